What follows belongs to an exercise in optimizing a design on an open flow for small area, a short achievable clock period and few clock cycles; a production flow would make more cautious choices.
The RTL was checked by simulation tests, not by an equivalence proof against the original design.
Order is by start time. A run may have started before the one above it ended, and the first run may already hold edits.
The series may have gaps, and a smaller design here may also do less where the tests do not look.
Power and IR drop assume default switching activity.

==> flow/design.v <==
`timescale 1ns / 100ps
module fpu_double( clk, rst, enable, rmode, fpu_op, opa, opb, out, ready, underflow,
overflow, inexact, exception, invalid);
input		clk;
input		rst;
input		enable;
input	[1:0]	rmode;
input	[2:0]	fpu_op;
input	[63:0]	opa, opb;
output	[63:0]	out;
output		ready;
output		underflow;
output		overflow;
output		inexact;
output		exception;
output		invalid;
reg [63:0]	opa_reg;
reg [63:0]	opb_reg;
reg [2:0]	fpu_op_reg;
reg [1:0]	rmode_reg;
reg			enable_reg;
reg			enable_reg_1;  
reg			enable_reg_2;  
reg			enable_reg_3;  
reg			op_enable;	  
reg [63:0]	out;
reg [6:0] 	count_cycles;
reg [6:0]	count_ready;
wire		count_busy = (count_ready <= count_cycles);
reg			ready;
reg			ready_0;
reg			ready_1;
reg		underflow;
reg		overflow;
reg		inexact;
reg		exception;
reg		invalid;
wire		underflow_0;
wire		overflow_0;
wire		inexact_0;
wire		exception_0;
wire		invalid_0;
wire	add_enable_0 = (fpu_op_reg == 3'b000) & !(opa_reg[63] ^ opb_reg[63]);
wire	add_enable_1 = (fpu_op_reg == 3'b001) & (opa_reg[63] ^ opb_reg[63]);
reg		add_enable; 
wire	sub_enable_0 = (fpu_op_reg == 3'b000) & (opa_reg[63] ^ opb_reg[63]);
wire	sub_enable_1 = (fpu_op_reg == 3'b001) & !(opa_reg[63] ^ opb_reg[63]);
reg		sub_enable; 
reg		mul_enable; 
reg		div_enable; 
wire	[55:0]	sum_out;
wire	[55:0]	diff_out;
reg		[55:0]	addsub_out;
wire	[55:0]	mul_out;
wire	[55:0]	div_out;
reg		[55:0]	mantissa_round;
wire	[10:0] 	exp_add_out;
wire	[10:0] 	exp_sub_out;
wire	[11:0] 	exp_mul_out;
wire	[11:0] 	exp_div_out;
reg		[11:0] 	exponent_round;
reg		[11:0] 	exp_addsub;
wire	[11:0]	exponent_post_round;
wire	add_sign;
wire	sub_sign;
wire	mul_sign;
wire	div_sign;
reg		addsub_sign;
reg		sign_round;
wire	[63:0]	out_round;
wire	[63:0]	out_except;
wire		except_enable;
fpu_add u1(
	.clk(clk),.rst(rst),.enable(add_enable),.opa(opa_reg),.opb(opb_reg),
	.sign(add_sign),.sum_2(sum_out),.exponent_2(exp_add_out));
fpu_sub u2(
	.clk(clk),.rst(rst),.enable(sub_enable),.opa(opa_reg),.opb(opb_reg),
	.fpu_op(fpu_op_reg),.sign(sub_sign),.diff_2(diff_out),
	.exponent_2(exp_sub_out));
fpu_mul u3(
	.clk(clk),.rst(rst),.enable(mul_enable),.opa(opa_reg),.opb(opb_reg),
	.sign(mul_sign),.product_7(mul_out),.exponent_5(exp_mul_out));	
fpu_div u4(
	.clk(clk),.rst(rst),.enable(div_enable),.opa(opa_reg),.opb(opb_reg),
	.sign(div_sign),.mantissa_7(div_out),.exponent_out(exp_div_out));	
fpu_round u5(.clk(clk),.rst(rst),.enable(op_enable),	.round_mode(rmode_reg),
	.sign_term(sign_round),.mantissa_term(mantissa_round), .exponent_term(exponent_round),
	.round_out(out_round),.exponent_final(exponent_post_round));		
fpu_exceptions u6(.clk(clk),.rst(rst),.enable(op_enable),.rmode(rmode_reg),
	.opa(opa_reg),.opb(opb_reg),
	.in_except(out_round), .exponent_in(exponent_post_round),
	.mantissa_in(mantissa_round[1:0]),.fpu_op(fpu_op_reg),.out(out_except),
	.ex_enable(except_enable),.underflow(underflow_0),.overflow(overflow_0),
	.inexact(inexact_0),.exception(exception_0),.invalid(invalid_0));
always @(posedge clk)
begin
	case (fpu_op_reg)
	3'b000:		mantissa_round <= addsub_out;
	3'b001:		mantissa_round <= addsub_out;
	3'b010:		mantissa_round <= mul_out;
	3'b011:		mantissa_round <= div_out;
	default:	mantissa_round <= 0;
	endcase
end
always @(posedge clk)
begin
	case (fpu_op_reg)
	3'b000:		exponent_round <= exp_addsub;
	3'b001:		exponent_round <= exp_addsub;
	3'b010:		exponent_round <= exp_mul_out;
	3'b011:		exponent_round <= exp_div_out;
	default:	exponent_round <= 0;
	endcase
end
always @(posedge clk)
begin
	case (fpu_op_reg)
	3'b000:		sign_round <= addsub_sign;
	3'b001:		sign_round <= addsub_sign;
	3'b010:		sign_round <= mul_sign;
	3'b011:		sign_round <= div_sign;
	default:	sign_round <= 0;
	endcase
end
always @(posedge clk)
begin
	case (fpu_op_reg)
	3'b000:		count_cycles <= 24;
	3'b001:		count_cycles <= 24;
	3'b010:		count_cycles <= 32;
	3'b011:		count_cycles <= 80;
	default:	count_cycles <= 0;
	endcase
end
always @(posedge clk)
begin
	if (rst) begin
		add_enable <= 0;
		sub_enable <= 0;
		mul_enable <= 0;
		div_enable <= 0;
		addsub_out <= 0;
		addsub_sign <= 0;
		exp_addsub <= 0;
		end
	else begin
		add_enable <= (add_enable_0 | add_enable_1) & op_enable;
		sub_enable <= (sub_enable_0 | sub_enable_1) & op_enable;
		mul_enable <= (fpu_op_reg == 3'b010) & op_enable;
		div_enable <= (fpu_op_reg == 3'b011) & op_enable & enable_reg_3;
		addsub_out <= add_enable ? sum_out : diff_out;
		addsub_sign <= add_enable ? add_sign : sub_sign;
		exp_addsub <= add_enable ? { 1'b0, exp_add_out} : { 1'b0, exp_sub_out};
		end
end 
always @ (posedge clk)
begin
	if (rst)
		count_ready <= 0;
	else if (enable_reg_1) 
		count_ready <= 0;
	else if (count_busy)
		count_ready <= count_ready + 1; 
end
always @(posedge clk)
begin
	if (rst) begin
		enable_reg <= 0;
		enable_reg_1 <= 0;
		enable_reg_2 <= 0;	   
		enable_reg_3 <= 0;
		end
	else begin
		enable_reg <= enable;
		enable_reg_1 <= enable & !enable_reg;
		enable_reg_2 <= enable_reg_1;  
		enable_reg_3 <= enable_reg_1 | enable_reg_2;
		end
end 
always @(posedge clk) 
begin
	if (rst) begin
		opa_reg <= 0;
		opb_reg <= 0;
		fpu_op_reg <= 0; 
		rmode_reg <= 0;
		op_enable <= 0;
		end
	else if (enable_reg_1) begin
		opa_reg <= opa;
		opb_reg <= opb;
		fpu_op_reg <= fpu_op; 
		rmode_reg <= rmode;
		op_enable <= 1;
		end
end
always @(posedge clk)
begin
	if (rst) begin
		ready_0 <= 0;
		ready_1 <= 0;
		ready <= 0;	   
		end
	else if (enable_reg_1) begin
		ready_0 <= 0;
		ready_1 <= 0;
		ready <= 0;	 
		end
	else begin
		ready_0 <= !count_busy;
		ready_1 <= ready_0;
		ready <= ready_1;  
		end
end 
always @(posedge clk)
begin
	if (rst) begin
		underflow <= 0;
		overflow <= 0;
		inexact <= 0;
		exception <= 0;
		invalid <= 0;	   	 
		out <= 0;
		end
	else if (ready_1) begin
		underflow <= underflow_0;
		overflow <= overflow_0;
		inexact <= inexact_0;
		exception <= exception_0;
		invalid <= invalid_0; 	
		out <= except_enable ? out_except : out_round;
		end
end 
endmodule
`timescale 1ns / 100ps
module fpu_add( clk, rst, enable, opa, opb, sign, sum_2, exponent_2);
input		clk;
input		rst;
input		enable;
input	[63:0]	opa, opb;
output		sign;
output  [55:0]	sum_2;
output	[10:0]	exponent_2;
reg   sign;
reg   [10:0] exponent_a;
reg   [10:0] exponent_b;
reg   [51:0] mantissa_a;
reg   [51:0] mantissa_b;
reg   expa_gt_expb;
reg   [10:0] exponent_small;
reg   [10:0] exponent_large;
reg   [51:0] mantissa_small;
reg   [51:0] mantissa_large;
reg   small_is_denorm;
reg   large_is_denorm;
reg   large_norm_small_denorm;
reg   [10:0] exponent_diff;
reg   [55:0] large_add;
reg   [55:0] small_add;
reg   [55:0] small_shift;
wire   small_shift_nonzero = |small_shift[55:0];
wire	small_is_nonzero = (exponent_small > 0) | |mantissa_small[51:0]; 
wire   small_fraction_enable = small_is_nonzero & !small_shift_nonzero;
wire   [55:0] small_shift_2 = { 55'b0, 1'b1 };
reg   [55:0] small_shift_3;
reg   [55:0] sum;
wire   sum_overflow = sum[55];  
reg   [55:0] sum_2;
reg   [10:0] exponent;
wire   sum_leading_one = sum_2[54];  
reg   denorm_to_norm;
reg   [10:0] exponent_2;
always @(posedge clk) 
	begin
		if (rst) begin
			sign <= 0;
			exponent_a <= 0;
			exponent_b <= 0;
			mantissa_a <= 0;
			mantissa_b <= 0;
			expa_gt_expb <= 0;
			exponent_small  <= 0;
			exponent_large  <= 0;
			mantissa_small  <= 0;
			mantissa_large  <= 0;
			small_is_denorm <= 0;
			large_is_denorm <= 0;
			large_norm_small_denorm <= 0;
			exponent_diff <= 0;
			large_add <= 0;
			small_add <= 0;
			small_shift <= 0;
			small_shift_3 <= 0;
			sum <= 0;
			sum_2 <= 0;
			exponent <= 0;
			denorm_to_norm <= 0;
			exponent_2 <= 0;
		end
		else if (enable) begin
			sign <= opa[63];
			exponent_a <= opa[62:52];
			exponent_b <= opb[62:52];
			mantissa_a <= opa[51:0];
			mantissa_b <= opb[51:0];
			expa_gt_expb <= exponent_a > exponent_b;
			exponent_small  <= expa_gt_expb ? exponent_b : exponent_a;
			exponent_large  <= expa_gt_expb ? exponent_a : exponent_b;
			mantissa_small  <= expa_gt_expb ? mantissa_b : mantissa_a;
			mantissa_large  <= expa_gt_expb ? mantissa_a : mantissa_b;
			small_is_denorm <= !(exponent_small > 0);
			large_is_denorm <= !(exponent_large > 0);
			large_norm_small_denorm <= (small_is_denorm && !large_is_denorm);
			exponent_diff <= exponent_large - exponent_small - large_norm_small_denorm;
			large_add <= { 1'b0, !large_is_denorm, mantissa_large, 2'b0 };
			small_add <= { 1'b0, !small_is_denorm, mantissa_small, 2'b0 };
			small_shift <= small_add >> exponent_diff;
			small_shift_3 <= small_fraction_enable ? small_shift_2 : small_shift;
			sum <= large_add + small_shift_3;
			sum_2 <= sum_overflow ? sum >> 1 : sum;
			exponent <= sum_overflow ? exponent_large + 1: exponent_large;
			denorm_to_norm <= sum_leading_one & large_is_denorm;
			exponent_2 <= denorm_to_norm ? exponent + 1 : exponent;
		end
	end
endmodule
`timescale 1ns / 100ps
module fpu_sub( clk, rst, enable, opa, opb, fpu_op, sign, diff_2, exponent_2);
input		clk;
input		rst;
input		enable;
input	[63:0]	opa, opb;	  
input	[2:0]	fpu_op;
output		sign;
output	[55:0]	diff_2;
output	[10:0]	exponent_2;
reg [6:0] 	diff_shift;
reg [6:0] 	diff_shift_2;
reg   [10:0] exponent_a;
reg   [10:0] exponent_b;
reg   [51:0] mantissa_a;
reg   [51:0] mantissa_b;
reg   expa_gt_expb;
reg   expa_et_expb;
reg   mana_gtet_manb;
reg   a_gtet_b;
reg   sign;
reg   [10:0] exponent_small;
reg   [10:0] exponent_large;
reg   [51:0] mantissa_small;
reg   [51:0] mantissa_large;
reg   small_is_denorm;
reg   large_is_denorm;
reg   large_norm_small_denorm;
reg   small_is_nonzero;
reg   [10:0] exponent_diff;
reg   [54:0] minuend;
reg   [54:0] subtrahend;
reg   [54:0] subtra_shift;
wire   subtra_shift_nonzero = |subtra_shift[54:0];
wire   subtra_fraction_enable = small_is_nonzero & !subtra_shift_nonzero;
wire   [54:0] subtra_shift_2 = { 54'b0, 1'b1 };
reg   [54:0] subtra_shift_3;
reg   [54:0] diff;
reg   diffshift_gt_exponent;
reg   diffshift_et_55;  
reg   [54:0] diff_1;
reg   [10:0] exponent;
reg   [10:0] exponent_2;
wire   in_norm_out_denorm = (exponent_large > 0) & (exponent== 0);
reg   [55:0] diff_2;
always @(posedge clk) 
	begin
		if (rst) begin
		exponent_a <= 0;
		exponent_b <= 0;
		mantissa_a <= 0;
		mantissa_b <= 0;
		expa_gt_expb <= 0;
		expa_et_expb <= 0;
		mana_gtet_manb <= 0;
   		a_gtet_b <= 0;
   		sign <= 0;
   		exponent_small  <= 0;
   		exponent_large  <= 0;
  		mantissa_small  <= 0;
   		mantissa_large  <= 0;
   		small_is_denorm <= 0;
   		large_is_denorm <= 0;
   		large_norm_small_denorm <= 0;
   		small_is_nonzero <= 0;
		exponent_diff <= 0;
		minuend <= 0;
		subtrahend <= 0;
		subtra_shift <= 0;
		subtra_shift_3 <= 0;
		diff_shift_2 <= 0;
		diff <= 0;
		diffshift_gt_exponent <= 0;
		diffshift_et_55 <= 0;
		diff_1 <= 0;
		exponent <= 0;
		exponent_2 <= 0;
		diff_2 <= 0;
		end
		else if (enable) begin
		exponent_a <= opa[62:52];
		exponent_b <= opb[62:52];
		mantissa_a <= opa[51:0];
		mantissa_b <= opb[51:0];
		expa_gt_expb <= exponent_a > exponent_b;
		expa_et_expb <= exponent_a == exponent_b;
		mana_gtet_manb <= mantissa_a >= mantissa_b;
   		a_gtet_b <= expa_gt_expb | (expa_et_expb & mana_gtet_manb);
   		sign <= a_gtet_b ? opa[63] :!opb[63] ^ (fpu_op == 3'b000);
   		exponent_small  <= a_gtet_b ? exponent_b : exponent_a;
   		exponent_large  <= a_gtet_b ? exponent_a : exponent_b;
  		mantissa_small  <= a_gtet_b ? mantissa_b : mantissa_a;
   		mantissa_large  <= a_gtet_b ? mantissa_a : mantissa_b;
   		small_is_denorm <= !(exponent_small > 0);
   		large_is_denorm <= !(exponent_large > 0);
   		large_norm_small_denorm <= (small_is_denorm == 1 && large_is_denorm == 0);
   		small_is_nonzero <= (exponent_small > 0) | |mantissa_small[51:0];
		exponent_diff <= exponent_large - exponent_small - large_norm_small_denorm;
		minuend <= { !large_is_denorm, mantissa_large, 2'b00 };
		subtrahend <= { !small_is_denorm, mantissa_small, 2'b00 };
		subtra_shift <= subtrahend >> exponent_diff;
		subtra_shift_3 <= subtra_fraction_enable ? subtra_shift_2 : subtra_shift;
		diff_shift_2 <= diff_shift;
		diff <= minuend - subtra_shift_3;
		diffshift_gt_exponent <= diff_shift_2 > exponent_large;
		diffshift_et_55 <= diff_shift_2 == 55; 
		diff_1 <= diffshift_gt_exponent ? diff << exponent_large : diff << diff_shift_2;
		exponent <= diffshift_gt_exponent ? 0 : (exponent_large - diff_shift_2);
		exponent_2 <= diffshift_et_55 ? 0 : exponent;
		diff_2 <= in_norm_out_denorm ? { 1'b0, diff_1 >> 1} : {1'b0, diff_1};
		end
	end
always @(diff)
   casex(diff)	
    55'b1??????????????????????????????????????????????????????: diff_shift <=  0;
	55'b01?????????????????????????????????????????????????????: diff_shift <=  1;
	55'b001????????????????????????????????????????????????????: diff_shift <=  2;
	55'b0001???????????????????????????????????????????????????: diff_shift <=  3;
	55'b00001??????????????????????????????????????????????????: diff_shift <=  4;
	55'b000001?????????????????????????????????????????????????: diff_shift <=  5;
	55'b0000001????????????????????????????????????????????????: diff_shift <=  6;
	55'b00000001???????????????????????????????????????????????: diff_shift <=  7;
	55'b000000001??????????????????????????????????????????????: diff_shift <=  8;
	55'b0000000001?????????????????????????????????????????????: diff_shift <=  9;
	55'b00000000001????????????????????????????????????????????: diff_shift <=  10;
	55'b000000000001???????????????????????????????????????????: diff_shift <=  11;
	55'b0000000000001??????????????????????????????????????????: diff_shift <=  12;
	55'b00000000000001?????????????????????????????????????????: diff_shift <=  13;
	55'b000000000000001????????????????????????????????????????: diff_shift <=  14;
	55'b0000000000000001???????????????????????????????????????: diff_shift <=  15;
	55'b00000000000000001??????????????????????????????????????: diff_shift <=  16;
	55'b000000000000000001?????????????????????????????????????: diff_shift <=  17;
	55'b0000000000000000001????????????????????????????????????: diff_shift <=  18;
	55'b00000000000000000001???????????????????????????????????: diff_shift <=  19;
	55'b000000000000000000001??????????????????????????????????: diff_shift <=  20;
	55'b0000000000000000000001?????????????????????????????????: diff_shift <=  21;
	55'b00000000000000000000001????????????????????????????????: diff_shift <=  22;
	55'b000000000000000000000001???????????????????????????????: diff_shift <=  23;
	55'b0000000000000000000000001??????????????????????????????: diff_shift <=  24;
	55'b00000000000000000000000001?????????????????????????????: diff_shift <=  25;
	55'b000000000000000000000000001????????????????????????????: diff_shift <=  26;
	55'b0000000000000000000000000001???????????????????????????: diff_shift <=  27;
	55'b00000000000000000000000000001??????????????????????????: diff_shift <=  28;
	55'b000000000000000000000000000001?????????????????????????: diff_shift <=  29;
	55'b0000000000000000000000000000001????????????????????????: diff_shift <=  30;
	55'b00000000000000000000000000000001???????????????????????: diff_shift <=  31;
	55'b000000000000000000000000000000001??????????????????????: diff_shift <=  32;
	55'b0000000000000000000000000000000001?????????????????????: diff_shift <=  33;
	55'b00000000000000000000000000000000001????????????????????: diff_shift <=  34;
	55'b000000000000000000000000000000000001???????????????????: diff_shift <=  35;
	55'b0000000000000000000000000000000000001??????????????????: diff_shift <=  36;
	55'b00000000000000000000000000000000000001?????????????????: diff_shift <=  37;
	55'b000000000000000000000000000000000000001????????????????: diff_shift <=  38;
	55'b0000000000000000000000000000000000000001???????????????: diff_shift <=  39;
	55'b00000000000000000000000000000000000000001??????????????: diff_shift <=  40;
	55'b000000000000000000000000000000000000000001?????????????: diff_shift <=  41;
	55'b0000000000000000000000000000000000000000001????????????: diff_shift <=  42;
	55'b00000000000000000000000000000000000000000001???????????: diff_shift <=  43;
	55'b000000000000000000000000000000000000000000001??????????: diff_shift <=  44;
	55'b0000000000000000000000000000000000000000000001?????????: diff_shift <=  45;
	55'b00000000000000000000000000000000000000000000001????????: diff_shift <=  46;
	55'b000000000000000000000000000000000000000000000001???????: diff_shift <=  47;
	55'b0000000000000000000000000000000000000000000000001??????: diff_shift <=  48;
    55'b00000000000000000000000000000000000000000000000001?????: diff_shift <=  49;
	55'b000000000000000000000000000000000000000000000000001????: diff_shift <=  50;
	55'b0000000000000000000000000000000000000000000000000001???: diff_shift <=  51;
	55'b00000000000000000000000000000000000000000000000000001??: diff_shift <=  52;
	55'b000000000000000000000000000000000000000000000000000001?: diff_shift <=  53;
	55'b0000000000000000000000000000000000000000000000000000001: diff_shift <=  54;
	55'b0000000000000000000000000000000000000000000000000000000: diff_shift <=  55;
	endcase	
endmodule
`timescale 1ns / 100ps
module fpu_mul( clk, rst, enable, opa, opb, sign, product_7, exponent_5);
input		clk;
input		rst;
input		enable;
input	[63:0]	opa, opb;
output		sign;
output  [55:0] product_7;
output  [11:0] exponent_5;
reg [5:0] 	product_shift;
reg [5:0] 	product_shift_2;
reg   sign;
reg   [51:0] mantissa_a;
reg   [51:0] mantissa_b;
reg   [10:0] exponent_a;
reg   [10:0] exponent_b;
reg		a_is_norm;
reg		b_is_norm;
reg		a_is_zero; 
reg		b_is_zero; 
reg		in_zero;
reg   [11:0] exponent_terms;
reg    exponent_gt_expoffset;
reg   [11:0] exponent_under;
reg   [11:0] exponent_1;
wire   [11:0] exponent = 0;
reg   [11:0] exponent_2;
reg   exponent_gt_prodshift;
reg   [11:0] exponent_3;
reg   [11:0] exponent_4;
reg  exponent_et_zero;
reg   [52:0] mul_a;
reg   [52:0] mul_b;
reg		[40:0] product_a;
reg		[40:0] product_b;
reg		[40:0] product_c;
reg		[25:0] product_d;
reg		[33:0] product_e;
reg		[33:0] product_f;
reg		[35:0] product_g;
reg		[28:0] product_h;
reg		[28:0] product_i;
reg		[30:0] product_j;
reg		[41:0] sum_0;
reg		[35:0] sum_1;
reg		[41:0] sum_2;
reg		[35:0] sum_3;
reg		[36:0] sum_4;
reg		[27:0] sum_5;
reg		[29:0] sum_6;
reg		[36:0] sum_7;
reg		[30:0] sum_8;
reg   [105:0] product;
reg   [105:0] product_1;
reg   [105:0] product_2;
reg   [105:0] product_3;
reg   [105:0] product_4; 
reg   [105:0] product_5;
reg   [105:0] product_6;
reg		product_lsb;  
wire  [55:0] product_7 =  { 1'b0, product_6[105:52], product_lsb }; 
reg  [11:0] exponent_5;		
always @(posedge clk) 
begin
	if (rst) begin
		sign <= 0;
		mantissa_a <= 0;
		mantissa_b <= 0;
		exponent_a <= 0;
		exponent_b <= 0;
		a_is_norm <= 0;
		b_is_norm <= 0;
		a_is_zero <= 0; 
		b_is_zero <= 0; 
		in_zero <= 0;
		exponent_terms <= 0;
		exponent_gt_expoffset <= 0;
		exponent_under <= 0;
		exponent_1 <= 0; 
		exponent_2 <= 0;
		exponent_gt_prodshift <= 0;
		exponent_3 <= 0;
		exponent_4 <= 0;
		exponent_et_zero <= 0;
		mul_a <= 0; 
		mul_b <= 0;
		product_a <= 0;
		product_b <= 0;
		product_c <= 0;
		product_d <= 0;
		product_e <= 0;
		product_f <= 0;
		product_g <= 0;
		product_h <= 0;
		product_i <= 0;
		product_j <= 0;
		sum_0 <= 0;
		sum_1 <= 0;
		sum_2 <= 0;
		sum_3 <= 0;
		sum_4 <= 0;
		sum_5 <= 0;
		sum_6 <= 0;
		sum_7 <= 0;
		sum_8 <= 0;
		product <= 0;
		product_1 <= 0;
		product_2 <= 0; 
		product_3 <= 0;
		product_4 <= 0;
		product_5 <= 0; 
		product_6 <= 0;
		product_lsb <= 0;
		exponent_5 <= 0;
		product_shift_2 <= 0;
	end
	else if (enable) begin
		sign <= opa[63] ^ opb[63];
		mantissa_a <= opa[51:0];
		mantissa_b <= opb[51:0];
		exponent_a <= opa[62:52];
		exponent_b <= opb[62:52];
		a_is_norm <= |exponent_a;
		b_is_norm <= |exponent_b;
		a_is_zero <= !(|opa[62:0]); 
		b_is_zero <= !(|opb[62:0]); 
		in_zero <= a_is_zero | b_is_zero;
		exponent_terms <= exponent_a + exponent_b + !a_is_norm + !b_is_norm;
		exponent_gt_expoffset <= exponent_terms > 1021;
		exponent_under <= 1022 - exponent_terms;
		exponent_1 <= exponent_terms - 1022; 
		exponent_2 <= exponent_gt_expoffset ? exponent_1 : exponent;
		exponent_gt_prodshift <= exponent_2 > product_shift_2;
		exponent_3 <= exponent_2 - product_shift;
		exponent_4 <= exponent_gt_prodshift ? exponent_3 : exponent;
		exponent_et_zero <= exponent_4 == 0;
		mul_a <= { a_is_norm, mantissa_a };
		mul_b <= { b_is_norm, mantissa_b };
		product_a <= mul_a[23:0] * mul_b[16:0];
		product_b <= mul_a[23:0] * mul_b[33:17];
		product_c <= mul_a[23:0] * mul_b[50:34];
		product_d <= mul_a[23:0] * mul_b[52:51];
		product_e <= mul_a[40:24] * mul_b[16:0];
		product_f <= mul_a[40:24] * mul_b[33:17];
		product_g <= mul_a[40:24] * mul_b[52:34];
		product_h <= mul_a[52:41] * mul_b[16:0];
		product_i <= mul_a[52:41] * mul_b[33:17];
		product_j <= mul_a[52:41] * mul_b[52:34];
		sum_0 <= product_a[40:17] + product_b;
		sum_1 <= sum_0[41:7] + product_e;
		sum_2 <= sum_1[35:10] + product_c;
		sum_3 <= sum_2[41:7] + product_h;
		sum_4 <= sum_3 + product_f;
		sum_5 <= sum_4[36:10] + product_d;
		sum_6 <= sum_5[27:7] + product_i;
		sum_7 <= sum_6 + product_g;
		sum_8 <= sum_7[36:17] + product_j;
		product <= { sum_8, sum_7[16:0], sum_5[6:0], sum_4[9:0], sum_2[6:0],
					sum_1[9:0], sum_0[6:0], product_a[16:0] };
		product_1 <= product >> exponent_under;
		product_2 <= exponent_gt_expoffset ? product : product_1; 
		product_3 <= product_2 << product_shift_2;
		product_4 <= product_2 << exponent_2;
		product_5 <= exponent_gt_prodshift ? product_3  : product_4;
		product_6 <= exponent_et_zero ? product_5 >> 1 : product_5;
		product_lsb <= |product_6[51:0];
		exponent_5 <= in_zero ? 12'b0 : exponent_4;
		product_shift_2 <= product_shift;  
	end
end
always @(product)
   casex(product)	
    106'b1?????????????????????????????????????????????????????????????????????????????????????????????????????????: product_shift <=  0;
	106'b01????????????????????????????????????????????????????????????????????????????????????????????????????????: product_shift <=  1;
	106'b001???????????????????????????????????????????????????????????????????????????????????????????????????????: product_shift <=  2;
	106'b0001??????????????????????????????????????????????????????????????????????????????????????????????????????: product_shift <=  3;
	106'b00001?????????????????????????????????????????????????????????????????????????????????????????????????????: product_shift <=  4;
	106'b000001????????????????????????????????????????????????????????????????????????????????????????????????????: product_shift <=  5;
	106'b0000001???????????????????????????????????????????????????????????????????????????????????????????????????: product_shift <=  6;
	106'b00000001??????????????????????????????????????????????????????????????????????????????????????????????????: product_shift <=  7;
	106'b000000001?????????????????????????????????????????????????????????????????????????????????????????????????: product_shift <=  8;
	106'b0000000001????????????????????????????????????????????????????????????????????????????????????????????????: product_shift <=  9;
	106'b00000000001???????????????????????????????????????????????????????????????????????????????????????????????: product_shift <=  10;
	106'b000000000001??????????????????????????????????????????????????????????????????????????????????????????????: product_shift <=  11;
	106'b0000000000001?????????????????????????????????????????????????????????????????????????????????????????????: product_shift <=  12;
	106'b00000000000001????????????????????????????????????????????????????????????????????????????????????????????: product_shift <=  13;
	106'b000000000000001???????????????????????????????????????????????????????????????????????????????????????????: product_shift <=  14;
	106'b0000000000000001??????????????????????????????????????????????????????????????????????????????????????????: product_shift <=  15;
	106'b00000000000000001?????????????????????????????????????????????????????????????????????????????????????????: product_shift <=  16;
	106'b000000000000000001????????????????????????????????????????????????????????????????????????????????????????: product_shift <=  17;
	106'b0000000000000000001???????????????????????????????????????????????????????????????????????????????????????: product_shift <=  18;
	106'b00000000000000000001??????????????????????????????????????????????????????????????????????????????????????: product_shift <=  19;
	106'b000000000000000000001?????????????????????????????????????????????????????????????????????????????????????: product_shift <=  20;
	106'b0000000000000000000001????????????????????????????????????????????????????????????????????????????????????: product_shift <=  21;
	106'b00000000000000000000001???????????????????????????????????????????????????????????????????????????????????: product_shift <=  22;
	106'b000000000000000000000001??????????????????????????????????????????????????????????????????????????????????: product_shift <=  23;
	106'b0000000000000000000000001?????????????????????????????????????????????????????????????????????????????????: product_shift <=  24;
	106'b00000000000000000000000001????????????????????????????????????????????????????????????????????????????????: product_shift <=  25;
	106'b000000000000000000000000001???????????????????????????????????????????????????????????????????????????????: product_shift <=  26;
	106'b0000000000000000000000000001??????????????????????????????????????????????????????????????????????????????: product_shift <=  27;
	106'b00000000000000000000000000001?????????????????????????????????????????????????????????????????????????????: product_shift <=  28;
	106'b000000000000000000000000000001????????????????????????????????????????????????????????????????????????????: product_shift <=  29;
	106'b0000000000000000000000000000001???????????????????????????????????????????????????????????????????????????: product_shift <=  30;
	106'b00000000000000000000000000000001??????????????????????????????????????????????????????????????????????????: product_shift <=  31;
	106'b000000000000000000000000000000001?????????????????????????????????????????????????????????????????????????: product_shift <=  32;
	106'b0000000000000000000000000000000001????????????????????????????????????????????????????????????????????????: product_shift <=  33;
	106'b00000000000000000000000000000000001???????????????????????????????????????????????????????????????????????: product_shift <=  34;
	106'b000000000000000000000000000000000001??????????????????????????????????????????????????????????????????????: product_shift <=  35;
	106'b0000000000000000000000000000000000001?????????????????????????????????????????????????????????????????????: product_shift <=  36;
	106'b00000000000000000000000000000000000001????????????????????????????????????????????????????????????????????: product_shift <=  37;
	106'b000000000000000000000000000000000000001???????????????????????????????????????????????????????????????????: product_shift <=  38;
	106'b0000000000000000000000000000000000000001??????????????????????????????????????????????????????????????????: product_shift <=  39;
	106'b00000000000000000000000000000000000000001?????????????????????????????????????????????????????????????????: product_shift <=  40;
	106'b000000000000000000000000000000000000000001????????????????????????????????????????????????????????????????: product_shift <=  41;
	106'b0000000000000000000000000000000000000000001???????????????????????????????????????????????????????????????: product_shift <=  42;
	106'b00000000000000000000000000000000000000000001??????????????????????????????????????????????????????????????: product_shift <=  43;
	106'b000000000000000000000000000000000000000000001?????????????????????????????????????????????????????????????: product_shift <=  44;
	106'b0000000000000000000000000000000000000000000001????????????????????????????????????????????????????????????: product_shift <=  45;
	106'b00000000000000000000000000000000000000000000001???????????????????????????????????????????????????????????: product_shift <=  46;
	106'b000000000000000000000000000000000000000000000001??????????????????????????????????????????????????????????: product_shift <=  47;
	106'b0000000000000000000000000000000000000000000000001?????????????????????????????????????????????????????????: product_shift <=  48;
    106'b00000000000000000000000000000000000000000000000001????????????????????????????????????????????????????????: product_shift <=  49;
	106'b000000000000000000000000000000000000000000000000001???????????????????????????????????????????????????????: product_shift <=  50;
	106'b0000000000000000000000000000000000000000000000000001??????????????????????????????????????????????????????: product_shift <=  51;
	106'b00000000000000000000000000000000000000000000000000001?????????????????????????????????????????????????????: product_shift <=  52;
	106'b000000000000000000000000000000000000000000000000000000????????????????????????????????????????????????????: product_shift <=  53;
	default: product_shift <=  53;
	endcase	
endmodule
`timescale 1ns / 100ps
module fpu_div( clk, rst, enable, opa, opb, sign, mantissa_7,
exponent_out);
input		clk;
input		rst;
input		enable;
input	[63:0]	opa;
input	[63:0]	opb;
output		sign;
output	[55:0] mantissa_7;
output  [11:0] exponent_out;
parameter	preset  = 53;
reg [53:0] dividend_reg;
reg [53:0] divisor_reg;
reg enable_reg;
reg enable_reg_2;
reg enable_reg_a;
reg enable_reg_b;
reg enable_reg_c;
reg enable_reg_d;
reg enable_reg_e;
reg [5:0] 	dividend_shift;
reg [5:0] 	dividend_shift_2;
reg [5:0] 	divisor_shift;
reg [5:0] 	divisor_shift_2;
reg [5:0] 	count_out;
reg [11:0]  exponent_out;
wire   sign = opa[63] ^ opb[63];
reg [51:0] mantissa_a;
reg [51:0] mantissa_b;
wire [10:0] expon_a = opa[62:52];
wire [10:0] expon_b = opb[62:52];
wire	a_is_norm = |expon_a;
wire	b_is_norm = |expon_b;
wire	a_is_zero = !(|opa[62:0]); 
wire [11:0] exponent_a = { 1'b0, expon_a};
wire [11:0] exponent_b = { 1'b0, expon_b};
reg [51:0] dividend_a;
reg [51:0] dividend_a_shifted;
wire [52:0] dividend_denorm = { dividend_a_shifted, 1'b0};
wire [53:0]	dividend_1 = a_is_norm ? { 2'b01, dividend_a } : { 1'b0, dividend_denorm};
reg [51:0] divisor_b;
reg [51:0] divisor_b_shifted;
wire [52:0] divisor_denorm = { divisor_b_shifted, 1'b0};
wire [53:0]	divisor_1 = b_is_norm ? { 2'b01, divisor_b } : { 1'b0, divisor_denorm};
wire [5:0] count_index = count_out;
wire count_nonzero = !(count_index == 0);
reg [53:0] quotient;
reg	[53:0] quotient_out;
reg [53:0] remainder;
reg [53:0] remainder_out;
reg remainder_msb;
reg count_nonzero_reg;
reg count_nonzero_reg_2;
reg [11:0] expon_term;
reg expon_uf_1;
reg [11:0] expon_uf_term_1;
reg [11:0] expon_final_1;
reg [11:0] expon_final_2;
reg [11:0] expon_shift_a;
reg [11:0] expon_shift_b;
reg expon_uf_2;
reg [11:0] expon_uf_term_2;
reg [11:0] expon_uf_term_3;
reg expon_uf_gt_maxshift;
reg [11:0] expon_uf_term_4;
reg [11:0] expon_final_3;
reg [11:0] expon_final_4;
wire quotient_msb = quotient_out[53];
reg expon_final_4_et0;
reg expon_final_4_term;
reg [11:0] expon_final_5;
reg [51:0] mantissa_1;
wire [51:0] mantissa_2 = quotient_out[52:1];
wire [51:0] mantissa_3 = quotient_out[51:0];
wire [51:0] mantissa_4 = quotient_msb ? mantissa_2 : mantissa_3;
wire [51:0] mantissa_5 = (expon_final_4 == 1) ? mantissa_2 : mantissa_4;
wire [51:0] mantissa_6 = expon_final_4_et0 ? mantissa_1 : mantissa_5;
wire [107:0] remainder_a = { quotient_out[53:0] , remainder_msb, remainder_out[52:0]};
reg [6:0] remainder_shift_term;
reg [107:0] remainder_b;
wire [55:0] remainder_1 = remainder_b[107:52];
wire [55:0] remainder_2 = { quotient_out[0] , remainder_msb, remainder_out[52:0], 1'b0 };
wire [55:0] remainder_3 = { remainder_msb , remainder_out[52:0], 2'b0 };
wire [55:0] remainder_4 = quotient_msb ? remainder_2 : remainder_3;
wire [55:0] remainder_5 = (expon_final_4 == 1) ? remainder_2 : remainder_4;
wire [55:0] remainder_6 = expon_final_4_et0 ? remainder_1 : remainder_5;
wire	m_norm = |expon_final_5;
wire	rem_lsb = |remainder_6[54:0];	
wire [55:0] mantissa_7 = { 1'b0, m_norm, mantissa_6, remainder_6[55], rem_lsb };
always @ (posedge clk)
begin
	if (rst)
		exponent_out <= 0;
	else 
		exponent_out <= a_is_zero ? 12'b0 : expon_final_5; 
end
always @ (posedge clk)
begin
	if (rst)
		count_out <= 0;
	else if (enable_reg) 
		count_out <= preset;
	else if (count_nonzero)
		count_out <= count_out - 1; 
end
always @ (posedge clk)
begin
	if (rst) begin
		quotient_out <= 0;
		remainder_out <= 0;
		end
	else begin
		quotient_out <= quotient;
		remainder_out <= remainder;
		end
end
always @ (posedge clk)
begin
	if (rst) 
		quotient <= 0;
	else if (count_nonzero_reg)
		quotient[count_index] <= !(divisor_reg > dividend_reg);  
end
always @ (posedge clk)
begin
	if (rst) begin
		remainder <= 0;
		remainder_msb <= 0;
		end  
	else if (!count_nonzero_reg & count_nonzero_reg_2) begin	  
	    remainder <= dividend_reg;
		remainder_msb <= (divisor_reg > dividend_reg) ? 0 : 1;
		end
end
always @ (posedge clk)
begin
	if (rst) begin
		dividend_reg <= 0;
		divisor_reg <= 0;
		end
	else if (enable_reg_e) begin
		dividend_reg <= dividend_1;
		divisor_reg <= divisor_1;
		end
	else if (count_nonzero_reg)
		dividend_reg <= (divisor_reg > dividend_reg) ? dividend_reg << 1 : 
						(dividend_reg - divisor_reg) << 1; 
end
always @ (posedge clk)
begin
	if (rst) begin
		expon_term  <= 0;
 		expon_uf_1 <= 0;
        expon_uf_term_1 <= 0;
        expon_final_1 <= 0;
        expon_final_2 <= 0;
        expon_shift_a <= 0;
        expon_shift_b <= 0;
 		expon_uf_2 <= 0;
        expon_uf_term_2 <= 0;
        expon_uf_term_3 <= 0;
 		expon_uf_gt_maxshift <= 0;
        expon_uf_term_4 <= 0;
        expon_final_3 <= 0;
        expon_final_4 <= 0;
 		expon_final_4_et0 <= 0;
 		expon_final_4_term <= 0;
        expon_final_5 <= 0;
        mantissa_a <= 0;
		mantissa_b <= 0;
		dividend_a <= 0;
		divisor_b <= 0;
		dividend_shift_2 <= 0;
		divisor_shift_2 <= 0;
		remainder_shift_term <= 0;
		remainder_b <= 0;
		dividend_a_shifted <= 0;
		divisor_b_shifted <=  0;
		mantissa_1 <= 0;
		end
	else if (enable_reg_2) begin
		expon_term  <= exponent_a + 1023;
 		expon_uf_1 <= exponent_b > expon_term;
        expon_uf_term_1 <= expon_uf_1 ? (exponent_b - expon_term) : 0;
        expon_final_1 <= expon_term - exponent_b;
        expon_final_2 <= expon_uf_1 ? 0 : expon_final_1;
        expon_shift_a <= a_is_norm ? 0 : dividend_shift_2;
        expon_shift_b <= b_is_norm ? 0 : divisor_shift_2;
 		expon_uf_2 <= expon_shift_a > expon_final_2;
        expon_uf_term_2 <= expon_uf_2 ? (expon_shift_a - expon_final_2) : 0;
        expon_uf_term_3 <= expon_uf_term_2 + expon_uf_term_1;
 		expon_uf_gt_maxshift <= (expon_uf_term_3 > 51);
        expon_uf_term_4 <= expon_uf_gt_maxshift ? 52 : expon_uf_term_3;
        expon_final_3 <= expon_uf_2 ? 0 : (expon_final_2 - expon_shift_a);
        expon_final_4 <= expon_final_3 + expon_shift_b;
 		expon_final_4_et0 <= (expon_final_4 == 0);
 		expon_final_4_term <= expon_final_4_et0 ? 0 : 1;
        expon_final_5 <= quotient_msb ? expon_final_4 : expon_final_4 - expon_final_4_term;
		mantissa_a <= opa[51:0];
		mantissa_b <= opb[51:0];
		dividend_a <= mantissa_a;
		divisor_b <= mantissa_b;
		dividend_shift_2 <= dividend_shift;
		divisor_shift_2 <= divisor_shift;
		remainder_shift_term <= 52 - expon_uf_term_4;
		remainder_b <= remainder_a << remainder_shift_term;
		dividend_a_shifted <= dividend_a << dividend_shift_2;
		divisor_b_shifted <= divisor_b << divisor_shift_2;
		mantissa_1 <= quotient_out[53:2] >> expon_uf_term_4;
		end
end
always @ (posedge clk)
begin
	if (rst) begin
		count_nonzero_reg <= 0;	
		count_nonzero_reg_2 <= 0;
		enable_reg <= 0;
		enable_reg_a <= 0;
		enable_reg_b <= 0;
		enable_reg_c <= 0;
		enable_reg_d <= 0;
		enable_reg_e <= 0;
		end
	else begin
		count_nonzero_reg <= count_nonzero;	 
		count_nonzero_reg_2 <= count_nonzero_reg;
		enable_reg <= enable_reg_e;
		enable_reg_a <= enable;
		enable_reg_b <= enable_reg_a;
		enable_reg_c <= enable_reg_b;
		enable_reg_d <= enable_reg_c;
		enable_reg_e <= enable_reg_d;
		end
end
always @ (posedge clk)
begin
	if (rst) 
		enable_reg_2 <= 0;
	else if (enable)
		enable_reg_2 <= 1;
end
always @(dividend_a)
   casex(dividend_a)
    52'b1???????????????????????????????????????????????????: dividend_shift <= 0;
    52'b01??????????????????????????????????????????????????: dividend_shift <= 1;
    52'b001?????????????????????????????????????????????????: dividend_shift <= 2;
    52'b0001????????????????????????????????????????????????: dividend_shift <= 3;
    52'b00001???????????????????????????????????????????????: dividend_shift <= 4;
    52'b000001??????????????????????????????????????????????: dividend_shift <= 5;
    52'b0000001?????????????????????????????????????????????: dividend_shift <= 6;
    52'b00000001????????????????????????????????????????????: dividend_shift <= 7;
	52'b000000001???????????????????????????????????????????: dividend_shift <= 8;
    52'b0000000001??????????????????????????????????????????: dividend_shift <= 9;
    52'b00000000001?????????????????????????????????????????: dividend_shift <= 10;
    52'b000000000001????????????????????????????????????????: dividend_shift <= 11;
    52'b0000000000001???????????????????????????????????????: dividend_shift <= 12;
    52'b00000000000001??????????????????????????????????????: dividend_shift <= 13;
    52'b000000000000001?????????????????????????????????????: dividend_shift <= 14;
    52'b0000000000000001????????????????????????????????????: dividend_shift <= 15;
    52'b00000000000000001???????????????????????????????????: dividend_shift <= 16;
    52'b000000000000000001??????????????????????????????????: dividend_shift <= 17;
    52'b0000000000000000001?????????????????????????????????: dividend_shift <= 18;
    52'b00000000000000000001????????????????????????????????: dividend_shift <= 19;
    52'b000000000000000000001???????????????????????????????: dividend_shift <= 20;
    52'b0000000000000000000001??????????????????????????????: dividend_shift <= 21;
    52'b00000000000000000000001?????????????????????????????: dividend_shift <= 22;
    52'b000000000000000000000001????????????????????????????: dividend_shift <= 23;
    52'b0000000000000000000000001???????????????????????????: dividend_shift <= 24;
    52'b00000000000000000000000001??????????????????????????: dividend_shift <= 25;
    52'b000000000000000000000000001?????????????????????????: dividend_shift <= 26;
    52'b0000000000000000000000000001????????????????????????: dividend_shift <= 27;
    52'b00000000000000000000000000001???????????????????????: dividend_shift <= 28;
    52'b000000000000000000000000000001??????????????????????: dividend_shift <= 29;
    52'b0000000000000000000000000000001?????????????????????: dividend_shift <= 30;
    52'b00000000000000000000000000000001????????????????????: dividend_shift <= 31;
    52'b000000000000000000000000000000001???????????????????: dividend_shift <= 32;
    52'b0000000000000000000000000000000001??????????????????: dividend_shift <= 33;
    52'b00000000000000000000000000000000001?????????????????: dividend_shift <= 34;
    52'b000000000000000000000000000000000001????????????????: dividend_shift <= 35;
    52'b0000000000000000000000000000000000001???????????????: dividend_shift <= 36;
    52'b00000000000000000000000000000000000001??????????????: dividend_shift <= 37;
    52'b000000000000000000000000000000000000001?????????????: dividend_shift <= 38;
    52'b0000000000000000000000000000000000000001????????????: dividend_shift <= 39;
    52'b00000000000000000000000000000000000000001???????????: dividend_shift <= 40;
    52'b000000000000000000000000000000000000000001??????????: dividend_shift <= 41;
    52'b0000000000000000000000000000000000000000001?????????: dividend_shift <= 42;
    52'b00000000000000000000000000000000000000000001????????: dividend_shift <= 43;
    52'b000000000000000000000000000000000000000000001???????: dividend_shift <= 44;
    52'b0000000000000000000000000000000000000000000001??????: dividend_shift <= 45;
    52'b00000000000000000000000000000000000000000000001?????: dividend_shift <= 46;
    52'b000000000000000000000000000000000000000000000001????: dividend_shift <= 47;
    52'b0000000000000000000000000000000000000000000000001???: dividend_shift <= 48;
    52'b00000000000000000000000000000000000000000000000001??: dividend_shift <= 49;
    52'b000000000000000000000000000000000000000000000000001?: dividend_shift <= 50;
    52'b0000000000000000000000000000000000000000000000000001: dividend_shift <= 51;
    52'b0000000000000000000000000000000000000000000000000000: dividend_shift <= 52;
    endcase
always @(divisor_b)
   casex(divisor_b)
    52'b1???????????????????????????????????????????????????: divisor_shift <= 0;
    52'b01??????????????????????????????????????????????????: divisor_shift <= 1;
    52'b001?????????????????????????????????????????????????: divisor_shift <= 2;
    52'b0001????????????????????????????????????????????????: divisor_shift <= 3;
    52'b00001???????????????????????????????????????????????: divisor_shift <= 4;
    52'b000001??????????????????????????????????????????????: divisor_shift <= 5;
    52'b0000001?????????????????????????????????????????????: divisor_shift <= 6;
    52'b00000001????????????????????????????????????????????: divisor_shift <= 7;
	52'b000000001???????????????????????????????????????????: divisor_shift <= 8;
    52'b0000000001??????????????????????????????????????????: divisor_shift <= 9;
    52'b00000000001?????????????????????????????????????????: divisor_shift <= 10;
    52'b000000000001????????????????????????????????????????: divisor_shift <= 11;
    52'b0000000000001???????????????????????????????????????: divisor_shift <= 12;
    52'b00000000000001??????????????????????????????????????: divisor_shift <= 13;
    52'b000000000000001?????????????????????????????????????: divisor_shift <= 14;
    52'b0000000000000001????????????????????????????????????: divisor_shift <= 15;
    52'b00000000000000001???????????????????????????????????: divisor_shift <= 16;
    52'b000000000000000001??????????????????????????????????: divisor_shift <= 17;
    52'b0000000000000000001?????????????????????????????????: divisor_shift <= 18;
    52'b00000000000000000001????????????????????????????????: divisor_shift <= 19;
    52'b000000000000000000001???????????????????????????????: divisor_shift <= 20;
    52'b0000000000000000000001??????????????????????????????: divisor_shift <= 21;
    52'b00000000000000000000001?????????????????????????????: divisor_shift <= 22;
    52'b000000000000000000000001????????????????????????????: divisor_shift <= 23;
    52'b0000000000000000000000001???????????????????????????: divisor_shift <= 24;
    52'b00000000000000000000000001??????????????????????????: divisor_shift <= 25;
    52'b000000000000000000000000001?????????????????????????: divisor_shift <= 26;
    52'b0000000000000000000000000001????????????????????????: divisor_shift <= 27;
    52'b00000000000000000000000000001???????????????????????: divisor_shift <= 28;
    52'b000000000000000000000000000001??????????????????????: divisor_shift <= 29;
    52'b0000000000000000000000000000001?????????????????????: divisor_shift <= 30;
    52'b00000000000000000000000000000001????????????????????: divisor_shift <= 31;
    52'b000000000000000000000000000000001???????????????????: divisor_shift <= 32;
    52'b0000000000000000000000000000000001??????????????????: divisor_shift <= 33;
    52'b00000000000000000000000000000000001?????????????????: divisor_shift <= 34;
    52'b000000000000000000000000000000000001????????????????: divisor_shift <= 35;
    52'b0000000000000000000000000000000000001???????????????: divisor_shift <= 36;
    52'b00000000000000000000000000000000000001??????????????: divisor_shift <= 37;
    52'b000000000000000000000000000000000000001?????????????: divisor_shift <= 38;
    52'b0000000000000000000000000000000000000001????????????: divisor_shift <= 39;
    52'b00000000000000000000000000000000000000001???????????: divisor_shift <= 40;
    52'b000000000000000000000000000000000000000001??????????: divisor_shift <= 41;
    52'b0000000000000000000000000000000000000000001?????????: divisor_shift <= 42;
    52'b00000000000000000000000000000000000000000001????????: divisor_shift <= 43;
    52'b000000000000000000000000000000000000000000001???????: divisor_shift <= 44;
    52'b0000000000000000000000000000000000000000000001??????: divisor_shift <= 45;
    52'b00000000000000000000000000000000000000000000001?????: divisor_shift <= 46;
    52'b000000000000000000000000000000000000000000000001????: divisor_shift <= 47;
    52'b0000000000000000000000000000000000000000000000001???: divisor_shift <= 48;
    52'b00000000000000000000000000000000000000000000000001??: divisor_shift <= 49;
    52'b000000000000000000000000000000000000000000000000001?: divisor_shift <= 50;
    52'b0000000000000000000000000000000000000000000000000001: divisor_shift <= 51;
    52'b0000000000000000000000000000000000000000000000000000: divisor_shift <= 52;
    endcase
endmodule
`timescale 1ns / 100ps
module fpu_round( clk, rst, enable, round_mode, sign_term, 
mantissa_term, exponent_term, round_out, exponent_final);
input		clk;
input		rst;
input		enable;
input	[1:0]	round_mode;
input		sign_term;
input	[55:0]	mantissa_term;
input	[11:0]	exponent_term;
output	[63:0]	round_out;
output	[11:0]	exponent_final;
wire	[55:0] rounding_amount = { 53'b0, 1'b1, 2'b0};
wire	round_nearest = (round_mode == 2'b00);
wire	round_to_zero = (round_mode == 2'b01);
wire	round_to_pos_inf = (round_mode == 2'b10);
wire	round_to_neg_inf = (round_mode == 2'b11);
wire 	round_nearest_trigger = round_nearest &  mantissa_term[1]; 
wire	round_to_pos_inf_trigger = !sign_term & |mantissa_term[1:0]; 
wire	round_to_neg_inf_trigger = sign_term & |mantissa_term[1:0];
wire 	round_trigger = ( round_nearest & round_nearest_trigger)
						| (round_to_pos_inf & round_to_pos_inf_trigger) 
						| (round_to_neg_inf & round_to_neg_inf_trigger);
reg	  [55:0] sum_round;
wire	sum_round_overflow = sum_round[55]; 
reg	  [55:0] sum_round_2;
reg   [11:0] exponent_round;
reg	  [55:0] sum_final; 
reg   [11:0] exponent_final;
reg   [63:0] round_out;
always @(posedge clk) 
	begin
		if (rst) begin
			sum_round <= 0;
			sum_round_2 <= 0;
			exponent_round <= 0;
			sum_final <= 0; 
			exponent_final <= 0;
			round_out <= 0;
		end
		else begin
			sum_round <= rounding_amount + mantissa_term;
			sum_round_2 <= sum_round_overflow ? sum_round >> 1 : sum_round;
			exponent_round <= sum_round_overflow ? (exponent_term + 1) : exponent_term;
			sum_final <= round_trigger ? sum_round_2 : mantissa_term; 
			exponent_final <= round_trigger ? exponent_round : exponent_term;
			round_out <= { sign_term, exponent_final[10:0], sum_final[53:2] };
			end
	end
endmodule	
`timescale 1ns / 100ps
module fpu_exceptions( clk, rst, enable, rmode, opa, opb, in_except,
exponent_in, mantissa_in, fpu_op, out, ex_enable, underflow, overflow, 
inexact, exception, invalid);
input		clk;
input		rst;
input		enable;
input	[1:0]	rmode;
input	[63:0]	opa;
input	[63:0]	opb;
input	[63:0]	in_except;
input	[11:0]	exponent_in;
input	[1:0]	mantissa_in;
input	[2:0]	fpu_op;
output	[63:0]	out;
output		ex_enable;
output		underflow;
output		overflow;
output		inexact;
output		exception;
output		invalid;
reg		[63:0]	out;
reg		ex_enable;
reg		underflow;
reg		overflow;
reg		inexact;
reg		exception;
reg		invalid;
reg		in_et_zero;
reg		opa_et_zero;
reg		opb_et_zero;
reg		input_et_zero;
reg		add;
reg		subtract;
reg		multiply;
reg		divide;
reg		opa_QNaN;
reg		opb_QNaN;
reg		opa_SNaN;
reg		opb_SNaN;
reg		opa_pos_inf;
reg		opb_pos_inf;
reg		opa_neg_inf;
reg		opb_neg_inf;
reg		opa_inf;
reg		opb_inf;
reg		NaN_input;
reg		SNaN_input;
reg		a_NaN;
reg		div_by_0;
reg		div_0_by_0;
reg		div_inf_by_inf;
reg		div_by_inf;
reg		mul_0_by_inf;
reg		mul_inf;
reg		div_inf;
reg		add_inf;
reg		sub_inf;
reg		addsub_inf_invalid;
reg		addsub_inf;
reg		out_inf_trigger;
reg		out_pos_inf;
reg		out_neg_inf;
reg		round_nearest;
reg		round_to_zero;
reg		round_to_pos_inf;
reg		round_to_neg_inf;
reg		inf_round_down_trigger;
reg		mul_uf;
reg		div_uf;								
reg		underflow_trigger;			
reg		invalid_trigger;
reg		overflow_trigger;
reg		inexact_trigger;
reg	 	except_trigger;
reg		enable_trigger;
reg		NaN_out_trigger;
reg		SNaN_trigger;
wire	[10:0]  exp_2047 = 11'b11111111111;
wire	[10:0]  exp_2046 = 11'b11111111110;
reg		[62:0] NaN_output_0; 
reg		[62:0] NaN_output; 
wire	[51:0]  mantissa_max = 52'b1111111111111111111111111111111111111111111111111111;
reg		[62:0]	inf_round_down;
reg		[62:0]	out_inf;
reg		[63:0]	out_0;
reg		[63:0]	out_1;
reg		[63:0]	out_2;
always @(posedge clk)
begin
	if (rst) begin
		in_et_zero <=    0;
		opa_et_zero <=   0;
		opb_et_zero <=   0;
		input_et_zero <= 0;
		add 	<= 	0;
		subtract <= 0;
		multiply <= 0;
		divide 	<= 	0;
		opa_QNaN <= 0;
		opb_QNaN <= 0;
		opa_SNaN <= 0;
		opb_SNaN <= 0;
		opa_pos_inf <= 0;
		opb_pos_inf <= 0;
		opa_neg_inf <= 0;
		opb_neg_inf <= 0; 
		opa_inf <= 0;
		opb_inf <= 0;
		NaN_input <= 0; 
		SNaN_input <= 0;
		a_NaN <= 0;
		div_by_0 <= 0;
		div_0_by_0 <= 0;
		div_inf_by_inf <= 0;
		div_by_inf <= 0;
		mul_0_by_inf <= 0;
		mul_inf <= 0;
		div_inf <= 0;
		add_inf <= 0;
		sub_inf <= 0;
		addsub_inf_invalid <= 0;
		addsub_inf <= 0;
		out_inf_trigger <= 0;
		out_pos_inf <= 0;
		out_neg_inf <= 0;
		round_nearest <= 0;
		round_to_zero <= 0;
		round_to_pos_inf <= 0;
		round_to_neg_inf <= 0;
		inf_round_down_trigger <= 0;
		mul_uf <= 0;
		div_uf <= 0;															
		underflow_trigger <= 0;		
		invalid_trigger <= 0;
		overflow_trigger <= 0;
		inexact_trigger <= 0;
		except_trigger <= 0;
		enable_trigger <= 0;
		NaN_out_trigger <= 0;
		SNaN_trigger <= 0;
		NaN_output_0 <= 0;
		NaN_output <= 0;
		inf_round_down <= 0;
		out_inf <= 0;
		out_0 <= 0;
		out_1 <= 0;
		out_2 <= 0;
		end
	else if (enable) begin
		in_et_zero <= !(|in_except[62:0]);
		opa_et_zero <= !(|opa[62:0]);
		opb_et_zero <= !(|opb[62:0]);
		input_et_zero <= !(|in_except[62:0]);	
		add 	<= 	fpu_op == 3'b000;
		subtract <= 	fpu_op == 3'b001;
		multiply <= 	fpu_op == 3'b010;
		divide 	<= 	fpu_op == 3'b011;
		opa_QNaN <= (opa[62:52] == 2047) & |opa[51:0] & opa[51];
		opb_QNaN <= (opb[62:52] == 2047) & |opb[51:0] & opb[51];
		opa_SNaN <= (opa[62:52] == 2047) & |opa[51:0] & !opa[51];
		opb_SNaN <= (opb[62:52] == 2047) & |opb[51:0] & !opb[51];
		opa_pos_inf <= !opa[63] & (opa[62:52] == 2047) & !(|opa[51:0]);
		opb_pos_inf <= !opb[63] & (opb[62:52] == 2047) & !(|opb[51:0]);
		opa_neg_inf <= opa[63] & (opa[62:52] == 2047) & !(|opa[51:0]);
		opb_neg_inf <= opb[63] & (opb[62:52] == 2047) & !(|opb[51:0]);
		opa_inf <= (opa[62:52] == 2047) & !(|opa[51:0]);
		opb_inf <= (opb[62:52] == 2047) & !(|opb[51:0]);
		NaN_input <= opa_QNaN | opb_QNaN | opa_SNaN | opb_SNaN;
		SNaN_input <= opa_SNaN | opb_SNaN;
		a_NaN <= opa_QNaN | opa_SNaN;
		div_by_0 <= divide & opb_et_zero & !opa_et_zero;
		div_0_by_0 <= divide & opb_et_zero & opa_et_zero;
		div_inf_by_inf <= divide & opa_inf & opb_inf;
		div_by_inf <= divide & !opa_inf & opb_inf;
		mul_0_by_inf <= multiply & ((opa_inf & opb_et_zero) | (opa_et_zero & opb_inf));
		mul_inf <= multiply & (opa_inf | opb_inf) & !mul_0_by_inf;
		div_inf <= divide & opa_inf & !opb_inf;
		add_inf <= (add & (opa_inf | opb_inf));
		sub_inf <= (subtract & (opa_inf | opb_inf));
		addsub_inf_invalid <= (add & opa_pos_inf & opb_neg_inf) | (add & opa_neg_inf & opb_pos_inf) | 
					(subtract & opa_pos_inf & opb_pos_inf) | (subtract & opa_neg_inf & opb_neg_inf);
		addsub_inf <= (add_inf | sub_inf) & !addsub_inf_invalid;
		out_inf_trigger <= addsub_inf | mul_inf | div_inf | div_by_0 | (exponent_in > 2046);
		out_pos_inf <= out_inf_trigger & !in_except[63];
		out_neg_inf <= out_inf_trigger & in_except[63];
		round_nearest <= (rmode == 2'b00);
		round_to_zero <= (rmode == 2'b01);
		round_to_pos_inf <= (rmode == 2'b10);
		round_to_neg_inf <= (rmode == 2'b11);
		inf_round_down_trigger <= (out_pos_inf & round_to_neg_inf) | 
								(out_neg_inf & round_to_pos_inf) |
								(out_inf_trigger & round_to_zero);
		mul_uf <= multiply & !opa_et_zero & !opb_et_zero & in_et_zero;
		div_uf <= divide & !opa_et_zero & in_et_zero;																
		underflow_trigger <= div_by_inf | mul_uf | div_uf;								
		invalid_trigger <= SNaN_input | addsub_inf_invalid | mul_0_by_inf |
						div_0_by_0 | div_inf_by_inf;
		overflow_trigger <= out_inf_trigger & !NaN_input;
		inexact_trigger <= (|mantissa_in[1:0] | out_inf_trigger | underflow_trigger) &
						!NaN_input;
		except_trigger <= invalid_trigger | overflow_trigger | underflow_trigger |
						inexact_trigger;
		enable_trigger <= except_trigger | out_inf_trigger | NaN_input;	
		NaN_out_trigger <= NaN_input | invalid_trigger;
		SNaN_trigger <= invalid_trigger & !SNaN_input;
		NaN_output_0 <= a_NaN ? { exp_2047, 1'b1, opa[50:0]} : { exp_2047, 1'b1, opb[50:0]};
		NaN_output <= SNaN_trigger ? { exp_2047, 2'b01, opa[49:0]} : NaN_output_0;
		inf_round_down <= { exp_2046, mantissa_max };
		out_inf <= inf_round_down_trigger ? inf_round_down : { exp_2047, 52'b0 };
		out_0 <= underflow_trigger ? { in_except[63], 63'b0 } : in_except;
		out_1 <= out_inf_trigger ? { in_except[63], out_inf } : out_0;
		out_2 <= NaN_out_trigger ? { in_except[63], NaN_output} : out_1;
		end
end 
always @(posedge clk)
begin
	if (rst) begin
		ex_enable <= 0;
		underflow <= 0;
		overflow <= 0;	   
		inexact <= 0;
		exception <= 0;
		invalid <= 0;
		out <= 0;
		end
	else if (enable) begin
		ex_enable <= enable_trigger;
		underflow <= underflow_trigger;
		overflow <= overflow_trigger;	   
		inexact <= inexact_trigger;
		exception <= except_trigger;
		invalid <= invalid_trigger;
		out <= out_2;
		end
end 
endmodule
==> flow/run.sh <==
#!/bin/bash
# synth_recipe.tcl (not shown) runs the flow's synth.tcl, then flattens the netlist and writes it again
# the make line also repeats each setting of config.mk as NAME=value (left out here)
make -C /OpenROAD-flow-scripts/flow DESIGN_CONFIG=/design/flow/config.mk WORK_HOME=/design/flow/orfs CLKGATE_MAP_FILE= SYNTH_SCRIPT=/design/flow/synth_recipe.tcl finish
==> flow/config.mk <==
export PLATFORM = sky130hd
export DESIGN_NAME = fpu_double
export DESIGN_NICKNAME = fpu_double
export VERILOG_FILES = /design/flow/design.v
export SDC_FILE = /design/flow/constraint.sdc
export NUM_CORES = 8
export LEC_CHECK = 0
export CAP_MARGIN = 20
export CORE_MARGIN = 2
export CORE_UTILIZATION = 40
export SLEW_MARGIN = 20
==> flow/constraint.sdc <==
create_clock -name core_clock -period 7.5 [get_ports {clk}]
set_input_delay 1.5000 -clock core_clock [delete_from_list [all_inputs] [get_ports {clk}]]
set_output_delay 1.5000 -clock core_clock [all_outputs]
set_load 0.01 [all_outputs]
==> results.cfg, run 1 <==
[outcome]
status = timing/DRC/antenna clean

[critical_path]
slowest_stage = dfxtp_2
crit_required_ps = 8420
path_max_fanout = 17
cp_top_family = adder cells
crit_buf_inv = 5
endpoint_kind = flip-flop
path_cells = buf_6 > nand2_1 > fa_1 > inv_1 > fa_1 > fa_1 > fa_1 > fa_1 > inv_1 > fa_1 > inv_1 > ha_1 > a21o_1 > a311oi_1 > a21oi_1 > a41o_1 > a21o_1 > a221o_1 > and4_1 > a2111oi_0 > buf_4 > mux2i_1 > a21oi_1
max_stage_delay_ps = 570
cp_common_cell = fa_1
critPathKind = flip-flop to flip-flop
worstPathArrival_ps = 8150
start_kind = flip-flop

[finish]
drive_gt1_share_pct = 6.97
fin_util_pct = 43.9
fillers = 85500
final_area_um2 = 381000
fin_cells = 51100
syn_to_final_growth_pct = 9.49
final_nets = 43000

[floorplanning]
die_h_um = 937
die_area_um2 = 877000
die-width_um = 937
core_um2 = 867000
io_pins = 206
placementRows = 342
initial_core_util_pct = 40.1

[flow_run]
maxCapViolCount = 0

[route]
routedWlPerCell_um = 26.0
top_layer_used = met5
drt_iter0_drc = 29600
wl_met3_um = 92300
viasPerCell = 5.72
wl_met2_um = 581000
drt_wl_total_um = 1330000
drc_errors = 0
wl_met1_um = 568000
vias = 293000
postRouteAntennaNets = 0
firstDrtPassIters = 10

[clocking]
numCtsBuffers = 577
clock_latency_ps = 1180
tritoncts = built
cts-root-buf = clkbuf_16
cts_sinks = 4984
postCtsHoldBufs = 0
htreeDepth = 6
clkTransAtPathRegs_ps = 60
cts_buffer_depth = 4

[timing]
finalSetupViolCount = 0
fin_worst_skew_ps = 137
whs_ps = 375
clock.fmax_mhz = 138
drv_slew = 0
relSlewSlack_pct = 10.6
hold_viol = 0
period_share_pct = 96.4
fin_crit_ps = 7230
fin_ws_ps = 268
worst_pin_slew_ps = 1300
finalSetupTns_ps = 0

[global_routing]
grt_overflow_total = 0
grt_pass1_wl_um = 1930000
antenna_found_initial = 111
grt_usage_pct = 29.2
grt_max_degree = 221
grt_pass1_vias = 280000

[place]
dpl_cell_area_um2 = 361000
portBuffers = 205
dpl_worst_slack_ps = 212
place_congestion = 0.980
hpwl_um = 1010000
placedCellCount = 50100

[logic_synthesis]
synth_edf_count = 0
avgSynthCellArea_um2 = 8.57
syn_inst = 40600
seq_area_frac_synth_pct = 28.7
yosys_register_bits = 4984
syn-cell-area_um2 = 348000
ys_warn_count = 7
synth-async-reset-ratio_pct = 0
ys_dominant_reg_cell = dfxtp_1
synthDistinctLibCells = 91

[worst_hold_path]
hold_class = flip-flop to flip-flop

[power]
pwr_density_cell_nw_per_um2 = 168
p_total_mw = 63.9
power_leakage_nw = 148
peakVddDrop_mv = 0.260
worst paths after layout:
| check | to | slack [ps] | from | cells after the start |
|---|---|---|---|---|
| worst max register to register | u3.product_a[40] | 270 | u3.mul_b[8] | 23 |
| worst min register to register | enable_reg_1 | 370 | enable_reg | 1 |
| worst min-delay path | enable_reg_1 | 370 | enable_reg | 1 |
| worst max-delay path | u3.product_a[40] | 270 | u3.mul_b[8] | 23 |
placed cells by master, fill, tap and decap left out, types with 468 or more instances in the layout:
master,n
nor2_1,5331
a211oi_1,1462
and2_1,1109
a21oi_1,1685
nand2_1,4348
dfxtp_1,4816
mux2i_1,3693
o21ai_0,1525
clkbuf_16,587
fa_1,2185
inv_1,3277
xnor2_1,488
mux4_2,468
buf_4,694
ha_1,1575
nand3_1,568
where the power goes:
part,total (mW),leakage [nW],internal (mW),switching [mW]
sequential,27.7,40.3,27.0,0.726
combinational,6.48,97.5,2.22,4.26
clock,29.7,9.69,17.2,12.5
cell type report:
type	count	area, µm²	area share (%)
Antenna cell	38	95.1	0.0250
Clock buffer	796	16600	4.36
Inverter	3303	12400	3.26
Sequential cell	4984	100000	26.3
Timing Repair Buffer	1010	9380	2.46
Multi-Input combinational cell	29300	225000	59.0
Clock inverter	228	3230	0.849
Tap cell	11500	14400	3.79
Yosys cell counts, drive strengths merged, types with 112 or more instances:
library cell	count	area share, %
xnor2	488	1.2
fa	2185	13
nor3	343	0.49
buf	416	0.45
ha	1575	5.7
nand3	570	0.82
dfxtp	4984	29
a211oi	1463	3.2
nor2b	380	0.68
mux4	468	3.0
mux2	190	0.62
a22oi	429	0.93
xor2	337	0.85
a311oi	116	0.29
inv	3291	3.6
nor2	5343	5.8
nand2	4350	4.7
o22ai	217	0.39
o21ai	1531	2.2
nand4	154	0.28
or3	122	0.22
a31oi	162	0.29
and3	131	0.24
nand2b	180	0.32
a21oi	1686	2.4
o21bai	112	0.24
a21o	404	0.87
o211ai	124	0.27
mux2i	3716	11
nor4	249	0.46
clkbuf	2639	2.8
o21a	134	0.29
and2	1114	2.0
repair_timing:
item	4_1_cts	5_1_grt
resized for setup	0	20
setup endpoints to repair	0	13
buffers inserted	0	0
cells by family (layout without fill, tap and decap cells):
group | after synthesis | in the layout | synth area share, %
XOR/XNOR | 825 | 825 | 2.08
flip-flops | 4984 | 4984 | 28.7
adder cells (fa/ha/maj) | 3760 | 3760 | 18.2
other | 0 | 38 | 0
multiplexers | 4374 | 4374 | 14.3
AND/OR/NAND/NOR | 13200 | 13200 | 16.5
AO/OA/AOI/OAI | 7140 | 7140 | 13.3
buffers and inverters | 6358 | 5337 | 6.86
layer usage:
layer	track usage, %	vias up
met5	0	-
met4	16.0	32
met3	4.22	2388
met2	45.0	10800
met1	39.4	145000
li1	-	135000
Testbench counts, summed over its fixed seeds: cycles 89,896.
==> run 2, diff against run 1 <==
==> flow/design.v (replaced) <==
`timescale 1ns / 100ps
module fpu_double( clk, rst, enable, rmode, fpu_op, opa, opb, out, ready, underflow,
overflow, inexact, exception, invalid);
input		clk;
input		rst;
input		enable;
input	[1:0]	rmode;
input	[2:0]	fpu_op;
input	[63:0]	opa, opb;
output	[63:0]	out;
output		ready;
output		underflow;
output		overflow;
output		inexact;
output		exception;
output		invalid;
reg [63:0] out;
reg ready, underflow, overflow, inexact, exception, invalid;
localparam [4:0]
  S_IDLE = 5'd0,
  S_A1   = 5'd1,  S_A1B = 5'd2,  S_A2  = 5'd3,  S_SN  = 5'd4,
  S_M    = 5'd5,  S_MC  = 5'd6,  S_MS0 = 5'd7,  S_MSR = 5'd8,  S_MSL = 5'd9,  S_MFIN = 5'd10,
  S_D    = 5'd11, S_D29 = 5'd12, S_D30 = 5'd13,
  S_DN   = 5'd14, S_DE1 = 5'd15, S_DE2 = 5'd16, S_DR1 = 5'd17, S_DR2 = 5'd18,
  S_DP   = 5'd19, S_DPS = 5'd20, S_DFIN = 5'd21,
  S_RND  = 5'd22, S_DE3 = 5'd23;
localparam [2:0] C_ADD = 3'd0, C_SUB = 3'd1, C_MUL = 3'd2, C_DIV = 3'd3, C_FIN = 3'd4, C_FINR = 3'd5;
reg [4:0] st;
reg en_d;
wire idle = (st == S_IDLE);
wire start = enable & ~en_d;
reg [63:0] A, B;
reg [1:0]  OPR, RMR;
reg a_zero, b_zero, a_inf, b_inf, a_qnan, b_qnan, a_snan, b_snan;
reg an, bn;            
reg agt, aeq;          
reg [10:0] diff;       
wire [10:0] ea_p = opa[62:52], eb_p = opb[62:52];
wire an_p = |ea_p, bn_p = |eb_p;
wire [10:0] ea1_p = an_p ? ea_p : 11'd1;
wire [10:0] eb1_p = bn_p ? eb_p : 11'd1;
wire [10:0] dab_p = ea1_p - eb1_p;
wire [10:0] dba_p = eb1_p - ea1_p;
wire agt_p = ea_p > eb_p;
wire [10:0] ea = A[62:52], eb = B[62:52];
wire sa = A[63], sb = B[63];
reg [63:0] X, Y;       
reg [59:0] R;          
reg [55:0] Q, QM;      
reg        qprev;      
reg        r0c, r1c;   
reg        neg3;       
reg        Dh;         
reg [11:0] E, E2;      
reg        e_is0, e_ge2, e_is1;
reg [2:0]  cls;
reg        sgn;
reg        stk;        
reg [6:0]  cnt;
reg [11:0] cnt2;
reg        esub;
reg        egt, mfast;
reg [11:0] e2m, eum;
reg [5:0]  sha, shb;
reg [11:0] ef4, uft4r, ef2r, uft1r;
reg        et0, dright;
reg        cpa_inv, cpa_cin;
wire [63:0] cpa_y0 = cpa_inv ? ~Y : Y;
wire [63:0] cpa_y = {cpa_y0[63:1], cpa_y0[0] | (st == S_MC & r1c)};
wire [63:0] cpa = X + cpa_y + {63'b0, cpa_cin};
wire a_den = ~an, b_den = ~bn;
wire mge = A[51:0] >= B[51:0];
wire a_ge_b = agt | (aeq & mge);
wire [55:0] fa = {1'b0, an, A[51:0], 2'b00};
wire [55:0] fb = {1'b0, bn, B[51:0], 2'b00};
wire [55:0] LA = a_ge_b ? fa : fb;
wire [55:0] sh_in = agt ? fb : fa;
wire [55:0] shifted = (|diff[10:6]) ? 56'd0 : (sh_in >> diff[5:0]);
wire small_den = agt ? b_den : a_den;
wire fix_fast = ~small_den & (diff >= 11'd55);
wire [55:0] SS = ((aeq & mge) ? fb : shifted) | {55'd0, fix_fast};
wire [10:0] el = agt ? ea : eb;
wire esub_w = OPR[0] ^ sa ^ sb;
wire sub_sign = a_ge_b ? sa : (~sb ^ (OPR == 2'b00));
wire small_nz = agt ? (|B[51:0]) : (|A[51:0]);
wire mfirst = (cnt == 7'd0);
wire [52:0] Mm = {an, A[51:0]};
wire [2:0] bd0 = {Q[1], Q[0], qprev};
wire [2:0] bd1 = {Q[3], Q[2], Q[1]};
wire [2:0] bd2 = {Q[5], Q[4], Q[3]};
wire [2:0] bd3 = {Q[7], Q[6], Q[5]};
wire [55:0] row0, row1, row2, row3;
wire n0, n1, n2, n3;
fpu_booth_row br0(.bits(bd0), .m(Mm), .row(row0), .neg(n0));
fpu_booth_row br1(.bits(bd1), .m(Mm), .row(row1), .neg(n1));
fpu_booth_row br2(.bits(bd2), .m(Mm), .row(row2), .neg(n2));
fpu_booth_row br3(.bits(bd3), .m(Mm), .row(row3), .neg(n3));
wire [55:0] us = mfirst ? 56'h80000000000000 : X[63:8];
wire [55:0] uc = mfirst ? 56'd0 : Y[63:8];
wire [63:0] ma_in0 = {8'b0, us};
wire [63:0] ma_in1 = {8'b0, uc};
wire [63:0] ma_in2 = {1'b0, 1'b1, 1'b0, 1'b1, 1'b0, 1'b1, 1'b0, 1'b1, row0};
wire [63:0] ma_in3 = {6'b0, row1, 1'b0, n0};
wire [63:0] ma_in4 = {4'b0, row2, 1'b0, n1, 2'b0};
wire [63:0] ma_in5 = {2'b0, row3, 1'b0, n2, 4'b0};
wire [63:0] l1s_a = ma_in0 ^ ma_in1 ^ ma_in2;
wire [63:0] l1c_a = {((ma_in0 & ma_in1) | (ma_in0 & ma_in2) | (ma_in1 & ma_in2)), 1'b0};
wire [63:0] l1s_b = ma_in3 ^ ma_in4 ^ ma_in5;
wire [63:0] l1c_b = {((ma_in3 & ma_in4) | (ma_in3 & ma_in5) | (ma_in4 & ma_in5)), 1'b0};
wire [63:0] l2s = l1s_a ^ l1c_a ^ l1s_b;
wire [63:0] l2c = {((l1s_a & l1c_a) | (l1s_a & l1s_b) | (l1c_a & l1s_b)), 1'b0};
wire [63:0] l3s = l2s ^ l2c ^ l1c_b;
wire [63:0] l3c = {((l2s & l2c) | (l2s & l1c_b) | (l2c & l1c_b)), 1'b0};
wire [7:0] lo_s = mfirst ? 8'd0 : X[7:0];
wire [9:0] retire = {2'b0, lo_s} + {2'b0, Y[7:1], r1c} + {3'b0, neg3, 6'b0} + {9'b0, r0c};
wire dfirst = (cnt == 7'd0);
wire dfast;
wire [52:0] Dv = {Dh, B[51:0]};
wire [55:0] ws = X[55:0];
wire [55:0] wc = dfirst ? 56'd0 : Y[55:0];
wire [6:0] yhat = ws[55:49] + wc[55:49];
wire [2:0] qd;    
fpu_srt_sel qs(.y(yhat), .d(Dv[51:49]), .q(qd));
wire q_neg = qd[2], q_two = qd[1], q_one = qd[0];
wire q_pos = (q_two | q_one) & ~q_neg;
wire [57:0] qD4 = q_two ? {2'b0, Dv, 3'b0} : q_one ? {3'b0, Dv, 2'b0} : 58'd0;
wire [57:0] dT = q_pos ? ~qD4 : qD4;
wire [57:0] w4s = {ws, 2'b00};
wire [57:0] w4c = {wc, 2'b00};
wire [57:0] ns = w4s ^ w4c ^ dT;
wire [57:0] nc = {((w4s & w4c) | (w4s & dT) | (w4c & dT)), q_pos};
wire [1:0] qmag = q_two ? 2'd2 : q_one ? 2'd1 : 2'd0;
wire [55:0] Q_nx  = q_neg ? {QM[53:0], 2'd0 - qmag} : {Q[53:0], qmag};
wire [55:0] QM_nx = (q_pos) ? {Q[53:0], qmag - 2'd1} : {QM[53:0], 2'd3 - qmag};
wire wneg = R[55];
wire rmsb_f = wneg ? QM[0] : Q[0];
wire [1:0] cmul = {1'b0, wneg} + {1'b0, rmsb_f};
wire [52:0] zx = R[54:2];
wire [52:0] zy = cmul == 2'd1 ? Dv : cmul == 2'd2 ? {Dv[51:0], 1'b0} : 53'd0;
wire zdiv = ~|((zx ^ zy) ^ {(zx[51:0] | zy[51:0]), 1'b0});
wire [11:0] d_et  = {1'b0, ea} + 12'd1023;
wire        d_uf1 = {1'b0, eb} > d_et;
wire [11:0] d_uft1 = d_uf1 ? ({1'b0, eb} - d_et) : 12'd0;
wire [11:0] d_ef1 = d_et - {1'b0, eb};
wire [11:0] d_ef2 = d_uf1 ? 12'd0 : d_ef1;
wire        d_uf2 = {6'd0, sha} > ef2r;
wire [11:0] d_uft2 = d_uf2 ? ({6'd0, sha} - ef2r) : 12'd0;
wire [11:0] d_uft3 = d_uft2 + uft1r;
wire [11:0] d_uft4 = (d_uft3 > 12'd51) ? 12'd52 : d_uft3;
wire [11:0] d_ef3 = d_uf2 ? 12'd0 : (ef2r - {6'd0, sha});
wire [11:0] d_ef4 = d_ef3 + {6'd0, shb};
wire [11:0] f_ef4 = d_uf1 ? 12'd0 : d_ef1;
assign dfast = an & bn & (|f_ef4);
wire [11:0] m_et = {1'b0, ea} + {1'b0, eb} + {11'd0, ~an} + {11'd0, ~bn};
wire        m_egt = m_et > 12'd1021;
wire [11:0] m_e1 = m_et - 12'd1022;
wire [11:0] m_e2 = m_egt ? m_e1 : 12'd0;
wire [11:0] m_eu = 12'd1022 - m_et;
wire [56:0] V = R[59:3];
reg  [1:0]  rsh;    
reg         ralt;   
always @* begin
  rsh = 2'd0; ralt = 1'b0;
  case (cls)
    C_ADD: begin rsh = V[55] ? 2'd1 : 2'd0; ralt = V[55] | (e_is0 & V[54]); end
    C_SUB: begin rsh = (~V[54] & V[53] & e_ge2) ? 2'd2 : 2'd0; ralt = ~V[54]; end
    C_MUL: begin rsh = V[54] ? 2'd0 : 2'd2; ralt = ~V[54]; end
    C_DIV: begin rsh = (V[54] | e_is1) ? 2'd0 : 2'd2; ralt = ~V[54]; end
    C_FINR: rsh = 2'd1;
    default: ;
  endcase
end
wire [55:0] rm_m0 = (rsh == 2'd1) ? V[56:1] : (rsh == 2'd2) ? {V[54:0], 1'b0} : V[55:0];
wire [55:0] rm_m = {rm_m0[55:1], rm_m0[0] | stk | (|R[2:0])};
wire [11:0] rm_e = ralt ? E2 : E;
wire [63:0] rnd_out;
wire [4:0]  rnd_flags;
fpu_round_exc rx(.m(rm_m), .e(rm_e), .s(sgn), .rm(RMR), .op(OPR),
  .a_zero(a_zero), .b_zero(b_zero), .a_inf(a_inf), .b_inf(b_inf),
  .a_qnan(a_qnan), .b_qnan(b_qnan), .a_snan(a_snan), .b_snan(b_snan),
  .sa(sa), .sb(sb), .pa(A[50:0]), .pb(B[50:0]),
  .out(rnd_out), .flags(rnd_flags));
wire sub_slow = (cls == C_SUB) & ~V[54] & ~V[53];
always @(posedge clk) begin
  if (rst) begin
    st <= S_IDLE;
    en_d <= 1'b0;
    ready <= 1'b0;
  end else begin
    en_d <= enable;
    case (st)
      S_IDLE: if (start) begin
        ready <= 1'b0;
        case (fpu_op[1:0])
          2'b00, 2'b01: st <= S_A1;
          2'b10: st <= S_M;
          default: st <= S_D;
        endcase
      end
      S_A1: st <= (small_den & ~aeq) ? S_A1B : S_A2;
      S_A1B: st <= S_A2;
      S_A2: st <= S_RND;
      S_SN: if (V[54] | ~e_ge2 | ~|V) st <= S_RND;
      S_M: if (cnt == 7'd6) st <= S_MC;
      S_MC: st <= mfast ? S_RND : S_MS0;
      S_MS0: st <= (a_zero | b_zero) ? S_RND : egt ? S_MSL : S_MSR;
      S_MSR: if (cnt2 == 12'd0) st <= S_MFIN;
      S_MSL: if (~((cnt2 < e2m) & (cnt2 < 12'd53) & ~R[57])) st <= S_MFIN;
      S_MFIN: st <= S_RND;
      S_D: if (dfirst & ~dfast) st <= S_DN;
           else if (cnt == 7'd27) st <= S_D29;
      S_D29: st <= S_D30;
      S_D30: st <= S_RND;
      S_DN: if (cnt[6] & cnt2[6]) st <= S_DE1;
      S_DE1: st <= S_DE2;
      S_DE2: st <= S_DE3;
      S_DE3: st <= S_DR1;
      S_DR1: st <= S_DR2;
      S_DR2: st <= (cnt == 7'd1) ? S_DP : S_DR1;
      S_DP: st <= S_DPS;
      S_DPS: if (cnt2 == 12'd0) st <= S_DFIN;
      S_DFIN: st <= S_RND;
      S_RND: if (sub_slow) st <= S_SN;
             else begin st <= S_IDLE; ready <= 1'b1; end
      default: st <= S_IDLE;
    endcase
  end
end
always @(posedge clk) begin
  if (st == S_RND && !sub_slow) begin
    out <= rnd_out;
    {underflow, overflow, inexact, exception, invalid} <= rnd_flags;
  end
end
always @(posedge clk) begin
  case (st)
  S_IDLE: begin
    A <= opa; B <= opb; OPR <= fpu_op[1:0]; RMR <= rmode;
    a_zero <= ~|opa[62:0];
    b_zero <= ~|opb[62:0];
    a_inf  <= (&ea_p) & ~|opa[51:0];
    b_inf  <= (&eb_p) & ~|opb[51:0];
    a_qnan <= (&ea_p) & (|opa[51:0]) & opa[51];
    b_qnan <= (&eb_p) & (|opb[51:0]) & opb[51];
    a_snan <= (&ea_p) & (|opa[51:0]) & ~opa[51];
    b_snan <= (&eb_p) & (|opb[51:0]) & ~opb[51];
    an <= an_p; bn <= bn_p;
    agt <= agt_p; aeq <= (ea_p == eb_p);
    diff <= agt_p ? dab_p : dba_p;
    X <= {11'd0, an_p, opa[51:0]};
    Y <= 64'd0;
    Q <= {3'd0, bn_p, opb[51:0]};
    Dh <= bn_p;
    qprev <= 1'b0; r0c <= 1'b0; r1c <= 1'b0; neg3 <= 1'b0;
    cnt <= 7'd0; cnt2 <= 12'd0;
    stk <= 1'b0;
  end
  S_A1: begin
    X <= {5'd0, LA, 3'd0};
    Y <= {5'd0, SS, 3'd0};
    E <= {1'b0, el};
    esub <= esub_w;
    sgn <= esub_w ? sub_sign : sa;
  end
  S_A1B: begin
    Y[3] <= Y[3] | (small_nz & ~|Y);
  end
  S_A2: begin
    R <= cpa[59:0];
    E2 <= esub ? ((E >= 12'd2) ? E - 12'd1 : 12'd0) : {1'b0, E[10:0] + 11'd1};
    cls <= esub ? C_SUB : C_ADD;
    e_is0 <= (E == 12'd0);
    e_ge2 <= (E >= 12'd2);
  end
  S_SN: begin
    if (V[54] | ~e_ge2 | ~|V) begin
      if (~V[54]) E <= 12'd0;
      cls <= C_FIN;
    end else begin
      R <= {R[58:0], 1'b0};
      E <= E - 12'd1;
      e_ge2 <= (E >= 12'd3);
    end
  end
  S_M: begin
    X <= {l3s[63:8], l3s[7:0]};
    Y <= {l3c[63:8], l3c[7:0]};
    Q <= {retire[7:0], Q[55:8]};
    qprev <= Q[7];
    r0c <= |retire[9:8]; r1c <= retire[9];
    neg3 <= n3;
    cnt <= cnt + 7'd1;
    if (mfirst) begin
      egt <= m_egt; e2m <= m_e2; eum <= m_eu;
      mfast <= an & bn & m_egt & (m_e2 >= 12'd2);
      sgn <= sa ^ sb;
    end
  end
  S_MC: begin
    R <= cpa[59:0];
    stk <= |Q[55:8];
    E <= e2m; E2 <= e2m - 12'd1;
    cls <= C_MUL;
    cnt2 <= 12'd0;
  end
  S_MS0: begin
    cls <= C_FIN;
    if (a_zero | b_zero) begin
      R <= 60'd0; stk <= 1'b0; E <= 12'd0;
    end else if (~egt) begin
      E <= 12'd0;
      if (eum >= 12'd106) begin
        R <= 60'd0; Q <= 56'd0; cnt2 <= 12'd0;
      end else cnt2 <= eum + 12'd1;
    end
  end
  S_MSR: begin
    if (cnt2 == 12'd0) begin
    end else begin
      R[57:0] <= {1'b0, R[57:1]};
      Q[55:8] <= {R[0], Q[55:9]};
      cnt2 <= cnt2 - 12'd1;
    end
  end
  S_MSL: begin
    if ((cnt2 < e2m) & (cnt2 < 12'd53) & ~R[57]) begin
      R[57:0] <= {R[56:0], Q[55]};
      Q[55:8] <= {Q[54:8], 1'b0};
      cnt2 <= cnt2 + 12'd1;
    end else begin
      if (e2m > cnt2) E <= e2m - cnt2;
      else begin
        E <= 12'd0;
        R[57:0] <= {1'b0, R[57:1]};
        Q[55:8] <= {R[0], Q[55:9]};
      end
    end
  end
  S_MFIN: begin
    stk <= |Q[55:8];
  end
  S_D: begin
    if (dfirst & ~dfast) begin
      cnt <= an ? 7'd64 : 7'd0;
      cnt2 <= bn ? 12'd64 : 12'd0;
      ef2r <= d_ef2; uft1r <= d_uft1;
      sgn <= sa ^ sb;
    end else begin
      X[55:0] <= ns[55:0];
      Y[55:0] <= nc[55:0];
      Q <= Q_nx; QM <= QM_nx;
      cnt <= cnt + 7'd1;
      if (dfirst) begin sgn <= sa ^ sb; ef4 <= f_ef4; end
    end
  end
  S_D29: begin
    R <= cpa[59:0];
  end
  S_D30: begin
    R <= {2'b00, (wneg ? QM[54:0] : Q[54:0]), 3'b000};
    stk <= ~zdiv;
    E <= ef4; E2 <= ef4 - 12'd1;
    e_is1 <= (ef4 == 12'd1);
    cls <= C_DIV;
  end
  S_DN: begin
    if (~cnt[6]) begin
      if (X[52] | (cnt[5:0] == 6'd53)) cnt[6] <= 1'b1;
      else begin X[52:0] <= {X[51:0], 1'b0}; cnt[5:0] <= cnt[5:0] + 6'd1; end
    end
    if (~cnt2[6]) begin
      if (Dh | (cnt2[5:0] == 6'd53)) cnt2[6] <= 1'b1;
      else begin {Dh, B[51:0]} <= {B[51:0], 1'b0}; cnt2[5:0] <= cnt2[5:0] + 6'd1; end
    end
  end
  S_DE1: begin
    sha <= an ? 6'd0 : cnt[5:0] - 6'd1;
    shb <= bn ? 6'd0 : cnt2[5:0] - 6'd1;
  end
  S_DE2: begin
    uft4r <= d_uft4;
    ef4 <= d_ef4;
  end
  S_DE3: begin
    et0 <= (ef4 == 12'd0);
    Y <= {11'd0, Dv};
    X[63:54] <= 10'd0;
    Q <= 56'd0;
    cnt <= 7'd55;
  end
  S_DR1: begin
    R <= cpa[59:0];
  end
  S_DR2: begin
    Q <= {Q[54:0], ~R[59]};
    if (cnt != 7'd1) X[53:0] <= R[59] ? {X[52:0], 1'b0} : {R[52:0], 1'b0};
    cnt <= cnt - 7'd1;
  end
  S_DP: begin
    R <= {2'b00, Q[54:0], 3'b000};
    Q <= {X[52:0], 3'b000};
    E <= a_zero ? 12'd0 : ((Q[54] | et0) ? ef4 : ef4 - 12'd1);
    E2 <= {11'd0, |((Q[54] | et0) ? ef4 : ef4 - 12'd1)};    
    cnt2 <= et0 ? uft4r : ((Q[54] | (ef4 == 12'd1)) ? 12'd1 : 12'd2);
    dright <= et0;    
    cls <= C_FINR;
  end
  S_DPS: begin
    if (cnt2 != 12'd0) begin
      cnt2 <= cnt2 - 12'd1;
      if (dright) begin
        R[57:3] <= {1'b0, R[57:4]};
        Q[55:3] <= {R[3], Q[55:4]};
      end else begin
        R[57:3] <= {R[56:3], Q[55]};
        Q[55:3] <= {Q[54:3], 1'b0};
      end
    end
  end
  S_DFIN: begin
    R[59] <= 1'b0;
    R[58] <= E2[0];
    stk <= R[3] | (|Q[55:3]);
  end
  default: ;
  endcase
end
always @* begin
  cpa_inv = 1'b0; cpa_cin = 1'b0;
  case (st)
    S_A2: begin cpa_inv = esub; cpa_cin = esub; end
    S_MC: begin cpa_cin = r0c; end
    S_DR1: begin cpa_inv = 1'b1; cpa_cin = 1'b1; end
    default: ;
  endcase
end
endmodule
`timescale 1ns / 100ps
module fpu_booth_row(bits, m, row, neg);
input	[2:0]	bits;
input	[52:0]	m;
output	[55:0]	row;
output		neg;
wire one = bits[1] ^ bits[0];
wire two = (bits == 3'b011) | (bits == 3'b100);
assign neg = bits[2] & ~(bits[1] & bits[0]);
wire [54:0] pp = ({55{one}} & {2'b00, m}) | ({55{two}} & {1'b0, m, 1'b0});
assign row = {~neg, pp ^ {55{neg}}};
endmodule
`timescale 1ns / 100ps
module fpu_srt_sel(y, d, q);
input	[6:0]	y;
input	[2:0]	d;
output	[2:0]	q;
reg signed [7:0] m2, m1, m0, mn1;
always @* begin
  case (d)
    3'd0: begin m2 = 12; m1 = 4; m0 = -4; mn1 = -13; end
    3'd1: begin m2 = 14; m1 = 4; m0 = -6; mn1 = -15; end
    3'd2: begin m2 = 15; m1 = 4; m0 = -6; mn1 = -16; end
    3'd3: begin m2 = 16; m1 = 4; m0 = -6; mn1 = -18; end
    3'd4: begin m2 = 18; m1 = 6; m0 = -8; mn1 = -20; end
    3'd5: begin m2 = 20; m1 = 6; m0 = -8; mn1 = -20; end
    3'd6: begin m2 = 20; m1 = 8; m0 = -8; mn1 = -22; end
    default: begin m2 = 24; m1 = 8; m0 = -8; mn1 = -24; end
  endcase
end
wire signed [7:0] ys = {y[6], y};
wire ge2 = ys >= m2;
wire ge1 = ys >= m1;
wire ge0 = ys >= m0;
wire gen1 = ys >= mn1;
assign q[2] = ~ge0;                           
assign q[1] = ge2 | ~gen1;                    
assign q[0] = (ge1 & ~ge2) | (~ge0 & gen1);   
endmodule
`timescale 1ns / 100ps
module fpu_round_exc(m, e, s, rm, op, a_zero, b_zero, a_inf, b_inf, a_qnan, b_qnan,
  a_snan, b_snan, sa, sb, pa, pb, out, flags);
input	[55:0]	m;
input	[11:0]	e;
input		s;
input	[1:0]	rm;
input	[1:0]	op;
input		a_zero, b_zero, a_inf, b_inf, a_qnan, b_qnan, a_snan, b_snan, sa, sb;
input	[50:0]	pa, pb;
output	[63:0]	out;
output	[4:0]	flags;    
wire rn = (rm == 2'b00), rz = (rm == 2'b01), rp = (rm == 2'b10), rmi = (rm == 2'b11);
wire gs = m[1] | m[0];
wire trig = (rn & m[1]) | (rp & ~s & gs) | (rmi & s & gs);
wire ones = &m[53:2];
wire zeros = ~|m[53:2];
wire ov = m[54] & ones;
wire [51:0] frac = trig ? (m[53:2] + 52'd1) : m[53:2];
wire [11:0] ef = e + {11'd0, trig & ov};
wire in_z = (ef[10:0] == 11'd0) & (trig ? ones : zeros);
wire add = (op == 2'b00), sub = (op == 2'b01), mul = (op == 2'b10), dv = (op == 2'b11);
wire apinf = a_inf & ~sa, aninf = a_inf & sa, bpinf = b_inf & ~sb, bninf = b_inf & sb;
wire nan_in = a_qnan | b_qnan | a_snan | b_snan;
wire snan_in = a_snan | b_snan;
wire a_nan = a_qnan | a_snan;
wire div_by_0 = dv & b_zero & ~a_zero;
wire div_0_0 = dv & b_zero & a_zero;
wire div_ii = dv & a_inf & b_inf;
wire div_by_inf = dv & ~a_inf & b_inf;
wire mul_0i = mul & ((a_inf & b_zero) | (a_zero & b_inf));
wire mul_inf = mul & (a_inf | b_inf) & ~mul_0i;
wire div_inf = dv & a_inf & ~b_inf;
wire asii = (add & apinf & bninf) | (add & aninf & bpinf) | (sub & apinf & bpinf) | (sub & aninf & bninf);
wire asi = (add | sub) & (a_inf | b_inf) & ~asii;
wire oit = asi | mul_inf | div_inf | div_by_0 | (ef > 12'd2046);
wire irdt = (oit & ~s & rmi) | (oit & s & rp) | (oit & rz);
wire mul_uf = mul & ~a_zero & ~b_zero & in_z;
wire div_uf = dv & ~a_zero & in_z;
wire uft = div_by_inf | mul_uf | div_uf;
wire inv = snan_in | asii | mul_0i | div_0_0 | div_ii;
wire ovf = oit & ~nan_in;
wire inx = (gs | oit | uft) & ~nan_in;
wire exc = inv | ovf | uft | inx;
wire nan_out = nan_in | inv;
wire snan_t = inv & ~snan_in;
wire [62:0] nan0 = a_nan ? {11'h7ff, 1'b1, pa} : {11'h7ff, 1'b1, pb};
wire [62:0] nano = snan_t ? {11'h7ff, 2'b01, pa[49:0]} : nan0;
wire [62:0] oinf = irdt ? {11'h7fe, {52{1'b1}}} : {11'h7ff, 52'd0};
wire [62:0] body = nan_out ? nano : oit ? oinf : uft ? 63'd0 : {ef[10:0], frac};
assign out = {s, body};
assign flags = {uft, ovf, inx, exc, inv};
endmodule
==> results.cfg, run 2 <==
[finish]
layout_commonest_cell = nand2_1
final_nets = 8697
final_cell_mix = nand2_1 (672), edfxtp_1 (664), inv_1 (554)
reg.largest.list = A: 64 flops, B: 64 flops, out: 64 flops
drive_gt1_share_pct = 10.0
syn_to_final_growth_pct = 12.2

[outcome]
status = timing/DRC/antenna clean

[route]
drc_errors = 0
postRouteAntennaNets = 0
routedWlPerCell_um = 40.8
drt_iter0_drc = 13700
firstDrtPassIters = 13
drt_wl_total_um = 423000
vias = 73400
viasPerCell = 7.09

[logic_synthesis]
synth_most_common_cell = nand2_1
syn_inst = 7947
ys_dominant_reg_cell = edfxtp_1
avgSynthCellArea_um2 = 8.95
syn-cell-area_um2 = 71100
ys_top_cells_by_area = edfxtp_1 (28%), fa_1 (8.0%), ha_1 (6.3%)
ys_warn_count = 2
synth-async-reset-ratio_pct = 0
synth_edf_count = 664
synthDistinctLibCells = 108
synthTopCellsByCount = nand2_1 (674), edfxtp_1 (664), clkbuf_1 (592)
synth.top_cell.area_share_pct = 28.0
yosys.area.top_type = edfxtp_1
seq_area_frac_synth_pct = 28.2
yosys_register_bits = 671

[timing]
period_share_pct = 96.8
clock.fmax_mhz = 138
worst_pin_slew_ps = 1240
fin_crit_ps = 7260
drv_slew = 0
whs_ps = 542
fin_worst_skew_ps = 86.6
hold_viol = 0
rsz0062_at_grt = false
finalSetupViolCount = 0
relSlewSlack_pct = 17.1

[critical_path]
crit_required_ps = 8030
crit_cells = 26
critPathKind = flip-flop to flip-flop
crit_start = R[58]
worstReg2RegStart = R[58]
max_stage_delay_ps = 570
slowest_stage = or4_1
r2r_cells = 26
worstPathArrival_ps = 7790
crit_buf_inv = 5
start_kind = flip-flop
r2r_slack_ps = 240
path_max_fanout = 42
endpoint_kind = flip-flop
cp_common_cell = buf_4
cp_top_family = simple AND/OR/NAND/NOR gates

[floorplanning]
die_h_um = 426
initial_core_util_pct = 40.3
io_pins = 206
die-width_um = 426
die_area_um2 = 181000
core_um2 = 176000
placementRows = 154

[place]
portBuffers = 204
hpwl_um = 325000
place_congestion = 1.08

[clocking]
cts_sinks = 671
cts_buffer_depth = 3
clock_latency_ps = 820
htreeDepth = 3
cts-root-buf = clkbuf_16
postCtsHoldBufs = 0
numCtsBuffers = 90
clkTransAtPathRegs_ps = 60
tritoncts = built

[global_routing]
grt_pass1_wl_um = 566000
grt_pass1_vias = 67400
grt_max_degree = 90
antenna_found_initial = 43
grt_overflow_total = 0
grt_usage_pct = 45.0

[worst_hold_path]
whs_path_depth = 2
min_from = ready
hold_class = flip-flop to flip-flop

[flow_run]
maxCapViolCount = 0
-- run 2: cell types whose count changed in the layout (fill, tap and decap cells not counted), sizes merged, moves of 1060 or more --
cell | previous run | this run
a211oi | 1463 | 43
a21oi | 1686 | 336
and2 | 1114 | 54
dfxtp | 4984 | 7
fa | 2185 | 285
ha | 1575 | 358
inv | 3325 | 567
mux2i | 3716 | 172
nand2 | 4350 | 676
nor2 | 5343 | 558
o21ai | 1531 | 408
-- run 2: cell families after synthesis --
family                     share of synthesized area, %
AOI/OAI and AO/OA                                  22.2
and+or+nand+nor                                    14.1
buffers and inverters                              7.00
xor gates and xnor gates                           8.27
DFF                                                28.2
adders and majority gates                          14.3
muxes                                              5.89
other                                           0.00527
-- run 2: timing repair --
action                                  4_1_cts  5_1_grt
endpoints found under the hold margin         0        0
endpoints found under the setup margin       29       55
buffers inserted                              0        7
resized for setup                             1        6
gates cloned                                  0        2
pin swaps                                     0        4
-- run 2: per-layer routing --
metal | global-route usage, % | wire (µm)
met1 | 57.9 | 158000
met2 | 60.8 | 165000
met3 | 18.5 | 62400
met4 | 30.6 | 36800
met5 | 0.847 | 456
-- run 2: per-stage QoR --
step,TNS (ps),area (µm²),instances,setup WS [ps],util (%)
CTS,0,79600,10300,19.6,45.1
global route,0,79800,10300,7.29,45.2
floorplan,0,71200,7955,277,-
global placement,0,76600,10200,20.6,43.4
detailed placement,-21.6,76600,10200,-7.61,43.4
finish,0,79800,10400,238,45.2
-- run 2: final timing paths --
path | to
setup / recovery | out[17]
hold / removal | ready
setup reg to reg | out[17]
hold reg to reg | ready
-- run 2: worst min-delay path: cells and delay by family, from the launching register on --
kind | cells | cell delay (ps)
AOI/OAI and AO/OA | 2 | 150
DFF | 1 | 340
-- run 2: layout make-up --
type	instances	area [µm²]
Inverter	568	2140
Multi-Input combinational cell	6006	46500
Sequential cell	671	20100
Timing Repair Buffer	581	5050
Clock buffer	115	2350
Tap cell	2340	2930
Fill cell	17100	96700
Clock inverter	50	671
Antenna cell	22	55.1
Testbench counts for the RTL of run 2, summed over its fixed seeds: cycles 25,837.
Power of run 2 is left out: the tool's default activity adds up to more than one toggle a clock period on the data nets, which glitch-free logic cannot reach.
==> run 3, diff against run 2 <==
==> flow/design.v (replaced) <==
`timescale 1ns / 100ps
module fpu_double( clk, rst, enable, rmode, fpu_op, opa, opb, out, ready, underflow,
overflow, inexact, exception, invalid);
input		clk;
input		rst;
input		enable;
input	[1:0]	rmode;
input	[2:0]	fpu_op;
input	[63:0]	opa, opb;
output	[63:0]	out;
output		ready;
output		underflow;
output		overflow;
output		inexact;
output		exception;
output		invalid;
reg [63:0] out;
reg ready, underflow, overflow, inexact, exception, invalid;
localparam [4:0]
  S_IDLE = 5'd0,
  S_A1   = 5'd1,  S_A1B = 5'd2,  S_A2  = 5'd3,  S_SN  = 5'd4,
  S_M    = 5'd5,  S_MC  = 5'd6,  S_MS0 = 5'd7,  S_MSR = 5'd8,  S_MSL = 5'd9,  S_MFIN = 5'd10,
  S_D    = 5'd11, S_D29 = 5'd12, S_D30 = 5'd13,
  S_DN   = 5'd14, S_DE1 = 5'd15, S_DE2 = 5'd16, S_DR1 = 5'd17, S_DR2 = 5'd18,
  S_DP   = 5'd19, S_DPS = 5'd20, S_DFIN = 5'd21,
  S_RND  = 5'd22, S_DE3 = 5'd23, S_DE4 = 5'd24;
localparam [2:0] C_ADD = 3'd0, C_SUB = 3'd1, C_MUL = 3'd2, C_DIV = 3'd3, C_FIN = 3'd4, C_FINR = 3'd5;
reg [4:0] st;
reg [4:0] st_nx;
reg [31:0] oh;    
reg en_d;
wire idle = oh[S_IDLE];
wire start = enable & ~en_d;
reg [63:0] A, B;
reg [1:0]  OPR, RMR;
reg a_zero, b_zero, a_inf, b_inf, a_qnan, b_qnan, a_snan, b_snan;
reg an, bn;            
reg agt, aeq;          
reg [10:0] dab, dba;   
reg  [3:0] mgt, meq;   
wire mge = mgt[3] | (meq[3] & (mgt[2] | (meq[2] & (mgt[1] | (meq[1] & (mgt[0] | meq[0]))))));
wire [10:0] diff = agt ? dab : dba;
wire [10:0] ea_p = opa[62:52], eb_p = opb[62:52];
wire an_p = |ea_p, bn_p = |eb_p;
wire [10:0] dab_p = ea_p - eb_p;
wire [11:0] dba_p = {1'b0, eb_p} - {1'b0, ea_p};
wire agt_p = dba_p[11];
wire [10:0] ea = A[62:52], eb = B[62:52];
wire sa = A[63], sb = B[63];
reg [63:0] X, Y;       
reg [59:0] R;          
reg [55:0] Q, QM;      
reg        qprev;      
reg        r0c, r1c;   
reg        neg3;       
reg        Dh;         
reg [11:0] E, E2;      
reg        e_is0, e_ge2, e_is1;
reg        c_add, c_sub, c_mul, c_div, c_finr;
reg        first;       
reg        sgn;
reg        stk;        
reg [6:0]  cnt;
reg [11:0] cnt2;
reg        esub;
reg        mfast;
reg        et0, dright;
reg        cpa_sub1;    
wire       cpa_cin = cpa_sub1 | (oh[S_MC] & r0c);
wire [63:0] cpa_y = {Y[63:1], Y[0] | (oh[S_MC] & r1c)};
wire [63:0] cpa = X + cpa_y + {63'b0, cpa_cin};
wire a_den = ~an, b_den = ~bn;
wire a_ge_b = agt | (aeq & mge);
wire [55:0] fa = {1'b0, an, A[51:0], 2'b00};
wire [55:0] fb = {1'b0, bn, B[51:0], 2'b00};
wire [55:0] LA = a_ge_b ? fa : fb;
wire lnsd = agt ? (b_den & an) : (a_den & bn);    
wire [55:0] sh_in = agt ? (lnsd ? {fb[54:0], 1'b0} : fb) : (lnsd ? {fa[54:0], 1'b0} : fa);
wire [55:0] shifted = (|diff[10:6]) ? 56'd0 : (sh_in >> diff[5:0]);
wire small_den = agt ? b_den : a_den;
wire fix_fast = ~small_den & (diff >= 11'd55);
wire [55:0] SS = ((aeq & mge) ? fb : shifted) | {55'd0, fix_fast};
wire [10:0] el = agt ? ea : eb;
wire esub_w = OPR[0] ^ sa ^ sb;
wire sub_sign = a_ge_b ? sa : (~sb ^ (OPR == 2'b00));
wire small_nz = agt ? (|B[51:0]) : (|A[51:0]);
wire mfirst = first;
wire [52:0] Mm = {an, A[51:0]};
reg [11:0] bdig;
function [2:0] benc;
  input [2:0] b;
  benc = {b[2] & ~(b[1] & b[0]), (b == 3'b011) | (b == 3'b100), b[1] ^ b[0]};
endfunction
wire [8:0] bsrc_cap = {opb[7:0], 1'b0};
wire [8:0] bsrc_m = {Q[15:8], Q[7]};
wire [11:0] bdig_cap = {benc(bsrc_cap[8:6]), benc(bsrc_cap[6:4]), benc(bsrc_cap[4:2]), benc(bsrc_cap[2:0])};
wire [11:0] bdig_m = {benc(bsrc_m[8:6]), benc(bsrc_m[6:4]), benc(bsrc_m[4:2]), benc(bsrc_m[2:0])};
wire [55:0] row0, row1, row2, row3;
wire n0 = bdig[2], n1 = bdig[5], n2 = bdig[8], n3 = bdig[11];
fpu_booth_row br0(.one(bdig[0]), .two(bdig[1]), .neg(bdig[2]), .m(Mm), .row(row0));
fpu_booth_row br1(.one(bdig[3]), .two(bdig[4]), .neg(bdig[5]), .m(Mm), .row(row1));
fpu_booth_row br2(.one(bdig[6]), .two(bdig[7]), .neg(bdig[8]), .m(Mm), .row(row2));
fpu_booth_row br3(.one(bdig[9]), .two(bdig[10]), .neg(bdig[11]), .m(Mm), .row(row3));
wire [55:0] us = X[63:8];
wire [55:0] uc = Y[63:8];
wire [63:0] ma_in0 = {8'b0, us};
wire [63:0] ma_in1 = {8'b0, uc};
wire [63:0] ma_in2 = {1'b0, 1'b1, 1'b0, 1'b1, 1'b0, 1'b1, 1'b0, 1'b1, row0};
wire [63:0] ma_in3 = {6'b0, row1, 1'b0, n0};
wire [63:0] ma_in4 = {4'b0, row2, 1'b0, n1, 2'b0};
wire [63:0] ma_in5 = {2'b0, row3, 1'b0, n2, 4'b0};
wire [63:0] l1s_a = ma_in0 ^ ma_in1 ^ ma_in2;
wire [63:0] l1c_a = {((ma_in0 & ma_in1) | (ma_in0 & ma_in2) | (ma_in1 & ma_in2)), 1'b0};
wire [63:0] l1s_b = ma_in3 ^ ma_in4 ^ ma_in5;
wire [63:0] l1c_b = {((ma_in3 & ma_in4) | (ma_in3 & ma_in5) | (ma_in4 & ma_in5)), 1'b0};
wire [63:0] l2s = l1s_a ^ l1c_a ^ l1s_b;
wire [63:0] l2c = {((l1s_a & l1c_a) | (l1s_a & l1s_b) | (l1c_a & l1s_b)), 1'b0};
wire [63:0] l3s = l2s ^ l2c ^ l1c_b;
wire [63:0] l3c = {((l2s & l2c) | (l2s & l1c_b) | (l2c & l1c_b)), 1'b0};
wire [7:0] lo_s = X[7:0];
wire [9:0] retire = {2'b0, lo_s} + {2'b0, Y[7:1], r1c} + {3'b0, neg3, 6'b0} + {9'b0, r0c};
wire dfirst = first;
wire dfast;
wire [52:0] Dv = {Dh, B[51:0]};
wire [55:0] ws = X[55:0];
wire [55:0] wc = Y[55:0];
reg  [2:0] qr;    
wire q_neg = qr[2], q_two = qr[1], q_one = qr[0];
wire q_pos = (q_two | q_one) & ~q_neg;
wire [57:0] qD4 = q_two ? {2'b0, Dv, 3'b0} : q_one ? {3'b0, Dv, 2'b0} : 58'd0;
wire [57:0] dT = q_pos ? ~qD4 : qD4;
wire [57:0] w4s = {ws, 2'b00};
wire [57:0] w4c = {wc, 2'b00};
wire [57:0] ns = w4s ^ w4c ^ dT;
wire [57:0] nc = {((w4s & w4c) | (w4s & dT) | (w4c & dT)), q_pos};
reg  [3:0] qh;    
wire [57:0] D2x = {2'b0, Dv, 3'b0}, D1x = {3'b0, Dv, 2'b0};
wire [55:48] dTn = ({8{qh[3]}} & ~D2x[55:48]) | ({8{qh[2]}} & ~D1x[55:48])
                 | ({8{qh[1]}} & D1x[55:48]) | ({8{qh[0]}} & D2x[55:48]);
wire [55:48] w4sn = ws[53:46], w4cn = wc[53:46];
wire [55:49] nsn = w4sn[55:49] ^ w4cn[55:49] ^ dTn[55:49];
wire [55:49] ncn = (w4sn[54:48] & w4cn[54:48]) | (w4sn[54:48] & dTn[54:48]) | (w4cn[54:48] & dTn[54:48]);
wire [6:0] yhat = nsn + ncn;
wire [2:0] qd;
fpu_srt_sel qs(.y(yhat), .d(Dv[51:49]), .q(qd));
wire q1two = ((opb[51:49] == 3'd0) & opa[51]) | ((opb[51:49] == 3'd1) & opa[51] & opa[50])
           | ((opb[51:49] == 3'd2) & (&opa[51:49]));
wire [2:0] qd1 = {1'b0, q1two, ~q1two};
wire [1:0] qmag = q_two ? 2'd2 : q_one ? 2'd1 : 2'd0;
wire [55:0] Q_nx  = q_neg ? {QM[53:0], 2'd0 - qmag} : {Q[53:0], qmag};
wire [55:0] QM_nx = (q_pos) ? {Q[53:0], qmag - 2'd1} : {QM[53:0], 2'd3 - qmag};
wire wneg = R[55];
wire rmsb_f = wneg ? QM[0] : Q[0];
wire [1:0] cmul = {1'b0, wneg} + {1'b0, rmsb_f};
wire [52:0] zx = R[54:2];
wire [52:0] zy = cmul == 2'd1 ? Dv : cmul == 2'd2 ? {Dv[51:0], 1'b0} : 53'd0;
wire zdiv = ~|((zx ^ zy) ^ {(zx[51:0] | zy[51:0]), 1'b0});
wire [11:0] d_et  = {1'b0, ea} + 12'd1023;
wire        d_uf1 = {1'b0, eb} > d_et;
wire [11:0] d_uft1 = d_uf1 ? ({1'b0, eb} - d_et) : 12'd0;
wire [11:0] d_ef1 = d_et - {1'b0, eb};
wire [11:0] d_ef2 = d_uf1 ? 12'd0 : d_ef1;
wire [11:0] f_ef4 = d_uf1 ? 12'd0 : d_ef1;
reg dfast_r;
assign dfast = dfast_r;
wire dfast_p = an_p & bn_p & (dba_p[11] | (dba_p[10:0] < 11'd1023));
wire [11:0] m_et0 = {1'b0, ea} + {1'b0, eb};
reg  [11:0] m_et;
wire        m_egt = m_et > 12'd1021;
wire [11:0] m_e1 = m_et - 12'd1022;
wire [11:0] m_e2 = m_egt ? m_e1 : 12'd0;
wire [11:0] m_eu = 12'd1022 - m_et;
wire [56:0] V = R[59:3];
wire shr = (c_add & V[55]) | c_finr;
wire shl = (c_sub & ~V[54] & V[53] & e_ge2) | (c_mul & ~V[54]) | (c_div & ~V[54] & ~e_is1);
wire shn = ~shr & ~shl;
wire ralt = (c_add & (V[55] | (e_is0 & V[54]))) | ((c_sub | c_mul | c_div) & ~V[54]);
wire [63:0] rnd_out;
wire [4:0]  rnd_flags;
fpu_round_exc rx(.v(V), .shn(shn), .shr(shr), .shl(shl), .st(stk | (|R[2:0])),
  .e1(E), .e2(E2), .ealt(ralt), .s(sgn), .rm(RMR), .op(OPR),
  .a_zero(a_zero), .b_zero(b_zero), .a_inf(a_inf), .b_inf(b_inf),
  .a_qnan(a_qnan), .b_qnan(b_qnan), .a_snan(a_snan), .b_snan(b_snan),
  .sa(sa), .sb(sb), .pa(A[50:0]), .pb(B[50:0]),
  .out(rnd_out), .flags(rnd_flags));
wire sub_slow = c_sub & ~V[54] & ~V[53];
wire sn_done = V[54] | ~e_ge2 | ~|V;
wire msl_go = (E != 12'd0) & (cnt2 < 12'd53) & ~R[57];
wire dabort = ~dfast;
always @* begin
  st_nx = st;
  case (st)
    S_IDLE: if (start) st_nx = (fpu_op[1:0] == 2'b10) ? S_M : (fpu_op[1:0] == 2'b11) ? S_D : S_A1;
    S_A1: st_nx = (small_den & ~aeq) ? S_A1B : S_A2;
    S_A1B: st_nx = S_A2;
    S_A2: st_nx = S_RND;
    S_SN: if (sn_done) st_nx = S_RND;
    S_M: if (cnt == 7'd6) st_nx = S_MC;
    S_MC: st_nx = mfast ? S_RND : S_MS0;
    S_MS0: st_nx = (a_zero | b_zero) ? S_RND : m_egt ? S_MSL : S_MSR;
    S_MSR: if (cnt2 == 12'd0) st_nx = S_MFIN;
    S_MSL: if (~msl_go) st_nx = S_MFIN;
    S_MFIN: st_nx = S_RND;
    S_D: if (first & dabort) st_nx = S_DN;
         else if (cnt == 7'd27) st_nx = S_D29;
    S_D29: st_nx = S_D30;
    S_D30: st_nx = S_RND;
    S_DN: if (X[52] | (cnt == 7'd53)) st_nx = S_DE1;
    S_DE1: if (Dh | (cnt == 7'd53)) st_nx = S_DE4;
    S_DE4: st_nx = S_DR1;
    S_DR1: st_nx = S_DR2;
    S_DR2: st_nx = (cnt == 7'd1) ? S_DP : S_DR1;
    S_DP: st_nx = S_DPS;
    S_DPS: if (cnt2 == 12'd0) st_nx = S_DFIN;
    S_DFIN: st_nx = S_RND;
    S_RND: st_nx = sub_slow ? S_SN : S_IDLE;
    default: st_nx = S_IDLE;
  endcase
end
always @(posedge clk) begin
  if (rst) begin
    st <= S_IDLE;
    oh <= 32'd1 << S_IDLE;
    en_d <= 1'b0;
    ready <= 1'b0;
  end else begin
    st <= st_nx;
    oh <= 32'd1 << st_nx;
    en_d <= enable;
    if (oh[S_IDLE] & start) ready <= 1'b0;
    if (oh[S_RND] & ~sub_slow) ready <= 1'b1;
  end
end
always @(posedge clk) begin
  cpa_sub1 <= (st_nx == S_A2) ? esub_w : (st_nx == S_DR1);
  first <= (st_nx != st);
end
always @(posedge clk) begin
  if (oh[S_RND] & ~sub_slow) begin
    out <= rnd_out;
    {underflow, overflow, inexact, exception, invalid} <= rnd_flags;
  end
end
wire dstep = oh[S_D] & ~(first & dabort);
wire dn_sha = oh[S_DN] & ~X[52] & (cnt != 7'd53);
wire dr2_upd = oh[S_DR2] & (cnt != 7'd1);
wire [63:0] Xcap = (fpu_op[1:0] == 2'b10) ? {1'b1, 63'd0} : {11'd0, an_p, opa[51:0]};
wire x_hold = ~(oh[S_IDLE] | oh[S_A1] | oh[S_M] | dstep | dn_sha | oh[S_DE4] | dr2_upd);
wire xf = oh[S_M] | dstep;
wire [63:0] X_fast = oh[S_M] ? l3s : {8'd0, ns[55:0]};
wire [63:0] X_slow =
    ({64{oh[S_IDLE]}} & Xcap)
  | ({64{oh[S_A1]}} & {5'd0, LA, 3'd0})
  | ({64{dn_sha}} & {X[63:53], X[51:0], 1'b0})
  | ({64{oh[S_DE4]}} & {10'd0, X[53:0]})
  | ({64{dr2_upd}} & {X[63:54], (R[59] ? {X[52:0], 1'b0} : {R[52:0], 1'b0})})
  | ({64{x_hold}} & X);
wire [63:0] X_nx = xf ? X_fast : X_slow;
wire a1b_fix = small_nz & (esub ? &Y : ~|Y);
wire y_hold = ~(oh[S_IDLE] | oh[S_A1] | oh[S_M] | dstep | oh[S_DE4] | oh[S_A1B]);
wire [63:0] Y_fast = oh[S_M] ? l3c : {8'd0, nc[55:0]};
wire [63:0] Y_slow =
    ({64{oh[S_A1]}} & ({5'd0, SS, 3'd0} ^ {64{esub_w}}))
  | ({64{oh[S_A1B]}} & {Y[63:4], Y[3] ^ a1b_fix, Y[2:0]})
  | ({64{oh[S_DE4]}} & ~{11'd0, Dv})
  | ({64{y_hold}} & Y);
wire [63:0] Y_nx = xf ? Y_fast : Y_slow;
wire r_cpa = oh[S_A2] | oh[S_MC] | oh[S_D29] | oh[S_DR1];
wire sn_sh = oh[S_SN] & ~sn_done;
wire ms_zero = oh[S_MS0] & ((a_zero | b_zero) | (~m_egt & (m_eu >= 12'd106)));
wire p_shr = (oh[S_MSR] & (cnt2 != 12'd0)) | (oh[S_MSL] & ~msl_go & (E == 12'd0));
wire p_shl = oh[S_MSL] & msl_go;
wire dps_go = oh[S_DPS] & (cnt2 != 12'd0);
wire q_shr = dps_go & dright;
wire q_shl = dps_go & ~dright;
wire r_hold = ~(r_cpa | sn_sh | ms_zero | p_shr | p_shl | oh[S_D30] | oh[S_DP] | q_shr | q_shl | oh[S_DFIN]);
wire [59:0] R_nx =
    ({60{r_cpa}} & cpa[59:0])
  | ({60{sn_sh}} & {R[58:0], 1'b0})
  | ({60{p_shr}} & {R[59:58], 1'b0, R[57:1]})
  | ({60{p_shl}} & {R[59:58], R[56:0], Q[55]})
  | ({60{oh[S_D30]}} & {2'b00, (wneg ? QM[54:0] : Q[54:0]), 3'b000})
  | ({60{oh[S_DP]}} & {2'b00, Q[54:0], 3'b000})
  | ({60{q_shr}} & {R[59:58], 1'b0, R[57:4], R[2:0]})
  | ({60{q_shl}} & {R[59:58], R[56:3], Q[55], R[2:0]})
  | ({60{oh[S_DFIN]}} & {1'b0, E2[0], R[57:0]})
  | ({60{r_hold}} & R);
wire q_hold = ~(oh[S_IDLE] | oh[S_M] | dstep | ms_zero | p_shr | p_shl | oh[S_DE4] | oh[S_DR2] | oh[S_DP] | q_shr | q_shl);
wire [55:0] Q_nx2 =
    ({56{oh[S_IDLE]}} & {3'd0, bn_p, opb[51:0]})
  | ({56{oh[S_M]}} & {retire[7:0], Q[55:8]})
  | ({56{dstep}} & Q_nx)
  | ({56{ms_zero}} & ((a_zero | b_zero) ? Q : 56'd0))
  | ({56{p_shr}} & {R[0], Q[55:9], Q[7:0]})
  | ({56{p_shl}} & {Q[54:8], 1'b0, Q[7:0]})
  | ({56{oh[S_DR2]}} & {Q[54:0], ~R[59]})
  | ({56{oh[S_DP]}} & {X[52:0], 3'b000})
  | ({56{q_shr}} & {R[3], Q[55:4], Q[2:0]})
  | ({56{q_shl}} & {Q[54:3], 1'b0, Q[2:0]})
  | ({56{q_hold}} & Q);
always @(posedge clk) begin
  qr <= oh[S_IDLE] ? qd1 : qd;
  qh <= oh[S_IDLE] ? {qd1[1], qd1[0], 2'b00} : {~qd[2] & qd[1], ~qd[2] & qd[0], qd[2] & qd[0], qd[2] & qd[1]};
  bdig <= oh[S_IDLE] ? bdig_cap : bdig_m;
  X <= X_nx;
  Y <= Y_nx;
  R <= R_nx;
  Q <= Q_nx2;
  if (dstep) QM <= QM_nx;
end
always @(posedge clk) begin
  case (st)
  S_IDLE: begin
    A <= opa; B <= opb; OPR <= fpu_op[1:0]; RMR <= rmode;
    a_zero <= ~|opa[62:0];
    b_zero <= ~|opb[62:0];
    a_inf  <= (&ea_p) & ~|opa[51:0];
    b_inf  <= (&eb_p) & ~|opb[51:0];
    a_qnan <= (&ea_p) & (|opa[51:0]) & opa[51];
    b_qnan <= (&eb_p) & (|opb[51:0]) & opb[51];
    a_snan <= (&ea_p) & (|opa[51:0]) & ~opa[51];
    b_snan <= (&eb_p) & (|opb[51:0]) & ~opb[51];
    an <= an_p; bn <= bn_p;
    agt <= agt_p; aeq <= (ea_p == eb_p);
    dab <= dab_p; dba <= dba_p[10:0];
    mgt <= {opa[51:39] > opb[51:39], opa[38:26] > opb[38:26], opa[25:13] > opb[25:13], opa[12:0] > opb[12:0]};
    meq <= {opa[51:39] == opb[51:39], opa[38:26] == opb[38:26], opa[25:13] == opb[25:13], opa[12:0] == opb[12:0]};
    Dh <= bn_p;
    dfast_r <= dfast_p;
    qprev <= 1'b0; r0c <= 1'b0; r1c <= 1'b0; neg3 <= 1'b0;
    cnt <= 7'd0; cnt2 <= 12'd0;
    stk <= 1'b0;
    c_add <= 1'b0; c_sub <= 1'b0; c_mul <= 1'b0; c_div <= 1'b0; c_finr <= 1'b0;
  end
  S_A1: begin
    E <= {1'b0, el};
    esub <= esub_w;
    sgn <= esub_w ? sub_sign : sa;
  end
  S_A2: begin
    E2 <= esub ? ((E >= 12'd2) ? E - 12'd1 : 12'd0) : {1'b0, E[10:0] + 11'd1};
    c_add <= ~esub; c_sub <= esub;
    e_is0 <= (E == 12'd0);
    e_ge2 <= (E >= 12'd2);
  end
  S_SN: begin
    if (sn_done) begin
      if (~V[54]) E <= 12'd0;
      c_sub <= 1'b0;
    end else begin
      E <= E - 12'd1;
      e_ge2 <= (E >= 12'd3);
    end
  end
  S_M: begin
    qprev <= Q[7];
    r0c <= |retire[9:8]; r1c <= retire[9];
    neg3 <= n3;
    cnt <= cnt + 7'd1;
    if (cnt == 7'd1) m_et <= m_et + {11'd0, ~an} + {11'd0, ~bn};
    if (mfirst) begin
      m_et <= m_et0;
      sgn <= sa ^ sb;
    end
    if (cnt == 7'd2) mfast <= an & bn & m_egt & (m_e2 >= 12'd2);
  end
  S_MC: begin
    stk <= |Q[55:8];
    E <= m_e2; E2 <= m_e2 - 12'd1;
    c_mul <= mfast;
    cnt2 <= 12'd0;
  end
  S_MS0: begin
    if (a_zero | b_zero) begin
      stk <= 1'b0; E <= 12'd0;
    end else if (~m_egt) begin
      E <= 12'd0;
      cnt2 <= (m_eu >= 12'd106) ? 12'd0 : m_eu + 12'd1;
    end
  end
  S_MSR: if (cnt2 != 12'd0) cnt2 <= cnt2 - 12'd1;
  S_MSL: begin
    if (msl_go) begin cnt2 <= cnt2 + 12'd1; E <= E - 12'd1; end
  end
  S_MFIN: stk <= |Q[55:8];
  S_D: begin
    if (first & dabort) begin
      cnt <= 7'd0;
      cnt2 <= d_uft1;
      E <= d_ef2;
      sgn <= sa ^ sb;
    end else begin
      cnt <= cnt + 7'd1;
      if (first) begin sgn <= sa ^ sb; E <= f_ef4; end
    end
  end
  S_D30: begin
    stk <= ~zdiv;
    E2 <= E - 12'd1;
    e_is1 <= (E == 12'd1);
    c_div <= 1'b1;
  end
  S_DN: begin    
    if (dn_sha) begin
      cnt <= cnt + 7'd1;
      if (cnt != 7'd0) begin
        if (E != 12'd0) E <= E - 12'd1; else cnt2 <= cnt2 + 12'd1;
      end
    end else cnt <= 7'd0;
  end
  S_DE1: begin   
    if (~Dh & (cnt != 7'd53)) begin
      {Dh, B[51:0]} <= {B[51:0], 1'b0};
      cnt <= cnt + 7'd1;
      if (cnt != 7'd0) E <= E + 12'd1;
    end
  end
  S_DE4: begin
    et0 <= (E == 12'd0);
    cnt <= 7'd55;
  end
  S_DR2: cnt <= cnt - 7'd1;
  S_DP: begin
    E <= a_zero ? 12'd0 : ((Q[54] | et0) ? E : E - 12'd1);
    E2 <= {11'd0, |((Q[54] | et0) ? E : E - 12'd1)};    
    cnt2 <= et0 ? ((cnt2 > 12'd51) ? 12'd52 : cnt2) : ((Q[54] | (E == 12'd1)) ? 12'd1 : 12'd2);
    dright <= et0;
    c_finr <= 1'b1;
  end
  S_DPS: if (cnt2 != 12'd0) cnt2 <= cnt2 - 12'd1;
  S_DFIN: stk <= R[3] | (|Q[55:3]);
  default: ;
  endcase
end
endmodule
`timescale 1ns / 100ps
module fpu_booth_row(one, two, neg, m, row);
input		one, two, neg;
input	[52:0]	m;
output	[55:0]	row;
wire [54:0] pp = ({55{one}} & {2'b00, m}) | ({55{two}} & {1'b0, m, 1'b0});
assign row = {~neg, pp ^ {55{neg}}};
endmodule
`timescale 1ns / 100ps
module fpu_srt_sel(y, d, q);
input	[6:0]	y;
input	[2:0]	d;
output	[2:0]	q;
reg signed [7:0] m2, m1, m0, mn1;
always @* begin
  case (d)
    3'd0: begin m2 = 12; m1 = 4; m0 = -4; mn1 = -13; end
    3'd1: begin m2 = 14; m1 = 4; m0 = -6; mn1 = -15; end
    3'd2: begin m2 = 15; m1 = 4; m0 = -6; mn1 = -16; end
    3'd3: begin m2 = 16; m1 = 4; m0 = -6; mn1 = -18; end
    3'd4: begin m2 = 18; m1 = 6; m0 = -8; mn1 = -20; end
    3'd5: begin m2 = 20; m1 = 6; m0 = -8; mn1 = -20; end
    3'd6: begin m2 = 20; m1 = 8; m0 = -8; mn1 = -22; end
    default: begin m2 = 24; m1 = 8; m0 = -8; mn1 = -24; end
  endcase
end
wire signed [7:0] ys = {y[6], y};
wire ge2 = ys >= m2;
wire ge1 = ys >= m1;
wire ge0 = ys >= m0;
wire gen1 = ys >= mn1;
assign q[2] = ~ge0;                           
assign q[1] = ge2 | ~gen1;                    
assign q[0] = (ge1 & ~ge2) | (~ge0 & gen1);   
endmodule
`timescale 1ns / 100ps
module fpu_round_exc(v, shn, shr, shl, st, e1, e2, ealt, s, rm, op, a_zero, b_zero, a_inf, b_inf,
  a_qnan, b_qnan, a_snan, b_snan, sa, sb, pa, pb, out, flags);
input	[56:0]	v;
input		shn, shr, shl;    
input		st;               
input	[11:0]	e1, e2;
input		ealt;             
input		s;
input	[1:0]	rm;
input	[1:0]	op;
input		a_zero, b_zero, a_inf, b_inf, a_qnan, b_qnan, a_snan, b_snan, sa, sb;
input	[50:0]	pa, pb;
output	[63:0]	out;
output	[4:0]	flags;    
wire [53:2] mf = ({52{shn}} & v[53:2]) | ({52{shr}} & v[54:3]) | ({52{shl}} & v[52:1]);
wire m54 = (shn & v[54]) | (shr & v[55]) | (shl & v[53]);
wire m1  = (shn & v[1]) | (shr & v[2]) | (shl & v[0]);
wire m0  = (shn & v[0]) | (shr & v[1]) | st;
wire ones_c = &v[52:3];
wire zeros_c = ~|v[52:3];
wire ones = ones_c & ((shn & v[53] & v[2]) | (shr & v[54] & v[53]) | (shl & v[2] & v[1]));
wire zeros = zeros_c & ((shn & ~v[53] & ~v[2]) | (shr & ~v[54] & ~v[53]) | (shl & ~v[2] & ~v[1]));
wire [53:0] w = {v[54:1]} | {52'd0, shr, shn | shr};
wire [53:0] wi = w + 54'd1;
wire [53:2] finc = ({52{shn}} & wi[52:1]) | ({52{shr}} & wi[53:2]) | ({52{shl}} & wi[51:0]);
wire rn = (rm == 2'b00), rz = (rm == 2'b01), rp = (rm == 2'b10), rmi = (rm == 2'b11);
wire gs = m1 | m0;
wire trig = (rn & m1) | (rp & ~s & gs) | (rmi & s & gs);
wire ov = m54 & ones;
wire [51:0] frac = trig ? finc : mf;
wire [11:0] e = ealt ? e2 : e1;
wire einc = trig & ov;
wire [11:0] ef = e + {11'd0, einc};
wire e1_big = e1 > 12'd2046, e1_big1 = e1 > 12'd2045;
wire e2_big = e2 > 12'd2046, e2_big1 = e2 > 12'd2045;
wire e1_z = (e1[10:0] == 11'd0), e1_z1 = (e1[10:0] == 11'h7ff);
wire e2_z = (e2[10:0] == 11'd0), e2_z1 = (e2[10:0] == 11'h7ff);
wire ebig = ealt ? (einc ? e2_big1 : e2_big) : (einc ? e1_big1 : e1_big);
wire ezero = ealt ? (einc ? e2_z1 : e2_z) : (einc ? e1_z1 : e1_z);
wire in_z = ezero & (trig ? ones : zeros);
wire add = (op == 2'b00), sub = (op == 2'b01), mul = (op == 2'b10), dv = (op == 2'b11);
wire apinf = a_inf & ~sa, aninf = a_inf & sa, bpinf = b_inf & ~sb, bninf = b_inf & sb;
wire nan_in = a_qnan | b_qnan | a_snan | b_snan;
wire snan_in = a_snan | b_snan;
wire a_nan = a_qnan | a_snan;
wire div_by_0 = dv & b_zero & ~a_zero;
wire div_0_0 = dv & b_zero & a_zero;
wire div_ii = dv & a_inf & b_inf;
wire div_by_inf = dv & ~a_inf & b_inf;
wire mul_0i = mul & ((a_inf & b_zero) | (a_zero & b_inf));
wire mul_inf = mul & (a_inf | b_inf) & ~mul_0i;
wire div_inf = dv & a_inf & ~b_inf;
wire asii = (add & apinf & bninf) | (add & aninf & bpinf) | (sub & apinf & bpinf) | (sub & aninf & bninf);
wire asi = (add | sub) & (a_inf | b_inf) & ~asii;
wire oit0 = asi | mul_inf | div_inf | div_by_0;
wire oit = oit0 | ebig;
wire irdt = (oit & ~s & rmi) | (oit & s & rp) | (oit & rz);
wire mul_uf0 = mul & ~a_zero & ~b_zero;
wire div_uf0 = dv & ~a_zero;
wire uft = div_by_inf | ((mul_uf0 | div_uf0) & in_z);
wire inv = snan_in | asii | mul_0i | div_0_0 | div_ii;
wire ovf = oit & ~nan_in;
wire inx = (gs | oit | uft) & ~nan_in;
wire exc = inv | ovf | uft | inx;
wire nan_out = nan_in | inv;
wire snan_t = inv & ~snan_in;
wire [62:0] nan0 = a_nan ? {11'h7ff, 1'b1, pa} : {11'h7ff, 1'b1, pb};
wire [62:0] nano = snan_t ? {11'h7ff, 2'b01, pa[49:0]} : nan0;
wire [62:0] oinf = irdt ? {11'h7fe, {52{1'b1}}} : {11'h7ff, 52'd0};
wire [62:0] body = nan_out ? nano : oit ? oinf : uft ? 63'd0 : {ef[10:0], frac};
assign out = {s, body};
assign flags = {uft, ovf, inx, exc, inv};
endmodule
--- a/flow/config.mk
+++ b/flow/config.mk
@@ -5,7 +5,10 @@
 export SDC_FILE = /design/flow/constraint.sdc
 export NUM_CORES = 8
 export LEC_CHECK = 0
+export ABC_CLOCK_PERIOD_IN_PS = 3000
 export CAP_MARGIN = 20
 export CORE_MARGIN = 2
 export CORE_UTILIZATION = 40
+export PLACE_DENSITY = 0.45
+export SETUP_SLACK_MARGIN = 4.2
 export SLEW_MARGIN = 20
==> results.cfg, run 3 <==
[floorplanning]
die_area_um2 = 179000
io_pins = 206
core_um2 = 174000
die_h_um = 423
initial_core_util_pct = 40.3
placementRows = 153
die-width_um = 423

[critical_path]
path_cells = and4_1 > and4_1 > nand4bb_1 > or4b_4 > nor3_4 > mux2i_2 > a32oi_4 > buf_12 > nor2_4 > nand2b_4 > buf_12 > buf_12 > buf_16 > o221ai_2
slowest_stage = dfxtp_1
max_stage_delay_ps = 730
worstPathArrival_ps = 4620
crit_required_ps = 8110
path_max_fanout = 9
endpoint_kind = flip-flop
cp_common_cell = buf_12
cp_top_family = simple AND/OR/NAND/NOR gates
crit_buf_inv = 4
start_kind = flip-flop
critPathKind = flip-flop to flip-flop

[logic_synthesis]
syn_inst = 8291
synthXorXnorAreaFrac_pct = 7.09
synth-simple-area-share_pct = 13.1
yosys_register_bits = 664
yosys.area.top_type = edfxtp_1
synth-adder-area-share_pct = 13.7
synthTopCellsByCount = inv_1 (702), clkbuf_1 (676), a21oi_1 (648)
synth_most_common_cell = inv_1
synth.top_cell.area_share_pct = 15.9
synth_edf_count = 371
muxShareOfSynthArea_pct = 6.68
syn-cell-area_um2 = 70100
seq_area_frac_synth_pct = 24.3
synth-async-reset-ratio_pct = 0
ys_top_cells_by_area = edfxtp_1 (16%), dfxtp_1 (8.4%), fa_1 (8.4%)
ys_dominant_reg_cell = edfxtp_1
ys_warn_count = 2
synth_top_family_by_area = compound AO/OA/AOI/OAI gates
avgSynthCellArea_um2 = 8.45
synthDistinctLibCells = 96
synth-compound-area-share_pct = 26.7

[timing]
drv_slew = 0
relSlewSlack_pct = 11.4
rsz0062_at_grt = true
period_share_pct = 53.5
fin_ws_ps = 3490
finalSetupViolCount = 0
fin_worst_skew_ps = 30.1
clock.fmax_mhz = 249
worst_pin_slew_ps = 1330
finalSetupTns_ps = 0
fin_crit_ps = 4010
hold_viol = 0

[clocking]
tritoncts = built
numCtsBuffers = 90
cts-root-buf = clkbuf_16
htreeDepth = 3
cts_buffer_depth = 3
clock_latency_ps = 800
postCtsHoldBufs = 0
clkTransAtPathRegs_ps = 60
cts_sinks = 664

[place]
place_congestion = 1.09
dpl_worst_slack_ps = 2080
hpwl_um = 312000
portBuffers = 204

[global_routing]
grt_overflow_total = 0
grt_pass1_vias = 72100
grt_pass1_wl_um = 601000
grt_max_degree = 123
antenna_found_initial = 24
grt_usage_pct = 47.9

[route]
drc_errors = 0
postRouteAntennaNets = 0
drt_iter0_drc = 13200
vias = 78200
drt_wl_total_um = 449000
viasPerCell = 7.03
firstDrtPassIters = 11
routedWlPerCell_um = 40.4

[worst_hold_path]
hold_class = flip-flop to flip-flop

[finish]
layout_commonest_cell = inv_1
drive_gt1_share_pct = 26.1
final_cell_mix = inv_1 (677), buf_4 (632), nand2_1 (577)
syn_to_final_growth_pct = 30.0
final_nets = 9439

[flow_run]
maxCapViolCount = 0

[outcome]
status = timing/DRC/antenna clean
## run 3: cell types whose count changed after synthesis, sizes merged, moves of 124 or more
cell,change
edfxtp,-293
nor2,-207
dfxtp,+286
a21oi,+313
a221o,+124
inv,+148
## run 3: layer usage
metal,global-route usage [%],vias to the layer above,wire [µm]
met3,14.7,1714,55000
met5,0.511,-,396
li1,-,31600,-
met4,44.7,14,52800
met1,56.8,38500,157000
met2,68.6,6383,184000
## run 3: final timing paths
kind | startpoint | to | slack, ps | depth (start not counted)
setup / recovery | R[43] | out[19] | 3490 | 14
hold / removal | X[62] | X[62] | 440 | 2
setup reg to reg | R[43] | out[19] | 3490 | 14
hold reg to reg | X[62] | X[62] | 440 | 2
## run 3: cell families after synthesis
| group | after synthesis |
|---|---|
| flops | 664 |
| mux | 404 |
| fa+ha+maj | 593 |
| simple gates | 1875 |
| buf+inv | 1533 |
| compound gates | 2655 |
| xor+xnor | 567 |
## run 3: area by class of cell
| class | instances | area [µm²] |
|---|---|---|
| Fill cell | 16200 | 82900 |
| Multi-Input combinational cell | 6102 | 53100 |
| Sequential cell | 664 | 17300 |
| Timing Repair Buffer | 1139 | 11900 |
| Tap cell | 2325 | 2910 |
| Inverter | 713 | 2760 |
| Clock buffer | 127 | 2610 |
| Clock inverter | 42 | 432 |
| Antenna cell | 20 | 50.0 |
## run 3: repair_timing
item | 4_1_cts | 5_1_grt
endpoints found under the hold margin | 0 | 0
setup endpoints to repair | 475 | 358
pin swaps | 206 | 332
resized for setup | 1033 | 628
gates cloned | 33 | 13
buffers inserted | 467 | 162
## run 3: tightest hold or removal path: cells and delay by family, from the launching register on
kind / cells / cell delay (ps)
flip-flops: 1 / 310
AND/OR/NAND/NOR: 2 / 90
## run 3: stage by stage
step | instance area (µm²) | hold slack, ps | utilization, % | instances
floorplan | 70300 | 422 | - | 8291
global placement | 74400 | 434 | 42.8 | 10300
detailed placement | 74400 | 437 | 42.8 | 10300
CTS | 86700 | 447 | 49.8 | 10900
global route | 91100 | 494 | 52.3 | 11100
finish | 91100 | 444 | 52.4 | 11100
Testbench counts for the RTL of run 3, summed over its fixed seeds: cycles 25,837.
Power of run 3 is not shown: the default activity estimate is doubtful for this run.
==> run 4, diff against run 3 <==
--- a/flow/design.v
+++ b/flow/design.v
@@ -74,7 +74,7 @@
 wire [55:0] fa = {1'b0, an, A[51:0], 2'b00};
 wire [55:0] fb = {1'b0, bn, B[51:0], 2'b00};
 wire [55:0] LA = a_ge_b ? fa : fb;
-wire lnsd = agt ? (b_den & an) : (a_den & bn);    
+reg  lnsd;            
 wire [55:0] sh_in = agt ? (lnsd ? {fb[54:0], 1'b0} : fb) : (lnsd ? {fa[54:0], 1'b0} : fa);
 wire [55:0] shifted = (|diff[10:6]) ? 56'd0 : (sh_in >> diff[5:0]);
 wire small_den = agt ? b_den : a_den;
@@ -323,6 +323,7 @@
     an <= an_p; bn <= bn_p;
     agt <= agt_p; aeq <= (ea_p == eb_p);
     dab <= dab_p; dba <= dba_p[10:0];
+    lnsd <= agt_p ? (~bn_p & an_p) : (~an_p & bn_p);
     mgt <= {opa[51:39] > opb[51:39], opa[38:26] > opb[38:26], opa[25:13] > opb[25:13], opa[12:0] > opb[12:0]};
     meq <= {opa[51:39] == opb[51:39], opa[38:26] == opb[38:26], opa[25:13] == opb[25:13], opa[12:0] == opb[12:0]};
     Dh <= bn_p;
@@ -501,11 +502,13 @@
 wire [51:0] frac = trig ? finc : mf;
 wire [11:0] e = ealt ? e2 : e1;
 wire einc = trig & ov;
-wire [11:0] ef = e + {11'd0, einc};
+wire [11:0] e1p = e1 + 12'd1, e2p = e2 + 12'd1;
+wire [11:0] ef = ealt ? (einc ? e2p : e2) : (einc ? e1p : e1);
 wire e1_big = e1 > 12'd2046, e1_big1 = e1 > 12'd2045;
 wire e2_big = e2 > 12'd2046, e2_big1 = e2 > 12'd2045;
 wire e1_z = (e1[10:0] == 11'd0), e1_z1 = (e1[10:0] == 11'h7ff);
 wire e2_z = (e2[10:0] == 11'd0), e2_z1 = (e2[10:0] == 11'h7ff);
+wire ebig0 = ealt ? e2_big : e1_big;       
 wire ebig = ealt ? (einc ? e2_big1 : e2_big) : (einc ? e1_big1 : e1_big);
 wire ezero = ealt ? (einc ? e2_z1 : e2_z) : (einc ? e1_z1 : e1_z);
 wire in_z = ezero & (trig ? ones : zeros);
@@ -538,7 +541,10 @@
 wire [62:0] nan0 = a_nan ? {11'h7ff, 1'b1, pa} : {11'h7ff, 1'b1, pb};
 wire [62:0] nano = snan_t ? {11'h7ff, 2'b01, pa[49:0]} : nan0;
 wire [62:0] oinf = irdt ? {11'h7fe, {52{1'b1}}} : {11'h7ff, 52'd0};
-wire [62:0] body = nan_out ? nano : oit ? oinf : uft ? 63'd0 : {ef[10:0], frac};
+wire early_inf = oit0 | ebig0;
+wire irdt0 = (early_inf & ~s & rmi) | (early_inf & s & rp) | (early_inf & rz);
+wire [62:0] oinf0 = irdt0 ? {11'h7fe, {52{1'b1}}} : {11'h7ff, 52'd0};
+wire [62:0] body = nan_out ? nano : early_inf ? oinf0 : div_by_inf ? 63'd0 : {ef[10:0], frac};
 assign out = {s, body};
 assign flags = {uft, ovf, inx, exc, inv};
 endmodule
==> results.cfg, run 4 <==
[outcome]
status = timing/DRC/antenna clean

[worst_hold_path]
hold_class = flip-flop to flip-flop

[critical_path]
cp-endpoint = R[58]
r2r_cells = 16
crit_required_ps = 8210
endpoint_kind = flip-flop
worstReg2RegStart = Y[0]
start_kind = flip-flop
r2r_slack_ps = 3350
crit_start = Y[0]
worstPathArrival_ps = 4850
r2r-end = R[58]
path_max_fanout = 2
critPathKind = flip-flop to flip-flop

[global_routing]
grt_max_degree = 124
grt_pass1_vias = 73100
grt_overflow_total = 0
grt_usage_pct = 49.6
antenna_found_initial = 60
grt_pass1_wl_um = 617000

[logic_synthesis]
ys_dominant_reg_cell = edfxtp_1
syn-cell-area_um2 = 69700
synth-compound-area-share_pct = 25.8
synth-simple-area-share_pct = 13.4
seq_area_frac_synth_pct = 24.4
synth_edf_count = 372
synthTopCellsByCount = nand2_1 (775), inv_1 (676), clkbuf_1 (605)
yosys_register_bits = 665
synth-adder-area-share_pct = 13.8
synth.top_cell.area_share_pct = 16.0
synthXorXnorAreaFrac_pct = 7.65
ys_top_cells_by_area = edfxtp_1 (16%), dfxtp_1 (8.4%), fa_1 (8.4%)
synthDistinctLibCells = 109
syn_inst = 8237
synth_most_common_cell = nand2_1
avgSynthCellArea_um2 = 8.47
synth_top_family_by_area = compound AO/OA/AOI/OAI gates
ys_warn_count = 2
synth-async-reset-ratio_pct = 0
yosys.area.top_type = edfxtp_1
muxShareOfSynthArea_pct = 6.56

[floorplanning]
die_area_um2 = 178000
die_h_um = 422
core_um2 = 174000
placementRows = 153
io_pins = 206
die-width_um = 422
initial_core_util_pct = 40.2

[clocking]
cts-root-buf = clkbuf_16
tritoncts = built
clkTransAtPathRegs_ps = 60
clock_latency_ps = 780
cts_buffer_depth = 3
numCtsBuffers = 87
cts_sinks = 665
htreeDepth = 3
postCtsHoldBufs = 0

[place]
hpwl_um = 320000
portBuffers = 204
place_congestion = 1.08

[timing]
hold_viol = 0
clock.fmax_mhz = 241
drv_slew = 0
finalSetupViolCount = 0
finalSetupTns_ps = 0
fin_crit_ps = 4150
period_share_pct = 55.3
rsz0062_at_grt = true
fin_worst_skew_ps = 49.4
relSlewSlack_pct = 14.3
worst_pin_slew_ps = 1280

[route]
firstDrtPassIters = 14
postRouteAntennaNets = 0
routedWlPerCell_um = 41.9
vias = 79300
drt_wl_total_um = 468000
drc_errors = 0
viasPerCell = 7.09
drt_iter0_drc = 12600

[finish]
final_cell_mix = nand2_1 (720), buf_4 (707), inv_1 (642)
syn_to_final_growth_pct = 31.9
drive_gt1_share_pct = 27.3
fillers = 16300
fin_util_pct = 53.0
final_nets = 9477
layout_commonest_cell = nand2_1

[flow_run]
maxCapViolCount = 0
==> run 4: logic make-up (layout without fill, tap and decap cells) <==
group,Yosys count,count (layout)
compound gates,2549,2554
fa+ha+maj,594,594
mux,372,374
flops,665,665
simple gates,1962,1978
other cells,0,35
xor+xnor,609,609
buf+inv,1486,2047
==> run 4: worst max-delay path, cell delays in order (launching register included) <==
cell	delay, ps
dfxtp_4	360
clkinvlp_4	250
nand2_2	140
fa_2	250
inv_2	50
fa_2	330
nand3b_1	200
a21oi_2	190
o211ai_1	250
o2111a_2	270
o32ai_4	280
a21oi_4	120
o31ai_4	330
a31o_4	230
a31oi_4	90
or4_4	610
nand3_2	110
==> run 4: layout make-up <==
| class | instances | area (µm²) | area share, % |
|---|---|---|---|
| Multi-Input combinational cell | 6109 | 53600 | 58.3 |
| Sequential cell | 665 | 17200 | 18.7 |
| Timing Repair Buffer | 1200 | 12500 | 13.6 |
| Tap cell | 2325 | 2910 | 3.16 |
| Inverter | 683 | 2670 | 2.91 |
| Clock buffer | 111 | 2370 | 2.58 |
| Clock inverter | 52 | 628 | 0.683 |
| Antenna cell | 35 | 87.6 | 0.0952 |
| Timing Repair inverter | 1 | 8.76 | 0.00952 |
==> run 4: per-layer routing <==
| metal | GRT usage (%) | up-vias | part of all wire [%] | routed length (µm) |
|---|---|---|---|---|
| li1 | - | 31500 | - | - |
| met1 | 56.9 | 39200 | 34 | 157000 |
| met2 | 71.7 | 6492 | 41 | 190000 |
| met3 | 17.9 | 2133 | 14 | 63800 |
| met4 | 45.7 | 20 | 12 | 56700 |
| met5 | 0.0269 | - | 0.073 | 344 |
==> run 4: stage by stage <==
step,instance area [µm²],setup WS [ps],hold slack (ps),cells
finish,92000,3350,455,11200
global route,91900,3380,475,11100
CTS,86400,3440,454,10900
detailed placement,74600,2420,445,10300
global placement,74600,2000,436,10300
floorplan,69900,3980,422,8237
==> run 4: worst min-delay path by stage <==
stage / start / endpoint / slack [ps] / cells past startpoint
after global routing: X[62] / X[62] / 470 / 2
after CTS: X[62] / X[62] / 450 / 2
final: X[62] / X[62] / 450 / 2
after floorplan: X[62] / X[62] / 420 / 2
after global placement: X[62] / X[62] / 440 / 2
after detailed placement: X[62] / X[62] / 440 / 2
==> run 4: what timing repair did <==
item / 4_1_cts / 5_1_grt
endpoints found under the hold margin: 0 / 0
setup buffers: 372 / 221
cloned: 48 / 32
pin swaps: 226 / 368
endpoints found under the setup margin: 474 / 378
gates resized for setup: 1065 / 724
Testbench counts for the RTL of run 4, summed over its fixed seeds: cycles 25,837.
Power of run 4 is left out: the tool's default activity adds up to more than one toggle a clock period on the data nets, which glitch-free logic cannot reach.
==> run 5, diff against run 4 <==
==> flow/config.mk (replaced) <==
export PLATFORM = sky130hd
export DESIGN_NAME = fpu_double
export DESIGN_NICKNAME = fpu_double
export VERILOG_FILES = /design/flow/design.v
export SDC_FILE = /design/flow/constraint.sdc
export NUM_CORES = 8
export LEC_CHECK = 0
export ABC_CLOCK_PERIOD_IN_PS = 2500
export CAP_MARGIN = 20
export CORE_MARGIN = 2
export CORE_UTILIZATION = 40
export PLACE_DENSITY = 0.45
export SETUP_SLACK_MARGIN = 4.6
export SLEW_MARGIN = 20
==> results.cfg, run 5 <==
[logic_synthesis]
synth-async-reset-ratio_pct = 0
synthDistinctLibCells = 109
yosys.area.top_type = edfxtp_1
avgSynthCellArea_um2 = 8.47
ys_warn_count = 2
syn_inst = 8237
synth_most_common_cell = nand2_1
seq_area_frac_synth_pct = 24.4
yosys_register_bits = 665
synthTopCellsByCount = nand2_1 (775), inv_1 (676), clkbuf_1 (605)
ys_top_cells_by_area = edfxtp_1 (16%), dfxtp_1 (8.4%), fa_1 (8.4%)
synth_edf_count = 372
ys_dominant_reg_cell = edfxtp_1
syn-cell-area_um2 = 69700
synth.top_cell.area_share_pct = 16.0

[finish]
layout_commonest_cell = buf_4
final_nets = 9798
syn_to_final_growth_pct = 42.7
final_cell_mix = buf_4 (830), nand2_1 (672), inv_1 (593)
final_area_um2 = 99500
drive_gt1_share_pct = 37.4

[critical_path]
r2r_cells = 17
slowest_stage = o2111ai_4
worstPathArrival_ps = 4710
endpoint_kind = flip-flop
worstReg2RegStart = Y[0]
path_max_fanout = 3
r2r-end = R[58]
path_cells = clkinvlp_4 > nand2_2 > fa_2 > inv_2 > fa_2 > nand3b_1 > a21oi_2 > o211ai_1 > o2111a_2 > o32ai_4 > a21oi_4 > o31ai_4 > a31o_4 > a31oi_4 > buf_12 > o2111ai_4 > nand3_2
start_kind = flip-flop
crit_required_ps = 8140
r2r_slack_ps = 3430
cp_common_cell = fa_2
critPathKind = flip-flop to flip-flop
max_stage_delay_ps = 370

[outcome]
violations = capacitance limit
status = failed layout checks

[floorplanning]
die_h_um = 422
die-width_um = 422
die_area_um2 = 178000
core_um2 = 174000
initial_core_util_pct = 40.2
placementRows = 153
io_pins = 206

[global_routing]
grt_overflow_total = 0
antenna_found_initial = 50
grt_pass1_wl_um = 656000
grt_usage_pct = 53.0
grt_max_degree = 127
grt_pass1_vias = 76800

[place]
dpl_cell_area_um2 = 75100
place_congestion = 1.07
dpl_worst_slack_ps = 2480
hpwl_um = 323000
portBuffers = 204

[clocking]
cts_buffer_depth = 3
clock_latency_ps = 790
htreeDepth = 3
tritoncts = built
cts-root-buf = clkbuf_16
clkTransAtPathRegs_ps = 60
numCtsBuffers = 86
cts_sinks = 665

[route]
vias = 82800
firstDrtPassIters = 12
routedWlPerCell_um = 43.1
drt_wl_total_um = 496000
postRouteAntennaNets = 0
drc_errors = 0
viasPerCell = 7.20
drt_iter0_drc = 14200

[timing]
finalSetupTns_ps = 0
rsz0062_at_grt = true
whs_ps = 447
fin_crit_ps = 4070
drv_slew = 7
fin_ws_ps = 3430
relSlewSlack_pct = -2.16
period_share_pct = 54.2
clock.fmax_mhz = 246
hold_viol = 0
fin_worst_skew_ps = 54.3
worst_pin_slew_ps = 1530
finalSetupViolCount = 0

[worst_hold_path]
hold_class = flip-flop to flip-flop
whs_path_depth = 2
worstHoldEndpoint = X[62]
min_from = X[62]

[flow_run]
maxCapViolCount = 1
==> run 5: cell counts after synthesis <==
No cell type changed its count.
==> run 5: cell type report <==
cell class / count / area, µm²
fillers: 15600 / 74100
multi-input cells: 6104 / 57000
flip-flops and latches: 665 / 17200
repair buffers: 1526 / 16600
well taps: 2325 / 2910
inverters: 683 / 2830
clock buffers: 121 / 2420
clock inverters: 37 / 513
diodes: 38 / 95.1
repair inverters: 2 / 17.5
==> run 5: repair_timing <==
item	4_1_cts	5_1_grt
hold endpoints to repair	0	0
gates resized for setup	2269	810
buffers inserted	700	180
gates cloned	94	13
hold buffers	0	0
pin swaps	707	636
setup endpoints to repair	737	590
==> run 5: worst max-delay path: cells and delay by family, from the launching register on <==
family | cells | cell delay (ps)
compound gates | 9 | 2140
fa+ha+maj | 2 | 570
buf+inv | 3 | 430
simple gates | 3 | 420
flops | 1 | 360
==> run 5: kinds of logic after synthesis <==
family,after synthesis,synth area share [%]
AO/OA/AOI/OAI,2549,25.8
buffers and inverters,1486,8.36
adder cells (fa/ha/maj),594,13.8
flip-flops,665,24.4
XOR/XNOR,609,7.65
AND/OR/NAND/NOR,1962,13.4
multiplexers,372,6.56
==> run 5: routing by layer <==
layer / wire (µm) / up-vias / part of all wire [%] / global-route usage [%]
met4: 65100 / 18 / 13 / 52.7
met1: 164000 / 40700 / 33 / 59.6
met2: 196000 / 7345 / 39 / 74.0
li1: - / 32100 / - / -
met5: 230 / - / 0.046 / 0.403
met3: 70900 / 2634 / 14 / 22.2
==> run 5: worst max-delay path by stage <==
stage	cells past startpoint	slack, ps	to	from
floorplan	11	4000	dfast_r	opa[53]
global placement	12	2500	Y[5]	agt
detailed placement	12	2480	Y[4]	agt
CTS	16	3500	R[58]	Y[0]
global route	17	3340	R[58]	Y[0]
finish	17	3430	R[58]	Y[0]
==> run 5: metrics by stage <==
step | std cells | utilization [%]
final | 11500 | 57.3
after global routing | 11500 | 57.3
after CTS | 11300 | 54.3
after detailed placement | 10300 | 43.3
after global placement | 10300 | 43.3
after floorplan | 8237 | -
Power of run 5 is left out for the same reason.
==> run 6, diff against run 5 <==
--- a/flow/design.v
+++ b/flow/design.v
@@ -68,7 +68,8 @@
 reg        cpa_sub1;    
 wire       cpa_cin = cpa_sub1 | (oh[S_MC] & r0c);
 wire [63:0] cpa_y = {Y[63:1], Y[0] | (oh[S_MC] & r1c)};
-wire [63:0] cpa = X + cpa_y + {63'b0, cpa_cin};
+wire [64:0] cpa_w = {X, cpa_cin} + {cpa_y, cpa_cin};
+wire [63:0] cpa = cpa_w[64:1];
 wire a_den = ~an, b_den = ~bn;
 wire a_ge_b = agt | (aeq & mge);
 wire [55:0] fa = {1'b0, an, A[51:0], 2'b00};
@@ -76,10 +77,24 @@
 wire [55:0] LA = a_ge_b ? fa : fb;
 reg  lnsd;            
 wire [55:0] sh_in = agt ? (lnsd ? {fb[54:0], 1'b0} : fb) : (lnsd ? {fa[54:0], 1'b0} : fa);
-wire [55:0] shifted = (|diff[10:6]) ? 56'd0 : (sh_in >> diff[5:0]);
+wire [3:0] sa10 = 4'b0001 << diff[1:0];
+wire [3:0] sa32 = 4'b0001 << diff[3:2];
+wire [3:0] sa54 = (|diff[10:6]) ? 4'b0000 : (4'b0001 << diff[5:4]);
+wire [55:0] sh_inx = sh_in ^ {56{esub_w}};
+wire [58:0] shx0 = {{3{esub_w}}, sh_inx};
+wire [55:0] shl1 = ({56{sa10[0]}} & shx0[55:0]) | ({56{sa10[1]}} & shx0[56:1])
+                 | ({56{sa10[2]}} & shx0[57:2]) | ({56{sa10[3]}} & shx0[58:3]);
+wire [103:0] shx1 = {{48{esub_w}}, shl1};
+wire [55:0] shl2 = ({56{sa32[0]}} & shx1[55:0]) | ({56{sa32[1]}} & shx1[59:4])
+                 | ({56{sa32[2]}} & shx1[63:8]) | ({56{sa32[3]}} & shx1[67:12]);
+wire [103:0] shx2 = {{48{esub_w}}, shl2};
+wire [55:0] shifted = ({56{sa54[0]}} & shx2[55:0]) | ({56{sa54[1]}} & shx2[71:16])
+                    | ({56{sa54[2]}} & shx2[87:32]) | ({56{sa54[3]}} & shx2[103:48])
+                    | {56{~|sa54 & esub_w}};
 wire small_den = agt ? b_den : a_den;
 wire fix_fast = ~small_den & (diff >= 11'd55);
-wire [55:0] SS = ((aeq & mge) ? fb : shifted) | {55'd0, fix_fast};
+wire [55:0] SS0 = (aeq & mge) ? (fb ^ {56{esub_w}}) : shifted;
+wire [55:0] SS = {SS0[55:1], SS0[0] ^ fix_fast};    
 wire [10:0] el = agt ? ea : eb;
 wire esub_w = OPR[0] ^ sa ^ sb;
 wire sub_sign = a_ge_b ? sa : (~sb ^ (OPR == 2'b00));
@@ -260,7 +275,7 @@
 wire y_hold = ~(oh[S_IDLE] | oh[S_A1] | oh[S_M] | dstep | oh[S_DE4] | oh[S_A1B]);
 wire [63:0] Y_fast = oh[S_M] ? l3c : {8'd0, nc[55:0]};
 wire [63:0] Y_slow =
-    ({64{oh[S_A1]}} & ({5'd0, SS, 3'd0} ^ {64{esub_w}}))
+    ({64{oh[S_A1]}} & {{5{esub_w}}, SS, {3{esub_w}}})
   | ({64{oh[S_A1B]}} & {Y[63:4], Y[3] ^ a1b_fix, Y[2:0]})
   | ({64{oh[S_DE4]}} & ~{11'd0, Dv})
   | ({64{y_hold}} & Y);
==> flow/config.mk (replaced) <==
export PLATFORM = sky130hd
export DESIGN_NAME = fpu_double
export DESIGN_NICKNAME = fpu_double
export VERILOG_FILES = /design/flow/design.v
export SDC_FILE = /design/flow/constraint.sdc
export NUM_CORES = 8
export LEC_CHECK = 0
export CAP_MARGIN = 40
export CORE_MARGIN = 2
export CORE_UTILIZATION = 40
export PLACE_DENSITY = 0.45
export SETUP_SLACK_MARGIN = 4.2
export SLEW_MARGIN = 40
==> results.cfg, run 6 <==
[critical_path]
crit_buf_inv = 2
critPathKind = flip-flop to flip-flop
start_kind = flip-flop
slowest_stage = edfxtp_1
r2r_cells = 15
crit_required_ps = 8170
cp_top_family = compound AO/OA/AOI/OAI gates
max_stage_delay_ps = 720
cp_common_cell = a21o_1
crit_cells = 15
worstPathArrival_ps = 4480
path_max_fanout = 3
path_cells = inv_2 > a22oi_2 > a22oi_2 > or2_4 > ha_2 > fa_2 > ha_4 > a21o_1 > a21o_1 > a21o_1 > a21o_1 > a21oi_2 > or2_4 > inv_2 > a221oi_2
endpoint_kind = flip-flop

[route]
drc_errors = 0
drt_wl_total_um = 446000
vias = 77900
routedWlPerCell_um = 40.0
firstDrtPassIters = 15
viasPerCell = 6.98
postRouteAntennaNets = 0
drt_iter0_drc = 12900

[worst_hold_path]
hold_class = flip-flop to flip-flop
whs_path_depth = 2

[global_routing]
antenna_found_initial = 24
grt_overflow_total = 0
grt_max_degree = 118
grt_pass1_wl_um = 597000
grt_pass1_vias = 72100
grt_usage_pct = 47.1

[place]
dpl_cell_area_um2 = 75800
placedCellCount = 10500
portBuffers = 204
hpwl_um = 319000
place_congestion = 1.05

[timing]
whs_ps = 448
finalSetupViolCount = 0
fin_worst_skew_ps = 38.9
drv_slew = 0
clock.fmax_mhz = 263
finalSetupTns_ps = 0
hold_viol = 0
period_share_pct = 50.8
relSlewSlack_pct = 32.2
rsz0062_at_grt = true
fin_crit_ps = 3810
worst_pin_slew_ps = 1010

[logic_synthesis]
synthTopCellsByCount = nand2_1 (737), inv_1 (704), clkbuf_1 (623)
synthDistinctLibCells = 101
ys_top_cells_by_area = edfxtp_1 (16%), dfxtp_1 (8.3%), fa_1 (8.2%)
ys_warn_count = 2
avgSynthCellArea_um2 = 8.41
yosys.area.top_type = edfxtp_1
syn_inst = 8443
ys_dominant_reg_cell = edfxtp_1
synth_most_common_cell = nand2_1
synth_edf_count = 372
seq_area_frac_synth_pct = 24.0
synth.top_cell.area_share_pct = 15.7
syn-cell-area_um2 = 71000
synth-async-reset-ratio_pct = 0
yosys_register_bits = 665

[outcome]
status = timing/DRC/antenna clean

[finish]
syn_to_final_growth_pct = 25.1
final_cell_mix = nand2_1 (707), inv_1 (679), buf_4 (594)
final_nets = 9463
drive_gt1_share_pct = 22.3
fin_cells = 11200
layout_commonest_cell = nand2_1
final_area_um2 = 88800
fillers = 17000

[floorplanning]
initial_core_util_pct = 40.3
die_h_um = 425
die_area_um2 = 181000
io_pins = 206
core_um2 = 176000
die-width_um = 425
placementRows = 154

[clocking]
tritoncts = built
clkTransAtPathRegs_ps = 60
cts_sinks = 665
clock_latency_ps = 800
cts_buffer_depth = 3
numCtsBuffers = 90
cts-root-buf = clkbuf_16
postCtsHoldBufs = 0
htreeDepth = 3

[flow_run]
maxCapViolCount = 0
run 6: kinds of logic after synthesis:
| group | after synthesis | share of synthesized area, % |
|---|---|---|
| xor+xnor | 649 | 8.03 |
| buf+inv | 1522 | 8.34 |
| fa+ha+maj | 594 | 13.6 |
| simple gates | 1964 | 13.3 |
| compound gates | 2641 | 26.0 |
| flops | 665 | 24.0 |
| mux | 408 | 6.81 |
run 6: routing by layer:
layer	track usage (%)	routed length, µm
met5	0	287
met4	42.8	52500
met3	13.2	53300
met2	68.0	182000
met1	56.6	158000
run 6: cell type report:
type / instances / area, µm² / share of cell area [%]
diodes: 14 / 35.0 / 0.0395
clock inverters: 54 / 541 / 0.609
well taps: 2340 / 2930 / 3.30
repair buffers: 998 / 10100 / 11.4
flip-flops and latches: 665 / 17200 / 19.4
multi-input cells: 6265 / 52700 / 59.3
clock buffers: 114 / 2500 / 2.81
inverters: 713 / 2780 / 3.13
run 6: what timing repair did:
item / CTS / global route
cloned: 23 / 17
buffers inserted: 297 / 147
pin swaps: 131 / 197
gates resized for setup: 692 / 566
endpoints found under the setup margin: 505 / 305
run 6: worst min-delay path, delay by kind of cell (launching register included):
family | cells | cell delay (ps)
DFF | 1 | 310
and+or+nand+nor | 2 | 90
run 6: worst paths after layout:
path / start / endpoint / slack [ps]
hold / removal: X[62] / X[62] / 450
hold reg to reg: X[62] / X[62] / 450
setup reg to reg: B[45] / qh[3] / 3690
setup / recovery: B[45] / qh[3] / 3690
run 6: stage by stage:
stage / util [%] / setup WS, ps
3_5_place_dp: 43.0 / 2600
2_1_floorplan: - / 3950
5_1_grt: 50.3 / 3640
3_3_place_gp: 42.8 / 2350
6_report: 50.4 / 3690
4_1_cts: 48.0 / 3720
Testbench counts for the RTL of run 6, summed over its fixed seeds: cycles 25,837.
Power of run 6 is left out for the same reason.
==> run 7, diff against run 6 <==
--- a/flow/design.v
+++ b/flow/design.v
@@ -150,12 +150,13 @@
 wire [57:0] nc = {((w4s & w4c) | (w4s & dT) | (w4c & dT)), q_pos};
 reg  [3:0] qh;    
 wire [57:0] D2x = {2'b0, Dv, 3'b0}, D1x = {3'b0, Dv, 2'b0};
-wire [55:48] dTn = ({8{qh[3]}} & ~D2x[55:48]) | ({8{qh[2]}} & ~D1x[55:48])
-                 | ({8{qh[1]}} & D1x[55:48]) | ({8{qh[0]}} & D2x[55:48]);
-wire [55:48] w4sn = ws[53:46], w4cn = wc[53:46];
-wire [55:49] nsn = w4sn[55:49] ^ w4cn[55:49] ^ dTn[55:49];
-wire [55:49] ncn = (w4sn[54:48] & w4cn[54:48]) | (w4sn[54:48] & dTn[54:48]) | (w4cn[54:48] & dTn[54:48]);
-wire [6:0] yhat = nsn + ncn;
+reg  [53:46] shs, shc;
+wire [55:44] dTn = ({12{qh[3]}} & ~D2x[55:44]) | ({12{qh[2]}} & ~D1x[55:44])
+                 | ({12{qh[1]}} & D1x[55:44]) | ({12{qh[0]}} & D2x[55:44]);
+wire [55:44] w4sn = {shs[53:46], ws[45:42]}, w4cn = {shc[53:46], wc[45:42]};
+wire [55:45] nsn = w4sn[55:45] ^ w4cn[55:45] ^ dTn[55:45];
+wire [55:45] ncn = (w4sn[54:44] & w4cn[54:44]) | (w4sn[54:44] & dTn[54:44]) | (w4cn[54:44] & dTn[54:44]);
+wire [6:0] yhat = nsn[55:49] + ncn[55:49];
 wire [2:0] qd;
 fpu_srt_sel qs(.y(yhat), .d(Dv[51:49]), .q(qd));
 wire q1two = ((opb[51:49] == 3'd0) & opa[51]) | ((opb[51:49] == 3'd1) & opa[51] & opa[50])
@@ -315,6 +316,8 @@
   | ({56{q_hold}} & Q);
 always @(posedge clk) begin
   qr <= oh[S_IDLE] ? qd1 : qd;
+  shs <= oh[S_IDLE] ? Xcap[53:46] : nsn[53:46];
+  shc <= oh[S_IDLE] ? 8'd0 : ncn[53:46];
   qh <= oh[S_IDLE] ? {qd1[1], qd1[0], 2'b00} : {~qd[2] & qd[1], ~qd[2] & qd[0], qd[2] & qd[0], qd[2] & qd[1]};
   bdig <= oh[S_IDLE] ? bdig_cap : bdig_m;
   X <= X_nx;
==> results.cfg, run 7 <==
[timing]
fin_worst_skew_ps = 47.0
fin_crit_ps = 3870
rsz0062_at_grt = true
worst_pin_slew_ps = 1160
period_share_pct = 51.6
hold_viol = 0
clock.fmax_mhz = 259
finalSetupTns_ps = 0
relSlewSlack_pct = 22.2
finalSetupViolCount = 0
drv_slew = 0

[logic_synthesis]
synthTopCellsByCount = nand2_1 (796), inv_1 (724), clkbuf_1 (602)
seq_area_frac_synth_pct = 24.6
ys_top_cells_by_area = edfxtp_1 (16%), dfxtp_1 (8.8%), fa_1 (8.4%)
synth_edf_count = 372
synth.top_cell.area_share_pct = 15.8
yosys.area.top_type = edfxtp_1
avgSynthCellArea_um2 = 8.40
yosys_register_bits = 681
synthDistinctLibCells = 106
synth-async-reset-ratio_pct = 0
syn-cell-area_um2 = 70500
syn_inst = 8391
ys_dominant_reg_cell = edfxtp_1
synth_most_common_cell = nand2_1
ys_warn_count = 2

[critical_path]
critPathKind = flip-flop to flip-flop
path_max_fanout = 3
r2r-end = qh[3]
slowest_stage = fa_2
path_cells = buf_8 > mux2_4 > a211oi_2 > fa_1 > inv_2 > ha_4 > fa_2 > ha_4 > a21oi_2 > nor2b_1 > o21ai_1 > nand2b_1 > a211o_1 > mux2i_1 > mux2i_1 > and2_1
r2r_slack_ps = 3630
cp-endpoint = qh[3]
crit_start = B[46]
max_stage_delay_ps = 510
worstReg2RegStart = B[46]
worstPathArrival_ps = 4510
r2r_cells = 16
crit_required_ps = 8140
endpoint_kind = flip-flop
start_kind = flip-flop

[clocking]
htreeDepth = 3
clkTransAtPathRegs_ps = 60
numCtsBuffers = 91
cts-root-buf = clkbuf_16
cts_buffer_depth = 3
clock_latency_ps = 790
tritoncts = built
cts_sinks = 681

[global_routing]
grt_use_met3_pct = 13.3
grt_pass1_vias = 71800
grt_usage_pct = 48.2
grt_busiest_layer = met2
grt_pass1_wl_um = 606000
grtUsageMet1_pct = 58.2
grt_max_degree = 79
grtUsageMet2_pct = 69.9
grt_overflow_total = 0
antenna_found_initial = 26

[floorplanning]
die_h_um = 424
die_area_um2 = 180000
core_um2 = 176000
initial_core_util_pct = 40.1
io_pins = 206
placementRows = 154
die-width_um = 424

[route]
viasPerCell = 6.97
vias = 78400
firstDrtPassIters = 13
routedWlPerCell_um = 40.4
drt_wl_total_um = 454000
drc_errors = 0
drt_iter0_drc = 12900
postRouteAntennaNets = 0

[place]
place_congestion = 1.04
hpwl_um = 313000
portBuffers = 204

[finish]
syn_to_final_growth_pct = 29.1
drive_gt1_share_pct = 24.6
final_cell_mix = nand2_1 (736), inv_1 (696), buf_4 (638)
layout_commonest_cell = nand2_1
final_nets = 9542

[worst_hold_path]
hold_class = flip-flop to flip-flop

[flow_run]
maxCapViolCount = 0

[outcome]
status = timing/DRC/antenna clean
run 7: kinds of logic (layout without fill, tap and decap cells):
| logic type | after synthesis | in the layout | share of synthesized area (%) |
|---|---|---|---|
| AO/OA/AOI/OAI | 2497 | 2501 | 24.8 |
| AND/OR/NAND/NOR | 2026 | 2033 | 13.6 |
| buffers and inverters | 1528 | 2012 | 8.46 |
| flip-flops | 681 | 681 | 24.6 |
| XOR/XNOR | 660 | 660 | 8.22 |
| adder cells (fa/ha/maj) | 597 | 597 | 13.7 |
| multiplexers | 402 | 402 | 6.58 |
| other | 0 | 24 | 0 |
run 7: cell type report:
class | count | area [µm²]
Antenna cell | 24 | 60.1
Clock inverter | 45 | 474
Inverter | 728 | 2820
Fill cell | 16800 | 84700
Sequential cell | 681 | 17700
Tap cell | 2340 | 2930
Timing Repair Buffer | 1114 | 11700
Multi-Input combinational cell | 6193 | 52800
Clock buffer | 125 | 2550
run 7: what timing repair did:
| action | in CTS | in global routing |
|---|---|---|
| resized for setup | 827 | 669 |
| pin swaps | 186 | 301 |
| cloned | 42 | 14 |
| setup endpoints to repair | 449 | 331 |
| buffers inserted | 386 | 208 |
| hold buffers | 0 | 0 |
run 7: worst min path at each step:
stage          start    end  cells after the start
2_1_floorplan  X[62]  X[62]                      2
3_3_place_gp   X[62]  X[62]                      2
3_5_place_dp   X[62]  X[62]                      2
4_1_cts        X[62]  X[62]                      2
5_1_grt        X[62]  X[62]                      2
6_report       X[62]  X[62]                      2
run 7: critical path: cells and delay by family (launching register included):
kind	cells	cell delay, ps
adders and majority gates	4	1380
buffers and inverters	2	260
and+or+nand+nor	3	340
AOI/OAI and AO/OA	4	710
DFF	1	470
muxes	3	590
run 7: layer usage:
layer / routed length (µm) / share of wire, %
met2: 187000 / 41
met3: 55900 / 12
met4: 50500 / 11
met5: 68 / 0.015
met1: 161000 / 36
run 7: through the flow:
stage	utilization (%)	hold WS (ps)	setup WS [ps]	cells	instance area (µm²)
global placement	42.6	434	2660	10400	74800
finish	51.8	456	3630	11300	91000
floorplan	-	422	3750	8391	70900
global route	51.8	480	3480	11200	91000
detailed placement	42.8	445	2570	10400	75200
CTS	49.0	453	3630	11000	86000
Testbench counts for the RTL of run 7, summed over its fixed seeds: cycles 25,837.
Power of run 7 is left out for the same reason.
==> run 8, diff against run 7 <==
--- a/flow/design.v
+++ b/flow/design.v
@@ -151,14 +151,16 @@
 reg  [3:0] qh;    
 wire [57:0] D2x = {2'b0, Dv, 3'b0}, D1x = {3'b0, Dv, 2'b0};
 reg  [53:46] shs, shc;
-wire [55:44] dTn = ({12{qh[3]}} & ~D2x[55:44]) | ({12{qh[2]}} & ~D1x[55:44])
-                 | ({12{qh[1]}} & D1x[55:44]) | ({12{qh[0]}} & D2x[55:44]);
+reg  [51:40] dsh;
+wire [55:44] D2n = {1'b1, dsh[51:41]}, D1n = {2'b01, dsh[51:42]};
+wire [55:44] dTn = ({12{qh[3]}} & ~D2n) | ({12{qh[2]}} & ~D1n)
+                 | ({12{qh[1]}} & D1n) | ({12{qh[0]}} & D2n);
 wire [55:44] w4sn = {shs[53:46], ws[45:42]}, w4cn = {shc[53:46], wc[45:42]};
 wire [55:45] nsn = w4sn[55:45] ^ w4cn[55:45] ^ dTn[55:45];
 wire [55:45] ncn = (w4sn[54:44] & w4cn[54:44]) | (w4sn[54:44] & dTn[54:44]) | (w4cn[54:44] & dTn[54:44]);
 wire [6:0] yhat = nsn[55:49] + ncn[55:49];
 wire [2:0] qd;
-fpu_srt_sel qs(.y(yhat), .d(Dv[51:49]), .q(qd));
+fpu_srt_sel qs(.y(yhat), .d(dsh[51:49]), .q(qd));
 wire q1two = ((opb[51:49] == 3'd0) & opa[51]) | ((opb[51:49] == 3'd1) & opa[51] & opa[50])
            | ((opb[51:49] == 3'd2) & (&opa[51:49]));
 wire [2:0] qd1 = {1'b0, q1two, ~q1two};
@@ -317,6 +319,7 @@
 always @(posedge clk) begin
   qr <= oh[S_IDLE] ? qd1 : qd;
   shs <= oh[S_IDLE] ? Xcap[53:46] : nsn[53:46];
+  if (oh[S_IDLE]) dsh <= opb[51:40];
   shc <= oh[S_IDLE] ? 8'd0 : ncn[53:46];
   qh <= oh[S_IDLE] ? {qd1[1], qd1[0], 2'b00} : {~qd[2] & qd[1], ~qd[2] & qd[0], qd[2] & qd[0], qd[2] & qd[1]};
   bdig <= oh[S_IDLE] ? bdig_cap : bdig_m;
==> results.cfg, run 8 <==
[clocking]
cts_sinks = 691
clock_latency_ps = 850
numCtsBuffers = 91
cts-root-buf = clkbuf_16
cts_buffer_depth = 3
htreeDepth = 3
tritoncts = built
postCtsHoldBufs = 0
clkTransAtPathRegs_ps = 60

[critical_path]
max_stage_delay_ps = 510
r2r_slack_ps = 3850
worstReg2RegStart = R[52]
endpoint_kind = flip-flop
crit_required_ps = 8250
r2r_cells = 13
r2r-end = R[19]
path_cells = buf_12 > nor4_4 > nand4_1 > nor4_4 > buf_6 > a21oi_4 > or3_4 > o21bai_4 > or2_4 > buf_6 > buf_12 > a22oi_2 > nand3_1
critPathKind = flip-flop to flip-flop
slowest_stage = nor4_4
start_kind = flip-flop
path_max_fanout = 7
worstPathArrival_ps = 4400

[finish]
drive_gt1_share_pct = 26.5
fillers = 16700
multi_input_area_um2 = 54800
final_cell_mix = inv_1 (695), nand2_1 (669), buf_4 (629)
syn_to_final_growth_pct = 30.9
layout_commonest_cell = inv_1
fin_util_pct = 52.7
final_nets = 9723
seq_area_um2 = 17900
fin_cells = 11500

[route]
drt_iter0_drc = 13800
drt_wl_total_um = 501000
routedWlPerCell_um = 43.7
viasPerCell = 7.32
postRouteAntennaNets = 0
vias = 84100
firstDrtPassIters = 12
drc_errors = 0

[global_routing]
grt_pass1_vias = 75600
grt_overflow_total = 0
grt_max_degree = 139
grt_usage_pct = 51.2
antenna_found_initial = 52
grt_pass1_wl_um = 652000

[logic_synthesis]
ys_dominant_reg_cell = edfxtp_1
synth-async-reset-ratio_pct = 0
synth_most_common_cell = nand2_1
syn-cell-area_um2 = 72000
synth_edf_count = 382
synthDistinctLibCells = 111
yosys.area.top_type = edfxtp_1
ys_warn_count = 2
ys_top_cells_by_area = edfxtp_1 (16%), dfxtp_1 (8.6%), fa_1 (8.2%)
seq_area_frac_synth_pct = 24.5
synth.top_cell.area_share_pct = 15.9
synthTopCellsByCount = nand2_1 (730), inv_1 (728), clkbuf_1 (575)
yosys_register_bits = 691
avgSynthCellArea_um2 = 8.44
syn_inst = 8533

[place]
portBuffers = 204
place_congestion = 1.10
hpwl_um = 346000
placedCellCount = 10600
dpl_worst_slack_ps = 2540

[worst_hold_path]
hold_class = flip-flop to flip-flop
whs_path_depth = 2
min_from = X[62]
worstHoldEndpoint = X[62]

[timing]
hold_viol = 0
finalSetupViolCount = 0
fin_worst_skew_ps = 58.8
finalSetupTns_ps = 0
drv_slew = 0
relSlewSlack_pct = 3.73
fin_crit_ps = 3650
fin_ws_ps = 3850
period_share_pct = 48.6
rsz0062_at_grt = true
clock.fmax_mhz = 274
worst_pin_slew_ps = 1430

[floorplanning]
initial_core_util_pct = 40.3
io_pins = 206
die_area_um2 = 183000
die-width_um = 428
core_um2 = 179000
placementRows = 155
die_h_um = 428

[flow_run]
maxCapViolCount = 0

[outcome]
status = timing/DRC/antenna clean
## run 8: changes by cell type in the layout (fill, tap and decap cells not counted), moves of 37 or more
cell,delta
nand2_1,-67
buf_6,+56
a21oi_1,+48
diode_2,+37
## run 8: worst max-delay path by stage
| stage | startpoint | end | cells past startpoint |
|---|---|---|---|
| floorplan | st[1] | first | 10 |
| global placement | agt | Y[53] | 10 |
| detailed placement | R[5] | out[41] | 11 |
| CTS | dsh[46] | qh[3] | 14 |
| global route | dsh[46] | qh[3] | 15 |
| finish | R[52] | R[19] | 13 |
## run 8: cell families after synthesis
logic type	after synthesis	synth area share (%)
compound gates	2590	25.2
simple gates	2042	13.5
buf+inv	1543	8.44
flops	691	24.5
xor+xnor	662	8.11
fa+ha+maj	597	13.5
mux	408	6.78
## run 8: metal layers
metal / part of all wire, % / routed length [µm] / GRT usage [%]
met5: 0.15 / 738 / 0.755
met4: 11 / 57000 / 44.6
met3: 15 / 76800 / 23.2
met2: 38 / 191000 / 68.6
met1: 35 / 176000 / 61.2
## run 8: critical path, delay by kind of cell (launching register included)
| family | cells | cell delay, ps |
|---|---|---|
| AND/OR/NAND/NOR | 6 | 2270 |
| buffers and inverters | 4 | 600 |
| AO/OA/AOI/OAI | 3 | 380 |
| flip-flops | 1 | 320 |
## run 8: timing repair
item | 4_1_cts | 5_1_grt
cloned | 40 | 25
resized for setup | 928 | 825
buffers inserted | 326 | 228
endpoints found under the setup margin | 433 | 336
pin swaps | 192 | 350
## run 8: metrics by stage
step                area, µm²  hold slack, ps
floorplan               72200             422
global placement        76700             443
detailed placement      77100             445
CTS                     87900             453
global route            94100             501
finish                  94200             455
## run 8: cell type report
class | instances | area share, %
multi-input cells | 6313 | 58.1
diodes | 61 | 0.162
well taps | 2355 | 3.13
inverters | 733 | 3.10
clock inverters | 55 | 0.825
clock buffers | 116 | 2.66
flip-flops and latches | 691 | 19.0
repair buffers | 1159 | 13.0
repair inverters | 1 | 0.0120
Testbench counts for the RTL of run 8, summed over its fixed seeds: cycles 25,837.
Power of run 8 is left out for the same reason.
==> run 9, diff against run 8 <==
--- a/flow/design.v
+++ b/flow/design.v
@@ -150,17 +150,14 @@
 wire [57:0] nc = {((w4s & w4c) | (w4s & dT) | (w4c & dT)), q_pos};
 reg  [3:0] qh;    
 wire [57:0] D2x = {2'b0, Dv, 3'b0}, D1x = {3'b0, Dv, 2'b0};
-reg  [53:46] shs, shc;
-reg  [51:40] dsh;
-wire [55:44] D2n = {1'b1, dsh[51:41]}, D1n = {2'b01, dsh[51:42]};
-wire [55:44] dTn = ({12{qh[3]}} & ~D2n) | ({12{qh[2]}} & ~D1n)
-                 | ({12{qh[1]}} & D1n) | ({12{qh[0]}} & D2n);
-wire [55:44] w4sn = {shs[53:46], ws[45:42]}, w4cn = {shc[53:46], wc[45:42]};
-wire [55:45] nsn = w4sn[55:45] ^ w4cn[55:45] ^ dTn[55:45];
-wire [55:45] ncn = (w4sn[54:44] & w4cn[54:44]) | (w4sn[54:44] & dTn[54:44]) | (w4cn[54:44] & dTn[54:44]);
-wire [6:0] yhat = nsn[55:49] + ncn[55:49];
+wire [55:48] dTn = ({8{qh[3]}} & ~D2x[55:48]) | ({8{qh[2]}} & ~D1x[55:48])
+                 | ({8{qh[1]}} & D1x[55:48]) | ({8{qh[0]}} & D2x[55:48]);
+wire [55:48] w4sn = ws[53:46], w4cn = wc[53:46];
+wire [55:49] nsn = w4sn[55:49] ^ w4cn[55:49] ^ dTn[55:49];
+wire [55:49] ncn = (w4sn[54:48] & w4cn[54:48]) | (w4sn[54:48] & dTn[54:48]) | (w4cn[54:48] & dTn[54:48]);
+wire [6:0] yhat = nsn + ncn;
 wire [2:0] qd;
-fpu_srt_sel qs(.y(yhat), .d(dsh[51:49]), .q(qd));
+fpu_srt_sel qs(.y(yhat), .d(Dv[51:49]), .q(qd));
 wire q1two = ((opb[51:49] == 3'd0) & opa[51]) | ((opb[51:49] == 3'd1) & opa[51] & opa[50])
            | ((opb[51:49] == 3'd2) & (&opa[51:49]));
 wire [2:0] qd1 = {1'b0, q1two, ~q1two};
@@ -318,9 +315,6 @@
   | ({56{q_hold}} & Q);
 always @(posedge clk) begin
   qr <= oh[S_IDLE] ? qd1 : qd;
-  shs <= oh[S_IDLE] ? Xcap[53:46] : nsn[53:46];
-  if (oh[S_IDLE]) dsh <= opb[51:40];
-  shc <= oh[S_IDLE] ? 8'd0 : ncn[53:46];
   qh <= oh[S_IDLE] ? {qd1[1], qd1[0], 2'b00} : {~qd[2] & qd[1], ~qd[2] & qd[0], qd[2] & qd[0], qd[2] & qd[1]};
   bdig <= oh[S_IDLE] ? bdig_cap : bdig_m;
   X <= X_nx;
--- a/flow/config.mk
+++ b/flow/config.mk
@@ -7,7 +7,7 @@
 export LEC_CHECK = 0
 export CAP_MARGIN = 40
 export CORE_MARGIN = 2
-export CORE_UTILIZATION = 40
-export PLACE_DENSITY = 0.45
-export SETUP_SLACK_MARGIN = 4.2
+export CORE_UTILIZATION = 42
+export PLACE_DENSITY = 0.5
+export SETUP_SLACK_MARGIN = 4.3
 export SLEW_MARGIN = 40
==> results.cfg, run 9 <==
[clocking]
cts_buffer_depth = 3
clkTransAtPathRegs_ps = 60
cts_sinks = 665
numCtsBuffers = 88
htreeDepth = 3
tritoncts = built
clock_latency_ps = 790
postCtsHoldBufs = 0
cts-root-buf = clkbuf_16

[finish]
layout_commonest_cell = nand2_1
fillers = 15700
final_cell_mix = nand2_1 (684), inv_1 (682), buf_4 (662)
final_nets = 9583
drive_gt1_share_pct = 25.3
syn_to_final_growth_pct = 28.3

[timing]
clock.fmax_mhz = 263
rsz0062_at_grt = true
fin_crit_ps = 3810
relSlewSlack_pct = 25.3
fin_worst_skew_ps = 36.1
drv_slew = 0
period_share_pct = 50.8
worst_pin_slew_ps = 1090
finalSetupViolCount = 0
whs_ps = 450
hold_viol = 0
finalSetupTns_ps = 0

[floorplanning]
die_h_um = 415
io_pins = 206
core_um2 = 168000
initial_core_util_pct = 42.4
placementRows = 150
die-width_um = 415
die_area_um2 = 172000

[critical_path]
slowest_stage = a222oi_1
crit_required_ps = 8130
worstPathArrival_ps = 4440
start_kind = flip-flop
endpoint_kind = flip-flop
path_max_fanout = 7
path_cells = buf_6 > buf_12 > or2_4 > buf_12 > o22ai_4 > nor2_4 > mux4_2 > xnor2_2 > mux2i_1 > a222oi_1 > a21o_1 > a21oi_1
max_stage_delay_ps = 880
critPathKind = flip-flop to flip-flop
cp_common_cell = buf_12

[route]
vias = 78900
postRouteAntennaNets = 0
firstDrtPassIters = 13
routedWlPerCell_um = 39.5
drt_iter0_drc = 12800
viasPerCell = 7.07
drt_wl_total_um = 440000
drc_errors = 0

[worst_hold_path]
hold_class = flip-flop to flip-flop

[global_routing]
grt_overflow_total = 0
grt_pass1_vias = 72400
grt_usage_pct = 48.7
grt_pass1_wl_um = 594000
antenna_found_initial = 36
grt_max_degree = 160

[logic_synthesis]
synth-async-reset-ratio_pct = 0
synth_edf_count = 372
syn-cell-area_um2 = 71000
synth.top_cell.area_share_pct = 15.7
yosys_register_bits = 665
synthTopCellsByCount = nand2_1 (737), inv_1 (704), clkbuf_1 (623)
yosys.area.top_type = edfxtp_1
synth_most_common_cell = nand2_1
syn_inst = 8443
ys_warn_count = 2
synthDistinctLibCells = 101
ys_dominant_reg_cell = edfxtp_1
avgSynthCellArea_um2 = 8.41
ys_top_cells_by_area = edfxtp_1 (16%), dfxtp_1 (8.3%), fa_1 (8.2%)
seq_area_frac_synth_pct = 24.0

[flow_run]
maxCapViolCount = 0

[place]
hpwl_um = 313000
place_congestion = 1.08
portBuffers = 204

[outcome]
status = timing/DRC/antenna clean
[run 9: area by class of cell]
cell class	instances	area, µm²	share of cell area [%]
Timing Repair Buffer	1118	11100	12.2
Tap cell	2204	2760	3.03
Inverter	713	2750	3.02
Clock inverter	45	606	0.665
Multi-Input combinational cell	6267	54000	59.3
Sequential cell	665	17300	19.0
Clock buffer	120	2460	2.71
Antenna cell	21	52.6	0.0577
[run 9: per-stage QoR]
step	cells	worst slack (ps)	util (%)	instance area [µm²]
6_report	11200	3690	54.3	91100
5_1_grt	11100	3690	54.3	91000
4_1_cts	10900	3720	51.5	86300
3_5_place_dp	10400	2730	45.3	75900
3_3_place_gp	10400	2310	45.1	75600
2_1_floorplan	8443	3980	-	71300
[run 9: kinds of logic after synthesis]
logic type,share of synthesized area [%]
buffers and inverters,8.34
AO/OA/AOI/OAI,26.0
flip-flops,24.0
XOR/XNOR,8.03
multiplexers,6.81
adder cells (fa/ha/maj),13.6
AND/OR/NAND/NOR,13.3
[run 9: worst paths after layout]
check	start	to	slack (ps)	cells past startpoint
setup / recovery	agt	Y[19]	3690	12
hold / removal	X[62]	X[62]	450	2
setup reg to reg	agt	Y[19]	3690	12
hold reg to reg	X[62]	X[62]	450	2
[run 9: routing by layer]
metal  share of wire, %  up-vias  wire length [µm]  global-route usage [%]
li1                   -    32100                 -                       -
met1                 35    38900            156000                    59.2
met2                 40     6151            178000                    69.2
met3                 13     1687             56700                    14.8
met4                 11       28             49700                    43.0
met5              0.038        -               168                       0
[run 9: timing repair]
item	4_1_cts	5_1_grt
resized for setup	965	647
endpoints found under the setup margin	510	361
pin swaps	235	312
setup buffers	343	208
gates cloned	29	10
[run 9: worst max-delay path, delay by kind of cell, from the launching register on]
family	cells	cell delay, ps
xor gates and xnor gates	1	190
DFF	1	450
AOI/OAI and AO/OA	4	1480
muxes	2	650
buffers and inverters	3	480
and+or+nand+nor	2	390
Testbench counts for the RTL of run 9, summed over its fixed seeds: cycles 25,837.
Power of run 9 is left out for the same reason.
==> run 10, diff against run 9 <==
--- a/flow/design.v
+++ b/flow/design.v
@@ -37,6 +37,7 @@
 reg an, bn;            
 reg agt, aeq;          
 reg [10:0] dab, dba;   
+reg        esub_w;     
 reg  [3:0] mgt, meq;   
 wire mge = mgt[3] | (meq[3] & (mgt[2] | (meq[2] & (mgt[1] | (meq[1] & (mgt[0] | meq[0]))))));
 wire [10:0] diff = agt ? dab : dba;
@@ -49,7 +50,8 @@
 wire sa = A[63], sb = B[63];
 reg [63:0] X, Y;       
 reg [59:0] R;          
-reg [55:0] Q, QM;      
+reg [55:0] Q;          
+reg [55:0] QN;         
 reg        qprev;      
 reg        r0c, r1c;   
 reg        neg3;       
@@ -66,7 +68,7 @@
 reg        mfast;
 reg        et0, dright;
 reg        cpa_sub1;    
-wire       cpa_cin = cpa_sub1 | (oh[S_MC] & r0c);
+wire       cpa_cin = cpa_sub1 | (oh[S_MC] & r0c) | (oh[S_D30] & ~R[55]);
 wire [63:0] cpa_y = {Y[63:1], Y[0] | (oh[S_MC] & r1c)};
 wire [64:0] cpa_w = {X, cpa_cin} + {cpa_y, cpa_cin};
 wire [63:0] cpa = cpa_w[64:1];
@@ -96,7 +98,6 @@
 wire [55:0] SS0 = (aeq & mge) ? (fb ^ {56{esub_w}}) : shifted;
 wire [55:0] SS = {SS0[55:1], SS0[0] ^ fix_fast};    
 wire [10:0] el = agt ? ea : eb;
-wire esub_w = OPR[0] ^ sa ^ sb;
 wire sub_sign = a_ge_b ? sa : (~sb ^ (OPR == 2'b00));
 wire small_nz = agt ? (|B[51:0]) : (|A[51:0]);
 wire mfirst = first;
@@ -150,22 +151,25 @@
 wire [57:0] nc = {((w4s & w4c) | (w4s & dT) | (w4c & dT)), q_pos};
 reg  [3:0] qh;    
 wire [57:0] D2x = {2'b0, Dv, 3'b0}, D1x = {3'b0, Dv, 2'b0};
-wire [55:48] dTn = ({8{qh[3]}} & ~D2x[55:48]) | ({8{qh[2]}} & ~D1x[55:48])
-                 | ({8{qh[1]}} & D1x[55:48]) | ({8{qh[0]}} & D2x[55:48]);
-wire [55:48] w4sn = ws[53:46], w4cn = wc[53:46];
-wire [55:49] nsn = w4sn[55:49] ^ w4cn[55:49] ^ dTn[55:49];
-wire [55:49] ncn = (w4sn[54:48] & w4cn[54:48]) | (w4sn[54:48] & dTn[54:48]) | (w4cn[54:48] & dTn[54:48]);
-wire [6:0] yhat = nsn + ncn;
+reg  [53:46] shs, shc;
+reg  [51:40] dsh;
+wire [55:44] D2n = {1'b1, dsh[51:41]}, D1n = {2'b01, dsh[51:42]};
+wire [55:44] dTn = ({12{qh[3]}} & ~D2n) | ({12{qh[2]}} & ~D1n)
+                 | ({12{qh[1]}} & D1n) | ({12{qh[0]}} & D2n);
+wire [55:44] w4sn = {shs[53:46], ws[45:42]}, w4cn = {shc[53:46], wc[45:42]};
+wire [55:45] nsn = w4sn[55:45] ^ w4cn[55:45] ^ dTn[55:45];
+wire [55:45] ncn = (w4sn[54:44] & w4cn[54:44]) | (w4sn[54:44] & dTn[54:44]) | (w4cn[54:44] & dTn[54:44]);
+wire [6:0] yhat = nsn[55:49] + ncn[55:49];
 wire [2:0] qd;
-fpu_srt_sel qs(.y(yhat), .d(Dv[51:49]), .q(qd));
+fpu_srt_sel qs(.y(yhat), .d(dsh[51:49]), .q(qd));
 wire q1two = ((opb[51:49] == 3'd0) & opa[51]) | ((opb[51:49] == 3'd1) & opa[51] & opa[50])
            | ((opb[51:49] == 3'd2) & (&opa[51:49]));
 wire [2:0] qd1 = {1'b0, q1two, ~q1two};
 wire [1:0] qmag = q_two ? 2'd2 : q_one ? 2'd1 : 2'd0;
-wire [55:0] Q_nx  = q_neg ? {QM[53:0], 2'd0 - qmag} : {Q[53:0], qmag};
-wire [55:0] QM_nx = (q_pos) ? {Q[53:0], qmag - 2'd1} : {QM[53:0], 2'd3 - qmag};
+wire [55:0] Q_nx  = {Q[53:0], q_neg ? 2'd0 : qmag};
+wire [55:0] QN_nx = {QN[53:0], q_neg ? qmag : 2'd0};
 wire wneg = R[55];
-wire rmsb_f = wneg ? QM[0] : Q[0];
+wire rmsb_f = X[3] ^ ~Y[3] ^ wneg;    
 wire [1:0] cmul = {1'b0, wneg} + {1'b0, rmsb_f};
 wire [52:0] zx = R[54:2];
 wire [52:0] zy = cmul == 2'd1 ? Dv : cmul == 2'd2 ? {Dv[51:0], 1'b0} : 53'd0;
@@ -260,27 +264,29 @@
 wire dn_sha = oh[S_DN] & ~X[52] & (cnt != 7'd53);
 wire dr2_upd = oh[S_DR2] & (cnt != 7'd1);
 wire [63:0] Xcap = (fpu_op[1:0] == 2'b10) ? {1'b1, 63'd0} : {11'd0, an_p, opa[51:0]};
-wire x_hold = ~(oh[S_IDLE] | oh[S_A1] | oh[S_M] | dstep | dn_sha | oh[S_DE4] | dr2_upd);
+wire x_hold = ~(oh[S_IDLE] | oh[S_A1] | oh[S_M] | dstep | dn_sha | oh[S_DE4] | dr2_upd | oh[S_D29]);
 wire xf = oh[S_M] | dstep;
 wire [63:0] X_fast = oh[S_M] ? l3s : {8'd0, ns[55:0]};
 wire [63:0] X_slow =
     ({64{oh[S_IDLE]}} & Xcap)
   | ({64{oh[S_A1]}} & {5'd0, LA, 3'd0})
+  | ({64{oh[S_D29]}} & {5'd0, Q, 3'd0})
   | ({64{dn_sha}} & {X[63:53], X[51:0], 1'b0})
   | ({64{oh[S_DE4]}} & {10'd0, X[53:0]})
   | ({64{dr2_upd}} & {X[63:54], (R[59] ? {X[52:0], 1'b0} : {R[52:0], 1'b0})})
   | ({64{x_hold}} & X);
 wire [63:0] X_nx = xf ? X_fast : X_slow;
 wire a1b_fix = small_nz & (esub ? &Y : ~|Y);
-wire y_hold = ~(oh[S_IDLE] | oh[S_A1] | oh[S_M] | dstep | oh[S_DE4] | oh[S_A1B]);
+wire y_hold = ~(oh[S_IDLE] | oh[S_A1] | oh[S_M] | dstep | oh[S_DE4] | oh[S_A1B] | oh[S_D29]);
 wire [63:0] Y_fast = oh[S_M] ? l3c : {8'd0, nc[55:0]};
 wire [63:0] Y_slow =
     ({64{oh[S_A1]}} & {{5{esub_w}}, SS, {3{esub_w}}})
   | ({64{oh[S_A1B]}} & {Y[63:4], Y[3] ^ a1b_fix, Y[2:0]})
   | ({64{oh[S_DE4]}} & ~{11'd0, Dv})
+  | ({64{oh[S_D29]}} & ~{5'd0, QN, 3'd0})
   | ({64{y_hold}} & Y);
 wire [63:0] Y_nx = xf ? Y_fast : Y_slow;
-wire r_cpa = oh[S_A2] | oh[S_MC] | oh[S_D29] | oh[S_DR1];
+wire r_cpa = oh[S_A2] | oh[S_MC] | oh[S_D29] | oh[S_D30] | oh[S_DR1];
 wire sn_sh = oh[S_SN] & ~sn_done;
 wire ms_zero = oh[S_MS0] & ((a_zero | b_zero) | (~m_egt & (m_eu >= 12'd106)));
 wire p_shr = (oh[S_MSR] & (cnt2 != 12'd0)) | (oh[S_MSL] & ~msl_go & (E == 12'd0));
@@ -288,13 +294,12 @@
 wire dps_go = oh[S_DPS] & (cnt2 != 12'd0);
 wire q_shr = dps_go & dright;
 wire q_shl = dps_go & ~dright;
-wire r_hold = ~(r_cpa | sn_sh | ms_zero | p_shr | p_shl | oh[S_D30] | oh[S_DP] | q_shr | q_shl | oh[S_DFIN]);
+wire r_hold = ~(r_cpa | sn_sh | ms_zero | p_shr | p_shl | oh[S_DP] | q_shr | q_shl | oh[S_DFIN]);
 wire [59:0] R_nx =
     ({60{r_cpa}} & cpa[59:0])
   | ({60{sn_sh}} & {R[58:0], 1'b0})
   | ({60{p_shr}} & {R[59:58], 1'b0, R[57:1]})
   | ({60{p_shl}} & {R[59:58], R[56:0], Q[55]})
-  | ({60{oh[S_D30]}} & {2'b00, (wneg ? QM[54:0] : Q[54:0]), 3'b000})
   | ({60{oh[S_DP]}} & {2'b00, Q[54:0], 3'b000})
   | ({60{q_shr}} & {R[59:58], 1'b0, R[57:4], R[2:0]})
   | ({60{q_shl}} & {R[59:58], R[56:3], Q[55], R[2:0]})
@@ -315,13 +320,16 @@
   | ({56{q_hold}} & Q);
 always @(posedge clk) begin
   qr <= oh[S_IDLE] ? qd1 : qd;
+  shs <= oh[S_IDLE] ? Xcap[53:46] : nsn[53:46];
+  if (oh[S_IDLE]) dsh <= opb[51:40];
+  shc <= oh[S_IDLE] ? 8'd0 : ncn[53:46];
   qh <= oh[S_IDLE] ? {qd1[1], qd1[0], 2'b00} : {~qd[2] & qd[1], ~qd[2] & qd[0], qd[2] & qd[0], qd[2] & qd[1]};
   bdig <= oh[S_IDLE] ? bdig_cap : bdig_m;
   X <= X_nx;
   Y <= Y_nx;
   R <= R_nx;
   Q <= Q_nx2;
-  if (dstep) QM <= QM_nx;
+  QN <= QN_nx;
 end
 always @(posedge clk) begin
   case (st)
@@ -338,6 +346,7 @@
     an <= an_p; bn <= bn_p;
     agt <= agt_p; aeq <= (ea_p == eb_p);
     dab <= dab_p; dba <= dba_p[10:0];
+    esub_w <= fpu_op[0] ^ opa[63] ^ opb[63];
     lnsd <= agt_p ? (~bn_p & an_p) : (~an_p & bn_p);
     mgt <= {opa[51:39] > opb[51:39], opa[38:26] > opb[38:26], opa[25:13] > opb[25:13], opa[12:0] > opb[12:0]};
     meq <= {opa[51:39] == opb[51:39], opa[38:26] == opb[38:26], opa[25:13] == opb[25:13], opa[12:0] == opb[12:0]};
--- a/flow/config.mk
+++ b/flow/config.mk
@@ -7,7 +7,7 @@
 export LEC_CHECK = 0
 export CAP_MARGIN = 40
 export CORE_MARGIN = 2
-export CORE_UTILIZATION = 42
-export PLACE_DENSITY = 0.5
-export SETUP_SLACK_MARGIN = 4.3
+export CORE_UTILIZATION = 40
+export PLACE_DENSITY = 0.45
+export SETUP_SLACK_MARGIN = 4.0
 export SLEW_MARGIN = 40
==> results.cfg, run 10 <==
[critical_path]
path_cells = buf_12 > nand4_1 > or4_4 > nor4_4 > buf_4 > or4b_4 > nor3_4 > buf_12 > buf_8 > buf_4 > buf_6 > mux2i_2 > nor2_1 > a21oi_2 > o21ai_1
max_stage_delay_ps = 690
start_kind = flip-flop
crit_buf_inv = 6
worstPathArrival_ps = 4670
path_max_fanout = 4
crit_required_ps = 8020
critPathKind = flip-flop to flip-flop
slowest_stage = or4_4
cp_top_family = simple AND/OR/NAND/NOR gates
endpoint_kind = flip-flop

[logic_synthesis]
ys_dominant_reg_cell = dfxtp_1
synth_most_common_cell = nand2_1
ys_warn_count = 2
muxShareOfSynthArea_pct = 4.72
syn-cell-area_um2 = 69700
synthXorXnorAreaFrac_pct = 8.02
syn_inst = 8539
synth_top_family_by_area = compound AO/OA/AOI/OAI gates
synth_edf_count = 328
ys_top_cells_by_area = edfxtp_1 (14%), dfxtp_1 (10%), fa_1 (8.5%)
synth-adder-area-share_pct = 13.9
yosys.area.top_type = edfxtp_1
seq_area_frac_synth_pct = 24.6
synthTopCellsByCount = nand2_1 (899), clkbuf_1 (665), inv_1 (662)
synth.top_cell.area_share_pct = 14.1
synthDistinctLibCells = 90
synth-compound-area-share_pct = 26.2
yosys_register_bits = 693
avgSynthCellArea_um2 = 8.17
synth-simple-area-share_pct = 14.4
synth-async-reset-ratio_pct = 0

[floorplanning]
io_pins = 206
die-width_um = 422
die_h_um = 422
die_area_um2 = 178000
core_um2 = 174000
initial_core_util_pct = 40.2
placementRows = 153

[timing]
period_share_pct = 55.4
relSlewSlack_pct = 21.6
finalSetupTns_ps = 0
drv_slew = 0
finalSetupViolCount = 0
fin_worst_skew_ps = 68.0
whs_ps = 347
hold_viol = 0
fin_crit_ps = 4150
clock.fmax_mhz = 241
rsz0062_at_grt = true
worst_pin_slew_ps = 1180

[flow_run]
maxCapViolCount = 0

[global_routing]
antenna_found_initial = 55
grt_max_degree = 111
grt_pass1_wl_um = 601000
grt_overflow_total = 0
grt_usage_pct = 48.0
grt_pass1_vias = 71200

[finish]
final_area_um2 = 84500
drive_gt1_share_pct = 17.2
syn_to_final_growth_pct = 21.1
final_nets = 9407
final_cell_mix = nand2_1 (873), inv_1 (643), a21oi_1 (572)
fin_cells = 11100
layout_commonest_cell = nand2_1

[route]
viasPerCell = 7.08
vias = 78700
firstDrtPassIters = 22
routedWlPerCell_um = 40.4
drt_wl_total_um = 449000
postRouteAntennaNets = 0
drc_errors = 0
drt_iter0_drc = 12900

[outcome]
status = timing/DRC/antenna clean

[clocking]
cts_sinks = 693
numCtsBuffers = 91
cts-root-buf = clkbuf_16
postCtsHoldBufs = 0
cts_buffer_depth = 3
htreeDepth = 3
clkTransAtPathRegs_ps = 60
clock_latency_ps = 850
tritoncts = built

[place]
portBuffers = 204
placedCellCount = 10600
hpwl_um = 320000
dpl_cell_area_um2 = 74700
place_congestion = 1.08

[worst_hold_path]
hold_class = flip-flop to flip-flop
## run 10: changes by cell type in the layout (fill, tap and decap cells not counted), moves of 46 or more
cell and change:
dfxtp_1 +92, a21oi_1 +144, o22ai_1 +134, buf_4 -162
o21ai_1 -54, nor2_1 +46, and3_1 +47, nand2_1 +189
xor2_1 +52
## run 10: final cells by class
type,instances,area [µm²]
Multi-Input combinational cell,6370,50200
Clock buffer,122,2510
Tap cell,2325,2910
Clock inverter,49,662
Antenna cell,45,113
Inverter,670,2560
Sequential cell,693,17300
Fill cell,16900,89200
Timing Repair Buffer,847,8140
## run 10: worst paths after layout
path,end,slack (ps),cells after the start,from
max,out[53],3350,15,R[20]
min,QN[55],350,0,QN[53]
max reg2reg,out[53],3350,15,R[20]
min reg2reg,QN[55],350,0,QN[53]
## run 10: cells by family (layout without fill, tap and decap cells)
group,count (synthesis),in the layout
muxes,303,303
other,0,45
buffers and inverters,1487,1688
DFF,693,693
AOI/OAI and AO/OA,2667,2667
and+or+nand+nor,2152,2162
xor gates and xnor gates,639,640
adders and majority gates,598,598
## run 10: metal layers
layer / vias to the layer above / share of wire (%) / GRT usage (%)
li1: 31600 / - / -
met1: 38700 / 36 / 59.4
met3: 1725 / 15 / 20.5
met4: 52 / 9.6 / 36.5
met2: 6701 / 39 / 65.4
met5: - / 0.16 / 0.215
## run 10: stage by stage
stage	setup WS [ps]	util [%]
floorplan	3850	-
finish	3350	48.6
global route	3430	48.6
detailed placement	2420	43.0
global placement	2130	42.8
CTS	3480	46.9
## run 10: repair_timing
item / 4_1_cts / 5_1_grt
setup endpoints to repair: 404 / 318
resized for setup: 480 / 368
pin swaps: 102 / 123
setup buffers: 164 / 131
cloned: 17 / 8
## run 10: worst reg2reg max path: stages (launching register included)
cell and delay, ps:
dfxtp_2 340, buf_12 100, nand4_1 600, or4_4 700, nor4_4 260, buf_4 190, or4b_4 520, nor3_4 170
buf_12 160, buf_8 140, buf_4 110, buf_6 100, mux2i_2 220, nor2_1 80, a21oi_2 150, o21ai_1 70
Testbench counts for the RTL of run 10, summed over its fixed seeds: cycles 25,837.
Power of run 10 is not shown: the default activity estimate is doubtful for this run.
==> run 11, diff against run 10 <==
--- a/flow/config.mk
+++ b/flow/config.mk
@@ -9,5 +9,5 @@
 export CORE_MARGIN = 2
 export CORE_UTILIZATION = 40
 export PLACE_DENSITY = 0.45
-export SETUP_SLACK_MARGIN = 4.0
+export SETUP_SLACK_MARGIN = 4.3
 export SLEW_MARGIN = 40
==> results.cfg, run 11 <==
[clocking]
cts_sinks = 693
clock_latency_ps = 810
postCtsHoldBufs = 0
htreeDepth = 3
cts_buffer_depth = 3
clkTransAtPathRegs_ps = 70
tritoncts = built
cts-root-buf = clkbuf_16
numCtsBuffers = 90

[finish]
final_cell_mix = nand2_1 (842), inv_1 (628), buf_4 (613)
fillers = 16500
drive_gt1_share_pct = 25.4
final_area_um2 = 91100
syn_to_final_growth_pct = 30.7
layout_commonest_cell = nand2_1
final_nets = 9671

[place]
place_congestion = 1.08
dpl_cell_area_um2 = 74800
portBuffers = 204
hpwl_um = 319000

[floorplanning]
die_h_um = 422
initial_core_util_pct = 40.2
placementRows = 153
io_pins = 206
core_um2 = 174000
die-width_um = 422
die_area_um2 = 178000

[worst_hold_path]
min_from = QN[15]
whs_path_depth = 0
worstHoldEndpoint = QN[17]
hold_class = flip-flop to flip-flop

[logic_synthesis]
synth.top_cell.area_share_pct = 14.1
synthDistinctLibCells = 90
avgSynthCellArea_um2 = 8.17
ys_warn_count = 2
yosys.area.top_type = edfxtp_1
synth_most_common_cell = nand2_1
ys_dominant_reg_cell = dfxtp_1
syn_inst = 8539
synth-async-reset-ratio_pct = 0
ys_top_cells_by_area = edfxtp_1 (14%), dfxtp_1 (10%), fa_1 (8.5%)
synthTopCellsByCount = nand2_1 (899), clkbuf_1 (665), inv_1 (662)
seq_area_frac_synth_pct = 24.6
syn-cell-area_um2 = 69700
synth_edf_count = 328
yosys_register_bits = 693

[timing]
finalSetupTns_ps = 0
hold_viol = 0
rsz0062_at_grt = true
clock.fmax_mhz = 242
fin_worst_skew_ps = 39.4
relSlewSlack_pct = 31.7
period_share_pct = 55.0
whs_ps = 340
drv_slew = 0
finalSetupViolCount = 0
fin_crit_ps = 4130
worst_pin_slew_ps = 1020

[outcome]
status = timing/DRC/antenna clean

[route]
drc_errors = 0
routedWlPerCell_um = 40.7
drt_iter0_drc = 14600
vias = 80600
firstDrtPassIters = 13
postRouteAntennaNets = 0
drt_wl_total_um = 463000
viasPerCell = 7.08

[global_routing]
grt_pass1_wl_um = 612000
grt_usage_pct = 49.0
grt_pass1_vias = 72400
grt_overflow_total = 0
grt_use_met3_pct = 21.6
grtUsageMet1_pct = 60.3
grtUsageMet2_pct = 65.5
grt_busiest_layer = met2
grt_max_degree = 107
antenna_found_initial = 38

[critical_path]
crit_start = R[21]
worstPathArrival_ps = 4640
r2r-end = out[58]
crit_required_ps = 8010
r2r_cells = 13
start_kind = flip-flop
endpoint_kind = flip-flop
critPathKind = flip-flop to flip-flop
r2r_slack_ps = 3370
path_max_fanout = 7
worstReg2RegStart = R[21]

[flow_run]
maxCapViolCount = 0
[run 11: cell count changes in the layout (fill, tap and decap cells not counted), moves of 52 or more]
cell and delta:
buf_4 +113, buf_6 +80, xnor2_1 -66, mux2i_1 -59
a21oi_1 -58, xnor2_2 +52
[run 11: layout make-up]
| cell class | count | area, µm² | share of cell area (%) |
|---|---|---|---|
| multi-input cells | 6375 | 53900 | 59.1 |
| diodes | 43 | 108 | 0.118 |
| well taps | 2325 | 2910 | 3.19 |
| clock inverters | 56 | 544 | 0.597 |
| clock buffers | 114 | 2430 | 2.67 |
| flip-flops and latches | 693 | 17300 | 19.0 |
| repair buffers | 1107 | 11300 | 12.4 |
| inverters | 670 | 2600 | 2.85 |
[run 11: logic make-up (layout without fill, tap and decap cells)]
logic type | Yosys count | count (layout) | share of synthesized area (%)
AO/OA/AOI/OAI | 2667 | 2667 | 26.2
AND/OR/NAND/NOR | 2152 | 2167 | 14.4
buffers and inverters | 1487 | 1947 | 8.18
flip-flops | 693 | 693 | 24.6
XOR/XNOR | 639 | 640 | 8.02
adder cells (fa/ha/maj) | 598 | 598 | 13.9
multiplexers | 303 | 303 | 4.72
other | 0 | 43 | 0
[run 11: per-stage QoR]
stage | setup WS, ps | cells | utilization, %
after floorplan | 3860 | 8539 | -
after global placement | 1610 | 10600 | 42.8
after detailed placement | 1960 | 10600 | 43.1
after CTS | 3550 | 11100 | 49.2
after global routing | 3470 | 11400 | 52.4
final | 3370 | 11400 | 52.5
[run 11: how the worst max path moves through the flow]
| stage | end | depth (start not counted) | slack (ps) |
|---|---|---|---|
| 2_1_floorplan | dfast_r | 12 | 3860 |
| 3_3_place_gp | R[58] | 12 | 1610 |
| 3_5_place_dp | R[59] | 15 | 1960 |
| 4_1_cts | R[57] | 17 | 3550 |
| 5_1_grt | out[58] | 13 | 3470 |
| 6_report | out[58] | 13 | 3370 |
[run 11: timing repair]
item | in CTS | in global routing
setup endpoints to repair | 545 | 386
hold endpoints to repair | 0 | 0
pin swaps | 241 | 366
resized for setup | 1035 | 758
setup buffers | 300 | 229
gates cloned | 32 | 23
[run 11: worst max-delay path, cell delays in order, from the launching register on]
cell and delay, ps:
dfxtp_2 340, buf_12 100, nand4_1 580, or4_4 770
nor4_4 170, buf_6 170, or4b_4 520, nor3_4 230
buf_12 160, buf_6 110, clkbuf_16 150, nand4_1 150
xor2_1 230, o221ai_1 150
[run 11: per-layer routing]
layer | vias up | routed length, µm
li1 | 32200 | -
met1 | 39400 | 165000
met2 | 7200 | 176000
met3 | 1834 | 72800
met4 | 36 | 48300
met5 | - | 783
Power of run 11 is not shown: the default activity estimate is doubtful for this run.
==> run 12, diff against run 11 <==
==> flow/design.v: back to that of run 6 <==
--- a/flow/config.mk
+++ b/flow/config.mk
@@ -7,7 +7,7 @@
 export LEC_CHECK = 0
 export CAP_MARGIN = 40
 export CORE_MARGIN = 2
-export CORE_UTILIZATION = 40
-export PLACE_DENSITY = 0.45
-export SETUP_SLACK_MARGIN = 4.3
+export CORE_UTILIZATION = 45
+export PLACE_DENSITY = 0.48
+export SETUP_SLACK_MARGIN = 4.2
 export SLEW_MARGIN = 40
==> results.cfg, run 12 <==
[outcome]
status = timing/DRC/antenna clean

[route]
postRouteAntennaNets = 0
firstDrtPassIters = 12
vias = 79300
drt_iter0_drc = 13600
drt_wl_total_um = 431000
routedWlPerCell_um = 39.5
drc_errors = 0
viasPerCell = 7.28

[place]
portBuffers = 204
place_congestion = 1.11
hpwl_um = 300000

[clocking]
clock_latency_ps = 770
cts_sinks = 665
tritoncts = built
cts_buffer_depth = 3
htreeDepth = 3
cts-root-buf = clkbuf_16
clkTransAtPathRegs_ps = 60
postCtsHoldBufs = 0
numCtsBuffers = 87

[logic_synthesis]
synth.top_cell.area_share_pct = 15.7
synth_most_common_cell = nand2_1
muxShareOfSynthArea_pct = 6.81
synthTopCellsByCount = nand2_1 (737), inv_1 (704), clkbuf_1 (623)
synth_top_family_by_area = compound AO/OA/AOI/OAI gates
synthXorXnorAreaFrac_pct = 8.03
synth-simple-area-share_pct = 13.3
avgSynthCellArea_um2 = 8.41
synth-compound-area-share_pct = 26.0
synthDistinctLibCells = 101
seq_area_frac_synth_pct = 24.0
synth_edf_count = 372
synth-adder-area-share_pct = 13.6
ys_top_cells_by_area = edfxtp_1 (16%), dfxtp_1 (8.3%), fa_1 (8.2%)
ys_dominant_reg_cell = edfxtp_1
synth-async-reset-ratio_pct = 0
syn_inst = 8443
ys_warn_count = 2
syn-cell-area_um2 = 71000
yosys_register_bits = 665
yosys.area.top_type = edfxtp_1

[critical_path]
worstPathArrival_ps = 4440
crit_cells = 9
cp_common_cell = o21ai_0
path_cells = ha_2 > a21oi_1 > o21ai_0 > a2111oi_2 > o31ai_2 > nor2_4 > o31a_1 > o21ai_0 > a211o_1
critPathKind = flip-flop to flip-flop
r2r-end = R[47]
r2r_cells = 9
start_kind = flip-flop
crit_required_ps = 8130
crit_start = Y[24]
slowest_stage = dfxtp_2
endpoint_kind = flip-flop
crit_buf_inv = 0
r2r_slack_ps = 3690
cp_top_family = compound AO/OA/AOI/OAI gates
cp-endpoint = R[47]
path_max_fanout = 6
max_stage_delay_ps = 680
worstReg2RegStart = Y[24]

[floorplanning]
die-width_um = 401
die_area_um2 = 161000
die_h_um = 401
initial_core_util_pct = 45.4
placementRows = 145
io_pins = 206
core_um2 = 156000

[timing]
drv_slew = 0
relSlewSlack_pct = 25.4
worst_pin_slew_ps = 1120
clock.fmax_mhz = 263
hold_viol = 0
fin_worst_skew_ps = 70.2
finalSetupTns_ps = 0
finalSetupViolCount = 0
rsz0062_at_grt = true
period_share_pct = 50.8
fin_crit_ps = 3810

[global_routing]
grt_overflow_total = 0
grt_usage_pct = 50.1
grt_max_degree = 118
antenna_found_initial = 59
grt_pass1_wl_um = 574000
grt_pass1_vias = 71700

[finish]
final_nets = 9457
seq_area_um2 = 17200
drive_gt1_share_pct = 22.2
fillers = 14400
fin_util_pct = 56.6
layout_commonest_cell = nand2_1
syn_to_final_growth_pct = 24.7
multi_input_area_um2 = 52800
final_cell_mix = nand2_1 (700), inv_1 (683), buf_4 (583)

[worst_hold_path]
whs_path_depth = 2
hold_class = flip-flop to flip-flop
min_from = X[62]

[flow_run]
maxCapViolCount = 0
-- run 12: cell types whose count changed after synthesis, moves of 44 or more --
cell,before,now
a21oi_1,631,525
a221oi_1,122,167
a22oi_1,322,390
and3_1,116,70
dfxtp_1,365,293
edfxtp_1,328,372
nand2_1,899,737
o21ai_0,390,444
o22ai_1,231,127
xnor2_1,402,455
xor2_1,237,193
-- run 12: worst min path at each step --
stage | end | slack (ps)
2_1_floorplan | X[62] | 420
3_3_place_gp | X[62] | 440
3_5_place_dp | X[62] | 440
4_1_cts | X[62] | 450
5_1_grt | X[62] | 490
6_report | X[62] | 450
-- run 12: logic make-up (layout without fill, tap and decap cells) --
group / Yosys count / in the layout
other cells: 0 / 35
compound gates: 2641 / 2647
buf+inv: 1522 / 1867
flops: 665 / 665
simple gates: 1964 / 1970
xor+xnor: 649 / 650
fa+ha+maj: 594 / 594
mux: 408 / 408
-- run 12: worst min-delay path, stage by stage (launching register included) --
cell and delay (ps):
dfxtp_1 310, nand2_1 50, nand2_1 40
-- run 12: cell type report --
class / count / area share, %
clock buffer: 120 / 2.94
antenna: 35 / 0.0989
inverter: 713 / 3.08
timing repair buffer: 991 / 11.3
sequential: 665 / 19.5
multi-input combinational: 6269 / 59.7
tap: 2058 / 2.91
clock inverter: 43 / 0.531
-- run 12: metrics by stage --
step	hold WS, ps	setup slack (ps)	std cells	cell area [µm²]
2_1_floorplan	422	3950	8443	71100
3_3_place_gp	436	2380	10200	75000
3_5_place_dp	436	2530	10200	75200
4_1_cts	446	3820	10600	83200
5_1_grt	490	3700	10900	88500
6_report	445	3690	10900	88500
-- run 12: what timing repair did --
| action | CTS | global route |
|---|---|---|
| setup endpoints to repair | 438 | 280 |
| cloned | 24 | 22 |
| pin swaps | 114 | 245 |
| setup buffers | 255 | 203 |
| gates resized for setup | 630 | 666 |
-- run 12: layer usage --
metal / vias to the layer above / wire (µm) / track usage, %
met4: 35 / 49700 / 44.1
met3: 2064 / 63100 / 18.0
met5: - / 555 / 0
met2: 6897 / 169000 / 70.7
met1: 38400 / 148000 / 59.9
li1: 31800 / - / -
Testbench counts for the RTL of run 12, summed over its fixed seeds: cycles 25,837.
Power of run 12 is not shown: default switching activity piles up to over one toggle a cycle in this logic, so the estimate is an artifact.
==> run 13, diff against run 12 <==
--- a/flow/design.v
+++ b/flow/design.v
@@ -37,6 +37,7 @@
 reg an, bn;            
 reg agt, aeq;          
 reg [10:0] dab, dba;   
+reg        esub_w;     
 reg  [3:0] mgt, meq;   
 wire mge = mgt[3] | (meq[3] & (mgt[2] | (meq[2] & (mgt[1] | (meq[1] & (mgt[0] | meq[0]))))));
 wire [10:0] diff = agt ? dab : dba;
@@ -49,7 +50,8 @@
 wire sa = A[63], sb = B[63];
 reg [63:0] X, Y;       
 reg [59:0] R;          
-reg [55:0] Q, QM;      
+reg [55:0] Q;          
+reg [55:0] QN;         
 reg        qprev;      
 reg        r0c, r1c;   
 reg        neg3;       
@@ -66,7 +68,7 @@
 reg        mfast;
 reg        et0, dright;
 reg        cpa_sub1;    
-wire       cpa_cin = cpa_sub1 | (oh[S_MC] & r0c);
+wire       cpa_cin = cpa_sub1 | (oh[S_MC] & r0c) | (oh[S_D30] & ~R[55]);
 wire [63:0] cpa_y = {Y[63:1], Y[0] | (oh[S_MC] & r1c)};
 wire [64:0] cpa_w = {X, cpa_cin} + {cpa_y, cpa_cin};
 wire [63:0] cpa = cpa_w[64:1];
@@ -96,7 +98,6 @@
 wire [55:0] SS0 = (aeq & mge) ? (fb ^ {56{esub_w}}) : shifted;
 wire [55:0] SS = {SS0[55:1], SS0[0] ^ fix_fast};    
 wire [10:0] el = agt ? ea : eb;
-wire esub_w = OPR[0] ^ sa ^ sb;
 wire sub_sign = a_ge_b ? sa : (~sb ^ (OPR == 2'b00));
 wire small_nz = agt ? (|B[51:0]) : (|A[51:0]);
 wire mfirst = first;
@@ -149,23 +150,55 @@
 wire [57:0] ns = w4s ^ w4c ^ dT;
 wire [57:0] nc = {((w4s & w4c) | (w4s & dT) | (w4c & dT)), q_pos};
 reg  [3:0] qh;    
-wire [57:0] D2x = {2'b0, Dv, 3'b0}, D1x = {3'b0, Dv, 2'b0};
-wire [55:48] dTn = ({8{qh[3]}} & ~D2x[55:48]) | ({8{qh[2]}} & ~D1x[55:48])
-                 | ({8{qh[1]}} & D1x[55:48]) | ({8{qh[0]}} & D2x[55:48]);
-wire [55:48] w4sn = ws[53:46], w4cn = wc[53:46];
-wire [55:49] nsn = w4sn[55:49] ^ w4cn[55:49] ^ dTn[55:49];
-wire [55:49] ncn = (w4sn[54:48] & w4cn[54:48]) | (w4sn[54:48] & dTn[54:48]) | (w4cn[54:48] & dTn[54:48]);
-wire [6:0] yhat = nsn + ncn;
+reg  [53:46] shs, shc;
+reg  [51:40] dsh;
+wire [55:43] D2n = {1'b1, dsh[51:40]}, D1n = {2'b01, dsh[51:41]};
+wire [55:43] dTn = ({13{qh[3]}} & ~D2n) | ({13{qh[2]}} & ~D1n)
+                 | ({13{qh[1]}} & D1n) | ({13{qh[0]}} & D2n);
+wire [55:43] w4sn = {shs[53:46], ws[45:41]}, w4cn = {shc[53:46], wc[45:41]};
+wire [55:44] nsn = w4sn[55:44] ^ w4cn[55:44] ^ dTn[55:44];
+wire [55:44] ncn = (w4sn[54:43] & w4cn[54:43]) | (w4sn[54:43] & dTn[54:43]) | (w4cn[54:43] & dTn[54:43]);
+wire [6:0] yhat = nsn[55:49] + ncn[55:49];
 wire [2:0] qd;
-fpu_srt_sel qs(.y(yhat), .d(Dv[51:49]), .q(qd));
+fpu_srt_sel qs(.y(yhat), .d(dsh[51:49]), .q(qd));
+wire [5:0] y2 = nsn[55:50] + ncn[55:50];
+wire qb_pos = ~y2[5] & (y2[4:0] >= (dsh[51] ? 5'd6 : 5'd4));
+wire qb_neg = y2[5] & (y2[4:0] < (dsh[51] ? 5'd25 : 5'd27));    
+wire [55:45] a2sn = nsn[54:44], a2cn = ncn[54:44];
+wire [55:45] Dkn = {2'b01, dsh[51:43]};
+wire [55:46] psn = a2sn[55:46] ^ a2cn[55:46] ^ ~Dkn[55:46];
+wire [55:46] pcn = (a2sn[54:45] & a2cn[54:45]) | (a2sn[54:45] & ~Dkn[54:45]) | (a2cn[54:45] & ~Dkn[54:45]);
+wire [55:46] msn = a2sn[55:46] ^ a2cn[55:46] ^ Dkn[55:46];
+wire [55:46] mcn = (a2sn[54:45] & a2cn[54:45]) | (a2sn[54:45] & Dkn[54:45]) | (a2cn[54:45] & Dkn[54:45]);
+wire [6:0] y4p = psn[55:49] + pcn[55:49];
+wire [6:0] y4m = msn[55:49] + mcn[55:49];
+wire [6:0] y40 = a2sn[55:49] + a2cn[55:49];
+wire [2:0] qdp, qdm, qd0;
+fpu_srt_sel qsp(.y(y4p), .d(dsh[51:49]), .q(qdp));
+fpu_srt_sel qsm(.y(y4m), .d(dsh[51:49]), .q(qdm));
+fpu_srt_sel qs0(.y(y40), .d(dsh[51:49]), .q(qd0));
+wire [2:0] qd_mix = qb_pos ? qdp : qb_neg ? qdm : qd0;
+wire [2:0] qd_nx = first ? qd : qd_mix;
+wire [53:46] shs_nx = first ? nsn[53:46] : (qb_pos ? psn[53:46] : qb_neg ? msn[53:46] : a2sn[53:46]);
+wire [53:46] shc_nx = first ? ncn[53:46] : (qb_pos ? pcn[53:46] : qb_neg ? mcn[53:46] : a2cn[53:46]);
+wire [55:0] wa_s = ns[55:0], wa_c = nc[55:0];
+wire [55:0] a2s = {wa_s[54:0], 1'b0}, a2c = {wa_c[54:0], 1'b0};
+wire [55:0] D4 = {1'b0, Dv, 2'b00};
+wire [55:0] sp = a2s ^ a2c ^ ~D4;
+wire [55:0] cp = {((a2s[54:0] & a2c[54:0]) | (a2s[54:0] & ~D4[54:0]) | (a2c[54:0] & ~D4[54:0])), 1'b1};
+wire [55:0] sm = a2s ^ a2c ^ D4;
+wire [55:0] cm = {((a2s[54:0] & a2c[54:0]) | (a2s[54:0] & D4[54:0]) | (a2c[54:0] & D4[54:0])), 1'b0};
+wire [55:0] dws = first ? wa_s : (qb_pos ? sp : qb_neg ? sm : a2s);
+wire [55:0] dwc = first ? wa_c : (qb_pos ? cp : qb_neg ? cm : a2c);
 wire q1two = ((opb[51:49] == 3'd0) & opa[51]) | ((opb[51:49] == 3'd1) & opa[51] & opa[50])
            | ((opb[51:49] == 3'd2) & (&opa[51:49]));
 wire [2:0] qd1 = {1'b0, q1two, ~q1two};
 wire [1:0] qmag = q_two ? 2'd2 : q_one ? 2'd1 : 2'd0;
-wire [55:0] Q_nx  = q_neg ? {QM[53:0], 2'd0 - qmag} : {Q[53:0], qmag};
-wire [55:0] QM_nx = (q_pos) ? {Q[53:0], qmag - 2'd1} : {QM[53:0], 2'd3 - qmag};
+wire [1:0] qap = q_neg ? 2'd0 : qmag, qan = q_neg ? qmag : 2'd0;
+wire [55:0] Q_nx  = first ? {Q[53:0], qap} : {Q[52:0], qap, qb_pos};
+wire [55:0] QN_nx = first ? {QN[53:0], qan} : {QN[52:0], qan, qb_neg};
 wire wneg = R[55];
-wire rmsb_f = wneg ? QM[0] : Q[0];
+wire rmsb_f = X[3] ^ ~Y[3] ^ wneg;    
 wire [1:0] cmul = {1'b0, wneg} + {1'b0, rmsb_f};
 wire [52:0] zx = R[54:2];
 wire [52:0] zy = cmul == 2'd1 ? Dv : cmul == 2'd2 ? {Dv[51:0], 1'b0} : 53'd0;
@@ -217,7 +250,7 @@
     S_MSL: if (~msl_go) st_nx = S_MFIN;
     S_MFIN: st_nx = S_RND;
     S_D: if (first & dabort) st_nx = S_DN;
-         else if (cnt == 7'd27) st_nx = S_D29;
+         else if (cnt == 7'd18) st_nx = S_D29;
     S_D29: st_nx = S_D30;
     S_D30: st_nx = S_RND;
     S_DN: if (X[52] | (cnt == 7'd53)) st_nx = S_DE1;
@@ -260,27 +293,29 @@
 wire dn_sha = oh[S_DN] & ~X[52] & (cnt != 7'd53);
 wire dr2_upd = oh[S_DR2] & (cnt != 7'd1);
 wire [63:0] Xcap = (fpu_op[1:0] == 2'b10) ? {1'b1, 63'd0} : {11'd0, an_p, opa[51:0]};
-wire x_hold = ~(oh[S_IDLE] | oh[S_A1] | oh[S_M] | dstep | dn_sha | oh[S_DE4] | dr2_upd);
+wire x_hold = ~(oh[S_IDLE] | oh[S_A1] | oh[S_M] | dstep | dn_sha | oh[S_DE4] | dr2_upd | oh[S_D29]);
 wire xf = oh[S_M] | dstep;
-wire [63:0] X_fast = oh[S_M] ? l3s : {8'd0, ns[55:0]};
+wire [63:0] X_fast = oh[S_M] ? l3s : {8'd0, dws};
 wire [63:0] X_slow =
     ({64{oh[S_IDLE]}} & Xcap)
   | ({64{oh[S_A1]}} & {5'd0, LA, 3'd0})
+  | ({64{oh[S_D29]}} & {5'd0, Q, 3'd0})
   | ({64{dn_sha}} & {X[63:53], X[51:0], 1'b0})
   | ({64{oh[S_DE4]}} & {10'd0, X[53:0]})
   | ({64{dr2_upd}} & {X[63:54], (R[59] ? {X[52:0], 1'b0} : {R[52:0], 1'b0})})
   | ({64{x_hold}} & X);
 wire [63:0] X_nx = xf ? X_fast : X_slow;
 wire a1b_fix = small_nz & (esub ? &Y : ~|Y);
-wire y_hold = ~(oh[S_IDLE] | oh[S_A1] | oh[S_M] | dstep | oh[S_DE4] | oh[S_A1B]);
-wire [63:0] Y_fast = oh[S_M] ? l3c : {8'd0, nc[55:0]};
+wire y_hold = ~(oh[S_IDLE] | oh[S_A1] | oh[S_M] | dstep | oh[S_DE4] | oh[S_A1B] | oh[S_D29]);
+wire [63:0] Y_fast = oh[S_M] ? l3c : {8'd0, dwc};
 wire [63:0] Y_slow =
     ({64{oh[S_A1]}} & {{5{esub_w}}, SS, {3{esub_w}}})
   | ({64{oh[S_A1B]}} & {Y[63:4], Y[3] ^ a1b_fix, Y[2:0]})
   | ({64{oh[S_DE4]}} & ~{11'd0, Dv})
+  | ({64{oh[S_D29]}} & ~{5'd0, QN, 3'd0})
   | ({64{y_hold}} & Y);
 wire [63:0] Y_nx = xf ? Y_fast : Y_slow;
-wire r_cpa = oh[S_A2] | oh[S_MC] | oh[S_D29] | oh[S_DR1];
+wire r_cpa = oh[S_A2] | oh[S_MC] | oh[S_D29] | oh[S_D30] | oh[S_DR1];
 wire sn_sh = oh[S_SN] & ~sn_done;
 wire ms_zero = oh[S_MS0] & ((a_zero | b_zero) | (~m_egt & (m_eu >= 12'd106)));
 wire p_shr = (oh[S_MSR] & (cnt2 != 12'd0)) | (oh[S_MSL] & ~msl_go & (E == 12'd0));
@@ -288,13 +323,12 @@
 wire dps_go = oh[S_DPS] & (cnt2 != 12'd0);
 wire q_shr = dps_go & dright;
 wire q_shl = dps_go & ~dright;
-wire r_hold = ~(r_cpa | sn_sh | ms_zero | p_shr | p_shl | oh[S_D30] | oh[S_DP] | q_shr | q_shl | oh[S_DFIN]);
+wire r_hold = ~(r_cpa | sn_sh | ms_zero | p_shr | p_shl | oh[S_DP] | q_shr | q_shl | oh[S_DFIN]);
 wire [59:0] R_nx =
     ({60{r_cpa}} & cpa[59:0])
   | ({60{sn_sh}} & {R[58:0], 1'b0})
   | ({60{p_shr}} & {R[59:58], 1'b0, R[57:1]})
   | ({60{p_shl}} & {R[59:58], R[56:0], Q[55]})
-  | ({60{oh[S_D30]}} & {2'b00, (wneg ? QM[54:0] : Q[54:0]), 3'b000})
   | ({60{oh[S_DP]}} & {2'b00, Q[54:0], 3'b000})
   | ({60{q_shr}} & {R[59:58], 1'b0, R[57:4], R[2:0]})
   | ({60{q_shl}} & {R[59:58], R[56:3], Q[55], R[2:0]})
@@ -314,14 +348,17 @@
   | ({56{q_shl}} & {Q[54:3], 1'b0, Q[2:0]})
   | ({56{q_hold}} & Q);
 always @(posedge clk) begin
-  qr <= oh[S_IDLE] ? qd1 : qd;
-  qh <= oh[S_IDLE] ? {qd1[1], qd1[0], 2'b00} : {~qd[2] & qd[1], ~qd[2] & qd[0], qd[2] & qd[0], qd[2] & qd[1]};
+  qr <= oh[S_IDLE] ? qd1 : qd_nx;
+  shs <= oh[S_IDLE] ? Xcap[53:46] : shs_nx;
+  if (oh[S_IDLE]) dsh <= opb[51:40];
+  shc <= oh[S_IDLE] ? 8'd0 : shc_nx;
+  qh <= oh[S_IDLE] ? {qd1[1], qd1[0], 2'b00} : {~qd_nx[2] & qd_nx[1], ~qd_nx[2] & qd_nx[0], qd_nx[2] & qd_nx[0], qd_nx[2] & qd_nx[1]};
   bdig <= oh[S_IDLE] ? bdig_cap : bdig_m;
   X <= X_nx;
   Y <= Y_nx;
   R <= R_nx;
   Q <= Q_nx2;
-  if (dstep) QM <= QM_nx;
+  QN <= QN_nx;
 end
 always @(posedge clk) begin
   case (st)
@@ -338,6 +375,7 @@
     an <= an_p; bn <= bn_p;
     agt <= agt_p; aeq <= (ea_p == eb_p);
     dab <= dab_p; dba <= dba_p[10:0];
+    esub_w <= fpu_op[0] ^ opa[63] ^ opb[63];
     lnsd <= agt_p ? (~bn_p & an_p) : (~an_p & bn_p);
     mgt <= {opa[51:39] > opb[51:39], opa[38:26] > opb[38:26], opa[25:13] > opb[25:13], opa[12:0] > opb[12:0]};
     meq <= {opa[51:39] == opb[51:39], opa[38:26] == opb[38:26], opa[25:13] == opb[25:13], opa[12:0] == opb[12:0]};
--- a/flow/config.mk
+++ b/flow/config.mk
@@ -7,7 +7,7 @@
 export LEC_CHECK = 0
 export CAP_MARGIN = 40
 export CORE_MARGIN = 2
-export CORE_UTILIZATION = 45
-export PLACE_DENSITY = 0.48
+export CORE_UTILIZATION = 40
+export PLACE_DENSITY = 0.45
 export SETUP_SLACK_MARGIN = 4.2
 export SLEW_MARGIN = 40
==> results.cfg, run 13 <==
[floorplanning]
initial_core_util_pct = 40.3
die_area_um2 = 205000
placementRows = 164
die-width_um = 453
die_h_um = 453
io_pins = 206
core_um2 = 200000

[flow_run]
maxCapViolCount = 0

[timing]
period_share_pct = 65.5
hold_viol = 0
drv_slew = 0
rsz0062_at_grt = true
worst_pin_slew_ps = 1120
finalSetupTns_ps = 0
fin_crit_ps = 4920
clock.fmax_mhz = 203
relSlewSlack_pct = 25.6
finalSetupViolCount = 0
fin_worst_skew_ps = 44.2

[route]
drt_wl_total_um = 528000
viasPerCell = 7.14
vias = 90600
drt_iter0_drc = 15900
drc_errors = 0
postRouteAntennaNets = 0
routedWlPerCell_um = 41.6
firstDrtPassIters = 10

[critical_path]
start_kind = flip-flop
crit_required_ps = 8190
path_max_fanout = 5
endpoint_kind = flip-flop
critPathKind = flip-flop to flip-flop
worstPathArrival_ps = 5610

[clocking]
clkTransAtPathRegs_ps = 70
clock_latency_ps = 810
htreeDepth = 3
cts_sinks = 695
cts-root-buf = clkbuf_16
numCtsBuffers = 96
cts_buffer_depth = 3
tritoncts = built

[finish]
layout_commonest_cell = inv_1
fin_cells = 12700
multi_input_area_um2 = 62000
final_nets = 10900
final_cell_mix = inv_1 (868), nand2_1 (802), buf_4 (533)
syn_to_final_growth_pct = 25.6
seq_area_um2 = 17500
fillers = 19100
drive_gt1_share_pct = 21.5

[logic_synthesis]
synth_most_common_cell = inv_1
syn-cell-area_um2 = 80600
ys_warn_count = 2
synth-async-reset-ratio_pct = 0
ys_top_cells_by_area = edfxtp_1 (12%), fa_1 (12%), dfxtp_1 (9.1%)
seq_area_frac_synth_pct = 21.4
synthTopCellsByCount = inv_1 (900), nand2_1 (875), clkbuf_1 (765)
ys_dominant_reg_cell = dfxtp_1
synth.top_cell.area_share_pct = 12.3
syn_inst = 9679
yosys_register_bits = 695
yosys.area.top_type = edfxtp_1
synth_edf_count = 330
synthDistinctLibCells = 99
avgSynthCellArea_um2 = 8.33

[place]
placedCellCount = 12000
place_congestion = 1.05
portBuffers = 204
hpwl_um = 368000

[worst_hold_path]
hold_class = flip-flop to flip-flop

[global_routing]
grt_pass1_vias = 82900
grt_overflow_total = 0
grt_usage_pct = 48.8
antenna_found_initial = 39
grt_max_degree = 127
grt_pass1_wl_um = 701000

[outcome]
status = timing/DRC/antenna clean
[run 13: cell types whose count changed after synthesis, moves of 60 or more]
cell      before  now
a22oi_1      390  299
clkbuf_1     623  765
dfxtp_1      293  365
fa_1         292  473
ha_1         302  367
inv_1        704  900
nand2_1      737  875
nand3_1      133  193
nor2_1       360  420
o211ai_1      36  188
o21ai_0      444  593
o221ai_1      48  125
o22ai_1      127  205
[run 13: logic make-up (layout without fill, tap and decap cells)]
kind of cell,Yosys count,count (layout),share of synthesized area (%)
simple gates,2192,2198,12.6
buf+inv,1831,2138,8.83
fa+ha+maj,841,841,17.5
mux,389,389,5.81
flops,695,695,21.4
xor+xnor,639,639,6.95
compound gates,3092,3093,27.0
other cells,0,38,0
[run 13: routing by layer]
metal / track usage (%) / vias to the layer above / wire [µm]
li1: - / 36000 / -
met1: 58.9 / 44700 / 186000
met2: 67.2 / 7637 / 206000
met3: 17.7 / 2214 / 73200
met4: 44.6 / 22 / 62400
met5: 0.420 / - / 241
[run 13: cell type report]
type	count	area share, %
Clock inverter	50	0.574
Clock buffer	130	2.59
Antenna cell	38	0.0940
Inverter	907	3.42
Sequential cell	695	17.3
Timing Repair Buffer	1051	11.5
Multi-Input combinational cell	7160	61.2
Tap cell	2656	3.28
[run 13: repair_timing]
action / 4_1_cts / 5_1_grt
cloned: 52 / 19
endpoints found under the setup margin: 503 / 399
resized for setup: 921 / 602
pin swaps: 222 / 297
hold buffers: 0 / 0
setup buffers: 244 / 159
[run 13: path summary, 6_finish.rpt]
check,start,endpoint,slack [ps],depth (start not counted)
setup / recovery,dsh[47],qh[3],2580,20
hold / removal,QN[18],QN[20],450,2
setup reg to reg,dsh[47],qh[3],2580,20
hold reg to reg,QN[18],QN[20],450,2
[run 13: stage by stage]
stage / instance area (µm²) / utilization, % / hold WS, ps / setup WS [ps]
global route: 101000 / 50.5 / 462 / 2420
detailed placement: 86200 / 43.1 / 443 / 2210
global placement: 85500 / 42.7 / 438 / 1860
CTS: 96300 / 48.1 / 452 / 2590
finish: 101000 / 50.6 / 453 / 2580
floorplan: 81000 / - / 421 / 2960
[run 13: critical path: stages (launching register included)]
cell and delay, ps:
edfxtp_1 480, buf_6 180, nor2b_2 180, a211oi_4 60
fa_2 600, inv_4 60, fa_1 580, inv_2 60
fa_2 390, a21o_1 220, a21oi_4 230, xnor2_4 160
ha_1 260, o21ai_1 100, a21oi_2 70, nor4_4 340
a311oi_4 90, a2111oi_4 280, a21oi_2 120, o21a_1 240
nor2b_1 120
Testbench counts for the RTL of run 13, summed over its fixed seeds: cycles 21,607.
Power of run 13 is left out for the same reason.
==> run 14, diff against run 13 <==
==> flow/design.v: back to that of run 10 <==
==> results.cfg, run 14 <==
[route]
drt_iter0_drc = 13900
vias = 78900
viasPerCell = 7.05
postRouteAntennaNets = 0
drt_wl_total_um = 450000
drc_errors = 0
firstDrtPassIters = 14
routedWlPerCell_um = 40.2

[critical_path]
path_cells = nand4_1 > or4_4 > nor4_4 > buf_6 > or4b_4 > nor3_4 > buf_6 > buf_6 > nor3b_2 > a311oi_2 > nor3_4 > or3_1
worstPathArrival_ps = 4450
worstReg2RegStart = R[21]
critPathKind = flip-flop to flip-flop
crit_required_ps = 8020
crit_buf_inv = 3
slowest_stage = or4_4
crit_start = R[21]
cp_common_cell = buf_6
start_kind = flip-flop
path_max_fanout = 4
cp_top_family = simple AND/OR/NAND/NOR gates
max_stage_delay_ps = 670
endpoint_kind = flip-flop

[finish]
syn_to_final_growth_pct = 26.1
drive_gt1_share_pct = 21.9
final_cell_mix = nand2_1 (848), inv_1 (629), a21oi_1 (533)
final_nets = 9499
layout_commonest_cell = nand2_1
final_area_um2 = 87900

[logic_synthesis]
synth-async-reset-ratio_pct = 0
yosys.area.top_type = edfxtp_1
synth_edf_count = 328
syn-cell-area_um2 = 69700
syn_inst = 8539
ys_top_cells_by_area = edfxtp_1 (14%), dfxtp_1 (10%), fa_1 (8.5%)
synth_most_common_cell = nand2_1
synthDistinctLibCells = 90
synth.top_cell.area_share_pct = 14.1
yosys_register_bits = 693
seq_area_frac_synth_pct = 24.6
ys_dominant_reg_cell = dfxtp_1
ys_warn_count = 2
synthTopCellsByCount = nand2_1 (899), clkbuf_1 (665), inv_1 (662)
avgSynthCellArea_um2 = 8.17

[timing]
relSlewSlack_pct = 33.2
finalSetupViolCount = 0
period_share_pct = 52.5
clock.fmax_mhz = 254
worst_pin_slew_ps = 999
rsz0062_at_grt = true
finalSetupTns_ps = 0
fin_worst_skew_ps = 46.3
fin_crit_ps = 3940
fin_ws_ps = 3560
drv_slew = 0
hold_viol = 0

[clocking]
tritoncts = built
clkTransAtPathRegs_ps = 70
numCtsBuffers = 91
cts_buffer_depth = 3
htreeDepth = 3
cts_sinks = 693
clock_latency_ps = 800
cts-root-buf = clkbuf_16

[place]
dpl_cell_area_um2 = 74700
place_congestion = 1.12
dpl_worst_slack_ps = 2390
hpwl_um = 320000
portBuffers = 204

[floorplanning]
die_h_um = 422
core_um2 = 174000
initial_core_util_pct = 40.2
placementRows = 153
die_area_um2 = 178000
io_pins = 206
die-width_um = 422

[worst_hold_path]
hold_class = flip-flop to flip-flop
min_from = QN[53]

[global_routing]
grt_pass1_wl_um = 601000
grt_pass1_vias = 71900
grt_usage_pct = 47.9
grt_overflow_total = 0
antenna_found_initial = 47
grt_max_degree = 101

[flow_run]
maxCapViolCount = 0

[outcome]
status = timing/DRC/antenna clean
[run 14: worst reg2reg max path: stages (launching register included)]
cell and delay [ps]:
dfxtp_2 350, nand4_1 520, or4_4 670, nor4_4 170, buf_6 180, or4b_4 510, nor3_4 180, buf_6 160
buf_6 130, nor3b_2 50, a311oi_2 320, nor3_4 110, or3_1 320
[run 14: cells by family (layout without fill, tap and decap cells)]
group / after synthesis / count (layout) / share of synthesized area (%)
buffers and inverters: 1487 / 1779 / 8.18
adders and majority gates: 598 / 598 / 13.9
AOI/OAI and AO/OA: 2667 / 2668 / 26.2
muxes: 303 / 303 / 4.72
other: 0 / 26 / 0
and+or+nand+nor: 2152 / 2163 / 14.4
DFF: 693 / 693 / 24.6
xor gates and xnor gates: 639 / 640 / 8.02
[run 14: repair_timing]
action	in CTS	in global routing
cloned	24	14
endpoints found under the setup margin	513	381
hold buffers	0	0
pin swaps	166	268
buffers inserted	205	173
gates resized for setup	791	659
[run 14: layout make-up]
| cell class | count | area [µm²] |
|---|---|---|
| Sequential cell | 693 | 17400 |
| Clock inverter | 53 | 602 |
| Fill cell | 16800 | 85700 |
| Clock buffer | 119 | 2530 |
| Multi-Input combinational cell | 6372 | 52400 |
| Inverter | 670 | 2570 |
| Timing Repair Buffer | 937 | 9500 |
| Tap cell | 2325 | 2910 |
| Antenna cell | 26 | 65.1 |
[run 14: per-stage QoR]
step | hold slack, ps | instances | util, %
after floorplan | 326 | 8539 | -
after global placement | 333 | 10600 | 42.8
after detailed placement | 337 | 10600 | 43.0
after CTS | 350 | 11000 | 48.0
after global routing | 355 | 11200 | 50.6
final | 352 | 11200 | 50.6
[run 14: worst paths after layout]
kind / end / slack [ps] / cells past startpoint
setup reg to reg: exception / 3560 / 12
hold reg to reg: QN[55] / 350 / 0
setup / recovery: exception / 3560 / 12
hold / removal: QN[55] / 350 / 0
[run 14: per-layer routing]
metal,GRT usage [%],share of wire [%],up-vias
met1,58.2,36,38800
met2,66.2,40,6503
met5,0.726,0.16,-
li1,-,-,31800
met4,37.9,9.9,32
met3,19.8,14,1745
Testbench counts for the RTL of run 14, summed over its fixed seeds: cycles 25,837.
Power of run 14 is not shown: the default activity estimate is doubtful for this run.
==> run 15, diff against run 14 <==
--- a/flow/config.mk
+++ b/flow/config.mk
@@ -5,6 +5,7 @@
 export SDC_FILE = /design/flow/constraint.sdc
 export NUM_CORES = 8
 export LEC_CHECK = 0
+export ABC_AREA = 1
 export CAP_MARGIN = 40
 export CORE_MARGIN = 2
 export CORE_UTILIZATION = 40
==> results.cfg, run 15 <==
[logic_synthesis]
syn-cell-area_um2 = 70500
synthTopCellsByCount = nand2_1 (1879), inv_1 (1196), nor2_1 (646)
synth-async-reset-ratio_pct = 0
ys_dominant_reg_cell = dfxtp_1
avgSynthCellArea_um2 = 7.13
seq_area_frac_synth_pct = 24.3
yosys.area.top_type = edfxtp_1
yosys_register_bits = 693
synthDistinctLibCells = 83
synth.top_cell.area_share_pct = 14.0
syn_inst = 9890
synth_edf_count = 328
ys_top_cells_by_area = edfxtp_1 (14%), dfxtp_1 (10%), nand2_1 (10%)
ys_warn_count = 2
synth_most_common_cell = nand2_1

[global_routing]
antenna_found_initial = 23
grt_pass1_wl_um = 595000
grt_usage_pct = 46.6
grt_overflow_total = 0
grt_max_degree = 105
grt_pass1_vias = 75600

[floorplanning]
io_pins = 206
placementRows = 154
die_h_um = 424
core_um2 = 176000
die_area_um2 = 180000
initial_core_util_pct = 40.1
die-width_um = 424

[critical_path]
path_cells = ha_4 > ha_4 > or2_4 > nand2_4 > buf_12 > inv_6 > nand2_8 > clkinv_8 > buf_12 > a22oi_1 > ha_1 > nand2_1 > nor3b_2 > nand4_1 > nor4_4 > nand4_1 > nand2_1 > nand3_1
worstReg2RegStart = X[3]
crit_start = X[3]
start_kind = flip-flop
max_stage_delay_ps = 440
critPathKind = flip-flop to flip-flop
cp-endpoint = stk
slowest_stage = nor4_4
r2r-end = stk
worstPathArrival_ps = 4330
path_max_fanout = 7
crit_required_ps = 7990
r2r_slack_ps = 3660
r2r_cells = 18
endpoint_kind = flip-flop

[route]
postRouteAntennaNets = 0
viasPerCell = 6.54
firstDrtPassIters = 14
vias = 82900
drc_errors = 0
routedWlPerCell_um = 35.2
drt_iter0_drc = 13100
drt_wl_total_um = 446000

[place]
hpwl_um = 326000
place_congestion = 1.06
portBuffers = 204

[clocking]
htreeDepth = 3
numCtsBuffers = 92
cts-root-buf = clkbuf_16
cts_buffer_depth = 3
cts_sinks = 693
clock_latency_ps = 790
clkTransAtPathRegs_ps = 70
tritoncts = built

[finish]
layout_commonest_cell = nand2_1
final_cell_mix = nand2_1 (1822), inv_1 (1105), nor2_1 (582)
final_nets = 11000
syn_to_final_growth_pct = 23.8
drive_gt1_share_pct = 17.2

[timing]
fin_crit_ps = 3840
finalSetupViolCount = 0
worst_pin_slew_ps = 1040
whs_ps = 347
fin_worst_skew_ps = 66.2
hold_viol = 0
rsz0062_at_grt = true
finalSetupTns_ps = 0
period_share_pct = 51.2
drv_slew = 0
relSlewSlack_pct = 30.7
clock.fmax_mhz = 260

[worst_hold_path]
hold_class = flip-flop to flip-flop

[flow_run]
maxCapViolCount = 0

[outcome]
status = timing/DRC/antenna clean
run 15: cell count changes after synthesis, sizes merged, moves of 112 or more:
cell	before	now
a22oi	322	68
a222oi	112	0
inv	666	1256
and3	116	1
mux2i	202	0
nand2	899	1907
nand3	131	608
o22ai	231	470
a221o	158	2
xor2	237	433
clkbuf	666	419
o21ai	397	675
xnor2	402	59
nor2	392	682
run 15: layer usage:
metal	global-route usage (%)	part of all wire [%]	wire, µm	up-vias
li1	-	-	-	34800
met4	40.8	11	48900	16
met1	57.2	36	161000	39800
met3	11.8	12	55700	1747
met2	67.5	40	180000	6581
met5	0	0.069	307	-
run 15: repair_timing:
item / in CTS / in global routing
buffers inserted: 233 / 183
hold buffers: 0 / 0
cloned: 23 / 32
setup endpoints to repair: 359 / 327
gates resized for setup: 638 / 643
pin swaps: 121 / 198
run 15: logic make-up (layout without fill, tap and decap cells):
family          Yosys count  in the layout  synth area share (%)
simple gates           3639           3644                  22.4
compound gates         2528           2528                  22.4
buf+inv                1939           2364                  10.9
flops                   693            693                  24.3
fa+ha+maj               598            598                  13.8
xor+xnor                492            492                  6.12
mux                       1              1                0.0160
other cells               0             16                     0
run 15: through the flow:
stage | area [µm²] | worst slack, ps | utilization (%) | cells
2_1_floorplan | 70600 | 3580 | - | 9890
3_5_place_dp | 74600 | 2500 | 42.5 | 12000
3_3_place_gp | 74500 | 2470 | 42.4 | 12000
5_1_grt | 87200 | 3660 | 49.7 | 12700
6_report | 87300 | 3660 | 49.7 | 12700
4_1_cts | 82500 | 3810 | 47.0 | 12400
run 15: final cells by class:
class,instances,area [µm²]
Clock buffer,123,2570
Timing Repair Buffer,877,9190
Multi-Input combinational cell,7263,49300
Fill cell,17600,88300
Timing Repair inverter,11,88.8
Antenna cell,16,40.0
Tap cell,2340,2930
Clock inverter,48,420
Inverter,1305,5440
Sequential cell,693,17300
run 15: worst min path at each step:
stage / endpoint / start / depth (start not counted)
after global routing: QN[15] / QN[13] / 0
after CTS: QN[6] / QN[4] / 0
after global placement: QN[44] / QN[42] / 0
final: QN[6] / QN[4] / 0
after floorplan: QN[34] / QN[32] / 0
after detailed placement: QN[53] / QN[51] / 0
run 15: worst max-delay path: cells and delay by family (launching register included):
kind | cells | cell delay, ps
flops | 1 | 350
fa+ha+maj | 3 | 840
simple gates | 10 | 1830
buf+inv | 4 | 400
compound gates | 1 | 140
Power of run 15 is not shown: the default activity estimate is doubtful for this run.

==> afterwards: timing with drivers on the ports <==
No port has a modelled driver above. Below, the same layouts with a new extraction and two added sets of constraints. Step 1 (the two cells are an assumption about what drives the block):
set clk [get_ports {clk}]
set_driving_cell -lib_cell sky130_fd_sc_hd__clkbuf_16 $clk
set_driving_cell -lib_cell sky130_fd_sc_hd__buf_2 [delete_from_list [all_inputs] $clk]
Step 2 also shifts input and output timing later by t, the mid clock arrival at the registers, as if the neighbouring blocks saw the same clock. Slacks: ideal / step 1 / step 2; pairs: ideal / step 1.
| run | t (ns) | setup WS [ns] | worst hold slack (ns) | worst data-port slew with drivers (ns) |
|---|---|---|---|---|
| run 1 | 1.281 | 0.268 / 0.268 / 0.268 | 0.375 / 0.375 / 0.375 | 0.26 |
| run 2 | 0.870 | 0.238 / 0.238 / 0.238 | 0.542 / 0.542 / 0.542 | 0.12 |
| run 3 | 0.870 | 3.488 / 3.488 / 3.317 | 0.444 / 0.444 / 0.444 | 0.05 |
| run 4 | 0.843 | 3.353 / 3.353 / 3.285 | 0.455 / 0.455 / 0.455 | 0.12 |
| run 5 | 0.857 | 3.432 / 3.432 / 3.432 | 0.447 / 0.447 / 0.447 | 0.08 |
| run 6 | 0.871 | 3.691 / 3.691 / 3.335 | 0.448 / 0.448 / 0.448 | 0.08 |
| run 7 | 0.852 | 3.633 / 3.633 / 3.373 | 0.456 / 0.456 / 0.456 | 0.09 |
| run 8 | 0.907 | 3.854 / 3.854 / 3.179 | 0.455 / 0.455 / 0.455 | 0.05 |
| run 9 | 0.863 | 3.693 / 3.693 / 3.418 | 0.450 / 0.450 / 0.450 | 0.16 |
| run 10 | 0.912 | 3.347 / 3.347 / 2.934 | 0.347 / 0.347 / 0.347 | 0.16 |
| run 11 | 0.885 | 3.371 / 3.371 / 3.371 | 0.340 / 0.340 / 0.340 | 0.16 |
| run 12 | 0.828 | 3.692 / 3.692 / 3.217 | 0.445 / 0.445 / 0.445 | 0.23 |
| run 13 | 0.886 | 2.584 / 2.584 / 2.584 | 0.453 / 0.453 / 0.453 | 0.11 |
| run 14 | 0.857 | 3.563 / 3.563 / 3.257 | 0.352 / 0.352 / 0.352 | 0.16 |
| run 15 | 0.852 | 3.661 / 3.661 / 3.317 | 0.347 / 0.347 / 0.347 | 0.10 |
The setup slack of run 8, which loses most, moves by 0.000 ns with the drivers and by -0.675 ns with both steps.
